Source: an optimization exercise on an open RTL-to-GDS flow (aim: small area). Production flows keep margins and buffers that such runs may drop. Only simulation tests tie the RTL to the original design; equivalence was not proved. The runs stand in the order in which they began. Some may have run side by side, so a run need not build on the results above it, and the first need not be the original design. The series may have gaps, and a smaller design here may also do less where the tests do not look. Power is estimated from default activity; no workload was simulated.

==> design/flow/design.v <==
`default_nettype none
module sd_crc16(
  input  wire       CLK,    
  input  wire       RST,   
  input  wire       IN,  
  input  wire       SH, 
  input  wire       EN,  
  output reg [15:0] CRC
); 
wire         xor15;
assign xor15 = IN ^ CRC[15];  
always @(posedge CLK or posedge RST) 
    if (RST) CRC = 16'd0;  
    else if (EN || SH) 
        begin                                        
            CRC[15]=        CRC[14];                 
            CRC[14]=        CRC[13];                 
            CRC[13]=        CRC[12];                 
            CRC[12]= SH?    CRC[11] : xor15 ^ CRC[11];           
            CRC[11]=        CRC[10];
            CRC[10]=        CRC[9];
            CRC[9] =        CRC[8];
            CRC[8] =        CRC[7];
            CRC[7] =        CRC[6];
            CRC[6] =        CRC[5];
            CRC[5] = SH?    CRC[4] : xor15 ^ CRC[4];
            CRC[4] =        CRC[3];
            CRC[3] =        CRC[2];
            CRC[2] =        CRC[1];
            CRC[1] =        CRC[0];
            CRC[0] = SH?      1'b1 : xor15         ;  
        end
endmodule
`default_nettype none
`timescale 1ns / 1ns                            
module sd_data_form
#(
parameter  [31:0] AVAIL_DATA_BITS      =  32'd4       
)
(                  
input  wire        SD_CLK,             
input  wire        RST,            
input  wire        SD_I_TRG,  
output wire        SD_I_DONE,
input  wire        SD_I_PKT_RDY, 
input  wire [ 63:0]SD_I_DAT,   
output wire        SD_I_ACK,
input  wire        SD_I_FIRST,  
input  wire        SD_I_LAST, 
output wire [(AVAIL_DATA_BITS-'d1):0]SD_O_DAT,
output wire        SD_OE
);                                                                                                  
localparam IDLE                     =  32'h00000000;
localparam WAIT_PKT                 =  32'h00000001;
localparam SEND_START               =  32'h00000002;
localparam SEND_DATA                =  32'h00000004;
localparam SEND_CRC                 =  32'h00000008;
localparam SEND_END                 =  32'h00000010;
integer     state;
wire        state_idle_f;      
wire        state_wait_pkt_f;    
wire        state_send_start_f;   
wire        state_send_data_f;   
wire        state_send_crc_f;   
wire        state_send_end_f;    
reg         o0_data_load; 
reg  [  6:0]o0_64nib_ptr;
wire        o0_64nib_last; 
wire        o0_64nib_1blast;
wire        o0_512nib_last;
wire        o0_crc_last;
reg         o1_en;      
reg  [ 63:0]o1_data; 
reg         o1_last_dw;
reg  [  1:0]o1_mux_ctrl;
wire        o1_crc_rst;                                                                             
reg         o1_crc_en; 
wire [  3:0]o1_crc_data;                                     
reg         o2_en;
reg  [(AVAIL_DATA_BITS-'d1):0]o2_data;
reg  [  1:0]o2_mux_ctrl;
reg         o2_crc_sh; 
wire [ 15:0]o2_crc_out[0:3];                        
wire [  3:0]o2_crc_out_4msb;                        
wire        o2_crc_out_1msb;      
wire [(AVAIL_DATA_BITS-'d1):0]o2_crc_out_mux;  
reg         o2_endbit_f;
reg         o3_en;
reg  [(AVAIL_DATA_BITS-'d1):0]o3_data_mux; 
reg         o3_endbit_f;
assign state_idle_f         =                                             (state == IDLE         );
assign state_wait_pkt_f     =                                             (state == WAIT_PKT     );
assign state_send_start_f   =                                             (state == SEND_START   );
assign state_send_data_f    =                                             (state == SEND_DATA    );
assign state_send_crc_f     =                                             (state == SEND_CRC     );
assign state_send_end_f     =                                             (state == SEND_END     );
always@(posedge SD_CLK or posedge RST)
 if(RST)                                                state   <=                          IDLE;
 else case(state)                                                  
 IDLE:          if(SD_I_TRG                           ) state   <=                      WAIT_PKT; 
           else                                         state   <=                          IDLE;
 WAIT_PKT:      if(SD_I_PKT_RDY                       ) state   <=                    SEND_START; 
           else                                         state   <=                      WAIT_PKT;                                                                 
 SEND_START:                                            state   <=                     SEND_DATA;                                                                 
 SEND_DATA:     if(o0_512nib_last                     ) state   <=                      SEND_CRC;                                                                 
           else                                         state   <=                     SEND_DATA;                                                                 
 SEND_CRC:      if(o0_crc_last                        ) state   <=                      SEND_END;                                                                
           else                                         state   <=                      SEND_CRC;   
 SEND_END:                                              state   <=                          IDLE;                                                                 
 endcase   
always@(posedge SD_CLK or posedge RST)
if(RST)                                      o0_data_load  <=                                 1'b0;        
else if(state_send_start_f                 ) o0_data_load  <=                                 1'b1;      
else if(state_send_data_f & o0_64nib_1blast) o0_data_load  <=                          !o1_last_dw; 
else                                         o0_data_load  <=                                 1'b0; 
always@(posedge SD_CLK or posedge RST)
if(RST)                                      o0_64nib_ptr  <=                                 7'd0;      
else if(state_send_start_f                 ) o0_64nib_ptr  <= (AVAIL_DATA_BITS=='d4)?7'd15 : 7'd63;      
else if(      o1_last_dw && o0_64nib_last  ) o0_64nib_ptr  <=                        7'd14        ;  
else if(                    o0_64nib_last  ) o0_64nib_ptr  <= (AVAIL_DATA_BITS=='d4)?7'd14 : 7'd62;  
else                                         o0_64nib_ptr  <=                  o0_64nib_ptr - 7'd1; 
assign o0_64nib_last   =                                                           o0_64nib_ptr[6]; 
assign o0_64nib_1blast =                                                 o0_64nib_ptr[5:0] == 6'd0; 
assign o0_512nib_last  =                                               o1_last_dw && o0_64nib_last;
assign o0_crc_last     =                                         state_send_crc_f && o0_64nib_last;
assign SD_I_ACK       =                                                               o0_data_load;
always@(posedge SD_CLK or posedge RST)
if(RST)                                      o1_en         <=                                 1'd0;        
else if(state_send_start_f                 ) o1_en         <=                                 1'b1;        
else if(state_send_data_f                  ) o1_en         <=                                 1'b1;        
else if(state_send_crc_f                   ) o1_en         <=                                 1'b1; 
else                                         o1_en         <=                                 1'b0; 
always@(posedge SD_CLK)
     if(o0_data_load                    ) o1_data <= {SD_I_DAT[7:0], SD_I_DAT[15:8], SD_I_DAT[23:16], SD_I_DAT[31:24], SD_I_DAT[39:32], SD_I_DAT[47:40], SD_I_DAT[55:48], SD_I_DAT[63:56]};      
else if(state_send_data_f               ) o1_data <= (AVAIL_DATA_BITS=='d4)? {o1_data[59:0], 4'hF}: 
                                                                             {o1_data[62:0], 1'h1}; 
else                                      o1_data <=                                       o1_data;
always@(posedge SD_CLK or posedge RST)
if(RST)                                      o1_last_dw    <=                                 1'd0;        
else if(o0_data_load                       ) o1_last_dw    <=                            SD_I_LAST;        
else if(state_send_end_f                   ) o1_last_dw    <=                                 1'b0; 
else                                         o1_last_dw    <=                           o1_last_dw; 
always@(posedge SD_CLK or posedge RST)
if(RST)                                      o1_mux_ctrl   <=                                 2'd3;      
else if(state_send_start_f                 ) o1_mux_ctrl   <=                                 2'd0;      
else if(state_send_data_f                  ) o1_mux_ctrl   <= (o0_512nib_last)?        2'd2 : 2'd1;      
else if(state_send_crc_f                   ) o1_mux_ctrl   <= (o0_64nib_last )?        2'd3 : 2'd2; 
else                                         o1_mux_ctrl   <=                                 2'd3; 
always@(posedge SD_CLK or posedge RST)
if(RST)                                      o1_crc_en     <=                                 1'd0;    
else if(state_send_data_f                  ) o1_crc_en     <= (o0_512nib_last)?        1'b0 : 1'b1; 
else                                         o1_crc_en     <=                                 1'b0; 
assign o1_crc_rst =                                                             state_send_start_f;
assign o1_crc_data= (AVAIL_DATA_BITS=='d4)?                    o1_data[63:60]: {3'd0, o1_data[63]}; 
sd_crc16 dat_crc3(
  .CLK  (SD_CLK),    
  .RST  ((AVAIL_DATA_BITS=='d4)? o1_crc_rst     : 1'b0),   
  .IN   ((AVAIL_DATA_BITS=='d4)? o1_crc_data[3] : 1'b0), 
  .SH   ((AVAIL_DATA_BITS=='d4)? o2_crc_sh      : 1'b0),  
  .EN   ((AVAIL_DATA_BITS=='d4)? o1_crc_en      : 1'b0),
  .CRC  (o2_crc_out[3])
);                                                                                             
sd_crc16 dat_crc2(
  .CLK  (SD_CLK),    
  .RST  ((AVAIL_DATA_BITS=='d4)? o1_crc_rst     : 1'b0),   
  .IN   ((AVAIL_DATA_BITS=='d4)? o1_crc_data[2] : 1'b0), 
  .SH   ((AVAIL_DATA_BITS=='d4)? o2_crc_sh      : 1'b0),  
  .EN   ((AVAIL_DATA_BITS=='d4)? o1_crc_en      : 1'b0),
  .CRC  (o2_crc_out[2])
);                                                                                             
sd_crc16 dat_crc1(
  .CLK  (SD_CLK),    
  .RST  ((AVAIL_DATA_BITS=='d4)? o1_crc_rst     : 1'b0),   
  .IN   ((AVAIL_DATA_BITS=='d4)? o1_crc_data[1] : 1'b0), 
  .SH   ((AVAIL_DATA_BITS=='d4)? o2_crc_sh      : 1'b0),  
  .EN   ((AVAIL_DATA_BITS=='d4)? o1_crc_en      : 1'b0),
  .CRC  (o2_crc_out[1])
);                                                                                             
sd_crc16 dat_crc0(
  .CLK  (SD_CLK),    
  .RST  (o1_crc_rst),   
  .IN   (o1_crc_data[0]), 
  .SH   (o2_crc_sh),  
  .EN   (o1_crc_en),
  .CRC  (o2_crc_out[0])
);                                                                                             
always@(posedge SD_CLK or posedge RST)
if(RST)                                      o2_crc_sh     <=                                 1'd0;    
else if(o1_mux_ctrl == 2'd2                ) o2_crc_sh     <=                                 1'b1; 
else                                         o2_crc_sh     <=                                 1'b0; 
assign o2_crc_out_4msb = {o2_crc_out[3][15], o2_crc_out[2][15], o2_crc_out[1][15], o2_crc_out[0][15]};
assign o2_crc_out_1msb =                                                           o2_crc_out[0][15];
assign o2_crc_out_mux  = (AVAIL_DATA_BITS=='d4)?                 o2_crc_out_4msb : o2_crc_out_1msb;
always@(posedge SD_CLK or posedge RST)
if(RST)                                      o2_mux_ctrl    <=                                1'd0; 
else                                         o2_mux_ctrl    <=                         o1_mux_ctrl; 
always@(posedge SD_CLK or posedge RST)
if(RST)                                      o2_data     <=                                     -1;        
else                                         o2_data     <= (AVAIL_DATA_BITS=='d4)? o1_data[63:60]:
                                                                                    o1_data[63   ];
always@(posedge SD_CLK or posedge RST)
if(RST)                                      o2_en         <=                                 1'b0;
else                                         o2_en         <=                                o1_en;
always@(posedge SD_CLK or posedge RST)
if(RST)                                      o2_endbit_f   <=                                 1'b0;
else                                         o2_endbit_f   <=                     state_send_end_f;  
always@(posedge SD_CLK)
     if(o2_mux_ctrl == 2'd0    ) o3_data_mux <=                                                'd0;  
else if(o2_mux_ctrl == 2'd1    ) o3_data_mux <=                                            o2_data;  
else if(o2_mux_ctrl == 2'd2    ) o3_data_mux <=                                     o2_crc_out_mux;  
else   o3_data_mux <=                                                 -1;  
always@(posedge SD_CLK or posedge RST)
if(RST)                                      o3_en         <=                                 1'b0;
else                                         o3_en         <=                                o2_en; 
always@(posedge SD_CLK or posedge RST)
if(RST)                                      o3_endbit_f   <=                                 1'b0;
else                                         o3_endbit_f   <=                          o2_endbit_f; 
assign SD_O_DAT   =                                                                    o3_data_mux;
assign SD_OE      =                                                                          o3_en;
assign SD_I_DONE  =                                                                    o3_endbit_f;
endmodule
==> design/flow/run.sh <==
#!/bin/bash
# synth_recipe.tcl (not shown) runs the flow's synth.tcl, then flattens the netlist and writes it again
# the make line also repeats each setting of config.mk as NAME=value (left out here)
make -C /OpenROAD-flow-scripts/flow DESIGN_CONFIG=/design/flow/config.mk WORK_HOME=/design/flow/orfs CLKGATE_MAP_FILE= SYNTH_SCRIPT=/design/flow/synth_recipe.tcl finish
==> design/flow/config.mk <==
export PLATFORM = sky130hd
export DESIGN_NAME = sd_data_form
export DESIGN_NICKNAME = sd_data_form
export VERILOG_FILES = /design/flow/design.v
export SDC_FILE = /design/flow/constraint.sdc
export NUM_CORES = 4
export LEC_CHECK = 0
export CAP_MARGIN = 20
export CORE_MARGIN = 2
export CORE_UTILIZATION = 40
export SLEW_MARGIN = 20
==> design/flow/constraint.sdc <==
create_clock -name core_clock -period 5.0 [get_ports {SD_CLK}]
set_input_delay 1.0000 -clock core_clock [delete_from_list [all_inputs] [get_ports {SD_CLK}]]
set_output_delay 1.0000 -clock core_clock [all_outputs]
set_load 0.01 [all_outputs]
==> implementation parameters, run 1 <==
Parameter                              Value

Worst setup path
  Crit path launch type    register
  Crit path max fanout    52
  Reg-to-Reg Start    state[0]
  Kind of capture point of the worst setup path    output port
  Worst setup path category    reg2out
  Arrival time of data at the critical path endpoint    2.28 ns
  Critical path startpoint    o0_data_load
  Required time at the endpoint of the critical path    4.00 ns

Clock tree
  TritonCTS clock tree    done
  CTS Hold Buffers Added    0
  Setup Fix Bufs, Post-CTS    0
  Clock Tree Buf Depth    2
  Number of buffers created by CTS    17
  Clock latency (worst-skew pair)    0.41 ns
  Clock Sinks    161
  Register clock-pin slew on the reported worst setup and hold paths    0.06 ns
  Number of H-tree levels    4
  Root buffer selected by CTS    sky130_fd_sc_hd__clkbuf_16
  Count of cells resized by post-cts repair    0

Placement
  HPWL Detailed    7050 um
  Buffers on Ports    75
  Final weighted congestion in routability-driven placement    0.7896

Logic synthesis
  Post-Syn Instances    420
  Sequential area share after synthesis    0.6676
  Unique masters post-synth    39
  Synthesized Nets    491
  Post-synth EDFFs    64
  Top flip-flop cell by instance count after synthesis    sky130_fd_sc_hd__dfrtp_1
  Flop and latch count out of synthesis    161
  Mean instance size in the synthesized netlist    15.47 um^2
  Warning count from the yosys run    2
  Mapped cell area    6496 um^2
  Asr flop ratio synth    0.5776

Die
  # IOs    77
  Total number of placement rows    46
  Initial standard-cell utilization of the core    0.4089
  Floorplan die width    131.4 um
  Core area    15890 um^2
  Die Height    131.4 um
  Area enclosed by the die boundary    17280 um^2

Global routing
  Initial antenna violation count    1
  Wire length of the first global-routing pass    18270 um
  Global-route usage over all layers    0.1347
  Number of global-route vias before repair    3723
  Overflow left after global routing    0
  Largest net degree at the start of global routing    67

Min path
  Worst min-delay path category    reg2reg
  Min-Delay Startpoint    o2_endbit_f

STA
  Max-slew violation count    0
  Setup repair after global routing missed its margin    false
  Transition at the pin with the smallest max-transition slack    0.8215 ns
  Achievable Freq    305.1 MHz
  Worst Clk Skew    0.007083 ns
  Accumulated negative setup slack    0 ns
  Number of endpoints with negative hold slack in the final report    0
  Final worst path period need    3.278 ns
  Worst slew margin relative to its limit    0.4523
  Final number of setup-violating endpoints    0
  Final worst-path cycle share    0.6556

Routing
  Post-route ant nets    0
  Length of routed wiring on met1    4653 um
  Count of routing violations after the opening detailed-route iteration    226
  DR WL met3    767 um
  Detailed Routing Iterations Pass 1    4
  Total wirelength of the detailed-routed design    10810 um
  Via density per instance    4.889
  Uppermost signal routing layer after detailed routing    met4
  Vias post-DR    3559
  DRC violations left    0
  Detailed route wirelength on metal2    5176 um
  WL/cell    14.85 um

Flow run
  Max-capacitance violation count    0

Cells and area
  Number of nets in the layout    570
  Fill cell count    1342
  Commonest non-fill, non-tap cell in the layout    sky130_fd_sc_hd__mux2_2
  Top library cells by usage in the layout, fill and taps aside    111 x sky130_fd_sc_hd__mux2_2, 86 x sky130_fd_sc_hd__dfrtp_1, 75 x sky130_fd_sc_hd__clkdlybuf4s50_1
  Proportion of layout cells with a drive suffix above 1    0.3105
  Share of the core filled with cells    0.5092
  Total area of multi-input combinational cells    2013 um^2
  Antenna Cells    0
  Combined flip-flop and latch cell area    4338 um^2
  Area Overhead vs Synth    24.52%

Power
  Power consumption    4.994 mW
  Static leakage power    2.948 nW
  Worst IR drop on VDD    0.3450 mV
  Pwr/cell area    617.4 nW/um^2

Status
  Outcome    complete, no violations
-- path summary, 6_finish.rpt --
path,slack [ns],cells past startpoint,end
min in group asynchronous,0.82,3,dat_crc1.CRC[0]
max reg2reg,2.51,5,o1_data[54]
min reg2reg,0.35,0,o3_endbit_f
max in group asynchronous,3.51,3,o2_data[0]
max,1.72,2,SD_I_ACK
min,0.35,0,o3_endbit_f
-- registers in the layout (all words and copies together), names as in the netlist, 2 cells and up --
signal / flops
dat_crc0.CRC: 16
o0_64nib_ptr: 7
o2_mux_ctrl: 2
state: 5
o2_data: 4
dat_crc2.CRC: 16
o1_mux_ctrl: 2
dat_crc1.CRC: 16
o3_data_mux: 4
dat_crc3.CRC: 16
o1_data: 64
-- critical path, cell delays in order, from the launching register on --
cell and delay [ns]:
sky130_fd_sc_hd__dfrtp_2 0.57, sky130_fd_sc_hd__buf_4 0.60, sky130_fd_sc_hd__clkdlybuf4s50_1 0.66
-- cell type report --
class,count,share of cell area
flip-flops and latches,161,0.5363
multi-input cells,231,0.2489
repair buffers,82,0.1043
clock buffers,20,0.05398
well taps,216,0.03341
clock inverters,12,0.02042
inverters,6,0.002784
-- stage by stage --
| stage | instances | cell area (um^2) | worst slack (ns) | hold slack, ns |
|---|---|---|---|---|
| 2_1_floorplan | 420 | 6496 | 2.117 | 0.3312 |
| 3_3_place_gp | 694 | 7432 | 2.159 | 0.3388 |
| 3_5_place_dp | 695 | 7460 | 2.136 | 0.3410 |
| 4_1_cts | 727 | 8061 | 1.665 | 0.3554 |
| 5_1_grt | 728 | 8089 | 1.560 | 0.3673 |
| 6_report | 728 | 8089 | 1.722 | 0.3501 |
-- where the power goes --
group	switching [mW]	leakage [nW]	internal, mW
combinational	0.593	1.05	0.776
clock	0.486	0.295	0.830
sequential	0.303	1.60	2.01
total	1.38	2.95	3.61
-- cells by family (layout without fill, tap and decap cells) --
| kind of cell | count (synthesis) | after routing | synth area share |
|---|---|---|---|
| simple gates | 56 | 56 | 0.04584 |
| xor+xnor | 12 | 12 | 0.01618 |
| flops | 161 | 161 | 0.6676 |
| buf+inv | 28 | 120 | 0.02330 |
| compound gates | 50 | 50 | 0.05104 |
| fa+ha+maj | 1 | 1 | 0.001926 |
| mux | 112 | 112 | 0.1941 |
-- synthesized netlist by cell type (all sizes together), types with 2 or more instances --
master / count / area share
mux2: 112 / 0.19
a211o: 4 / 0.0054
o22a: 8 / 0.011
xor2: 6 / 0.0081
edfxtp: 64 / 0.30
nor2: 21 / 0.013
nor3b: 2 / 0.0023
clkbuf: 2 / 0.0012
nor2b: 6 / 0.0058
a21oi: 16 / 0.012
nor3: 5 / 0.0039
inv: 6 / 0.0035
nand2: 6 / 0.0035
dfstp: 6 / 0.024
nand2b: 7 / 0.0067
nand3: 2 / 0.0015
xnor2: 6 / 0.0081
dfrtp: 87 / 0.34
a31oi: 10 / 0.0096
buf: 20 / 0.019
dfxtp: 4 / 0.012
o21ai: 7 / 0.0054
-- routing by layer --
metal  vias to the layer above  track usage
li1                       1693            -
met1                      1773       0.1612
met2                        75       0.2097
met3                        18      0.06250
met4                         0      0.05676
met5                         -            0
==> run 2: changes to the inputs <==
==> design/flow/design.v (replaced) <==
`default_nettype none
module sd_crc16(
  input  wire       CLK,
  input  wire       IN,
  input  wire       DAT,
  input  wire       CS,
  output reg [15:0] CRC
);
wire fb  = DAT & (IN ^ CRC[15]);
wire clr = ~(DAT | CS);
always @(posedge CLK)
  CRC <= {CRC[14:12], (CRC[11] ^ fb) & ~clr, CRC[10:8], CRC[7] & ~clr,
          CRC[6:5], CRC[4] ^ fb, CRC[3] & ~clr, CRC[2:0], fb | CS};
endmodule
`default_nettype none
`timescale 1ns / 1ns
module sd_data_form
#(
parameter  [31:0] AVAIL_DATA_BITS      =  32'd4       
)
(
input  wire        SD_CLK,
input  wire        RST,
input  wire        SD_I_TRG,
output wire        SD_I_DONE,
input  wire        SD_I_PKT_RDY,
input  wire [ 63:0]SD_I_DAT,
output wire        SD_I_ACK,
input  wire        SD_I_FIRST,
input  wire        SD_I_LAST,
output wire [(AVAIL_DATA_BITS-'d1):0]SD_O_DAT,
output wire        SD_OE
);
reg         s_wait;      
reg         s_pre;       
reg         s_data;      
reg         s_crc;       
reg         s_end;       
reg  [  3:0]cnt;         
wire        c15  = &cnt;
wire        idle = ~(s_wait | s_pre | s_data | s_crc) | (s_crc & c15);
always @(posedge SD_CLK or posedge RST)
if (RST) begin
  s_wait <= 1'b0; s_pre <= 1'b0; s_data <= 1'b0; s_crc <= 1'b0; s_end <= 1'b0;
end else begin
  s_wait <= (idle & SD_I_TRG) | (s_wait & ~SD_I_PKT_RDY);
  s_pre  <= (s_wait & SD_I_PKT_RDY) | (s_pre & ~c15);
  s_data <= (s_pre & c15) | (s_data & ~(c15 & SD_I_LAST));
  s_crc  <= (s_data & c15 & SD_I_LAST) | (s_crc & ~c15);
  s_end  <= s_crc & c15;
end
always @(posedge SD_CLK)
  cnt <= (s_pre | s_data | s_crc) ? cnt + 4'd1 : 4'd12;
wire [  3:0]nib = SD_I_DAT[{cnt[3:1], ~cnt[0], 2'b00} +: 4];
wire [ 15:0]crc[0:3];
genvar i;
generate for (i = 0; i < 4; i = i + 1) begin : lane
  sd_crc16 dat_crc(.CLK(SD_CLK), .IN(nib[i]), .DAT(s_data), .CS(s_crc), .CRC(crc[i]));
end endgenerate
wire [  3:0]crc_msb = {crc[3][15], crc[2][15], crc[1][15], crc[0][15]};
assign SD_O_DAT  = s_data ? nib : crc_msb;
assign SD_OE     = (s_pre & c15) | s_data | s_crc | s_end;
assign SD_I_DONE = s_end;
assign SD_I_ACK  = s_data & c15;
endmodule
==> run 2 against run 1 <==
  * Core utilization increased by 4.2 points
  * Synthesized cell count decreased by 40%
  * Largest power group unchanged
  * Area after synthesis decreased by 54%
  * Global-route usage increased by 3.0 points
  * Worst hold slack got worse by 0.025 ns
  * Still clean
  * Die area decreased by 52%
  * Register-to-register slack got worse by 0.16 ns
==> implementation parameters, run 2 <==
Parameter                              Value

Routing
  Vias post-DR    2169
  DRC violations left    0
  Via density per instance    5.021
  Detailed Routing Iterations Pass 1    4
  WL/cell    14.73 um
  Post-route ant nets    0
  Total wirelength of the detailed-routed design    6363 um
  Count of routing violations after the opening detailed-route iteration    126

STA
  Number of endpoints with negative hold slack in the final report    0
  Final number of setup-violating endpoints    0
  Achievable Freq    243.2 MHz
  Setup repair after global routing missed its margin    false
  Transition at the pin with the smallest max-transition slack    0.8583 ns
  Accumulated negative setup slack    0 ns
  Worst slew margin relative to its limit    0.4270
  Final worst-path cycle share    0.8223
  Max-slew violation count    0
  WHS    0.3247 ns
  Worst Clk Skew    0.01061 ns
  Worst-case setup margin in the final layout    0.8887 ns
  Final worst path period need    4.111 ns

Logic synthesis
  Most frequent cells after synthesis    68 x sky130_fd_sc_hd__dfxtp_1, 17 x sky130_fd_sc_hd__mux2i_1, 15 x sky130_fd_sc_hd__nand2_1
  Flop and latch count out of synthesis    73
  Asr flop ratio synth    0.06849
  Sequential area share after synthesis    0.4952
  Unique masters post-synth    49
  Warning count from the yosys run    2
  Mapped cell area    3002 um^2
  Post-synth EDFFs    0
  Post-Syn Instances    254
  Top flip-flop cell by instance count after synthesis    sky130_fd_sc_hd__dfxtp_1
  Mean instance size in the synthesized netlist    11.82 um^2
  Cell with the most instances after synthesis    sky130_fd_sc_hd__dfxtp_1
  Fraction of post-synthesis cell area in the top cell type by area    0.4535
  Synthesized Nets    325
  Leading cell types by total area after synthesis    sky130_fd_sc_hd__dfxtp_1 45%, sky130_fd_sc_hd__mux4_2 9.8%, sky130_fd_sc_hd__mux2i_1 5.7%, sky130_fd_sc_hd__dfrtp_1 4.2%, sky130_fd_sc_hd__nor2b_1 2.9%
  Yosys top cell by area    sky130_fd_sc_hd__dfxtp_1

Clock tree
  Number of buffers created by CTS    9
  Number of H-tree levels    3
  Clock Tree Buf Depth    2
  Root buffer selected by CTS    sky130_fd_sc_hd__clkbuf_8
  Clock Sinks    73
  Clock latency (worst-skew pair)    0.34 ns
  Setup Fix Bufs, Post-CTS    0
  Count of cells resized by post-cts repair    0
  CTS Hold Buffers Added    0
  Register clock-pin slew on the reported worst setup and hold paths    0.07 ns
  TritonCTS clock tree    done

Worst setup path
  Worst setup path category    in2out
  Arrival time of data at the critical path endpoint    3.11 ns
  Slowest library cell on the worst path    sky130_fd_sc_hd__clkdlybuf4s50_1
  Kind of capture point of the worst setup path    output port
  Delay of the slowest cell on the worst path    0.50 ns
  Cell chain of the critical path    clkdlybuf4s50_1, mux4_2, mux2i_1, and2_1, or2_2, o21ai_0, clkdlybuf4s50_1
  Crit path launch type    primary input
  Library cell appearing most often on the critical path    sky130_fd_sc_hd__clkdlybuf4s50_1
  Required time at the endpoint of the critical path    4.00 ns
  Crit path max fanout    5

Cells and area
  Finished Cell Area    3996 um^2
  Fin cells    432
  Antenna Cells    0
  Register bank with the most flops    lane.dat_crc.CRC
  Area Overhead vs Synth    33.14%
  Share of the core filled with cells    0.5510
  Commonest non-fill, non-tap cell in the layout    sky130_fd_sc_hd__clkdlybuf4s50_1
  Top library cells by usage in the layout, fill and taps aside    75 x sky130_fd_sc_hd__clkdlybuf4s50_1, 68 x sky130_fd_sc_hd__dfxtp_1, 17 x sky130_fd_sc_hd__mux2i_1
  Max FFs per register    64
  Largest regs    lane.dat_crc.CRC x64, cnt x4
  Number of nets in the layout    399
  Fill cell count    645
  Proportion of layout cells with a drive suffix above 1    0.1231

Power
  Power consumption    2.542 mW
  Static leakage power    1.614 nW
  Worst IR drop on VDD    0.2883 mV
  Pwr/cell area    636.2 nW/um^2

Min path
  Worst min-delay path category    reg2reg

Die
  # IOs    77
  Die Height    90.63 um
  Floorplan die width    90.63 um
  Initial standard-cell utilization of the core    0.4138
  Area enclosed by the die boundary    8213 um^2
  Core area    7253 um^2
  Total number of placement rows    31

Global routing
  GR met1 Demand/Resource    0.2101
  Global Route met3 Usage    0.04424
  Wire length of the first global-routing pass    10610 um
  Overflow left after global routing    0
  Initial antenna violation count    0
  Number of global-route vias before repair    2203
  GRT met2 Usage    0.2575
  Most utilized layer in the global route result    met2
  Largest net degree at the start of global routing    24
  Global-route usage over all layers    0.1648

Status
  Outcome    complete, no violations

Placement
  HPWL Detailed    4752 um
  Final weighted congestion in routability-driven placement    0.7539
  Post-place instance area    3806 um^2
  Placed cell count    416
  Buffers on Ports    75
  Worst slack, placed    0.8639 ns

Flow run
  Max-capacitance violation count    0
-- run 2: worst paths after layout --
| kind | start | endpoint | slack [ns] | cells past startpoint |
|---|---|---|---|---|
| worst max-delay path | SD_I_DAT[25] | SD_O_DAT[1] | 0.89 | 7 |
| worst min-delay path | lane[1].dat_crc.CRC[10] | lane[1].dat_crc.CRC[11] | 0.32 | 0 |
| worst max register to register | cnt[1] | lane[1].dat_crc.CRC[0] | 2.35 | 5 |
| worst min register to register | lane[1].dat_crc.CRC[10] | lane[1].dat_crc.CRC[11] | 0.32 | 0 |
| max in group asynchronous | RST | s_data | 3.96 | 2 |
| min in group asynchronous | RST | s_end | 0.85 | 2 |
-- run 2: area by class of cell --
class	count	area, um^2	share of cell area
Inverter	6	22.52	0.005636
Sequential cell	73	1486	0.3719
Timing Repair Buffer	77	765.7	0.1916
Clock inverter	6	41.29	0.01033
Clock buffer	10	148.9	0.03726
Tap cell	99	123.9	0.03100
Multi-Input combinational cell	161	1408	0.3522
-- run 2: kinds of logic after synthesis --
| group | after synthesis | share of synthesized area |
|---|---|---|
| AND/OR/NAND/NOR | 84 | 0.1517 |
| flip-flops | 73 | 0.4952 |
| multiplexers | 39 | 0.2151 |
| AO/OA/AOI/OAI | 28 | 0.07170 |
| buffers and inverters | 20 | 0.03584 |
| XOR/XNOR | 9 | 0.02626 |
| adder cells (fa/ha/maj) | 1 | 0.004168 |
-- run 2: per-layer routing --
layer | vias to the layer above | wire, um
li1 | 1072 | -
met1 | 1027 | 2799
met2 | 54 | 3076
met3 | 16 | 326
met4 | 0 | 161
met5 | - | 0
-- run 2: worst max-delay path, delay by kind of cell --
kind | cells | cell delay (ns)
buffers and inverters | 2 | 0.91
multiplexers | 2 | 0.83
AND/OR/NAND/NOR | 2 | 0.31
AO/OA/AOI/OAI | 1 | 0.07
-- run 2: power breakdown --
group          leakage (nW)  internal [mW]  switching [mW]
clock                 0.101          0.210           0.210
sequential            0.633          0.861           0.219
combinational         0.879          0.588           0.455
==> run 3: changes to the inputs <==
==> design/flow/flow/run.sh (new file) <==
#!/bin/bash
# Standard layout, but with the smallest buffer on the ports.
set -euo pipefail
bash standard.sh finish BUFFER_PORTS_ARGS="-buffer_cell sky130_fd_sc_hd__buf_1" > standard.log 2>&1
==> design/flow/standard.sh (new file) <==
#!/bin/bash
# synth_recipe.tcl (not shown) runs the flow's synth.tcl, then flattens the netlist and writes it again
# the make line also repeats each setting of config.mk as NAME=value (left out here)
make -C /OpenROAD-flow-scripts/flow DESIGN_CONFIG=/design/flow/config.mk WORK_HOME=/design/flow/orfs CLKGATE_MAP_FILE= SYNTH_SCRIPT=/design/flow/synth_recipe.tcl "${@:-finish}"
removed: design/flow/run.sh
==> run 3 against run 2 <==
  * Power shrank 1.7%
  * Combinational power shrank 7%
  * Worst setup slack gained 0.32 ns
  * Non-clock buffer count is the same
  * Critical endpoint unchanged
  * Cell count is the same
  * Synthesized cell count is the same
  * Worst hold slack lost 0.0053 ns
==> implementation parameters, run 3 <==
Parameter                              Value

Cells and area
  Max FFs per register    64
  Number of nets in the layout    399
  Proportion of layout cells with a drive suffix above 1    0.1231
  Commonest non-fill, non-tap cell in the layout    sky130_fd_sc_hd__buf_1
  Largest regs    lane.dat_crc.CRC x64, cnt x4
  Total area of multi-input combinational cells    1408 um^2
  Combined flip-flop and latch cell area    1486 um^2
  Antenna Cells    0
  Area Overhead vs Synth    17.92%
  Register bank with the most flops    lane.dat_crc.CRC
  Fill cell count    707
  Top library cells by usage in the layout, fill and taps aside    75 x sky130_fd_sc_hd__buf_1, 68 x sky130_fd_sc_hd__dfxtp_1, 17 x sky130_fd_sc_hd__mux2i_1

Power
  Pwr/cell area    706.1 nW/um^2
  Net Sw Power    0.8888 mW
  Seq pwr share    0.431
  Switching portion of total power    0.3556
  Share of power burned in combinational logic    0.387
  Part of the total power dissipated in the clock network    0.182
  Worst IR drop on VDD    0.4523 mV
  Internal Power    1.611 mW
  Static leakage power    1.412 nW

Routing
  Post-route ant nets    0
  Count of routing violations after the opening detailed-route iteration    105
  Total wirelength of the detailed-routed design    5900 um
  DRC violations left    0
  Vias post-DR    2180
  Detailed Routing Iterations Pass 1    4
  Via density per instance    5.046
  WL/cell    13.66 um

Global routing
  Overflow left after global routing    0
  Number of global-route vias before repair    2239
  Global-route usage over all layers    0.1587
  Largest net degree at the start of global routing    25
  Wire length of the first global-routing pass    10250 um
  Initial antenna violation count    0

STA
  Worst Clk Skew    0.01250 ns
  Worst slew margin relative to its limit    0.3871
  WHS    0.3194 ns
  Transition at the pin with the smallest max-transition slack    0.9181 ns
  Final worst path period need    3.791 ns
  Setup repair after global routing missed its margin    false
  Accumulated negative setup slack    0 ns
  Final worst-path cycle share    0.7582
  Max-slew violation count    0
  Achievable Freq    263.8 MHz
  Number of endpoints with negative hold slack in the final report    0
  Final number of setup-violating endpoints    0

Clock tree
  Clock latency (worst-skew pair)    0.35 ns
  Clock Sinks    73
  TritonCTS clock tree    done
  CTS Hold Buffers Added    0
  Register clock-pin slew on the reported worst setup and hold paths    0.08 ns
  Count of cells resized by post-cts repair    0
  Root buffer selected by CTS    sky130_fd_sc_hd__clkbuf_8
  Number of buffers created by CTS    9
  Setup Fix Bufs, Post-CTS    0
  Clock Tree Buf Depth    2
  Number of H-tree levels    3

Worst setup path
  Required time at the endpoint of the critical path    4.00 ns
  Kind of capture point of the worst setup path    output port
  Crit path launch type    register
  Crit path max fanout    17
  Arrival time of data at the critical path endpoint    2.79 ns
  Worst setup path category    reg2out

Status
  Outcome    complete, no violations

Logic synthesis
  Top flip-flop cell by instance count after synthesis    sky130_fd_sc_hd__dfxtp_1
  Leading cell types by total area after synthesis    sky130_fd_sc_hd__dfxtp_1 45%, sky130_fd_sc_hd__mux4_2 9.8%, sky130_fd_sc_hd__mux2i_1 5.7%, sky130_fd_sc_hd__dfrtp_1 4.2%, sky130_fd_sc_hd__nor2b_1 2.9%
  Post-synth EDFFs    0
  Most frequent cells after synthesis    68 x sky130_fd_sc_hd__dfxtp_1, 17 x sky130_fd_sc_hd__mux2i_1, 15 x sky130_fd_sc_hd__nand2_1
  Sequential area share after synthesis    0.4952
  Asr flop ratio synth    0.06849
  Yosys top cell by area    sky130_fd_sc_hd__dfxtp_1
  Mapped cell area    3002 um^2
  Synthesized Nets    325
  Mean instance size in the synthesized netlist    11.82 um^2
  Unique masters post-synth    49
  Warning count from the yosys run    2
  Cell with the most instances after synthesis    sky130_fd_sc_hd__dfxtp_1
  Flop and latch count out of synthesis    73
  Fraction of post-synthesis cell area in the top cell type by area    0.4535
  Post-Syn Instances    254

Die
  Floorplan die width    90.63 um
  # IOs    77
  Core area    7253 um^2
  Initial standard-cell utilization of the core    0.4138
  Area enclosed by the die boundary    8213 um^2
  Die Height    90.63 um
  Total number of placement rows    31

Placement
  Final weighted congestion in routability-driven placement    0.7567
  HPWL Detailed    4351 um
  Buffers on Ports    75

Min path
  Worst min-delay path category    reg2reg

Flow run
  Max-capacitance violation count    0
-- run 3: changes by cell type in the layout (fill, tap and decap cells not counted), sizes merged --
cell	before	now
clkinvlp	0	1
buf	2	77
bufinv	0	1
clkdlybuf4s50	75	0
clkinv	6	3
inv	6	7
-- run 3: worst max-delay path: stages (launching register included) --
cell	delay, ns
sky130_fd_sc_hd__dfxtp_1	0.93
sky130_fd_sc_hd__mux4_2	0.59
sky130_fd_sc_hd__mux2i_1	0.38
sky130_fd_sc_hd__and2_1	0.20
sky130_fd_sc_hd__or2_2	0.11
sky130_fd_sc_hd__o21ai_0	0.08
sky130_fd_sc_hd__buf_1	0.15
-- run 3: layout make-up --
class / instances / share of cell area
multi-input cells: 161 / 0.3977
clock buffers: 10 / 0.03888
flip-flops and latches: 73 / 0.4199
repair buffers: 77 / 0.08378
well taps: 99 / 0.03499
inverters: 6 / 0.006363
clock inverters: 6 / 0.01838
-- run 3: power by group through the flow --
| stage | Combinational, mW | Clock, mW | Sequential [mW] |
|---|---|---|---|
| floorplan | 0.899 | 0 | 0.948 |
| global placement | 0.966 | 0 | 1.08 |
| detailed placement | 0.973 | 0 | 1.09 |
| CTS | 0.982 | 0.468 | 1.09 |
| global route | 1.08 | 0.497 | 1.12 |
| finish | 0.967 | 0.455 | 1.08 |
-- run 3: final timing paths --
check	slack (ns)	to	depth (start not counted)	startpoint
setup / recovery	1.21	SD_O_DAT[1]	6	cnt[1]
hold / removal	0.32	lane[0].dat_crc.CRC[14]	0	lane[0].dat_crc.CRC[13]
setup reg to reg	2.34	lane[3].dat_crc.CRC[0]	5	cnt[1]
hold reg to reg	0.32	lane[0].dat_crc.CRC[14]	0	lane[0].dat_crc.CRC[13]
max in group asynchronous	4.32	s_crc	2	RST
min in group asynchronous	0.51	s_wait	2	RST
-- run 3: kinds of logic after synthesis --
kind of cell               after synthesis  synth area share
and+or+nand+nor                         84            0.1517
DFF                                     73            0.4952
muxes                                   39            0.2151
AOI/OAI and AO/OA                       28           0.07170
buffers and inverters                   20           0.03584
xor gates and xnor gates                 9           0.02626
adders and majority gates                1          0.004168
-- run 3: routing by layer --
| metal | up-vias | part of all wire | track usage |
|---|---|---|---|
| met5 | - | 0 | 0 |
| met4 | 0 | 0.021 | 0.07564 |
| met3 | 16 | 0.042 | 0.04341 |
| met2 | 40 | 0.47 | 0.2537 |
| met1 | 1050 | 0.46 | 0.1988 |
| li1 | 1074 | - | - |
-- run 3: metrics by stage --
step | setup slack [ns] | instance area, um^2 | utilization | std cells | power [mW]
floorplan | 1.903 | 3002 | - | 254 | 1.847
global placement | 1.551 | 3337 | 0.4601 | 416 | 2.050
detailed placement | 1.517 | 3337 | 0.4601 | 416 | 2.066
CTS | 1.128 | 3540 | 0.4880 | 432 | 2.535
global route | 0.9452 | 3540 | 0.4880 | 432 | 2.695
finish | 1.209 | 3540 | 0.4880 | 432 | 2.499
==> run 4: changes to the inputs <==
--- a/design/flow/config.mk
+++ b/design/flow/config.mk
@@ -10,2 +10,5 @@
 export CORE_UTILIZATION = 40
+export CTS_BUF_LIST = sky130_fd_sc_hd__clkbuf_16 sky130_fd_sc_hd__clkbuf_8
+export CTS_CLUSTER_DIAMETER = 500
+export CTS_CLUSTER_SIZE = 100
 export SLEW_MARGIN = 20
==> run 4 against run 3 <==
  * Area after synthesis stayed put
  * Still clean on timing, DRC and antenna
  * Critical path depth stayed put
  * Clock-buffer cell count stayed put
  * Via count stayed put
  * Worst setup slack stayed put
  * Wire length stayed put
  * Critical endpoint unchanged
  * Core utilization stayed put
  * Design area stayed put
  * First-iteration DRC count stayed put
  * Sequential power hardly changed
  * Synthesized cell count stayed put
  * Cell count stayed put
==> implementation parameters, run 4 <==
Parameter                              Value

Routing
  Count of routing violations after the opening detailed-route iteration    105
  WL/cell    13.66 um
  Post-route ant nets    0
  DRC violations left    0
  Vias post-DR    2180
  Detailed Routing Iterations Pass 1    4
  Total wirelength of the detailed-routed design    5900 um
  Via density per instance    5.046

Die
  Floorplan die width    90.63 um
  Area enclosed by the die boundary    8213 um^2
  Initial standard-cell utilization of the core    0.4138
  # IOs    77
  Total number of placement rows    31
  Die Height    90.63 um
  Core area    7253 um^2

Placement
  HPWL Detailed    4351 um
  Worst slack, placed    1.517 ns
  Final weighted congestion in routability-driven placement    0.7567
  Buffers on Ports    75

Worst setup path
  Crit path max fanout    17
  Worst setup path category    reg2out
  Kind of capture point of the worst setup path    output port
  Worst reg2reg endpoint    lane[3].dat_crc.CRC[0]
  Crit path launch type    register
  Required time at the endpoint of the critical path    4.00 ns
  Setup slack of the worst register-to-register path    2.34 ns
  Worst-case reg-to-reg path depth    5
  Reg-to-Reg Start    cnt[1]
  Arrival time of data at the critical path endpoint    2.79 ns
  Critical path startpoint    cnt[1]

Cells and area
  Antenna Cells    0
  Largest regs    lane.dat_crc.CRC x64, cnt x4
  Number of nets in the layout    399
  Proportion of layout cells with a drive suffix above 1    0.1231
  Max FFs per register    64
  Area Overhead vs Synth    17.92%
  Commonest non-fill, non-tap cell in the layout    sky130_fd_sc_hd__buf_1
  Top library cells by usage in the layout, fill and taps aside    75 x sky130_fd_sc_hd__buf_1, 68 x sky130_fd_sc_hd__dfxtp_1, 17 x sky130_fd_sc_hd__mux2i_1
  Register bank with the most flops    lane.dat_crc.CRC

Logic synthesis
  Top flip-flop cell by instance count after synthesis    sky130_fd_sc_hd__dfxtp_1
  Asr flop ratio synth    0.06849
  Synthesized-area fraction occupied by ao, oa, aoi and oai cells    0.07170
  Mean instance size in the synthesized netlist    11.82 um^2
  Warning count from the yosys run    2
  Post-synthesis adder-cell area fraction    0.004168
  Simple-Gate Fraction of Synth Area    0.1517
  Post-Syn Instances    254
  Yosys top cell by area    sky130_fd_sc_hd__dfxtp_1
  Most frequent cells after synthesis    68 x sky130_fd_sc_hd__dfxtp_1, 17 x sky130_fd_sc_hd__mux2i_1, 15 x sky130_fd_sc_hd__nand2_1
  Sequential area share after synthesis    0.4952
  Flop and latch count out of synthesis    73
  Unique masters post-synth    49
  Post-synthesis share of cell area spent on xor and xnor gates    0.02626
  Largest family of logic cells by synthesized area    multiplexers
  Fraction of post-synthesis cell area in the top cell type by area    0.4535
  Leading cell types by total area after synthesis    sky130_fd_sc_hd__dfxtp_1 45%, sky130_fd_sc_hd__mux4_2 9.8%, sky130_fd_sc_hd__mux2i_1 5.7%, sky130_fd_sc_hd__dfrtp_1 4.2%, sky130_fd_sc_hd__nor2b_1 2.9%
  Post-synth EDFFs    0
  Multiplexer area fraction after synthesis    0.2151
  Cell with the most instances after synthesis    sky130_fd_sc_hd__dfxtp_1
  Mapped cell area    3002 um^2
  Synthesized Nets    325

Global routing
  GR met1 Demand/Resource    0.1988
  Overflow left after global routing    0
  Wire length of the first global-routing pass    10250 um
  Most utilized layer in the global route result    met2
  Initial antenna violation count    0
  GRT met2 Usage    0.2537
  Number of global-route vias before repair    2239
  Global-route usage over all layers    0.1587
  Global Route met3 Usage    0.04341
  Largest net degree at the start of global routing    25

STA
  Final number of setup-violating endpoints    0
  Transition at the pin with the smallest max-transition slack    0.9181 ns
  Worst-case setup margin in the final layout    1.209 ns
  Setup repair after global routing missed its margin    false
  Final worst-path cycle share    0.7582
  Accumulated negative setup slack    0 ns
  Number of endpoints with negative hold slack in the final report    0
  Final worst path period need    3.791 ns
  Max-slew violation count    0
  Achievable Freq    263.8 MHz
  Worst slew margin relative to its limit    0.3871
  WHS    0.3194 ns
  Worst Clk Skew    0.01250 ns

Status
  Outcome    complete, no violations

Clock tree
  Register clock-pin slew on the reported worst setup and hold paths    0.08 ns
  Clock latency (worst-skew pair)    0.35 ns
  Clock Tree Buf Depth    2
  Root buffer selected by CTS    sky130_fd_sc_hd__clkbuf_8
  CTS Hold Buffers Added    0
  Setup Fix Bufs, Post-CTS    0
  Number of buffers created by CTS    9
  TritonCTS clock tree    done
  Count of cells resized by post-cts repair    0
  Number of H-tree levels    3
  Clock Sinks    73

Min path
  Min-Delay Startpoint    lane[0].dat_crc.CRC[13]
  End of the worst hold path    lane[0].dat_crc.CRC[14]
  Worst min-delay path category    reg2reg
  Worst hold path stage count    0

Flow run
  Max-capacitance violation count    0

Power
  Pwr/cell area    706.1 nW/um^2
  Power consumption    2.499 mW
  Worst IR drop on VDD    0.4523 mV
  Static leakage power    1.412 nW
-- run 4: cell counts after synthesis --
No cell type changed its count.
-- run 4: report_power, final --
group          switching, mW  leakage, nW  internal (mW)
Combinational          0.462        0.676          0.505
Clock                  0.211        0.103          0.245
Sequential             0.216        0.633          0.861
-- run 4: how the worst max path moves through the flow --
stage,endpoint,slack (ns),cells after the start
final,SD_O_DAT[1],1.21,6
after global routing,SD_O_DAT[1],0.95,6
after CTS,SD_O_DAT[1],1.13,6
after detailed placement,SD_O_DAT[1],1.52,6
after global placement,SD_O_DAT[1],1.55,6
after floorplan,SD_O_DAT[1],1.90,5
-- run 4: stage by stage --
step,instance area (um^2),cells,util
CTS,3540,432,0.4880
detailed placement,3337,416,0.4601
global route,3540,432,0.4880
global placement,3337,416,0.4601
finish,3540,432,0.4880
floorplan,3002,254,-
-- run 4: logic make-up (layout without fill, tap and decap cells) --
logic type / Yosys count / count (layout)
AND/OR/NAND/NOR: 84 / 84
flip-flops: 73 / 73
multiplexers: 39 / 39
AO/OA/AOI/OAI: 28 / 28
buffers and inverters: 20 / 99
XOR/XNOR: 9 / 9
adder cells (fa/ha/maj): 1 / 1
-- run 4: critical path: stages (launching register included) --
cell	delay, ns
sky130_fd_sc_hd__dfxtp_1	0.93
sky130_fd_sc_hd__mux4_2	0.59
sky130_fd_sc_hd__mux2i_1	0.38
sky130_fd_sc_hd__and2_1	0.20
sky130_fd_sc_hd__or2_2	0.11
sky130_fd_sc_hd__o21ai_0	0.08
sky130_fd_sc_hd__buf_1	0.15
-- run 4: final cells by class --
| type | count | area (um^2) |
|---|---|---|
| clock buffer | 10 | 137.6 |
| clock inverter | 6 | 65.06 |
| fill | 707 | 3714 |
| inverter | 6 | 22.52 |
| multi-input combinational | 161 | 1408 |
| sequential | 73 | 1486 |
| tap | 99 | 123.9 |
| timing repair buffer | 77 | 296.5 |
-- run 4: routing by layer --
layer,vias up,wire length (um),share of wire
met5,-,0,0
met4,0,121,0.021
met2,40,2790,0.47
li1,1074,-,-
met1,1050,2741,0.46
met3,16,247,0.042
==> run 5: changes to the inputs <==
==> design/flow/config.mk (replaced) <==
export PLATFORM = sky130hd
export DESIGN_NAME = sd_data_form
export DESIGN_NICKNAME = sd_data_form
export VERILOG_FILES = /design/flow/design.v
export SDC_FILE = /design/flow/constraint.sdc
export NUM_CORES = 4
export LEC_CHECK = 0
export ABC_AREA = 1
export CAP_MARGIN = 20
export CORE_MARGIN = 2
export CORE_UTILIZATION = 40
export SLEW_MARGIN = 20
==> run 5 against run 4 <==
  * Clock power shrank 5.7%
  * Power shrank 3.4%
  * Wire length grew 0.95%
  * Critical path depth grew 5
  * Maximum frequency grew 16%
  * Die area shrank 1.6%
  * Via count grew 14%
  * Non-clock buffer count shrank 2
  * Combinational power shrank 4.8%
  * Design area shrank 3.2%
  * Largest cell class unchanged
  * Highest routed layer unchanged
==> implementation parameters, run 5 <==
Parameter                              Value

Logic synthesis
  Fraction of post-synthesis cell area in the top cell type by area    0.4612
  Asr flop ratio synth    0.06849
  Mapped cell area    2952 um^2
  Leading cell types by total area after synthesis    sky130_fd_sc_hd__dfxtp_1 46%, sky130_fd_sc_hd__nand2_1 18%, sky130_fd_sc_hd__inv_1 9.0%, sky130_fd_sc_hd__nand3_1 5.3%, sky130_fd_sc_hd__dfrtp_1 4.2%
  Cell with the most instances after synthesis    sky130_fd_sc_hd__nand2_1
  Flop and latch count out of synthesis    73
  Yosys top cell by area    sky130_fd_sc_hd__dfxtp_1
  Mean instance size in the synthesized netlist    7.530 um^2
  Sequential area share after synthesis    0.5036
  Top flip-flop cell by instance count after synthesis    sky130_fd_sc_hd__dfxtp_1
  Warning count from the yosys run    2
  Synthesized Nets    463
  Post-synth EDFFs    0
  Most frequent cells after synthesis    142 x sky130_fd_sc_hd__nand2_1, 71 x sky130_fd_sc_hd__inv_1, 68 x sky130_fd_sc_hd__dfxtp_1
  Unique masters post-synth    23
  Post-Syn Instances    392

Die
  Die Height    89.90 um
  Total number of placement rows    31
  Floorplan die width    89.90 um
  Core area    7214 um^2
  Area enclosed by the die boundary    8082 um^2
  Initial standard-cell utilization of the core    0.4091
  # IOs    77

Clock tree
  Root buffer selected by CTS    sky130_fd_sc_hd__clkbuf_8
  Count of cells resized by post-cts repair    0
  Clock latency (worst-skew pair)    0.34 ns
  Number of H-tree levels    3
  Clock Tree Buf Depth    2
  Setup Fix Bufs, Post-CTS    0
  Register clock-pin slew on the reported worst setup and hold paths    0.07 ns
  Clock Sinks    73
  Number of buffers created by CTS    9
  TritonCTS clock tree    done
  CTS Hold Buffers Added    0

STA
  Final worst path period need    3.273 ns
  Setup repair after global routing missed its margin    false
  Final number of setup-violating endpoints    0
  Max-slew violation count    0
  Final worst-path cycle share    0.6546
  Achievable Freq    305.6 MHz
  Accumulated negative setup slack    0 ns
  Number of endpoints with negative hold slack in the final report    0
  Worst slew margin relative to its limit    0.4775
  Transition at the pin with the smallest max-transition slack    0.7837 ns
  Worst-case setup margin in the final layout    1.727 ns
  Worst Clk Skew    0.008231 ns

Worst setup path
  Worst setup path category    reg2out
  Required time at the endpoint of the critical path    4.00 ns
  Cell chain of the critical path    inv_6, nand2_1, nand3_1, nand2_1, nand2_1, nand2_1, inv_2, nand2_2, nand2_1, o21ai_0, buf_1
  Arrival time of data at the critical path endpoint    2.27 ns
  Crit path launch type    register
  Library cell appearing most often on the critical path    sky130_fd_sc_hd__nand2_1
  Delay of the slowest cell on the worst path    0.77 ns
  Crit path max fanout    36
  Slowest library cell on the worst path    sky130_fd_sc_hd__dfxtp_2
  Kind of capture point of the worst setup path    output port

Routing
  Vias post-DR    2486
  DRC violations left    0
  Via density per instance    4.377
  Total wirelength of the detailed-routed design    5956 um
  Length of routed wiring on met1    2802 um
  DR WL met3    294 um
  WL/cell    10.49 um
  Post-route ant nets    0
  Detailed route wirelength on metal2    2804 um
  Count of routing violations after the opening detailed-route iteration    72
  Detailed Routing Iterations Pass 1    4
  Uppermost signal routing layer after detailed routing    met4

Placement
  Placed cell count    553
  HPWL Detailed    4380 um
  Worst slack, placed    2.003 ns
  Final weighted congestion in routability-driven placement    0.7652
  Buffers on Ports    75

Global routing
  Initial antenna violation count    0
  Wire length of the first global-routing pass    10090 um
  Global-route usage over all layers    0.1552
  Largest net degree at the start of global routing    37
  Overflow left after global routing    0
  Number of global-route vias before repair    2395

Min path
  Worst min-delay path category    reg2reg

Power
  Static leakage power    1.785 nW
  Worst IR drop on VDD    0.2739 mV
  Pwr/cell area    704.8 nW/um^2

Cells and area
  Proportion of layout cells with a drive suffix above 1    0.08955
  Number of nets in the layout    536
  Register bank with the most flops    lane.dat_crc.CRC
  Fin cells    568
  Share of the core filled with cells    0.4750
  Top library cells by usage in the layout, fill and taps aside    142 x sky130_fd_sc_hd__nand2_1, 75 x sky130_fd_sc_hd__buf_1, 71 x sky130_fd_sc_hd__inv_1
  Commonest non-fill, non-tap cell in the layout    sky130_fd_sc_hd__nand2_1
  Antenna Cells    0
  Max FFs per register    64
  Largest regs    lane.dat_crc.CRC x64, cnt x4
  Area Overhead vs Synth    16.11%

Flow run
  Max-capacitance violation count    0

Status
  Outcome    complete, no violations
run 5: cell types whose count changed in the layout (fill, tap and decap cells not counted), sizes merged, moves of 5 or more:
cell    before  now
nand2       15  150
inv          7   77
nand3       14   43
mux2i       21    0
mux4        16    0
nor2b       14    0
nand4        0    9
nor2         9   16
or3          6    0
and2         5    0
nand2b       5    0
run 5: critical path, delay by kind of cell, from the launching register on:
family                 cells  cell delay (ns)
and+or+nand+nor            7             0.59
DFF                        1             0.77
AOI/OAI and AO/OA          1             0.12
buffers and inverters      3             0.45
run 5: final timing paths:
| path | slack, ns | cells past startpoint | to | from |
|---|---|---|---|---|
| max in group asynchronous | 4.30 | 2 | s_crc | RST |
| min reg2reg | 0.32 | 0 | lane[0].dat_crc.CRC[1] | lane[0].dat_crc.CRC[0] |
| max reg2reg | 2.94 | 5 | s_wait | s_data |
| min | 0.32 | 0 | lane[0].dat_crc.CRC[1] | lane[0].dat_crc.CRC[0] |
| min in group asynchronous | 0.52 | 2 | s_data | RST |
| max | 1.73 | 11 | SD_O_DAT[2] | cnt[0] |
run 5: per-layer routing:
| layer | GRT usage | up-vias |
|---|---|---|
| met3 | 0.05700 | 10 |
| met4 | 0.04487 | 0 |
| li1 | - | 1317 |
| met2 | 0.2582 | 48 |
| met1 | 0.1895 | 1111 |
| met5 | 0 | - |
run 5: power by group:
part | switching (mW) | total (mW) | internal (mW)
clock | 0.203 | 0.429 | 0.227
sequential | 0.186 | 1.07 | 0.880
combinational | 0.592 | 0.921 | 0.328
run 5: logic make-up after synthesis:
logic type | Yosys count | share of synthesized area
AND/OR/NAND/NOR | 218 | 0.3311
buffers and inverters | 90 | 0.1390
flip-flops | 73 | 0.5036
AO/OA/AOI/OAI | 9 | 0.01908
XOR/XNOR | 1 | 0.002968
adder cells (fa/ha/maj) | 1 | 0.004238
run 5: layout make-up:
cell class	instances	area, um^2
fillers	751	3787
clock buffers	10	127.6
flip-flops and latches	73	1488
repair buffers	75	281.5
well taps	99	123.9
multi-input cells	229	1055
clock inverters	5	57.56
inverters	77	294.0
run 5: through the flow:
step / total power [mW] / instance area (um^2) / hold WS, ns
4_1_cts: 2.443 / 3427 / 0.3291
3_5_place_dp: 2.006 / 3242 / 0.3121
5_1_grt: 2.640 / 3427 / 0.3340
6_report: 2.415 / 3427 / 0.3243
3_3_place_gp: 1.980 / 3241 / 0.3104
2_1_floorplan: 1.826 / 2952 / 0.3096
==> run 6: changes to the inputs <==
==> design/flow/flow/run.sh (replaced) <==
#!/bin/bash
# The standard layout (standard.sh), with two changes:
#  - synthesis maps the logic with an area-oriented ABC script (flow/area.abc)
#    instead of ORFS's; everything else in the standard flow's synthesis script is kept,
#    so the registers are the standard synthesis's;
#  - the port buffers are the smallest buffer, sky130_fd_sc_hd__buf_1.
set -euo pipefail
W=$(pwd)
{
  printf 'proc abc {args} {\n'
  printf '  set i [lsearch -exact $args -script]\n'
  printf '  if {$i >= 0} { lset args [expr {$i + 1}] %s }\n' "$W/flow/area.abc"
  printf '  yosys abc {*}$args\n'
  printf '}\n'
  cat synth_recipe.tcl
} > flow_synth.tcl
bash standard.sh finish SYNTH_SCRIPT="$W/flow_synth.tcl" \
  BUFFER_PORTS_ARGS="-buffer_cell sky130_fd_sc_hd__buf_1" > standard.log 2>&1
==> design/flow/flow/area.abc (new file) <==
&get -n
&deepsyn -T 30
&put
dch -f
amap
--- a/design/flow/config.mk
+++ b/design/flow/config.mk
@@ -7,3 +7,2 @@
 export LEC_CHECK = 0
-export ABC_AREA = 1
 export CAP_MARGIN = 20
==> run 6 against run 5 <==
  * Combinational power fell by 21%
  * Synthesized cell count is 41% lower
  * Critical path depth shrank 3
  * Clock-buffer cell count grew 2
  * Power decreased by 8.2%
  * Flip-flop and latch count unchanged
  * Register-to-register slack lost 0.80 ns
  * Design area shrank 15%
  * Global-route usage decreased by 0.099 points
  * Core utilization rose by 5.4 points
  * Clock skew is essentially flat
  * Wire length shrank 20%
  * Critical endpoint is now SD_O_DAT[0]
==> implementation parameters, run 6 <==
Parameter                              Value

Clock tree
  Clock latency (worst-skew pair)    0.33 ns
  Number of buffers created by CTS    9
  TritonCTS clock tree    done
  CTS Hold Buffers Added    0
  Register clock-pin slew on the reported worst setup and hold paths    0.07 ns
  Clock Tree Buf Depth    2
  Number of H-tree levels    3
  Count of cells resized by post-cts repair    0
  Setup Fix Bufs, Post-CTS    0
  Root buffer selected by CTS    sky130_fd_sc_hd__clkbuf_8
  Clock Sinks    73

Global routing
  Wire length of the first global-routing pass    7348 um
  Global-route usage over all layers    0.1542
  Largest net degree at the start of global routing    16
  Initial antenna violation count    0
  Overflow left after global routing    0
  Number of global-route vias before repair    1693

Placement
  Worst slack, placed    1.648 ns
  HPWL Detailed    3600 um
  Buffers on Ports    75
  Placed cell count    378
  Final weighted congestion in routability-driven placement    0.7138

Power
  Worst IR drop on VDD    0.3187 mV
  Pwr/cell area    757.0 nW/um^2
  Net Sw Power    0.7451 mW
  Part of the total power dissipated in the clock network    0.226
  Share of power burned in combinational logic    0.329
  Switching portion of total power    0.3361
  Seq pwr share    0.445
  Internal Power    1.472 mW
  Static leakage power    1.119 nW

Worst setup path
  Arrival time of data at the critical path endpoint    2.69 ns
  Worst setup path category    reg2out
  Crit path max fanout    15
  Kind of capture point of the worst setup path    output port
  Crit path launch type    register
  Library cell appearing most often on the critical path    sky130_fd_sc_hd__clkinv_1
  Required time at the endpoint of the critical path    4.00 ns
  Slowest library cell on the worst path    sky130_fd_sc_hd__dfxtp_1
  Buffers plus inverters on the worst setup path    3
  Delay of the slowest cell on the worst path    0.41 ns
  Cell chain of the critical path    clkinv_1, nor2_1, clkinv_1, o221ai_1, o41ai_1, a222oi_1, o22ai_1, buf_1
  Critical path's top delay family    compound AO/OA/AOI/OAI gates

Logic synthesis
  Fraction of post-synthesis cell area in the top cell type by area    0.5868
  Yosys top cell by area    sky130_fd_sc_hd__dfxtp_1
  Post-Syn Instances    230
  Mean instance size in the synthesized netlist    10.09 um^2
  Leading cell types by total area after synthesis    sky130_fd_sc_hd__dfxtp_1 59%, sky130_fd_sc_hd__nor2_1 6.0%, sky130_fd_sc_hd__dfrtp_1 5.4%, sky130_fd_sc_hd__clkinv_1 3.7%, sky130_fd_sc_hd__o21ai_0 3.0%
  Cell with the most instances after synthesis    sky130_fd_sc_hd__dfxtp_1
  Most frequent cells after synthesis    68 x sky130_fd_sc_hd__dfxtp_1, 37 x sky130_fd_sc_hd__nor2_1, 23 x sky130_fd_sc_hd__clkinv_1
  Synthesized Nets    301
  Warning count from the yosys run    2
  Top flip-flop cell by instance count after synthesis    sky130_fd_sc_hd__dfxtp_1
  Unique masters post-synth    29
  Asr flop ratio synth    0.06849
  Sequential area share after synthesis    0.6408
  Post-synth EDFFs    0
  Flop and latch count out of synthesis    73
  Mapped cell area    2320 um^2

Cells and area
  Antenna Cells    0
  Top library cells by usage in the layout, fill and taps aside    75 x sky130_fd_sc_hd__buf_1, 68 x sky130_fd_sc_hd__dfxtp_1, 37 x sky130_fd_sc_hd__nor2_1
  Fin cells    394
  Largest regs    lane.dat_crc.CRC x64, cnt x4
  Number of nets in the layout    388
  Max FFs per register    64
  Fill cell count    540
  Register bank with the most flops    lane.dat_crc.CRC
  Commonest non-fill, non-tap cell in the layout    sky130_fd_sc_hd__buf_1
  Proportion of layout cells with a drive suffix above 1    0.04969
  Area Overhead vs Synth    26.27%

STA
  Worst Clk Skew    0.008017 ns
  Accumulated negative setup slack    0 ns
  Final number of setup-violating endpoints    0
  Final worst path period need    3.692 ns
  Number of endpoints with negative hold slack in the final report    0
  Worst slew margin relative to its limit    0.6556
  Transition at the pin with the smallest max-transition slack    0.5112 ns
  Final worst-path cycle share    0.7385
  Worst-case setup margin in the final layout    1.308 ns
  Setup repair after global routing missed its margin    false
  Achievable Freq    270.8 MHz
  Max-slew violation count    0

Die
  # IOs    77
  Initial standard-cell utilization of the core    0.4187
  Core area    5540 um^2
  Die Height    80.16 um
  Area enclosed by the die boundary    6425 um^2
  Total number of placement rows    27
  Floorplan die width    80.16 um

Routing
  Total wirelength of the detailed-routed design    4761 um
  Detailed Routing Iterations Pass 1    4
  Post-route ant nets    0
  WL/cell    12.08 um
  DRC violations left    0
  Vias post-DR    1841
  Count of routing violations after the opening detailed-route iteration    42
  Via density per instance    4.673

Min path
  Worst min-delay path category    reg2reg

Status
  Outcome    complete, no violations

Flow run
  Max-capacitance violation count    0
==> run 6: cell types whose count changed in the layout (fill, tap and decap cells not counted), sizes merged, moves of 8 or more <==
cell | before | now
o22ai | 1 | 9
inv | 77 | 0
nand2 | 150 | 9
clkinv | 1 | 23
nor2b | 0 | 9
nor2 | 16 | 37
nand4 | 9 | 0
o21ai | 4 | 14
nand3 | 43 | 3
a21oi | 1 | 12
==> run 6: layer usage <==
layer | track usage | vias up | share of wire
met3 | 0.05618 | 10 | 0.094
met1 | 0.1651 | 783 | 0.45
met4 | 0.08136 | 0 | 0.020
met5 | 0 | - | 0
met2 | 0.2642 | 71 | 0.44
li1 | - | 977 | -
==> run 6: cell families after synthesis <==
logic type      count (synthesis)  share of synthesized area
simple gates                   70                     0.1354
flops                          73                     0.6408
compound gates                 63                     0.1812
buf+inv                        23                    0.03722
fa+ha+maj                       1                   0.005393
==> run 6: per-stage QoR <==
stage	power, mW	hold slack, ns	cell area (um^2)	util
after global routing	2.404	0.3308	2929	0.5287
after global placement	1.722	0.3104	2699	0.4871
after detailed placement	1.737	0.3121	2699	0.4871
after floorplan	1.504	0.3096	2320	-
final	2.217	0.3224	2929	0.5287
after CTS	2.252	0.3260	2929	0.5287
==> run 6: final timing paths <==
check	startpoint	endpoint	slack, ns	cells after the start
worst max-delay path	cnt[0]	SD_O_DAT[0]	1.31	8
worst min-delay path	lane[2].dat_crc.CRC[2]	lane[2].dat_crc.CRC[3]	0.32	0
worst max register to register	cnt[0]	lane[0].dat_crc.CRC[5]	2.14	10
worst min register to register	lane[2].dat_crc.CRC[2]	lane[2].dat_crc.CRC[3]	0.32	0
max in group asynchronous	RST	s_pre	4.34	2
min in group asynchronous	RST	s_crc	0.52	2
==> run 6: final cells by class <==
type	instances	area (um^2)	share of cell area
sequential	73	1486	0.5075
multi-input combinational	134	747.0	0.2550
timing repair buffer	76	289.0	0.09868
clock buffer	12	155.1	0.05297
tap	72	90.09	0.03076
inverter	23	86.33	0.02947
clock inverter	4	75.07	0.02563
==> run 6: power groups by stage <==
stage / logic [mW] / clock network, mW / registers [mW]
detailed placement: 0.735 / 0 / 1.00
global route: 0.844 / 0.541 / 1.02
CTS: 0.742 / 0.519 / 0.991
floorplan: 0.533 / 0 / 0.970
global placement: 0.729 / 0 / 0.993
finish: 0.729 / 0.502 / 0.987
==> run 6: worst reg2reg max path: stages, from the launching register on <==
cell and delay [ns]:
sky130_fd_sc_hd__dfxtp_1 0.41, sky130_fd_sc_hd__clkinv_1 0.19, sky130_fd_sc_hd__nor2_1 0.22, sky130_fd_sc_hd__clkinv_1 0.38
sky130_fd_sc_hd__o221ai_1 0.33, sky130_fd_sc_hd__o41ai_1 0.12, sky130_fd_sc_hd__a222oi_1 0.41, sky130_fd_sc_hd__o21ai_0 0.14
sky130_fd_sc_hd__a21oi_1 0.34, sky130_fd_sc_hd__nor2_1 0.08, sky130_fd_sc_hd__a21oi_1 0.15
==> run 7: changes to the inputs <==
--- a/design/flow/flow/run.sh
+++ b/design/flow/flow/run.sh
@@ -17,2 +17,2 @@
 bash standard.sh finish SYNTH_SCRIPT="$W/flow_synth.tcl" \
-  BUFFER_PORTS_ARGS="-buffer_cell sky130_fd_sc_hd__buf_1" > standard.log 2>&1
+  BUFFER_PORTS_ARGS="-buffer_cell sky130_fd_sc_hd__buf_1" CTS_ARGS="-sink_clustering_enable -repair_clock_nets -dont_use_dummy_load -buf_list sky130_fd_sc_hd__clkbuf_4" > standard.log 2>&1
==> run 7 against run 6 <==
  * Largest cell class unchanged
  * Highest routed layer unchanged
  * Clock-buffer cell count shrank 3
  * First-iteration DRC count up 38%
  * Worst hold slack worse by 0.023 ns
  * Critical path type unchanged
  * Critical endpoint unchanged
  * Register-to-register slack improved by 0.03 ns
  * Die area is the same
  * Cell count down 1.8%
  * Wire length is 0.97% lower
  * Power fell by 12%
  * Sequential power about the same
  * Via count decreased by 1.1%
  * Still clean
  * Combinational power hardly changed
  * Sequential share of layout area is 3.0 points higher
==> implementation parameters, run 7 <==
Parameter                              Value

Global routing
  Number of global-route vias before repair    1682
  Wire length of the first global-routing pass    7272 um
  Global-route usage over all layers    0.1526
  Largest net degree at the start of global routing    16
  Initial antenna violation count    0
  Overflow left after global routing    0

Logic synthesis
  Unique masters post-synth    29
  Cell with the most instances after synthesis    sky130_fd_sc_hd__dfxtp_1
  Post-Syn Instances    230
  Asr flop ratio synth    0.06849
  Fraction of post-synthesis cell area in the top cell type by area    0.5868
  Sequential area share after synthesis    0.6408
  Mean instance size in the synthesized netlist    10.09 um^2
  Flop and latch count out of synthesis    73
  Leading cell types by total area after synthesis    sky130_fd_sc_hd__dfxtp_1 59%, sky130_fd_sc_hd__nor2_1 6.0%, sky130_fd_sc_hd__dfrtp_1 5.4%, sky130_fd_sc_hd__clkinv_1 3.7%, sky130_fd_sc_hd__o21ai_0 3.0%
  Synthesized Nets    301
  Most frequent cells after synthesis    68 x sky130_fd_sc_hd__dfxtp_1, 37 x sky130_fd_sc_hd__nor2_1, 23 x sky130_fd_sc_hd__clkinv_1
  Post-synth EDFFs    0
  Warning count from the yosys run    2
  Top flip-flop cell by instance count after synthesis    sky130_fd_sc_hd__dfxtp_1
  Yosys top cell by area    sky130_fd_sc_hd__dfxtp_1
  Mapped cell area    2320 um^2

Cells and area
  Largest regs    lane.dat_crc.CRC x64, cnt x4
  Commonest non-fill, non-tap cell in the layout    sky130_fd_sc_hd__buf_1
  Register bank with the most flops    lane.dat_crc.CRC
  Proportion of layout cells with a drive suffix above 1    0.03175
  Number of nets in the layout    388
  Antenna Cells    0
  Area Overhead vs Synth    19.26%
  Max FFs per register    64
  Top library cells by usage in the layout, fill and taps aside    75 x sky130_fd_sc_hd__buf_1, 68 x sky130_fd_sc_hd__dfxtp_1, 37 x sky130_fd_sc_hd__nor2_1

STA
  Transition at the pin with the smallest max-transition slack    0.5342 ns
  WHS    0.2998 ns
  Number of endpoints with negative hold slack in the final report    0
  Achievable Freq    268.2 MHz
  Final worst path period need    3.729 ns
  Accumulated negative setup slack    0 ns
  Worst Clk Skew    0.02722 ns
  Final worst-path cycle share    0.7458
  Setup repair after global routing missed its margin    false
  Worst slew margin relative to its limit    0.6401
  Final number of setup-violating endpoints    0
  Max-slew violation count    0

Worst setup path
  Worst setup path category    reg2out
  Required time at the endpoint of the critical path    4.00 ns
  Kind of capture point of the worst setup path    output port
  Arrival time of data at the critical path endpoint    2.73 ns
  Crit path max fanout    15
  Cell chain of the critical path    clkinv_1, nor2_1, clkinv_1, o221ai_1, o41ai_1, a222oi_1, o22ai_1, buf_1
  Library cell appearing most often on the critical path    sky130_fd_sc_hd__clkinv_1
  Slowest library cell on the worst path    sky130_fd_sc_hd__dfxtp_1
  Delay of the slowest cell on the worst path    0.41 ns
  Crit path launch type    register
  Critical path's top delay family    compound AO/OA/AOI/OAI gates
  Buffers plus inverters on the worst setup path    3

Flow run
  Max-capacitance violation count    0

Placement
  Buffers on Ports    75
  Final weighted congestion in routability-driven placement    0.7138
  HPWL Detailed    3600 um

Die
  # IOs    77
  Core area    5540 um^2
  Initial standard-cell utilization of the core    0.4187
  Total number of placement rows    27
  Floorplan die width    80.16 um
  Die Height    80.16 um
  Area enclosed by the die boundary    6425 um^2

Clock tree
  CTS Hold Buffers Added    0
  Setup Fix Bufs, Post-CTS    0
  Root buffer selected by CTS    sky130_fd_sc_hd__clkbuf_4
  Clock Sinks    73
  Number of H-tree levels    3
  Clock Tree Buf Depth    2
  Number of buffers created by CTS    9
  Count of cells resized by post-cts repair    0
  TritonCTS clock tree    done
  Register clock-pin slew on the reported worst setup and hold paths    0.11 ns
  Clock latency (worst-skew pair)    0.39 ns

Routing
  DRC violations left    0
  WL/cell    12.18 um
  Via density per instance    4.703
  Count of routing violations after the opening detailed-route iteration    58
  Total wirelength of the detailed-routed design    4715 um
  Vias post-DR    1820
  Post-route ant nets    0
  Detailed Routing Iterations Pass 1    4

Power
  Static leakage power    1.051 nW
  Worst IR drop on VDD    0.2714 mV
  Pwr/cell area    704.7 nW/um^2

Status
  Outcome    complete, no violations

Min path
  Worst min-delay path category    reg2reg
==> run 7: cell types whose count changed in the layout (fill, tap and decap cells not counted) <==
| cell | before | now |
|---|---|---|
| sky130_fd_sc_hd__clkinvlp_4 | 2 | 0 |
| sky130_fd_sc_hd__clkbuf_1 | 1 | 0 |
| sky130_fd_sc_hd__clkbuf_4 | 0 | 9 |
| sky130_fd_sc_hd__bufinv_16 | 2 | 0 |
| sky130_fd_sc_hd__clkbuf_8 | 11 | 0 |
==> run 7: power by group <==
| part | internal, mW | switching [mW] |
|---|---|---|
| clock network | 0.0838 | 0.153 |
| logic | 0.278 | 0.450 |
| registers | 0.885 | 0.100 |
| total | 1.25 | 0.703 |
==> run 7: layout make-up <==
cell class / count / area (um^2)
inverter: 23 / 86.33
tap: 72 / 90.09
fill: 563 / 2774
multi-input combinational: 134 / 747.0
timing repair buffer: 76 / 289.0
sequential: 73 / 1486
clock buffer: 9 / 67.56
==> run 7: kinds of logic after synthesis <==
kind of cell / count (synthesis) / share of synthesized area
flip-flops: 73 / 0.6408
AND/OR/NAND/NOR: 70 / 0.1354
AO/OA/AOI/OAI: 63 / 0.1812
buffers and inverters: 23 / 0.03722
adder cells (fa/ha/maj): 1 / 0.005393
==> run 7: worst paths after layout <==
check                                       start                endpoint  slack [ns]  cells after the start
max reg2reg                                cnt[0]  lane[0].dat_crc.CRC[5]        2.17                     10
min in group asynchronous                     RST                   s_crc        0.47                      2
max                                        cnt[0]             SD_O_DAT[0]        1.27                      8
max in group asynchronous                     RST                  s_data        4.40                      2
min                        lane[2].dat_crc.CRC[2]  lane[2].dat_crc.CRC[3]        0.30                      0
min reg2reg                lane[2].dat_crc.CRC[2]  lane[2].dat_crc.CRC[3]        0.30                      0
==> run 7: through the flow <==
step / area (um^2) / power, mW / setup slack (ns) / utilization / std cells
final: 2766 / 1.950 / 1.271 / 0.4993 / 387
after global routing: 2766 / 2.134 / 0.9351 / 0.4993 / 387
after CTS: 2766 / 1.982 / 1.210 / 0.4993 / 387
after detailed placement: 2699 / 1.737 / 1.648 / 0.4871 / 378
after global placement: 2699 / 1.722 / 1.673 / 0.4871 / 378
after floorplan: 2320 / 1.504 / 2.086 / - / 230
==> run 7: metal layers <==
layer / vias up / part of all wire / GRT usage / routed length, um
met4: 0 / 0.0091 / 0.07627 / 43
li1: 975 / - / - / -
met3: 4 / 0.085 / 0.05955 / 400
met1: 775 / 0.46 / 0.1644 / 2165
met2: 66 / 0.45 / 0.2592 / 2107
met5: - / 0 / 0 / 0
==> run 8: changes to the inputs <==
--- a/design/flow/flow/run.sh
+++ b/design/flow/flow/run.sh
@@ -17,2 +17,2 @@
 bash standard.sh finish SYNTH_SCRIPT="$W/flow_synth.tcl" \
-  BUFFER_PORTS_ARGS="-buffer_cell sky130_fd_sc_hd__buf_1" CTS_ARGS="-sink_clustering_enable -repair_clock_nets -dont_use_dummy_load -buf_list sky130_fd_sc_hd__clkbuf_4" > standard.log 2>&1
+  BUFFER_PORTS_ARGS="-buffer_cell sky130_fd_sc_hd__buf_1" CTS_ARGS="-repair_clock_nets -dont_use_dummy_load -buf_list {sky130_fd_sc_hd__clkbuf_16}" > standard.log 2>&1
==> run 8 against run 7 <==
  * Still clean on timing, DRC and antenna
  * Critical path depth unchanged
  * Die area unchanged
  * Clock-buffer cell count is the same
  * Synthesized cell count unchanged
  * Clock skew down 0.013 ns
  * Area after synthesis did not move
  * Via count increased by 0.88%
  * Register-to-register slack about the same
  * Worst hold slack better by 0.0094 ns
  * Critical endpoint unchanged
  * Largest power group unchanged
==> implementation parameters, run 8 <==
Parameter                              Value

Clock tree
  Register clock-pin slew on the reported worst setup and hold paths    0.05 ns
  Root buffer selected by CTS    sky130_fd_sc_hd__clkbuf_16
  Clock Tree Buf Depth    2
  Count of cells resized by post-cts repair    0
  Clock latency (worst-skew pair)    0.32 ns
  CTS Hold Buffers Added    0
  Number of H-tree levels    3
  TritonCTS clock tree    done
  Setup Fix Bufs, Post-CTS    0
  Number of buffers created by CTS    9
  Clock Sinks    73

Routing
  Detailed Routing Iterations Pass 1    4
  Count of routing violations after the opening detailed-route iteration    53
  Vias post-DR    1836
  WL/cell    12.38 um
  Via density per instance    4.744
  Total wirelength of the detailed-routed design    4791 um
  Post-route ant nets    0
  DRC violations left    0

Logic synthesis
  Post-synth EDFFs    0
  Multiplexer area fraction after synthesis    0
  Post-Syn Instances    230
  Unique masters post-synth    29
  Mapped cell area    2320 um^2
  Post-synthesis adder-cell area fraction    0.005394
  Mean instance size in the synthesized netlist    10.09 um^2
  Top flip-flop cell by instance count after synthesis    sky130_fd_sc_hd__dfxtp_1
  Sequential area share after synthesis    0.6408
  Simple-Gate Fraction of Synth Area    0.1354
  Leading cell types by total area after synthesis    sky130_fd_sc_hd__dfxtp_1 59%, sky130_fd_sc_hd__nor2_1 6.0%, sky130_fd_sc_hd__dfrtp_1 5.4%, sky130_fd_sc_hd__clkinv_1 3.7%, sky130_fd_sc_hd__o21ai_0 3.0%
  Yosys top cell by area    sky130_fd_sc_hd__dfxtp_1
  Warning count from the yosys run    2
  Asr flop ratio synth    0.06849
  Cell with the most instances after synthesis    sky130_fd_sc_hd__dfxtp_1
  Fraction of post-synthesis cell area in the top cell type by area    0.5868
  Flop and latch count out of synthesis    73
  Synthesized-area fraction occupied by ao, oa, aoi and oai cells    0.1812
  Largest family of logic cells by synthesized area    compound AO/OA/AOI/OAI gates
  Synthesized Nets    301
  Most frequent cells after synthesis    68 x sky130_fd_sc_hd__dfxtp_1, 37 x sky130_fd_sc_hd__nor2_1, 23 x sky130_fd_sc_hd__clkinv_1
  Post-synthesis share of cell area spent on xor and xnor gates    0

Cells and area
  Area Overhead vs Synth    26.05%
  Antenna Cells    0
  Fill cell count    537
  Commonest non-fill, non-tap cell in the layout    sky130_fd_sc_hd__buf_1
  Largest regs    lane.dat_crc.CRC x64, cnt x4
  Number of nets in the layout    388
  Share of the core filled with cells    0.5278
  Top library cells by usage in the layout, fill and taps aside    75 x sky130_fd_sc_hd__buf_1, 68 x sky130_fd_sc_hd__dfxtp_1, 37 x sky130_fd_sc_hd__nor2_1
  Proportion of layout cells with a drive suffix above 1    0.03175
  Max FFs per register    64
  Combined flip-flop and latch cell area    1486 um^2
  Register bank with the most flops    lane.dat_crc.CRC
  Total area of multi-input combinational cells    747.0 um^2

Worst setup path
  Crit path launch type    register
  Arrival time of data at the critical path endpoint    2.66 ns
  Worst setup path category    reg2out
  Crit path max fanout    15
  Kind of capture point of the worst setup path    output port
  Required time at the endpoint of the critical path    4.00 ns
  Setup slack of the worst register-to-register path    2.17 ns
  Cell chain of the critical path    clkinv_1, nor2_1, clkinv_1, o221ai_1, o41ai_1, a222oi_1, o22ai_1, buf_1
  Slowest library cell on the worst path    sky130_fd_sc_hd__a222oi_1
  Library cell appearing most often on the critical path    sky130_fd_sc_hd__clkinv_1
  Delay of the slowest cell on the worst path    0.41 ns

STA
  Accumulated negative setup slack    0 ns
  Final worst path period need    3.664 ns
  Transition at the pin with the smallest max-transition slack    0.5160 ns
  Final number of setup-violating endpoints    0
  Final worst-path cycle share    0.7327
  Setup repair after global routing missed its margin    false
  Number of endpoints with negative hold slack in the final report    0
  Worst Clk Skew    0.01468 ns
  Max-slew violation count    0
  Worst slew margin relative to its limit    0.6524
  Achievable Freq    273.0 MHz

Die
  Floorplan die width    80.16 um
  Core area    5540 um^2
  Area enclosed by the die boundary    6425 um^2
  # IOs    77
  Total number of placement rows    27
  Die Height    80.16 um
  Initial standard-cell utilization of the core    0.4187

Global routing
  GRT met2 Usage    0.2683
  Global-route usage over all layers    0.1569
  Overflow left after global routing    0
  Largest net degree at the start of global routing    16
  Wire length of the first global-routing pass    7458 um
  Initial antenna violation count    0
  Number of global-route vias before repair    1703
  Most utilized layer in the global route result    met2
  Global Route met3 Usage    0.06966
  GR met1 Demand/Resource    0.1673

Power
  Seq pwr share    0.447
  Switching portion of total power    0.3325
  Worst IR drop on VDD    0.3795 mV
  Net Sw Power    0.7368 mW
  Static leakage power    1.121 nW
  Pwr/cell area    757.9 nW/um^2
  Part of the total power dissipated in the clock network    0.225
  Internal Power    1.479 mW
  Share of power burned in combinational logic    0.329

Flow run
  Max-capacitance violation count    0

Min path
  Worst min-delay path category    reg2reg

Placement
  Buffers on Ports    75
  Final weighted congestion in routability-driven placement    0.7138
  HPWL Detailed    3600 um

Status
  Outcome    complete, no violations
==> run 8: area by class of cell <==
cell class,count,area share
clock buffers,9,0.07702
inverters,23,0.02953
multi-input cells,134,0.2555
flip-flops and latches,73,0.5083
well taps,72,0.03081
repair buffers,76,0.09884
==> run 8: final timing paths <==
check,startpoint,end,depth (start not counted)
min in group asynchronous,RST,s_crc,2
worst max register to register,cnt[0],lane[0].dat_crc.CRC[5],10
worst min register to register,lane[2].dat_crc.CRC[2],lane[2].dat_crc.CRC[3],0
worst min-delay path,lane[2].dat_crc.CRC[2],lane[2].dat_crc.CRC[3],0
worst max-delay path,cnt[0],SD_O_DAT[0],8
max in group asynchronous,RST,s_data,2
==> run 8: power by group through the flow <==
stage | Sequential (mW) | Clock (mW) | Combinational, mW
floorplan | 0.970 | 0 | 0.533
global placement | 0.993 | 0 | 0.729
detailed placement | 1.00 | 0 | 0.735
CTS | 0.995 | 0.512 | 0.742
global route | 1.02 | 0.542 | 0.844
finish | 0.990 | 0.498 | 0.728
==> run 8: cell families after synthesis <==
kind of cell / count (synthesis)
and+or+nand+nor: 70
DFF: 73
buffers and inverters: 23
AOI/OAI and AO/OA: 63
adders and majority gates: 1
==> run 8: critical path, delay by kind of cell (launching register included) <==
| kind | cells | cell delay (ns) |
|---|---|---|
| buffers and inverters | 3 | 0.72 |
| and+or+nand+nor | 1 | 0.22 |
| DFF | 1 | 0.40 |
| AOI/OAI and AO/OA | 4 | 1.01 |
==> run 8: routing by layer <==
layer	vias to the layer above	wire, um
met5	-	0
li1	971	-
met4	0	48
met3	5	459
met2	68	2134
met1	792	2148
==> run 8: metrics by stage <==
stage	cells	setup WS (ns)	hold slack [ns]	power [mW]	cell area, um^2
CTS	387	1.309	0.3180	2.249	2924
detailed placement	378	1.648	0.3121	1.737	2699
global route	387	1.038	0.3250	2.408	2924
floorplan	230	2.086	0.3096	1.504	2320
finish	387	1.336	0.3092	2.216	2924
global placement	378	1.673	0.3104	1.722	2699
==> run 9: changes to the inputs <==
--- a/design/flow/flow/run.sh
+++ b/design/flow/flow/run.sh
@@ -17,2 +17,2 @@
 bash standard.sh finish SYNTH_SCRIPT="$W/flow_synth.tcl" \
-  BUFFER_PORTS_ARGS="-buffer_cell sky130_fd_sc_hd__buf_1" CTS_ARGS="-repair_clock_nets -dont_use_dummy_load -buf_list {sky130_fd_sc_hd__clkbuf_16}" > standard.log 2>&1
+  BUFFER_PORTS_ARGS="-buffer_cell sky130_fd_sc_hd__buf_1" CTS_ARGS="-sink_clustering_enable -repair_clock_nets -dont_use_dummy_load -sink_clustering_size 40 -sink_clustering_max_diameter 200 -buf_list {sky130_fd_sc_hd__clkbuf_8 sky130_fd_sc_hd__clkbuf_16}" > standard.log 2>&1
==> run 9 against run 8 <==
  * Still clean on timing, DRC and antenna
  * Cell count stayed put
  * Sequential share of layout area is 1.8 points higher
  * Core utilization shrank 1.8 points
  * Maximum frequency shrank 0.36%
  * Sequential power shrank 0.4%
  * First-iteration DRC count decreased by 3.8%
  * Via count shrank 0.49%
  * Clock-buffer cell count stayed put
  * Flip-flop and latch count unchanged
  * Critical path type unchanged
  * Largest power group unchanged
  * Highest routed layer unchanged
==> implementation parameters, run 9 <==
Parameter                              Value

Power
  Share of power burned in combinational logic    0.357
  Power consumption    2.036 mW
  Internal Power    1.325 mW
  Pwr/cell area    721.2 nW/um^2
  Part of the total power dissipated in the clock network    0.159
  Net Sw Power    0.7113 mW
  Static leakage power    1.075 nW
  Seq pwr share    0.484
  Worst IR drop on VDD    0.3073 mV
  Switching portion of total power    0.3494

Clock tree
  Root buffer selected by CTS    sky130_fd_sc_hd__clkbuf_8
  Count of cells resized by post-cts repair    0
  Number of H-tree levels    3
  Number of buffers created by CTS    9
  TritonCTS clock tree    done
  CTS Hold Buffers Added    0
  Register clock-pin slew on the reported worst setup and hold paths    0.07 ns
  Clock Sinks    73
  Clock latency (worst-skew pair)    0.33 ns
  Clock Tree Buf Depth    2
  Setup Fix Bufs, Post-CTS    0

Routing
  DRC violations left    0
  Via density per instance    4.721
  Post-route ant nets    0
  Count of routing violations after the opening detailed-route iteration    51
  Vias post-DR    1827
  Detailed Routing Iterations Pass 1    4
  Total wirelength of the detailed-routed design    4698 um
  WL/cell    12.14 um

Logic synthesis
  Flop and latch count out of synthesis    73
  Sequential area share after synthesis    0.6408
  Asr flop ratio synth    0.06849
  Cell with the most instances after synthesis    sky130_fd_sc_hd__dfxtp_1
  Warning count from the yosys run    2
  Synthesized Nets    301
  Post-Syn Instances    230
  Mapped cell area    2320 um^2
  Leading cell types by total area after synthesis    sky130_fd_sc_hd__dfxtp_1 59%, sky130_fd_sc_hd__nor2_1 6.0%, sky130_fd_sc_hd__dfrtp_1 5.4%, sky130_fd_sc_hd__clkinv_1 3.7%, sky130_fd_sc_hd__o21ai_0 3.0%
  Fraction of post-synthesis cell area in the top cell type by area    0.5868
  Top flip-flop cell by instance count after synthesis    sky130_fd_sc_hd__dfxtp_1
  Yosys top cell by area    sky130_fd_sc_hd__dfxtp_1
  Mean instance size in the synthesized netlist    10.09 um^2
  Post-synth EDFFs    0
  Most frequent cells after synthesis    68 x sky130_fd_sc_hd__dfxtp_1, 37 x sky130_fd_sc_hd__nor2_1, 23 x sky130_fd_sc_hd__clkinv_1
  Unique masters post-synth    29

Flow run
  Max-capacitance violation count    0

Min path
  Worst min-delay path category    reg2reg
  End of the worst hold path    lane[2].dat_crc.CRC[3]
  Min-Delay Startpoint    lane[2].dat_crc.CRC[2]
  Worst hold path stage count    0

Worst setup path
  Reg-to-Reg Start    cnt[0]
  Arrival time of data at the critical path endpoint    2.68 ns
  Worst-case reg-to-reg path depth    10
  Critical path's top delay family    compound AO/OA/AOI/OAI gates
  Cell chain of the critical path    clkinv_1, nor2_1, clkinv_1, o221ai_1, o41ai_1, a222oi_1, o22ai_1, buf_1
  Worst setup path category    reg2out
  Required time at the endpoint of the critical path    4.00 ns
  Setup slack of the worst register-to-register path    2.16 ns
  Library cell appearing most often on the critical path    sky130_fd_sc_hd__clkinv_1
  Delay of the slowest cell on the worst path    0.41 ns
  Worst reg2reg endpoint    lane[0].dat_crc.CRC[5]
  Crit path max fanout    15
  Slowest library cell on the worst path    sky130_fd_sc_hd__dfxtp_1
  Kind of capture point of the worst setup path    output port
  Buffers plus inverters on the worst setup path    3
  Crit path launch type    register

Status
  Outcome    complete, no violations

Global routing
  Number of global-route vias before repair    1688
  Largest net degree at the start of global routing    16
  Global-route usage over all layers    0.1523
  Initial antenna violation count    0
  Overflow left after global routing    0
  Wire length of the first global-routing pass    7245 um

Die
  Floorplan die width    80.16 um
  Total number of placement rows    27
  Die Height    80.16 um
  Core area    5540 um^2
  Initial standard-cell utilization of the core    0.4187
  Area enclosed by the die boundary    6425 um^2
  # IOs    77

Cells and area
  Largest regs    lane.dat_crc.CRC x64, cnt x4
  Antenna Cells    0
  Commonest non-fill, non-tap cell in the layout    sky130_fd_sc_hd__buf_1
  Fill cell count    549
  Fin cells    387
  Max FFs per register    64
  Area Overhead vs Synth    21.68%
  Top library cells by usage in the layout, fill and taps aside    75 x sky130_fd_sc_hd__buf_1, 68 x sky130_fd_sc_hd__dfxtp_1, 37 x sky130_fd_sc_hd__nor2_1
  Register bank with the most flops    lane.dat_crc.CRC
  Proportion of layout cells with a drive suffix above 1    0.03175
  Number of nets in the layout    388

STA
  Setup repair after global routing missed its margin    false
  Worst-case setup margin in the final layout    1.323 ns
  Achievable Freq    272.0 MHz
  Accumulated negative setup slack    0 ns
  Worst Clk Skew    0.01431 ns
  WHS    0.3104 ns
  Final number of setup-violating endpoints    0
  Final worst-path cycle share    0.7354
  Number of endpoints with negative hold slack in the final report    0
  Final worst path period need    3.677 ns
  Max-slew violation count    0
  Transition at the pin with the smallest max-transition slack    0.5105 ns
  Worst slew margin relative to its limit    0.6560

Placement
  HPWL Detailed    3600 um
  Worst slack, placed    1.648 ns
  Placed cell count    378
  Buffers on Ports    75
  Final weighted congestion in routability-driven placement    0.7138
## run 9: cell counts after synthesis
Identical to the previous run, type by type.
## run 9: metrics by stage
stage / area [um^2] / utilization
floorplan: 2320 / -
detailed placement: 2699 / 0.4871
finish: 2823 / 0.5095
global placement: 2699 / 0.4871
CTS: 2823 / 0.5095
global route: 2823 / 0.5095
## run 9: worst register-to-register path: stages (launching register included)
cell                       delay (ns)
sky130_fd_sc_hd__dfxtp_1         0.41
sky130_fd_sc_hd__clkinv_1        0.19
sky130_fd_sc_hd__nor2_1          0.22
sky130_fd_sc_hd__clkinv_1        0.38
sky130_fd_sc_hd__o221ai_1        0.33
sky130_fd_sc_hd__o41ai_1         0.12
sky130_fd_sc_hd__a222oi_1        0.41
sky130_fd_sc_hd__o21ai_0         0.14
sky130_fd_sc_hd__a21oi_1         0.34
sky130_fd_sc_hd__nor2_1          0.08
sky130_fd_sc_hd__a21oi_1         0.14
## run 9: kinds of logic (layout without fill, tap and decap cells)
kind of cell / after synthesis / count (layout) / synth area share
flip-flops: 73 / 73 / 0.6408
AND/OR/NAND/NOR: 70 / 70 / 0.1354
AO/OA/AOI/OAI: 63 / 63 / 0.1812
buffers and inverters: 23 / 108 / 0.03722
adder cells (fa/ha/maj): 1 / 1 / 0.005393
## run 9: area by class of cell
| cell class | count | area (um^2) | area share |
|---|---|---|---|
| clock buffer | 9 | 123.9 | 0.04388 |
| multi-input combinational | 134 | 747.0 | 0.2646 |
| tap | 72 | 90.09 | 0.03191 |
| inverter | 23 | 86.33 | 0.03059 |
| timing repair buffer | 76 | 289.0 | 0.1024 |
| sequential | 73 | 1486 | 0.5266 |
## run 9: worst max-delay path by stage
| stage | from | end | depth (start not counted) |
|---|---|---|---|
| floorplan | SD_I_DAT[29] | SD_O_DAT[1] | 6 |
| global placement | cnt[0] | SD_O_DAT[0] | 8 |
| detailed placement | cnt[0] | SD_O_DAT[0] | 8 |
| CTS | cnt[0] | SD_O_DAT[0] | 8 |
| global route | cnt[0] | SD_O_DAT[0] | 8 |
| finish | cnt[0] | SD_O_DAT[0] | 8 |
## run 9: metal layers
layer | up-vias | part of all wire | global-route usage
met5 | - | 0 | 0
met4 | 0 | 0.019 | 0.08136
met3 | 10 | 0.091 | 0.05618
met2 | 74 | 0.44 | 0.2600
met1 | 773 | 0.45 | 0.1630
li1 | 970 | - | -
## run 9: power groups by stage
stage	logic, mW	registers (mW)	clock network, mW
2_1_floorplan	0.533	0.970	0
3_3_place_gp	0.729	0.993	0
3_5_place_dp	0.735	1.00	0
4_1_cts	0.740	0.992	0.337
5_1_grt	0.842	1.02	0.360
6_report	0.726	0.986	0.324
==> run 10: changes to the inputs <==
==> design/flow/design.v (replaced) <==
`default_nettype none
module sd_crc16(
  input  wire       CLK,
  input  wire       IN,
  input  wire       DAT,
  input  wire       RUN,
  input  wire       END,
  output wire       OUT
);
reg  [15:0] crc;
assign OUT = DAT ? IN : crc[15];
wire fb = OUT ^ crc[15];
always @(posedge CLK)
  crc <= {crc[14] | END, crc[13], crc[12], (crc[11] ^ fb) & RUN, crc[10:6],
          crc[5] & RUN, crc[4] ^ fb, crc[3:0], fb};
endmodule
`default_nettype none
`timescale 1ns / 1ns
module sd_data_form
#(
parameter  [31:0] AVAIL_DATA_BITS      =  32'd4       
)
(
input  wire        SD_CLK,
input  wire        RST,
input  wire        SD_I_TRG,
output wire        SD_I_DONE,
input  wire        SD_I_PKT_RDY,
input  wire [ 63:0]SD_I_DAT,
output wire        SD_I_ACK,
input  wire        SD_I_FIRST,
input  wire        SD_I_LAST,
output wire [(AVAIL_DATA_BITS-'d1):0]SD_O_DAT,
output wire        SD_OE
);
reg         x, y, z;
reg  [  3:0]cnt;
wire        c15  = &cnt;
wire        s_data = x & y & ~z;
wire        s_crc  = x & z;
always @(posedge SD_CLK or posedge RST)
if (RST) begin
  x <= 1'b0; y <= 1'b0; z <= 1'b0;
end else begin
  x <= x ? ~(z & c15) : (z & SD_I_PKT_RDY);
  y <= x & (y | c15);
  z <= x ? (y & (z ? (~c15 | SD_I_TRG) : (c15 & SD_I_LAST)))
         : (z ? ~SD_I_PKT_RDY : SD_I_TRG);
end
always @(posedge SD_CLK)
  cnt <= x ? cnt + 4'd1 : 4'd12;
wire [  3:0]nib = SD_I_DAT[{cnt[3:1], ~cnt[0], 2'b00} +: 4];
genvar i;
generate for (i = 0; i < 4; i = i + 1) begin : lane
  sd_crc16 dat_crc(.CLK(SD_CLK), .IN(nib[i]), .DAT(s_data), .RUN(x & y),
                   .END(s_crc & c15), .OUT(SD_O_DAT[i]));
end endgenerate
assign SD_OE     = y | (x & c15);
assign SD_I_DONE = ~x & y;
assign SD_I_ACK  = s_data & c15;
endmodule
--- a/design/flow/flow/run.sh
+++ b/design/flow/flow/run.sh
@@ -17,2 +17,2 @@
 bash standard.sh finish SYNTH_SCRIPT="$W/flow_synth.tcl" \
-  BUFFER_PORTS_ARGS="-buffer_cell sky130_fd_sc_hd__buf_1" CTS_ARGS="-sink_clustering_enable -repair_clock_nets -dont_use_dummy_load -sink_clustering_size 40 -sink_clustering_max_diameter 200 -buf_list {sky130_fd_sc_hd__clkbuf_8 sky130_fd_sc_hd__clkbuf_16}" > standard.log 2>&1
+  BUFFER_PORTS_ARGS="-buffer_cell sky130_fd_sc_hd__buf_1" CTS_ARGS="-sink_clustering_enable -repair_clock_nets -dont_use_dummy_load -buf_list sky130_fd_sc_hd__clkbuf_4" > standard.log 2>&1
==> run 10 against run 9 <==
  * Still clean
  * Maximum frequency down 5.3%
  * Wire length is 8.6% lower
  * Flip-flop and latch count decreased by 2
  * Critical path depth increased by 1
  * Die area is 4.2% lower
  * Core utilization down 2.6 points
  * Synthesized cell count fell by 9.6%
  * Register-to-register slack worse by 0.10 ns
  * Clock power shrank 29%
  * Sequential power shrank 21%
  * Highest routed layer unchanged
==> implementation parameters, run 10 <==
Parameter                              Value

Status
  Outcome    complete, no violations

Die
  Area enclosed by the die boundary    6158 um^2
  Total number of placement rows    27
  Initial standard-cell utilization of the core    0.4079
  Die Height    78.47 um
  Floorplan die width    78.47 um
  Core area    5439 um^2
  # IOs    77

Worst setup path
  Worst-case reg-to-reg path depth    11
  Required time at the endpoint of the critical path    4.00 ns
  Worst setup path category    reg2out
  Crit path max fanout    7
  Kind of capture point of the worst setup path    output port
  Arrival time of data at the critical path endpoint    2.88 ns
  Crit path launch type    register

Global routing
  Number of global-route vias before repair    1548
  Wire length of the first global-routing pass    6768 um
  Initial antenna violation count    0
  Global-route usage over all layers    0.1424
  Largest net degree at the start of global routing    13
  Overflow left after global routing    0

Cells and area
  Area Overhead vs Synth    18.44%
  Top library cells by usage in the layout, fill and taps aside    75 x sky130_fd_sc_hd__buf_1, 68 x sky130_fd_sc_hd__dfxtp_1, 23 x sky130_fd_sc_hd__nor2_1
  Share of the core filled with cells    0.4831
  Max FFs per register    64
  Number of nets in the layout    361
  Proportion of layout cells with a drive suffix above 1    0.03125
  Commonest non-fill, non-tap cell in the layout    sky130_fd_sc_hd__buf_1
  Largest regs    lane.dat_crc.crc x64, cnt x4
  Register bank with the most flops    lane.dat_crc.crc
  Antenna Cells    0

Power
  Net Sw Power    0.5245 mW
  Pwr/cell area    577.6 nW/um^2
  Share of power burned in combinational logic    0.337
  Switching portion of total power    0.3456
  Static leakage power    1.011 nW
  Seq pwr share    0.511
  Part of the total power dissipated in the clock network    0.151
  Worst IR drop on VDD    0.2347 mV
  Internal Power    0.9931 mW

Logic synthesis
  Synthesized Nets    279
  Unique masters post-synth    24
  Sequential area share after synthesis    0.6475
  Mapped cell area    2218 um^2
  Most frequent cells after synthesis    68 x sky130_fd_sc_hd__dfxtp_1, 23 x sky130_fd_sc_hd__nor2_1, 19 x sky130_fd_sc_hd__nand2_1
  Asr flop ratio synth    0.04225
  Fraction of post-synthesis cell area in the top cell type by area    0.6136
  Cell with the most instances after synthesis    sky130_fd_sc_hd__dfxtp_1
  Post-Syn Instances    208
  Mean instance size in the synthesized netlist    10.67 um^2
  Top flip-flop cell by instance count after synthesis    sky130_fd_sc_hd__dfxtp_1
  Warning count from the yosys run    2
  Leading cell types by total area after synthesis    sky130_fd_sc_hd__dfxtp_1 61%, sky130_fd_sc_hd__a222oi_1 4.5%, sky130_fd_sc_hd__nor2_1 3.9%, sky130_fd_sc_hd__dfrtp_1 3.4%, sky130_fd_sc_hd__nand2_1 3.2%
  Yosys top cell by area    sky130_fd_sc_hd__dfxtp_1
  Post-synth EDFFs    0
  Flop and latch count out of synthesis    71

Clock tree
  Root buffer selected by CTS    sky130_fd_sc_hd__clkbuf_4
  Clock Sinks    71
  Count of cells resized by post-cts repair    0
  Number of H-tree levels    3
  CTS Hold Buffers Added    0
  Clock Tree Buf Depth    2
  Number of buffers created by CTS    9
  TritonCTS clock tree    done
  Register clock-pin slew on the reported worst setup and hold paths    0.11 ns
  Clock latency (worst-skew pair)    0.38 ns
  Setup Fix Bufs, Post-CTS    0

STA
  Achievable Freq    257.4 MHz
  Max-slew violation count    0
  Accumulated negative setup slack    0 ns
  Worst slew margin relative to its limit    0.5044
  Final worst-path cycle share    0.7769
  Transition at the pin with the smallest max-transition slack    0.7406 ns
  Number of endpoints with negative hold slack in the final report    0
  Worst Clk Skew    0.02869 ns
  Setup repair after global routing missed its margin    false
  Final worst path period need    3.885 ns
  Final number of setup-violating endpoints    0

Routing
  Count of routing violations after the opening detailed-route iteration    96
  DRC violations left    0
  Detailed Routing Iterations Pass 1    4
  Vias post-DR    1748
  Total wirelength of the detailed-routed design    4296 um
  Post-route ant nets    0
  WL/cell    11.93 um
  Via density per instance    4.856

Flow run
  Max-capacitance violation count    0

Min path
  Worst min-delay path category    reg2reg
  Worst hold path stage count    0

Placement
  Final weighted congestion in routability-driven placement    0.7397
  Buffers on Ports    75
  HPWL Detailed    3236 um
==> run 10: cell count changes in the layout (fill, tap and decap cells not counted), moves of 6 or more <==
cell	delta
sky130_fd_sc_hd__o22ai_1	-6
sky130_fd_sc_hd__o21ai_0	-7
sky130_fd_sc_hd__a222oi_1	+9
sky130_fd_sc_hd__nand2_1	+10
sky130_fd_sc_hd__clkbuf_4	+9
sky130_fd_sc_hd__clkbuf_8	-9
sky130_fd_sc_hd__clkinv_1	-9
sky130_fd_sc_hd__nor2_1	-14
==> run 10: power groups by stage <==
stage          Combinational (mW)  Sequential (mW)  Clock (mW)
6_report                    0.512            0.776       0.230
5_1_grt                     0.588            0.794       0.266
4_1_cts                     0.517            0.777       0.246
3_5_place_dp                0.513            0.790           0
3_3_place_gp                0.514            0.784           0
2_1_floorplan               0.404            0.772           0
==> run 10: kinds of logic (layout without fill, tap and decap cells) <==
family	Yosys count	in the layout	synth area share
buf+inv	18	98	0.03723
compound gates	57	57	0.1856
fa+ha+maj	1	1	0.005639
simple gates	61	61	0.1241
flops	71	71	0.6475
==> run 10: final timing paths <==
check                                     endpoint  slack, ns                    from
max reg2reg                lane[2].dat_crc.crc[12]       2.06                       x
max in group asynchronous                        y       4.44                     RST
min                        lane[1].dat_crc.crc[10]       0.31  lane[1].dat_crc.crc[9]
min in group asynchronous                        z       0.46                     RST
max                                    SD_O_DAT[2]       1.12                       x
min reg2reg                lane[1].dat_crc.crc[10]       0.31  lane[1].dat_crc.crc[9]
==> run 10: metal layers <==
| layer | vias to the layer above | track usage | part of all wire |
|---|---|---|---|
| li1 | 901 | - | - |
| met1 | 768 | 0.1729 | 0.46 |
| met2 | 77 | 0.2284 | 0.45 |
| met3 | 2 | 0.04943 | 0.088 |
| met4 | 0 | 0.06316 | 0.0054 |
| met5 | - | 0 | 0 |
==> run 10: critical path: stages (launching register included) <==
cell and delay [ns]:
sky130_fd_sc_hd__dfrtp_1 0.43, sky130_fd_sc_hd__clkinv_1 0.18, sky130_fd_sc_hd__nor2_1 0.29, sky130_fd_sc_hd__clkinv_1 0.27
sky130_fd_sc_hd__nor2_1 0.35, sky130_fd_sc_hd__clkinv_1 0.26, sky130_fd_sc_hd__a311oi_1 0.29, sky130_fd_sc_hd__o21ai_0 0.15
sky130_fd_sc_hd__o21ai_0 0.14, sky130_fd_sc_hd__buf_1 0.18
==> run 10: metrics by stage <==
step / cell area [um^2] / instances / setup WS [ns] / power [mW] / hold WS (ns)
after floorplan: 2218 / 208 / 2.099 / 1.176 / 0.3096
after global placement: 2560 / 351 / 1.452 / 1.299 / 0.3101
after detailed placement: 2560 / 351 / 1.437 / 1.303 / 0.3121
after CTS: 2628 / 360 / 1.010 / 1.539 / 0.3170
after global routing: 2628 / 360 / 0.7324 / 1.647 / 0.3243
final: 2628 / 360 / 1.115 / 1.518 / 0.3134
==> run 10: area by class of cell <==
cell class              count  area, um^2
inverters                  14       52.55
well taps                  72       90.09
repair buffers             75       281.5
flip-flops and latches     71        1436
clock buffers               9       67.56
multi-input cells         119       699.4
fillers                   552        2811
==> run 11: changes to the inputs <==
--- a/design/flow/flow/run.sh
+++ b/design/flow/flow/run.sh
@@ -17,2 +17,2 @@
 bash standard.sh finish SYNTH_SCRIPT="$W/flow_synth.tcl" \
-  BUFFER_PORTS_ARGS="-buffer_cell sky130_fd_sc_hd__buf_1" CTS_ARGS="-sink_clustering_enable -repair_clock_nets -dont_use_dummy_load -buf_list sky130_fd_sc_hd__clkbuf_4" > standard.log 2>&1
+  BUFFER_PORTS_ARGS="-buffer_cell sky130_fd_sc_hd__buf_1" CTS_ARGS="-sink_clustering_enable -repair_clock_nets -dont_use_dummy_load -sink_buffer_max_cap_derate 1.0 -buf_list sky130_fd_sc_hd__clkbuf_4" > standard.log 2>&1
==> run 11 against run 10 <==
  * Still clean
  * Area after synthesis unchanged
  * Worst hold slack did not move
  * Synthesized cell count stayed put
  * Sequential power about the same
  * Critical endpoint unchanged
==> implementation parameters, run 11 <==
Parameter                              Value

Cells and area
  Max FFs per register    64
  Commonest non-fill, non-tap cell in the layout    sky130_fd_sc_hd__buf_1
  Largest regs    lane.dat_crc.crc x64, cnt x4
  Antenna Cells    0
  Top library cells by usage in the layout, fill and taps aside    75 x sky130_fd_sc_hd__buf_1, 68 x sky130_fd_sc_hd__dfxtp_1, 23 x sky130_fd_sc_hd__nor2_1
  Register bank with the most flops    lane.dat_crc.crc
  Finished Cell Area    2628 um^2
  Area Overhead vs Synth    18.44%
  Fin cells    360
  Proportion of layout cells with a drive suffix above 1    0.03125
  Number of nets in the layout    361

Logic synthesis
  Mean instance size in the synthesized netlist    10.67 um^2
  Top flip-flop cell by instance count after synthesis    sky130_fd_sc_hd__dfxtp_1
  Cell with the most instances after synthesis    sky130_fd_sc_hd__dfxtp_1
  Fraction of post-synthesis cell area in the top cell type by area    0.6136
  Sequential area share after synthesis    0.6475
  Flop and latch count out of synthesis    71
  Warning count from the yosys run    2
  Post-Syn Instances    208
  Unique masters post-synth    24
  Yosys top cell by area    sky130_fd_sc_hd__dfxtp_1
  Leading cell types by total area after synthesis    sky130_fd_sc_hd__dfxtp_1 61%, sky130_fd_sc_hd__a222oi_1 4.5%, sky130_fd_sc_hd__nor2_1 3.9%, sky130_fd_sc_hd__dfrtp_1 3.4%, sky130_fd_sc_hd__nand2_1 3.2%
  Asr flop ratio synth    0.04225
  Mapped cell area    2218 um^2
  Post-synth EDFFs    0
  Synthesized Nets    279
  Most frequent cells after synthesis    68 x sky130_fd_sc_hd__dfxtp_1, 23 x sky130_fd_sc_hd__nor2_1, 19 x sky130_fd_sc_hd__nand2_1

Worst setup path
  Buffers plus inverters on the worst setup path    4
  Kind of capture point of the worst setup path    output port
  Slowest library cell on the worst path    sky130_fd_sc_hd__dfrtp_1
  Cell chain of the critical path    clkinv_1, nor2_1, clkinv_1, nor2_1, clkinv_1, a311oi_1, o21ai_0, o21ai_0, buf_1
  Crit path max fanout    7
  Reg-to-Reg Start    x
  Library cell appearing most often on the critical path    sky130_fd_sc_hd__clkinv_1
  Critical path's top delay family    buffers and inverters
  Critical path startpoint    x
  Crit path launch type    register
  Arrival time of data at the critical path endpoint    2.88 ns
  Required time at the endpoint of the critical path    4.00 ns
  Worst setup path category    reg2out
  Delay of the slowest cell on the worst path    0.43 ns

Clock tree
  Number of buffers created by CTS    9
  Root buffer selected by CTS    sky130_fd_sc_hd__clkbuf_4
  Clock Tree Buf Depth    2
  Clock Sinks    71
  CTS Hold Buffers Added    0
  Register clock-pin slew on the reported worst setup and hold paths    0.11 ns
  Clock latency (worst-skew pair)    0.38 ns
  Count of cells resized by post-cts repair    0
  Setup Fix Bufs, Post-CTS    0
  Number of H-tree levels    3
  TritonCTS clock tree    done

Placement
  HPWL Detailed    3236 um
  Post-place instance area    2560 um^2
  Final weighted congestion in routability-driven placement    0.7397
  Buffers on Ports    75
  Placed cell count    351
  Worst slack, placed    1.437 ns

Power
  Static leakage power    1.011 nW
  Internal Power    0.9931 mW
  Part of the total power dissipated in the clock network    0.151
  Power consumption    1.518 mW
  Worst IR drop on VDD    0.2347 mV
  Share of power burned in combinational logic    0.337
  Switching portion of total power    0.3456
  Pwr/cell area    577.6 nW/um^2
  Net Sw Power    0.5245 mW
  Seq pwr share    0.511

STA
  Setup repair after global routing missed its margin    false
  Final number of setup-violating endpoints    0
  Transition at the pin with the smallest max-transition slack    0.7406 ns
  Accumulated negative setup slack    0 ns
  Final worst path period need    3.885 ns
  Worst slew margin relative to its limit    0.5044
  Number of endpoints with negative hold slack in the final report    0
  Worst-case setup margin in the final layout    1.115 ns
  Worst Clk Skew    0.02869 ns
  Achievable Freq    257.4 MHz
  Final worst-path cycle share    0.7769
  Max-slew violation count    0

Routing
  Vias post-DR    1748
  Total wirelength of the detailed-routed design    4296 um
  Via density per instance    4.856
  WL/cell    11.93 um
  Detailed Routing Iterations Pass 1    4
  Post-route ant nets    0
  Count of routing violations after the opening detailed-route iteration    96
  DRC violations left    0

Global routing
  Initial antenna violation count    0
  Global-route usage over all layers    0.1424
  Wire length of the first global-routing pass    6768 um
  Largest net degree at the start of global routing    13
  Overflow left after global routing    0
  Number of global-route vias before repair    1548

Die
  Floorplan die width    78.47 um
  # IOs    77
  Area enclosed by the die boundary    6158 um^2
  Core area    5439 um^2
  Die Height    78.47 um
  Total number of placement rows    27
  Initial standard-cell utilization of the core    0.4079

Flow run
  Max-capacitance violation count    0

Min path
  Min-Delay Startpoint    lane[1].dat_crc.crc[9]
  Worst min-delay path category    reg2reg

Status
  Outcome    complete, no violations
-- run 11: cell counts after synthesis --
No cell type changed its count.
-- run 11: cells by family (layout without fill, tap and decap cells) --
| group | after synthesis | after routing | share of synthesized area |
|---|---|---|---|
| and+or+nand+nor | 61 | 61 | 0.1241 |
| AOI/OAI and AO/OA | 57 | 57 | 0.1856 |
| buffers and inverters | 18 | 98 | 0.03723 |
| adders and majority gates | 1 | 1 | 0.005639 |
| DFF | 71 | 71 | 0.6475 |
-- run 11: worst reg2reg max path, stage by stage, from the launching register on --
cell and delay, ns:
sky130_fd_sc_hd__dfrtp_1 0.43, sky130_fd_sc_hd__clkinv_1 0.18, sky130_fd_sc_hd__nor2_1 0.29, sky130_fd_sc_hd__clkinv_1 0.28, sky130_fd_sc_hd__nor2_1 0.35, sky130_fd_sc_hd__clkinv_1 0.26, sky130_fd_sc_hd__a311oi_1 0.29, sky130_fd_sc_hd__o21ai_0 0.15
sky130_fd_sc_hd__o21ai_0 0.14, sky130_fd_sc_hd__o22ai_1 0.21, sky130_fd_sc_hd__o21ai_0 0.20, sky130_fd_sc_hd__a21oi_1 0.06
-- run 11: final timing paths --
path / to / slack (ns) / depth (start not counted)
worst max register to register: lane[2].dat_crc.crc[12] / 2.06 / 11
worst min-delay path: lane[1].dat_crc.crc[10] / 0.31 / 0
max in group asynchronous: y / 4.44 / 2
worst max-delay path: SD_O_DAT[2] / 1.12 / 9
worst min register to register: lane[1].dat_crc.crc[10] / 0.31 / 0
min in group asynchronous: z / 0.46 / 2
-- run 11: power groups by stage --
stage                     logic (mW)  clock network [mW]  registers [mW]
after floorplan                0.404                   0           0.772
after global placement         0.514                   0           0.784
after detailed placement       0.513                   0           0.790
after CTS                      0.517               0.246           0.777
after global routing           0.588               0.266           0.794
final                          0.512               0.230           0.776
-- run 11: metrics by stage --
stage | hold WS [ns] | utilization
after detailed placement | 0.3121 | 0.4707
after floorplan | 0.3096 | -
after global placement | 0.3101 | 0.4707
final | 0.3134 | 0.4831
after global routing | 0.3243 | 0.4831
after CTS | 0.3170 | 0.4831
-- run 11: layer usage --
metal / global-route usage / vias up / wire, um
met1: 0.1729 / 768 / 1980
met5: 0 / - / 0
met4: 0.06316 / 0 / 23
met2: 0.2284 / 77 / 1914
li1: - / 901 / -
met3: 0.04943 / 2 / 377
-- run 11: cell type report --
type | instances | area, um^2
Multi-Input combinational cell | 119 | 699.4
Inverter | 14 | 52.55
Tap cell | 72 | 90.09
Timing Repair Buffer | 75 | 281.5
Clock buffer | 9 | 67.56
Sequential cell | 71 | 1436
Fill cell | 552 | 2811
==> run 12: changes to the inputs <==
--- a/design/flow/flow/run.sh
+++ b/design/flow/flow/run.sh
@@ -17,2 +17,2 @@
 bash standard.sh finish SYNTH_SCRIPT="$W/flow_synth.tcl" \
-  BUFFER_PORTS_ARGS="-buffer_cell sky130_fd_sc_hd__buf_1" CTS_ARGS="-sink_clustering_enable -repair_clock_nets -dont_use_dummy_load -sink_buffer_max_cap_derate 1.0 -buf_list sky130_fd_sc_hd__clkbuf_4" > standard.log 2>&1
+  BUFFER_PORTS_ARGS="-buffer_cell sky130_fd_sc_hd__buf_1" CTS_ARGS="-sink_clustering_enable -repair_clock_nets -dont_use_dummy_load -sink_clustering_size 30 -sink_clustering_max_diameter 150 -buf_list sky130_fd_sc_hd__clkbuf_4" > standard.log 2>&1
==> run 12 against run 11 <==
  * Critical path depth did not move
  * Highest routed layer unchanged
  * Power did not move
  * Global-route usage did not move
  * Sequential power barely moved
  * Largest power group unchanged
  * First-iteration DRC count did not move
  * Via count did not move
  * Combinational power barely moved
  * Critical path type unchanged
  * Worst setup slack did not move
==> implementation parameters, run 12 <==
Parameter                              Value

Die
  Initial standard-cell utilization of the core    0.4079
  Total number of placement rows    27
  Die Height    78.47 um
  Core area    5439 um^2
  Floorplan die width    78.47 um
  Area enclosed by the die boundary    6158 um^2
  # IOs    77

Power
  Net Sw Power    0.5245 mW
  Switching portion of total power    0.3456
  Power consumption    1.518 mW
  Seq pwr share    0.511
  Pwr/cell area    577.6 nW/um^2
  Worst IR drop on VDD    0.2347 mV
  Internal Power    0.9931 mW
  Static leakage power    1.011 nW
  Part of the total power dissipated in the clock network    0.151
  Share of power burned in combinational logic    0.337

STA
  Final worst-path cycle share    0.7769
  Final worst path period need    3.885 ns
  Worst slew margin relative to its limit    0.5044
  Transition at the pin with the smallest max-transition slack    0.7406 ns
  Number of endpoints with negative hold slack in the final report    0
  Worst-case setup margin in the final layout    1.115 ns
  Final number of setup-violating endpoints    0
  Setup repair after global routing missed its margin    false
  Accumulated negative setup slack    0 ns
  Max-slew violation count    0
  Achievable Freq    257.4 MHz
  Worst Clk Skew    0.02869 ns

Global routing
  Global-route usage over all layers    0.1424
  Number of global-route vias before repair    1548
  Initial antenna violation count    0
  Wire length of the first global-routing pass    6768 um
  Largest net degree at the start of global routing    13
  Overflow left after global routing    0

Logic synthesis
  Most frequent cells after synthesis    68 x sky130_fd_sc_hd__dfxtp_1, 23 x sky130_fd_sc_hd__nor2_1, 19 x sky130_fd_sc_hd__nand2_1
  Post-Syn Instances    208
  Mapped cell area    2218 um^2
  Unique masters post-synth    24
  Yosys top cell by area    sky130_fd_sc_hd__dfxtp_1
  Cell with the most instances after synthesis    sky130_fd_sc_hd__dfxtp_1
  Fraction of post-synthesis cell area in the top cell type by area    0.6136
  Asr flop ratio synth    0.04225
  Post-synth EDFFs    0
  Leading cell types by total area after synthesis    sky130_fd_sc_hd__dfxtp_1 61%, sky130_fd_sc_hd__a222oi_1 4.5%, sky130_fd_sc_hd__nor2_1 3.9%, sky130_fd_sc_hd__dfrtp_1 3.4%, sky130_fd_sc_hd__nand2_1 3.2%
  Synthesized Nets    279
  Flop and latch count out of synthesis    71
  Sequential area share after synthesis    0.6475
  Mean instance size in the synthesized netlist    10.67 um^2
  Top flip-flop cell by instance count after synthesis    sky130_fd_sc_hd__dfxtp_1
  Warning count from the yosys run    2

Routing
  Via density per instance    4.856
  Detailed Routing Iterations Pass 1    4
  Total wirelength of the detailed-routed design    4296 um
  Vias post-DR    1748
  DRC violations left    0
  WL/cell    11.93 um
  Count of routing violations after the opening detailed-route iteration    96
  Post-route ant nets    0

Clock tree
  CTS Hold Buffers Added    0
  Clock Tree Buf Depth    2
  Setup Fix Bufs, Post-CTS    0
  Count of cells resized by post-cts repair    0
  Number of buffers created by CTS    9
  Clock latency (worst-skew pair)    0.38 ns
  TritonCTS clock tree    done
  Number of H-tree levels    3
  Clock Sinks    71
  Root buffer selected by CTS    sky130_fd_sc_hd__clkbuf_4
  Register clock-pin slew on the reported worst setup and hold paths    0.11 ns

Worst setup path
  Kind of capture point of the worst setup path    output port
  Critical path startpoint    x
  Reg-to-Reg Start    x
  Slowest library cell on the worst path    sky130_fd_sc_hd__dfrtp_1
  Buffers plus inverters on the worst setup path    4
  Cell chain of the critical path    clkinv_1, nor2_1, clkinv_1, nor2_1, clkinv_1, a311oi_1, o21ai_0, o21ai_0, buf_1
  Number of logic stages on the critical path including buffering    9
  Critical path's top delay family    buffers and inverters
  Worst reg2reg endpoint    lane[2].dat_crc.crc[12]
  Delay of the slowest cell on the worst path    0.43 ns
  Worst-case reg-to-reg path depth    11
  Worst setup path category    reg2out
  Library cell appearing most often on the critical path    sky130_fd_sc_hd__clkinv_1
  Crit path launch type    register
  Setup slack of the worst register-to-register path    2.06 ns
  Critical path capture point    SD_O_DAT[2]
  Required time at the endpoint of the critical path    4.00 ns
  Crit path max fanout    7
  Arrival time of data at the critical path endpoint    2.88 ns

Placement
  Worst slack, placed    1.437 ns
  HPWL Detailed    3236 um
  Buffers on Ports    75
  Placed cell count    351
  Post-place instance area    2560 um^2
  Final weighted congestion in routability-driven placement    0.7397

Cells and area
  Proportion of layout cells with a drive suffix above 1    0.03125
  Register bank with the most flops    lane.dat_crc.crc
  Commonest non-fill, non-tap cell in the layout    sky130_fd_sc_hd__buf_1
  Number of nets in the layout    361
  Finished Cell Area    2628 um^2
  Antenna Cells    0
  Max FFs per register    64
  Largest regs    lane.dat_crc.crc x64, cnt x4
  Area Overhead vs Synth    18.44%
  Fin cells    360
  Top library cells by usage in the layout, fill and taps aside    75 x sky130_fd_sc_hd__buf_1, 68 x sky130_fd_sc_hd__dfxtp_1, 23 x sky130_fd_sc_hd__nor2_1

Min path
  Worst min-delay path category    reg2reg

Flow run
  Max-capacitance violation count    0

Status
  Outcome    complete, no violations
-- run 12: per-layer routing --
metal,track usage,wire [um],vias up,share of wire
met5,0,0,-,0
met3,0.04943,377,2,0.088
met2,0.2284,1914,77,0.45
met1,0.1729,1980,768,0.46
li1,-,-,901,-
met4,0.06316,23,0,0.0054
-- run 12: worst min-delay path by stage --
stage                            startpoint                       to  slack, ns  cells after the start
CTS                  lane[1].dat_crc.crc[9]  lane[1].dat_crc.crc[10]       0.32                      0
finish               lane[1].dat_crc.crc[9]  lane[1].dat_crc.crc[10]       0.31                      0
global placement    lane[0].dat_crc.crc[10]  lane[0].dat_crc.crc[11]       0.31                      0
global route         lane[1].dat_crc.crc[9]  lane[1].dat_crc.crc[10]       0.32                      0
floorplan            lane[0].dat_crc.crc[9]  lane[0].dat_crc.crc[10]       0.31                      0
detailed placement   lane[3].dat_crc.crc[0]   lane[3].dat_crc.crc[1]       0.31                      0
-- run 12: power groups by stage --
stage               registers (mW)  clock network (mW)  logic, mW
floorplan                    0.772                   0      0.404
CTS                          0.777               0.246      0.517
global placement             0.784                   0      0.514
global route                 0.794               0.266      0.588
detailed placement           0.790                   0      0.513
finish                       0.776               0.230      0.512
-- run 12: worst reg2reg max path, cell delays in order (launching register included) --
cell and delay (ns):
sky130_fd_sc_hd__dfrtp_1 0.43, sky130_fd_sc_hd__clkinv_1 0.18, sky130_fd_sc_hd__nor2_1 0.29, sky130_fd_sc_hd__clkinv_1 0.28, sky130_fd_sc_hd__nor2_1 0.35, sky130_fd_sc_hd__clkinv_1 0.26
sky130_fd_sc_hd__a311oi_1 0.29, sky130_fd_sc_hd__o21ai_0 0.15, sky130_fd_sc_hd__o21ai_0 0.14, sky130_fd_sc_hd__o22ai_1 0.21, sky130_fd_sc_hd__o21ai_0 0.20, sky130_fd_sc_hd__a21oi_1 0.06
-- run 12: per-stage QoR --
stage,utilization,hold slack (ns)
2_1_floorplan,-,0.3096
3_3_place_gp,0.4707,0.3101
3_5_place_dp,0.4707,0.3121
4_1_cts,0.4831,0.3170
5_1_grt,0.4831,0.3243
6_report,0.4831,0.3134
-- run 12: area by class of cell --
type                       count  area, um^2
tap                           72       90.09
clock buffer                   9       67.56
multi-input combinational    119       699.4
sequential                    71        1436
timing repair buffer          75       281.5
inverter                      14       52.55
fill                         552        2811
-- run 12: cells by family after synthesis --
logic type               synth area share
buffers and inverters             0.03723
AND/OR/NAND/NOR                    0.1241
adder cells (fa/ha/maj)          0.005639
AO/OA/AOI/OAI                      0.1856
flip-flops                         0.6475
==> run 13: changes to the inputs <==
--- a/design/flow/flow/run.sh
+++ b/design/flow/flow/run.sh
@@ -17,2 +17,2 @@
 bash standard.sh finish SYNTH_SCRIPT="$W/flow_synth.tcl" \
-  BUFFER_PORTS_ARGS="-buffer_cell sky130_fd_sc_hd__buf_1" CTS_ARGS="-sink_clustering_enable -repair_clock_nets -dont_use_dummy_load -sink_clustering_size 30 -sink_clustering_max_diameter 150 -buf_list sky130_fd_sc_hd__clkbuf_4" > standard.log 2>&1
+  BUFFER_PORTS_ARGS="-buffer_cell sky130_fd_sc_hd__buf_1" CTS_ARGS="-sink_clustering_enable -repair_clock_nets -dont_use_dummy_load -buf_list sky130_fd_sc_hd__clkbuf_4" > standard.log 2>&1
==> design/flow/flow/area.abc (replaced) <==
&get -n
&deepsyn -T 10
&put
dch -f
amap -F 4 -A 10
==> run 13 against run 12 <==
  * Sequential power grew 0.6%
  * Maximum frequency grew 2.7%
  * Critical path depth is the same
  * Still clean on timing, DRC and antenna
  * Largest power group unchanged
  * Highest routed layer unchanged
==> implementation parameters, run 13 <==
Parameter                              Value

Status
  Outcome    complete, no violations

Cells and area
  Number of nets in the layout    357
  Share of the core filled with cells    0.4861
  Register bank with the most flops    lane.dat_crc.crc
  Antenna Cells    0
  Total area of multi-input combinational cells    684.4 um^2
  Max FFs per register    64
  Combined flip-flop and latch cell area    1436 um^2
  Largest regs    lane.dat_crc.crc x64, cnt x4
  Proportion of layout cells with a drive suffix above 1    0.03521
  Area Overhead vs Synth    18.85%
  Top library cells by usage in the layout, fill and taps aside    75 x sky130_fd_sc_hd__buf_1, 68 x sky130_fd_sc_hd__dfxtp_1, 26 x sky130_fd_sc_hd__nor2_1
  Commonest non-fill, non-tap cell in the layout    sky130_fd_sc_hd__buf_1
  Fill cell count    536

STA
  Achievable Freq    264.5 MHz
  Setup repair after global routing missed its margin    false
  Transition at the pin with the smallest max-transition slack    0.8768 ns
  Final number of setup-violating endpoints    0
  Worst slew margin relative to its limit    0.4133
  Max-slew violation count    0
  Final worst-path cycle share    0.7561
  Worst-case setup margin in the final layout    1.219 ns
  Worst Clk Skew    0.01066 ns
  Final worst path period need    3.781 ns
  Number of endpoints with negative hold slack in the final report    0
  Accumulated negative setup slack    0 ns

Global routing
  Global-route usage over all layers    0.1543
  Largest net degree at the start of global routing    13
  Wire length of the first global-routing pass    7196 um
  Number of global-route vias before repair    1600
  Initial antenna violation count    0
  Overflow left after global routing    0

Power
  Switching portion of total power    0.3483
  Part of the total power dissipated in the clock network    0.153
  Seq pwr share    0.509
  Pwr/cell area    583.8 nW/um^2
  Worst IR drop on VDD    0.2729 mV
  Static leakage power    0.9962 nW
  Share of power burned in combinational logic    0.338
  Net Sw Power    0.5343 mW
  Internal Power    0.9997 mW

Worst setup path
  Crit path max fanout    8
  Crit path launch type    register
  Worst setup path category    reg2out
  Arrival time of data at the critical path endpoint    2.78 ns
  Required time at the endpoint of the critical path    4.00 ns
  Kind of capture point of the worst setup path    output port

Logic synthesis
  Fraction of post-synthesis cell area in the top cell type by area    0.6157
  Asr flop ratio synth    0.04225
  Top flip-flop cell by instance count after synthesis    sky130_fd_sc_hd__dfxtp_1
  Flop and latch count out of synthesis    71
  Warning count from the yosys run    2
  Yosys top cell by area    sky130_fd_sc_hd__dfxtp_1
  Mean instance size in the synthesized netlist    10.89 um^2
  Unique masters post-synth    25
  Sequential area share after synthesis    0.6497
  Leading cell types by total area after synthesis    sky130_fd_sc_hd__dfxtp_1 62%, sky130_fd_sc_hd__a222oi_1 4.5%, sky130_fd_sc_hd__nor2_1 4.4%, sky130_fd_sc_hd__dfrtp_1 3.4%, sky130_fd_sc_hd__a21oi_1 2.9%
  Post-Syn Instances    203
  Cell with the most instances after synthesis    sky130_fd_sc_hd__dfxtp_1
  Synthesized Nets    274
  Post-synth EDFFs    0
  Most frequent cells after synthesis    68 x sky130_fd_sc_hd__dfxtp_1, 26 x sky130_fd_sc_hd__nor2_1, 16 x sky130_fd_sc_hd__clkinv_1
  Mapped cell area    2211 um^2

Routing
  Detailed Routing Iterations Pass 1    5
  Vias post-DR    1758
  DRC violations left    0
  Via density per instance    4.938
  Total wirelength of the detailed-routed design    4608 um
  Post-route ant nets    0
  WL/cell    12.94 um
  Count of routing violations after the opening detailed-route iteration    81

Clock tree
  Setup Fix Bufs, Post-CTS    0
  Root buffer selected by CTS    sky130_fd_sc_hd__clkbuf_4
  Register clock-pin slew on the reported worst setup and hold paths    0.09 ns
  Number of buffers created by CTS    9
  Clock latency (worst-skew pair)    0.37 ns
  Number of H-tree levels    3
  CTS Hold Buffers Added    0
  Count of cells resized by post-cts repair    0
  Clock Sinks    71
  TritonCTS clock tree    done
  Clock Tree Buf Depth    2

Die
  Area enclosed by the die boundary    6138 um^2
  # IOs    77
  Total number of placement rows    27
  Die Height    78.35 um
  Floorplan die width    78.35 um
  Initial standard-cell utilization of the core    0.4090
  Core area    5405 um^2

Placement
  Buffers on Ports    75
  Final weighted congestion in routability-driven placement    0.7505
  HPWL Detailed    3515 um
  Worst slack, placed    1.562 ns

Flow run
  Max-capacitance violation count    0

Min path
  Worst min-delay path category    reg2reg
[run 13: cell types whose count changed after synthesis, moves of 2 or more]
cell	change
sky130_fd_sc_hd__nand2_1	-7
sky130_fd_sc_hd__a31oi_1	-6
sky130_fd_sc_hd__and3_1	-4
sky130_fd_sc_hd__nor2b_1	-4
sky130_fd_sc_hd__a211oi_1	+3
sky130_fd_sc_hd__a32o_1	+3
sky130_fd_sc_hd__nor2_1	+3
sky130_fd_sc_hd__nor3_1	+3
sky130_fd_sc_hd__o221ai_1	+3
sky130_fd_sc_hd__clkinv_1	+2
sky130_fd_sc_hd__o211ai_1	-2
[run 13: power groups by stage]
stage          clock network [mW]  logic (mW)  registers (mW)
2_1_floorplan                   0       0.405           0.774
3_3_place_gp                    0       0.518           0.790
3_5_place_dp                    0       0.520           0.796
4_1_cts                     0.246       0.525           0.783
5_1_grt                     0.266       0.589           0.800
6_report                    0.235       0.518           0.781
[run 13: worst paths after layout]
path                                            to  slack [ns]               startpoint  cells after the start
max                                    SD_O_DAT[2]        1.22                        x                      9
min                        lane[3].dat_crc.crc[14]        0.32  lane[3].dat_crc.crc[13]                      0
max reg2reg                lane[3].dat_crc.crc[12]        2.02                   cnt[0]                     10
min reg2reg                lane[3].dat_crc.crc[14]        0.32  lane[3].dat_crc.crc[13]                      0
max in group asynchronous                        x        4.45                      RST                      2
min in group asynchronous                        z        0.44                      RST                      2
[run 13: kinds of logic after synthesis]
group / after synthesis / synth area share
DFF: 71 / 0.6497
AOI/OAI and AO/OA: 59 / 0.2020
buffers and inverters: 20 / 0.04075
and+or+nand+nor: 52 / 0.1019
adders and majority gates: 1 / 0.005658
[run 13: area by class of cell]
| class | instances | area share |
|---|---|---|
| Timing Repair Buffer | 76 | 0.1100 |
| Inverter | 16 | 0.02286 |
| Clock buffer | 9 | 0.02571 |
| Multi-Input combinational cell | 112 | 0.2605 |
| Tap cell | 72 | 0.03429 |
| Sequential cell | 71 | 0.5467 |
[run 13: critical path: stages, from the launching register on]
cell and delay (ns):
sky130_fd_sc_hd__dfrtp_1 0.45, sky130_fd_sc_hd__clkinv_1 0.18, sky130_fd_sc_hd__nor2_1 0.30, sky130_fd_sc_hd__clkinv_1 0.29, sky130_fd_sc_hd__nor2_1 0.20, sky130_fd_sc_hd__clkinv_1 0.25, sky130_fd_sc_hd__a41oi_1 0.23, sky130_fd_sc_hd__o221ai_1 0.17
sky130_fd_sc_hd__o21ai_0 0.16, sky130_fd_sc_hd__buf_1 0.18
[run 13: routing by layer]
metal  share of wire  vias to the layer above  track usage
li1                -                      902            -
met1            0.42                      756       0.1712
met2            0.45                       93       0.2612
met3            0.11                        7      0.05402
met4           0.018                        0      0.07895
met5               0                        -            0
[run 13: through the flow]
stage / hold WS (ns) / cells / area (um^2) / total power, mW
after floorplan: 0.3096 / 203 / 2211 / 1.180
after global placement: 0.3096 / 347 / 2560 / 1.307
after detailed placement: 0.3121 / 347 / 2560 / 1.317
after CTS: 0.3222 / 356 / 2628 / 1.555
after global routing: 0.3350 / 356 / 2628 / 1.655
final: 0.3237 / 356 / 2628 / 1.534
==> run 14: changes to the inputs <==
==> design/flow/flow/run.sh (replaced) <==
#!/bin/bash
# The standard layout (standard.sh), with these changes:
#  - synthesis maps the logic with several area-oriented ABC scripts and keeps
#    the smallest result (flow/abc_multi.tcl) instead of ORFS's one script;
#    everything else in the standard flow's synthesis script is kept, so the registers are
#    the standard synthesis's;
#  - the port buffers are the smallest buffer, sky130_fd_sc_hd__buf_1;
#  - CTS uses sky130_fd_sc_hd__clkbuf_4 and no dummy loads.
# Each tool's output is in the ORFS logs (orfs/logs/); make's in standard.log.
set -euo pipefail
W=$(pwd)
mkdir -p abc_scripts
i=0
for s in 0 1 2 3 4 5 6 7; do
  for d in "dch" "dch -f"; do
    printf '&get -n\n&deepsyn -J 50 -S %s -T 20\n&put\n%s\namap -F 4 -A 10\n' "$s" "$d" \
      > abc_scripts/s$i.abc
    i=$((i + 1))
  done
done
printf 'strash\ndch\namap -F 4 -A 10\n' > abc_scripts/s$i.abc; i=$((i + 1))
printf 'strash\ndch -f\namap -F 4 -A 10\n' > abc_scripts/s$i.abc
{
  printf 'set ::abc_scripts [lsort -dictionary [glob %s/abc_scripts/*.abc]]\n' "$W"
  cat flow/abc_multi.tcl
  cat synth_recipe.tcl
} > flow_synth.tcl
bash standard.sh finish SYNTH_SCRIPT="$W/flow_synth.tcl" \
  BUFFER_PORTS_ARGS="-buffer_cell sky130_fd_sc_hd__buf_1" \
  CTS_ARGS="-sink_clustering_enable -repair_clock_nets -dont_use_dummy_load -buf_list sky130_fd_sc_hd__clkbuf_4" \
  > standard.log 2>&1
==> design/flow/flow/abc_multi.tcl (new file) <==
# Area-oriented replacement of the abc command ORFS's synthesis calls: maps the
# logic with each script in abc_scripts and keeps the smallest result.
proc abc {args} {
  set libs {}
  for {set i 0} {$i < [llength $args]} {incr i} {
    if {[lindex $args $i] eq "-liberty"} { lappend libs -liberty [lindex $args [expr {$i + 1}]] }
  }
  set si [lsearch -exact $args -script]
  yosys design -save abc_multi_in
  set best_area ""
  set best_script ""
  foreach script $::abc_scripts {
    yosys design -load abc_multi_in
    set a $args
    lset a [expr {$si + 1}] $script
    yosys abc {*}$a
    set rpt [yosys tee -q -s result.string stat {*}$libs]
    set area ""
    regexp {Chip area for (?:top )?module[^:]*:\s*([0-9.eE+]+)} $rpt -> area
    puts "abc_multi: $script area $area"
    if {$area ne "" && ($best_area eq "" || $area < $best_area)} {
      set best_area $area
      set best_script $script
      yosys design -save abc_multi_best
    }
  }
  puts "abc_multi: kept $best_script area $best_area"
  yosys design -load abc_multi_best
}
removed: design/flow/flow/area.abc
==> run 14 against run 13 <==
  * Non-clock buffer count is 3 higher
  * Sequential power fell by 2%
  * Sequential share of layout area increased by 0.21 points
  * Flip-flop and latch count did not move
  * Combinational power is essentially flat
  * Highest routed layer unchanged
==> implementation parameters, run 14 <==
Parameter                              Value

Status
  Outcome    complete, no violations

Cells and area
  Proportion of layout cells with a drive suffix above 1    0.04545
  Fill cell count    505
  Top library cells by usage in the layout, fill and taps aside    75 x sky130_fd_sc_hd__buf_1, 68 x sky130_fd_sc_hd__dfxtp_1, 21 x sky130_fd_sc_hd__nor2_1
  Largest regs    lane.dat_crc.crc x64, cnt x4
  Register bank with the most flops    lane.dat_crc.crc
  Area Overhead vs Synth    20.02%
  Max FFs per register    64
  Antenna Cells    0
  Finished Cell Area    2618 um^2
  Number of nets in the layout    359
  Commonest non-fill, non-tap cell in the layout    sky130_fd_sc_hd__buf_1

Worst setup path
  Kind of capture point of the worst setup path    output port
  Slowest library cell on the worst path    sky130_fd_sc_hd__nor2_1
  Crit path max fanout    8
  Worst setup path category    reg2out
  Required time at the endpoint of the critical path    4.00 ns
  Delay of the slowest cell on the worst path    0.48 ns
  Arrival time of data at the critical path endpoint    2.75 ns
  Cell chain of the critical path    clkinv_1, nor2_1, clkinv_1, nor2_1, o311ai_0, o21ai_0, buf_1
  Crit path launch type    register
  Setup slack of the worst register-to-register path    2.20 ns

Clock tree
  Count of cells resized by post-cts repair    0
  Number of H-tree levels    3
  Setup Fix Bufs, Post-CTS    0
  Root buffer selected by CTS    sky130_fd_sc_hd__clkbuf_4
  CTS Hold Buffers Added    0
  Number of buffers created by CTS    9
  Clock latency (worst-skew pair)    0.37 ns
  Clock Tree Buf Depth    2
  Register clock-pin slew on the reported worst setup and hold paths    0.09 ns
  TritonCTS clock tree    done
  Clock Sinks    71

Placement
  Buffers on Ports    75
  Final weighted congestion in routability-driven placement    0.7375
  Post-place instance area    2550 um^2
  HPWL Detailed    3537 um

Routing
  Post-route ant nets    0
  Detailed Routing Iterations Pass 1    6
  Total wirelength of the detailed-routed design    4678 um
  Count of routing violations after the opening detailed-route iteration    83
  Via density per instance    4.944
  DRC violations left    0
  Vias post-DR    1760
  WL/cell    13.14 um

STA
  Final number of setup-violating endpoints    0
  Achievable Freq    266.5 MHz
  Final worst path period need    3.753 ns
  Worst slew margin relative to its limit    0.6570
  Transition at the pin with the smallest max-transition slack    0.5135 ns
  Number of endpoints with negative hold slack in the final report    0
  Setup repair after global routing missed its margin    false
  Max-slew violation count    0
  Worst Clk Skew    0.01726 ns
  Final worst-path cycle share    0.7506
  Accumulated negative setup slack    0 ns
  WHS    0.3137 ns

Global routing
  Wire length of the first global-routing pass    7721 um
  Largest net degree at the start of global routing    13
  Initial antenna violation count    0
  Overflow left after global routing    0
  Global-route usage over all layers    0.1652
  Number of global-route vias before repair    1694

Die
  Initial standard-cell utilization of the core    0.4216
  Floorplan die width    77.84 um
  # IOs    77
  Die Height    77.84 um
  Total number of placement rows    26
  Core area    5172 um^2
  Area enclosed by the die boundary    6059 um^2

Logic synthesis
  Mapped cell area    2181 um^2
  Synthesized Nets    273
  Top flip-flop cell by instance count after synthesis    sky130_fd_sc_hd__dfxtp_1
  Most frequent cells after synthesis    68 x sky130_fd_sc_hd__dfxtp_1, 21 x sky130_fd_sc_hd__nor2_1, 16 x sky130_fd_sc_hd__clkinv_1
  Cell with the most instances after synthesis    sky130_fd_sc_hd__dfxtp_1
  Mean instance size in the synthesized netlist    10.80 um^2
  Unique masters post-synth    22
  Sequential area share after synthesis    0.6586
  Post-Syn Instances    202
  Flop and latch count out of synthesis    71
  Warning count from the yosys run    2
  Fraction of post-synthesis cell area in the top cell type by area    0.6242
  Asr flop ratio synth    0.04225
  Post-synth EDFFs    0
  Leading cell types by total area after synthesis    sky130_fd_sc_hd__dfxtp_1 62%, sky130_fd_sc_hd__a222oi_1 4.6%, sky130_fd_sc_hd__nor2_1 3.6%, sky130_fd_sc_hd__a21oi_1 3.4%, sky130_fd_sc_hd__dfrtp_1 3.4%
  Yosys top cell by area    sky130_fd_sc_hd__dfxtp_1

Power
  Static leakage power    0.9723 nW
  Worst IR drop on VDD    0.3002 mV
  Pwr/cell area    581.8 nW/um^2

Min path
  Worst min-delay path category    reg2reg

Flow run
  Max-capacitance violation count    0
-- run 14: cell types whose count changed after synthesis, sizes merged, moves of 2 or more --
cell	before	now
o221a	3	0
nor2	26	21
a32o	3	0
o21ai	7	12
o311ai	1	4
a32oi	1	5
a211oi	3	0
a21o	4	1
a22oi	0	2
a21oi	13	15
o22ai	4	9
o221ai	7	3
-- run 14: cell type report --
type	count	area, um^2	share of cell area
Timing Repair Buffer	79	311.5	0.1190
Multi-Input combinational cell	111	654.4	0.2500
Clock buffer	9	67.56	0.02581
Inverter	16	60.06	0.02294
Tap cell	70	87.58	0.03346
Sequential cell	71	1436	0.5488
-- run 14: power breakdown --
part           total [mW]  switching (mW)  internal [mW]
combinational       0.520           0.323          0.197
clock               0.234           0.151         0.0837
sequential          0.768          0.0579          0.710
-- run 14: per-stage QoR --
stage               cells  power [mW]  setup slack (ns)    util
floorplan             202       1.145             1.876       -
global placement      347       1.295             1.597  0.4930
detailed placement    347       1.306             1.550  0.4930
CTS                   356       1.545             1.121  0.5060
global route          356       1.654            0.8544  0.5060
finish                356       1.523             1.247  0.5060
-- run 14: kinds of logic (layout without fill, tap and decap cells) --
| kind of cell | count (synthesis) | in the layout | share of synthesized area |
|---|---|---|---|
| AO/OA/AOI/OAI | 62 | 62 | 0.1956 |
| adder cells (fa/ha/maj) | 1 | 1 | 0.005736 |
| buffers and inverters | 20 | 104 | 0.04131 |
| flip-flops | 71 | 71 | 0.6586 |
| AND/OR/NAND/NOR | 48 | 48 | 0.09868 |
-- run 14: critical path: cells and delay by family, from the launching register on --
family | cells | cell delay [ns]
compound gates | 2 | 0.48
buf+inv | 3 | 0.70
flops | 1 | 0.45
simple gates | 2 | 0.75
-- run 14: final timing paths --
kind                                              from                       to  cells past startpoint
worst max register to register                       x  lane[1].dat_crc.crc[12]                      9
worst min register to register  lane[2].dat_crc.crc[7]   lane[2].dat_crc.crc[8]                      0
worst max-delay path                                 x              SD_O_DAT[1]                      7
worst min-delay path            lane[2].dat_crc.crc[7]   lane[2].dat_crc.crc[8]                      0
min in group asynchronous                          RST                        x                      2
max in group asynchronous                          RST                        z                      2
-- run 14: layer usage --
metal / wire, um / up-vias / global-route usage / part of all wire
li1: - / 903 / - / -
met1: 2026 / 768 / 0.1810 / 0.43
met2: 2128 / 85 / 0.2810 / 0.45
met3: 471 / 4 / 0.06744 / 0.10
met4: 51 / 0 / 0.06964 / 0.011
met5: 0 / - / 0 / 0
==> run 15: changes to the inputs <==
--- a/design/flow/config.mk
+++ b/design/flow/config.mk
@@ -7,5 +7,5 @@
 export LEC_CHECK = 0
-export CAP_MARGIN = 20
+export CAP_MARGIN = 0
 export CORE_MARGIN = 2
 export CORE_UTILIZATION = 40
-export SLEW_MARGIN = 20
+export SLEW_MARGIN = 0
==> run 15 against run 14 <==
  * Largest cell class unchanged
  * Clock-buffer cell count unchanged
  * Largest power group unchanged
  * Flip-flop and latch count stayed put
  * Cell count unchanged
  * First-iteration DRC count did not move
  * Wire length is the same
  * Highest routed layer unchanged
  * Synthesized cell count unchanged
  * Sequential share of layout area did not move
  * Worst hold slack did not move
  * Register-to-register slack about the same
  * Sequential power is essentially flat
==> implementation parameters, run 15 <==
Parameter                              Value

Logic synthesis
  Post-synthesis adder-cell area fraction    0.005737
  Post-synth EDFFs    0
  Mean instance size in the synthesized netlist    10.80 um^2
  Asr flop ratio synth    0.04225
  Leading cell types by total area after synthesis    sky130_fd_sc_hd__dfxtp_1 62%, sky130_fd_sc_hd__a222oi_1 4.6%, sky130_fd_sc_hd__nor2_1 3.6%, sky130_fd_sc_hd__a21oi_1 3.4%, sky130_fd_sc_hd__dfrtp_1 3.4%
  Yosys top cell by area    sky130_fd_sc_hd__dfxtp_1
  Multiplexer area fraction after synthesis    0
  Warning count from the yosys run    2
  Simple-Gate Fraction of Synth Area    0.09868
  Unique masters post-synth    22
  Post-synthesis share of cell area spent on xor and xnor gates    0
  Cell with the most instances after synthesis    sky130_fd_sc_hd__dfxtp_1
  Flop and latch count out of synthesis    71
  Post-Syn Instances    202
  Largest family of logic cells by synthesized area    compound AO/OA/AOI/OAI gates
  Most frequent cells after synthesis    68 x sky130_fd_sc_hd__dfxtp_1, 21 x sky130_fd_sc_hd__nor2_1, 16 x sky130_fd_sc_hd__clkinv_1
  Mapped cell area    2181 um^2
  Fraction of post-synthesis cell area in the top cell type by area    0.6242
  Synthesized Nets    273
  Sequential area share after synthesis    0.6586
  Synthesized-area fraction occupied by ao, oa, aoi and oai cells    0.1956
  Top flip-flop cell by instance count after synthesis    sky130_fd_sc_hd__dfxtp_1

Power
  Pwr/cell area    581.8 nW/um^2
  Worst IR drop on VDD    0.3002 mV
  Static leakage power    0.9723 nW
  Part of the total power dissipated in the clock network    0.154
  Switching portion of total power    0.3490
  Share of power burned in combinational logic    0.342
  Seq pwr share    0.505
  Internal Power    0.9913 mW
  Net Sw Power    0.5315 mW

Worst setup path
  Kind of capture point of the worst setup path    output port
  Crit path max fanout    8
  Worst setup path category    reg2out
  Crit path launch type    register
  Required time at the endpoint of the critical path    4.00 ns
  Arrival time of data at the critical path endpoint    2.75 ns
  Reg-to-Reg Start    x
  Critical path startpoint    x

Global routing
  Global-route usage over all layers    0.1652
  Number of global-route vias before repair    1694
  Largest net degree at the start of global routing    13
  Overflow left after global routing    0
  Wire length of the first global-routing pass    7721 um
  Initial antenna violation count    0

Routing
  Post-route ant nets    0
  WL/cell    13.14 um
  Via density per instance    4.944
  DRC violations left    0
  Vias post-DR    1760
  Detailed Routing Iterations Pass 1    6
  Total wirelength of the detailed-routed design    4678 um
  Count of routing violations after the opening detailed-route iteration    83

Cells and area
  Area Overhead vs Synth    20.02%
  Max FFs per register    64
  Largest regs    lane.dat_crc.crc x64, cnt x4
  Proportion of layout cells with a drive suffix above 1    0.04545
  Share of the core filled with cells    0.5060
  Top library cells by usage in the layout, fill and taps aside    75 x sky130_fd_sc_hd__buf_1, 68 x sky130_fd_sc_hd__dfxtp_1, 21 x sky130_fd_sc_hd__nor2_1
  Commonest non-fill, non-tap cell in the layout    sky130_fd_sc_hd__buf_1
  Number of nets in the layout    359
  Antenna Cells    0
  Register bank with the most flops    lane.dat_crc.crc

STA
  Final worst-path cycle share    0.7506
  Final worst path period need    3.753 ns
  Accumulated negative setup slack    0 ns
  Achievable Freq    266.5 MHz
  Transition at the pin with the smallest max-transition slack    0.5135 ns
  Worst slew margin relative to its limit    0.6570
  Worst Clk Skew    0.01726 ns
  Max-slew violation count    0
  Setup repair after global routing missed its margin    false
  Final number of setup-violating endpoints    0
  Number of endpoints with negative hold slack in the final report    0

Clock tree
  CTS Hold Buffers Added    0
  TritonCTS clock tree    done
  Number of buffers created by CTS    9
  Register clock-pin slew on the reported worst setup and hold paths    0.09 ns
  Clock Tree Buf Depth    2
  Count of cells resized by post-cts repair    0
  Root buffer selected by CTS    sky130_fd_sc_hd__clkbuf_4
  Setup Fix Bufs, Post-CTS    0
  Clock Sinks    71
  Clock latency (worst-skew pair)    0.37 ns
  Number of H-tree levels    3

Placement
  HPWL Detailed    3537 um
  Final weighted congestion in routability-driven placement    0.7375
  Buffers on Ports    75

Die
  Die Height    77.84 um
  Core area    5172 um^2
  # IOs    77
  Area enclosed by the die boundary    6059 um^2
  Initial standard-cell utilization of the core    0.4216
  Total number of placement rows    26
  Floorplan die width    77.84 um

Flow run
  Max-capacitance violation count    0

Status
  Outcome    complete, no violations

Min path
  Min-Delay Startpoint    lane[2].dat_crc.crc[7]
  Worst min-delay path category    reg2reg
-- run 15: cell counts after synthesis --
No cell type changed its count.
-- run 15: per-stage QoR --
| stage | std cells | area (um^2) | hold WS (ns) | power, mW | setup WS (ns) |
|---|---|---|---|---|---|
| 2_1_floorplan | 202 | 2181 | 0.3096 | 1.145 | 1.876 |
| 6_report | 356 | 2618 | 0.3137 | 1.523 | 1.247 |
| 3_5_place_dp | 347 | 2550 | 0.3121 | 1.306 | 1.550 |
| 4_1_cts | 356 | 2618 | 0.3151 | 1.545 | 1.121 |
| 3_3_place_gp | 347 | 2550 | 0.3105 | 1.295 | 1.597 |
| 5_1_grt | 356 | 2618 | 0.3188 | 1.654 | 0.8544 |
-- run 15: critical path, cell delays in order (launching register included) --
cell                       delay (ns)
sky130_fd_sc_hd__dfrtp_1         0.45
sky130_fd_sc_hd__clkinv_1        0.17
sky130_fd_sc_hd__nor2_1          0.27
sky130_fd_sc_hd__clkinv_1        0.34
sky130_fd_sc_hd__nor2_1          0.48
sky130_fd_sc_hd__o311ai_0        0.29
sky130_fd_sc_hd__o21ai_0         0.19
sky130_fd_sc_hd__buf_1           0.19
-- run 15: kinds of logic after synthesis --
| kind of cell | Yosys count |
|---|---|
| simple gates | 48 |
| compound gates | 62 |
| flops | 71 |
| fa+ha+maj | 1 |
| buf+inv | 20 |
-- run 15: worst paths after layout --
| path | to | slack [ns] | cells past startpoint |
|---|---|---|---|
| hold reg to reg | lane[2].dat_crc.crc[8] | 0.31 | 0 |
| hold / removal | lane[2].dat_crc.crc[8] | 0.31 | 0 |
| max in group asynchronous | z | 4.45 | 2 |
| setup / recovery | SD_O_DAT[1] | 1.25 | 7 |
| setup reg to reg | lane[1].dat_crc.crc[12] | 2.20 | 9 |
| min in group asynchronous | x | 0.44 | 2 |
-- run 15: layer usage --
metal	up-vias	part of all wire	global-route usage
li1	903	-	-
met1	768	0.43	0.1810
met2	85	0.45	0.2810
met3	4	0.10	0.06744
met4	0	0.011	0.06964
met5	-	0	0
-- run 15: cell type report --
| type | instances | area, um^2 |
|---|---|---|
| clock buffers | 9 | 67.56 |
| fillers | 505 | 2555 |
| inverters | 16 | 60.06 |
| multi-input cells | 111 | 654.4 |
| flip-flops and latches | 71 | 1436 |
| well taps | 70 | 87.58 |
| repair buffers | 79 | 311.5 |
-- run 15: power by group through the flow --
stage	combinational (mW)	sequential [mW]	clock, mW
floorplan	0.381	0.764	0
global placement	0.518	0.777	0
detailed placement	0.523	0.783	0
CTS	0.525	0.770	0.250
global route	0.594	0.788	0.273
finish	0.520	0.768	0.234
==> run 16: changes to the inputs <==
--- a/design/flow/config.mk
+++ b/design/flow/config.mk
@@ -7,5 +7,5 @@
 export LEC_CHECK = 0
-export CAP_MARGIN = 0
+export CAP_MARGIN = 5
 export CORE_MARGIN = 2
 export CORE_UTILIZATION = 40
-export SLEW_MARGIN = 0
+export SLEW_MARGIN = 5
==> run 16 against run 15 <==
  * Still clean
  * Register-to-register slack about the same
  * Cell count did not move
  * Design area unchanged
  * Die area unchanged
  * Clock-buffer cell count unchanged
  * Worst setup slack is the same
  * Flip-flop and latch count did not move
  * Synthesized cell count did not move
  * First-iteration DRC count unchanged
  * Combinational power is essentially flat
  * Core utilization did not move
  * Non-clock buffer count stayed put
  * Critical path type unchanged
  * Largest cell class unchanged
  * Largest power group unchanged
==> implementation parameters, run 16 <==
Parameter                              Value

Status
  Outcome    complete, no violations

Worst setup path
  Arrival time of data at the critical path endpoint    2.75 ns
  Kind of capture point of the worst setup path    output port
  Crit path max fanout    8
  Crit path launch type    register
  Worst setup path category    reg2out
  Required time at the endpoint of the critical path    4.00 ns

Cells and area
  Total area of multi-input combinational cells    654.4 um^2
  Combined flip-flop and latch cell area    1436 um^2
  Fill cell count    505
  Number of nets in the layout    359
  Antenna Cells    0
  Max FFs per register    64
  Finished Cell Area    2618 um^2
  Largest regs    lane.dat_crc.crc x64, cnt x4
  Area Overhead vs Synth    20.02%
  Proportion of layout cells with a drive suffix above 1    0.04545
  Top library cells by usage in the layout, fill and taps aside    75 x sky130_fd_sc_hd__buf_1, 68 x sky130_fd_sc_hd__dfxtp_1, 21 x sky130_fd_sc_hd__nor2_1
  Commonest non-fill, non-tap cell in the layout    sky130_fd_sc_hd__buf_1
  Register bank with the most flops    lane.dat_crc.crc

Placement
  HPWL Detailed    3537 um
  Post-place instance area    2550 um^2
  Buffers on Ports    75
  Final weighted congestion in routability-driven placement    0.7375

Logic synthesis
  Most frequent cells after synthesis    68 x sky130_fd_sc_hd__dfxtp_1, 21 x sky130_fd_sc_hd__nor2_1, 16 x sky130_fd_sc_hd__clkinv_1
  Leading cell types by total area after synthesis    sky130_fd_sc_hd__dfxtp_1 62%, sky130_fd_sc_hd__a222oi_1 4.6%, sky130_fd_sc_hd__nor2_1 3.6%, sky130_fd_sc_hd__a21oi_1 3.4%, sky130_fd_sc_hd__dfrtp_1 3.4%
  Flop and latch count out of synthesis    71
  Mapped cell area    2181 um^2
  Sequential area share after synthesis    0.6586
  Top flip-flop cell by instance count after synthesis    sky130_fd_sc_hd__dfxtp_1
  Unique masters post-synth    22
  Cell with the most instances after synthesis    sky130_fd_sc_hd__dfxtp_1
  Post-Syn Instances    202
  Asr flop ratio synth    0.04225
  Fraction of post-synthesis cell area in the top cell type by area    0.6242
  Synthesized Nets    273
  Mean instance size in the synthesized netlist    10.80 um^2
  Warning count from the yosys run    2
  Yosys top cell by area    sky130_fd_sc_hd__dfxtp_1
  Post-synth EDFFs    0

STA
  Worst Clk Skew    0.01726 ns
  Max-slew violation count    0
  Transition at the pin with the smallest max-transition slack    0.5135 ns
  Achievable Freq    266.5 MHz
  Worst slew margin relative to its limit    0.6570
  Number of endpoints with negative hold slack in the final report    0
  Final worst path period need    3.753 ns
  Accumulated negative setup slack    0 ns
  Setup repair after global routing missed its margin    false
  Final number of setup-violating endpoints    0
  Final worst-path cycle share    0.7506

Global routing
  Largest net degree at the start of global routing    13
  Overflow left after global routing    0
  Wire length of the first global-routing pass    7721 um
  Global-route usage over all layers    0.1652
  Number of global-route vias before repair    1694
  Initial antenna violation count    0

Routing
  Vias post-DR    1760
  Count of routing violations after the opening detailed-route iteration    83
  DRC violations left    0
  Via density per instance    4.944
  Total wirelength of the detailed-routed design    4678 um
  Detailed Routing Iterations Pass 1    6
  Post-route ant nets    0
  WL/cell    13.14 um

Clock tree
  Root buffer selected by CTS    sky130_fd_sc_hd__clkbuf_4
  Clock Sinks    71
  Clock Tree Buf Depth    2
  Register clock-pin slew on the reported worst setup and hold paths    0.09 ns
  Number of H-tree levels    3
  Count of cells resized by post-cts repair    0
  TritonCTS clock tree    done
  Number of buffers created by CTS    9
  CTS Hold Buffers Added    0
  Setup Fix Bufs, Post-CTS    0
  Clock latency (worst-skew pair)    0.37 ns

Power
  Static leakage power    0.9723 nW
  Worst IR drop on VDD    0.3002 mV
  Internal Power    0.9913 mW
  Part of the total power dissipated in the clock network    0.154
  Switching portion of total power    0.3490
  Seq pwr share    0.505
  Pwr/cell area    581.8 nW/um^2
  Net Sw Power    0.5315 mW
  Share of power burned in combinational logic    0.342

Flow run
  Max-capacitance violation count    0

Die
  Total number of placement rows    26
  Floorplan die width    77.84 um
  Initial standard-cell utilization of the core    0.4216
  Die Height    77.84 um
  # IOs    77
  Area enclosed by the die boundary    6059 um^2
  Core area    5172 um^2

Min path
  Worst min-delay path category    reg2reg
-- run 16: per-stage QoR --
stage	power, mW	util	hold WS, ns	cells	setup slack [ns]
final	1.523	0.5060	0.3137	356	1.247
after global routing	1.654	0.5060	0.3188	356	0.8544
after CTS	1.545	0.5060	0.3151	356	1.121
after detailed placement	1.306	0.4930	0.3121	347	1.550
after global placement	1.295	0.4930	0.3105	347	1.597
after floorplan	1.145	-	0.3096	202	1.876
-- run 16: power by group through the flow --
stage	Combinational (mW)	Sequential (mW)	Clock (mW)
final	0.520	0.768	0.234
after global routing	0.594	0.788	0.273
after CTS	0.525	0.770	0.250
after detailed placement	0.523	0.783	0
after global placement	0.518	0.777	0
after floorplan	0.381	0.764	0
-- run 16: area by class of cell --
cell class,instances,area share
multi-input combinational,111,0.2500
inverter,16,0.02294
tap,70,0.03346
clock buffer,9,0.02581
sequential,71,0.5488
timing repair buffer,79,0.1190
-- run 16: cells by family after synthesis --
logic type / synth area share
DFF: 0.6586
adders and majority gates: 0.005736
buffers and inverters: 0.04131
AOI/OAI and AO/OA: 0.1956
and+or+nand+nor: 0.09868
-- run 16: critical path: stages, from the launching register on --
cell	delay (ns)
sky130_fd_sc_hd__dfrtp_1	0.45
sky130_fd_sc_hd__clkinv_1	0.17
sky130_fd_sc_hd__nor2_1	0.27
sky130_fd_sc_hd__clkinv_1	0.34
sky130_fd_sc_hd__nor2_1	0.48
sky130_fd_sc_hd__o311ai_0	0.29
sky130_fd_sc_hd__o21ai_0	0.19
sky130_fd_sc_hd__buf_1	0.19
-- run 16: metal layers --
metal | vias to the layer above | share of wire | GRT usage | wire length, um
met2 | 85 | 0.45 | 0.2810 | 2128
met3 | 4 | 0.10 | 0.06744 | 471
met4 | 0 | 0.011 | 0.06964 | 51
met1 | 768 | 0.43 | 0.1810 | 2026
li1 | 903 | - | - | -
met5 | - | 0 | 0 | 0
-- run 16: path summary, 6_finish.rpt --
check                                       startpoint  depth (start not counted)                 endpoint  slack (ns)
worst max-delay path                                 x                          7              SD_O_DAT[1]        1.25
worst min-delay path            lane[2].dat_crc.crc[7]                          0   lane[2].dat_crc.crc[8]        0.31
worst max register to register                       x                          9  lane[1].dat_crc.crc[12]        2.20
worst min register to register  lane[2].dat_crc.crc[7]                          0   lane[2].dat_crc.crc[8]        0.31
max in group asynchronous                          RST                          2                        z        4.45
min in group asynchronous                          RST                          2                        x        0.44
==> run 17: changes to the inputs <==
--- a/design/flow/flow/run.sh
+++ b/design/flow/flow/run.sh
@@ -29,3 +29,3 @@
   BUFFER_PORTS_ARGS="-buffer_cell sky130_fd_sc_hd__buf_1" \
-  CTS_ARGS="-sink_clustering_enable -repair_clock_nets -dont_use_dummy_load -buf_list sky130_fd_sc_hd__clkbuf_4" \
+  CTS_ARGS="-sink_clustering_enable -sink_clustering_size 80 -sink_clustering_max_diameter 500 -sink_clustering_levels 1 -dont_use_dummy_load -buf_list sky130_fd_sc_hd__clkbuf_16" \
   > standard.log 2>&1
--- a/design/flow/config.mk
+++ b/design/flow/config.mk
@@ -7,5 +7,5 @@
 export LEC_CHECK = 0
-export CAP_MARGIN = 5
+export CAP_MARGIN = 20
 export CORE_MARGIN = 2
 export CORE_UTILIZATION = 40
-export SLEW_MARGIN = 5
+export SLEW_MARGIN = 20
==> run 17 against run 16 <==
  * Still clean
  * Maximum frequency is 2.0% higher
  * Worst hold slack better by 0.0027 ns
  * Via count is 1.4% lower
  * Design area is 6.0% higher
  * Sequential share of layout area is 3.1 points lower
  * Largest cell class unchanged
==> implementation parameters, run 17 <==
Parameter                              Value

Status
  Outcome    complete, no violations

Global routing
  Largest net degree at the start of global routing    13
  Wire length of the first global-routing pass    7803 um
  Number of global-route vias before repair    1701
  Overflow left after global routing    0
  Global-route usage over all layers    0.1672
  Initial antenna violation count    0

STA
  Achievable Freq    271.8 MHz
  Final worst-path cycle share    0.7358
  Final worst path period need    3.679 ns
  Number of endpoints with negative hold slack in the final report    0
  Max-slew violation count    0
  Setup repair after global routing missed its margin    false
  Final number of setup-violating endpoints    0
  Worst-case setup margin in the final layout    1.321 ns
  Worst slew margin relative to its limit    0.6507
  Worst Clk Skew    0.008389 ns
  Accumulated negative setup slack    0 ns
  Transition at the pin with the smallest max-transition slack    0.5228 ns

Routing
  Via density per instance    4.874
  WL/cell    13.26 um
  DRC violations left    0
  Detailed Routing Iterations Pass 1    4
  Total wirelength of the detailed-routed design    4720 um
  Count of routing violations after the opening detailed-route iteration    87
  Vias post-DR    1735
  Post-route ant nets    0

Placement
  Final weighted congestion in routability-driven placement    0.7375
  HPWL Detailed    3537 um
  Worst slack, placed    1.550 ns
  Post-place instance area    2550 um^2
  Buffers on Ports    75

Power
  Power consumption    1.785 mW
  Pwr/cell area    643.3 nW/um^2
  Static leakage power    1.042 nW
  Worst IR drop on VDD    0.3071 mV

Clock tree
  Count of cells resized by post-cts repair    0
  Clock latency (worst-skew pair)    0.31 ns
  Root buffer selected by CTS    sky130_fd_sc_hd__clkbuf_16
  Clock Tree Buf Depth    2
  TritonCTS clock tree    done
  Register clock-pin slew on the reported worst setup and hold paths    0.05 ns
  Clock Sinks    71
  Number of buffers created by CTS    9
  Number of H-tree levels    3
  CTS Hold Buffers Added    0
  Setup Fix Bufs, Post-CTS    0

Cells and area
  Number of nets in the layout    359
  Top library cells by usage in the layout, fill and taps aside    75 x sky130_fd_sc_hd__buf_1, 68 x sky130_fd_sc_hd__dfxtp_1, 21 x sky130_fd_sc_hd__nor2_1
  Commonest non-fill, non-tap cell in the layout    sky130_fd_sc_hd__buf_1
  Proportion of layout cells with a drive suffix above 1    0.04545
  Antenna Cells    0
  Max FFs per register    64
  Share of the core filled with cells    0.5365
  Finished Cell Area    2775 um^2
  Largest regs    lane.dat_crc.crc x64, cnt x4
  Register bank with the most flops    lane.dat_crc.crc
  Area Overhead vs Synth    27.25%

Worst setup path
  Worst setup path category    reg2out
  Required time at the endpoint of the critical path    4.00 ns
  Crit path max fanout    8
  Crit path launch type    register
  Kind of capture point of the worst setup path    output port
  Setup slack of the worst register-to-register path    2.20 ns
  Arrival time of data at the critical path endpoint    2.68 ns

Die
  Die Height    77.84 um
  Initial standard-cell utilization of the core    0.4216
  Total number of placement rows    26
  Area enclosed by the die boundary    6059 um^2
  Core area    5172 um^2
  Floorplan die width    77.84 um
  # IOs    77

Logic synthesis
  Mean instance size in the synthesized netlist    10.80 um^2
  Unique masters post-synth    22
  Asr flop ratio synth    0.04225
  Yosys top cell by area    sky130_fd_sc_hd__dfxtp_1
  Sequential area share after synthesis    0.6586
  Post-synth EDFFs    0
  Cell with the most instances after synthesis    sky130_fd_sc_hd__dfxtp_1
  Synthesized Nets    273
  Flop and latch count out of synthesis    71
  Post-Syn Instances    202
  Mapped cell area    2181 um^2
  Top flip-flop cell by instance count after synthesis    sky130_fd_sc_hd__dfxtp_1
  Most frequent cells after synthesis    68 x sky130_fd_sc_hd__dfxtp_1, 21 x sky130_fd_sc_hd__nor2_1, 16 x sky130_fd_sc_hd__clkinv_1
  Leading cell types by total area after synthesis    sky130_fd_sc_hd__dfxtp_1 62%, sky130_fd_sc_hd__a222oi_1 4.6%, sky130_fd_sc_hd__nor2_1 3.6%, sky130_fd_sc_hd__a21oi_1 3.4%, sky130_fd_sc_hd__dfrtp_1 3.4%
  Warning count from the yosys run    2
  Fraction of post-synthesis cell area in the top cell type by area    0.6242

Flow run
  Max-capacitance violation count    0

Min path
  Worst min-delay path category    reg2reg
==> run 17: cell counts after synthesis <==
Identical to the previous run, type by type.
==> run 17: area by class of cell <==
class	count	area (um^2)
Clock buffer	9	225.2
Multi-Input combinational cell	111	654.4
Sequential cell	71	1436
Tap cell	70	87.58
Timing Repair Buffer	79	311.5
Inverter	16	60.06
Fill cell	495	2397
==> run 17: per-layer routing <==
metal / routed length, um / share of wire / GRT usage / up-vias
met3: 413 / 0.088 / 0.07093 / 2
met5: 0 / 0 / 0 / -
li1: - / - / - / 899
met1: 2062 / 0.44 / 0.1824 / 768
met2: 2222 / 0.47 / 0.2836 / 66
met4: 23 / 0.0049 / 0.06964 / 0
==> run 17: metrics by stage <==
stage / hold WS (ns) / std cells
2_1_floorplan: 0.3096 / 202
5_1_grt: 0.3249 / 356
4_1_cts: 0.3209 / 356
6_report: 0.3165 / 356
3_5_place_dp: 0.3121 / 347
3_3_place_gp: 0.3105 / 347
==> run 17: cells by family (layout without fill, tap and decap cells) <==
kind of cell | count (synthesis) | after routing | share of synthesized area
buffers and inverters | 20 | 104 | 0.04131
AOI/OAI and AO/OA | 62 | 62 | 0.1956
and+or+nand+nor | 48 | 48 | 0.09868
adders and majority gates | 1 | 1 | 0.005736
DFF | 71 | 71 | 0.6586
==> run 17: worst max-delay path, stage by stage (launching register included) <==
cell	delay [ns]
sky130_fd_sc_hd__dfrtp_1	0.44
sky130_fd_sc_hd__clkinv_1	0.17
sky130_fd_sc_hd__nor2_1	0.28
sky130_fd_sc_hd__clkinv_1	0.34
sky130_fd_sc_hd__nor2_1	0.48
sky130_fd_sc_hd__o311ai_0	0.29
sky130_fd_sc_hd__o21ai_0	0.19
sky130_fd_sc_hd__buf_1	0.19
==> run 17: report_power, final <==
| group | internal [mW] | total, mW | switching, mW |
|---|---|---|---|
| registers | 0.713 | 0.771 | 0.0581 |
| clock network | 0.314 | 0.495 | 0.182 |
| logic | 0.197 | 0.519 | 0.322 |
==> run 17: final timing paths <==
check	start	endpoint	cells past startpoint
worst max-delay path	x	SD_O_DAT[1]	7
worst min-delay path	lane[2].dat_crc.crc[7]	lane[2].dat_crc.crc[8]	0
worst max register to register	x	lane[1].dat_crc.crc[12]	9
worst min register to register	lane[2].dat_crc.crc[7]	lane[2].dat_crc.crc[8]	0
max in group asynchronous	RST	x	2
min in group asynchronous	RST	y	2
==> run 18: changes to the inputs <==
--- a/design/flow/flow/run.sh
+++ b/design/flow/flow/run.sh
@@ -29,3 +29,3 @@
   BUFFER_PORTS_ARGS="-buffer_cell sky130_fd_sc_hd__buf_1" \
-  CTS_ARGS="-sink_clustering_enable -sink_clustering_size 80 -sink_clustering_max_diameter 500 -sink_clustering_levels 1 -dont_use_dummy_load -buf_list sky130_fd_sc_hd__clkbuf_16" \
+  CTS_ARGS="-sink_clustering_enable -repair_clock_nets -dont_use_dummy_load -buf_list sky130_fd_sc_hd__clkbuf_4" \
   > standard.log 2>&1
--- a/design/flow/config.mk
+++ b/design/flow/config.mk
@@ -10,2 +10,3 @@
 export CORE_UTILIZATION = 40
+export GPL_TIMING_DRIVEN = 0
 export SLEW_MARGIN = 20
==> run 18 against run 17 <==
  * Worst hold slack got worse by 0.00085 ns
  * Power fell by 15%
  * Clock-buffer cell count unchanged
==> implementation parameters, run 18 <==
Parameter                              Value

Status
  Outcome    complete, no violations

STA
  Accumulated negative setup slack    0 ns
  Transition at the pin with the smallest max-transition slack    0.8284 ns
  Final worst path period need    4.249 ns
  WHS    0.3156 ns
  Final worst-path cycle share    0.8497
  Worst slew margin relative to its limit    0.4457
  Worst Clk Skew    0.02711 ns
  Number of endpoints with negative hold slack in the final report    0
  Final number of setup-violating endpoints    0
  Max-slew violation count    0
  Setup repair after global routing missed its margin    false
  Achievable Freq    235.4 MHz

Routing
  Total wirelength of the detailed-routed design    4536 um
  Via density per instance    4.890
  Post-route ant nets    0
  Detailed Routing Iterations Pass 1    4
  DRC violations left    0
  Vias post-DR    1741
  Count of routing violations after the opening detailed-route iteration    69
  WL/cell    12.74 um

Placement
  Buffers on Ports    75
  Placed cell count    347
  HPWL Detailed    3474 um
  Final weighted congestion in routability-driven placement    0.7446
  Post-place instance area    2550 um^2

Cells and area
  Share of the core filled with cells    0.5060
  Combined flip-flop and latch cell area    1436 um^2
  Area Overhead vs Synth    20.02%
  Finished Cell Area    2618 um^2
  Largest regs    lane.dat_crc.crc x64, cnt x4
  Proportion of layout cells with a drive suffix above 1    0.04545
  Fill cell count    523
  Top library cells by usage in the layout, fill and taps aside    75 x sky130_fd_sc_hd__buf_1, 68 x sky130_fd_sc_hd__dfxtp_1, 21 x sky130_fd_sc_hd__nor2_1
  Register bank with the most flops    lane.dat_crc.crc
  Fin cells    356
  Total area of multi-input combinational cells    654.4 um^2
  Commonest non-fill, non-tap cell in the layout    sky130_fd_sc_hd__buf_1
  Number of nets in the layout    359
  Antenna Cells    0
  Max FFs per register    64

Logic synthesis
  Asr flop ratio synth    0.04225
  Post-synth EDFFs    0
  Fraction of post-synthesis cell area in the top cell type by area    0.6242
  Leading cell types by total area after synthesis    sky130_fd_sc_hd__dfxtp_1 62%, sky130_fd_sc_hd__a222oi_1 4.6%, sky130_fd_sc_hd__nor2_1 3.6%, sky130_fd_sc_hd__a21oi_1 3.4%, sky130_fd_sc_hd__dfrtp_1 3.4%
  Top flip-flop cell by instance count after synthesis    sky130_fd_sc_hd__dfxtp_1
  Post-Syn Instances    202
  Warning count from the yosys run    2
  Mean instance size in the synthesized netlist    10.80 um^2
  Most frequent cells after synthesis    68 x sky130_fd_sc_hd__dfxtp_1, 21 x sky130_fd_sc_hd__nor2_1, 16 x sky130_fd_sc_hd__clkinv_1
  Unique masters post-synth    22
  Cell with the most instances after synthesis    sky130_fd_sc_hd__dfxtp_1
  Flop and latch count out of synthesis    71
  Mapped cell area    2181 um^2
  Sequential area share after synthesis    0.6586
  Yosys top cell by area    sky130_fd_sc_hd__dfxtp_1
  Synthesized Nets    273

Die
  Total number of placement rows    26
  Core area    5172 um^2
  Floorplan die width    77.84 um
  # IOs    77
  Die Height    77.84 um
  Initial standard-cell utilization of the core    0.4216
  Area enclosed by the die boundary    6059 um^2

Global routing
  Overflow left after global routing    0
  Most utilized layer in the global route result    met2
  Wire length of the first global-routing pass    7555 um
  Number of global-route vias before repair    1677
  Global Route met3 Usage    0.05930
  GR met1 Demand/Resource    0.1817
  Largest net degree at the start of global routing    13
  Initial antenna violation count    0
  Global-route usage over all layers    0.1635
  GRT met2 Usage    0.2750

Clock tree
  Clock Tree Buf Depth    2
  TritonCTS clock tree    done
  Number of H-tree levels    3
  Register clock-pin slew on the reported worst setup and hold paths    0.09 ns
  Clock Sinks    71
  Number of buffers created by CTS    9
  Clock latency (worst-skew pair)    0.38 ns
  Root buffer selected by CTS    sky130_fd_sc_hd__clkbuf_4
  Setup Fix Bufs, Post-CTS    0
  Count of cells resized by post-cts repair    0
  CTS Hold Buffers Added    0

Worst setup path
  Cell chain of the critical path    clkinv_1, nor2_1, clkinv_1, o221ai_1, nor2_1, o311ai_0, o21ai_0, buf_4, buf_1
  Slowest library cell on the worst path    sky130_fd_sc_hd__nor2_1
  Required time at the endpoint of the critical path    4.00 ns
  Kind of capture point of the worst setup path    output port
  Worst-case reg-to-reg path depth    10
  Worst setup path category    reg2out
  Buffers plus inverters on the worst setup path    4
  Number of logic stages on the critical path including buffering    9
  Critical path's top delay family    compound AO/OA/AOI/OAI gates
  Arrival time of data at the critical path endpoint    3.25 ns
  Crit path launch type    register
  Delay of the slowest cell on the worst path    0.66 ns
  Crit path max fanout    12

Min path
  Worst min-delay path category    reg2reg
  Worst hold path stage count    0

Flow run
  Max-capacitance violation count    0

Power
  Worst IR drop on VDD    0.3106 mV
  Static leakage power    0.9730 nW
  Pwr/cell area    580.6 nW/um^2
[run 18: cell counts after synthesis]
No cell type changed its count.
[run 18: worst paths after layout]
path                                    startpoint                       to  slack (ns)
hold reg to reg            lane[1].dat_crc.crc[12]  lane[1].dat_crc.crc[13]        0.32
hold / removal             lane[1].dat_crc.crc[12]  lane[1].dat_crc.crc[13]        0.32
setup reg to reg                            cnt[0]  lane[0].dat_crc.crc[12]        1.65
max in group asynchronous                      RST                        x        4.47
min in group asynchronous                      RST                        y        0.42
setup / recovery                            cnt[0]              SD_O_DAT[0]        0.75
[run 18: per-stage QoR]
stage,setup WS (ns),total power [mW]
after floorplan,1.876,1.145
after global placement,1.191,1.296
after detailed placement,1.152,1.303
after CTS,0.7055,1.540
after global routing,0.2130,1.655
final,0.7514,1.520
[run 18: final cells by class]
cell class | count | share of cell area
timing repair buffer | 75 | 0.1076
tap | 70 | 0.03346
inverter | 16 | 0.02294
multi-input combinational | 111 | 0.2500
buffer | 4 | 0.01147
clock buffer | 9 | 0.02581
sequential | 71 | 0.5488
[run 18: layer usage]
layer | vias up | wire length [um]
met5 | - | 0
met4 | 0 | 99
met3 | 8 | 421
met2 | 67 | 2037
met1 | 768 | 1977
li1 | 898 | -
[run 18: where the power goes]
| part | switching (mW) | leakage, nW | total, mW | internal [mW] |
|---|---|---|---|---|
| combinational | 0.318 | 0.340 | 0.518 | 0.200 |
| sequential | 0.0574 | 0.592 | 0.768 | 0.710 |
| clock | 0.150 | 0.0414 | 0.234 | 0.0837 |
[run 18: logic make-up after synthesis]
logic type                 synth area share
and+or+nand+nor                     0.09868
adders and majority gates          0.005736
DFF                                  0.6586
AOI/OAI and AO/OA                    0.1956
buffers and inverters               0.04131
[run 18: worst reg2reg max path, delay by kind of cell (launching register included)]
family          cells  cell delay, ns
compound gates      6            1.66
flops               1            0.41
buf+inv             2            0.51
simple gates        2            0.72
==> run 19: changes to the inputs <==
--- a/design/flow/flow/run.sh
+++ b/design/flow/flow/run.sh
@@ -27,3 +27,3 @@
 } > flow_synth.tcl
-bash standard.sh finish SYNTH_SCRIPT="$W/flow_synth.tcl" \
+bash standard.sh finish SYNTH_SCRIPT="$W/flow_synth.tcl" SYNTH_INSBUF=0 \
   BUFFER_PORTS_ARGS="-buffer_cell sky130_fd_sc_hd__buf_1" \
--- a/design/flow/config.mk
+++ b/design/flow/config.mk
@@ -10,3 +10,2 @@
 export CORE_UTILIZATION = 40
-export GPL_TIMING_DRIVEN = 0
 export SLEW_MARGIN = 20
==> run 19 against run 18 <==
  * Area after synthesis fell by 1.4%
  * Still clean on timing, DRC and antenna
  * Global-route usage fell by 0.43 points
  * Register-to-register slack improved by 0.57 ns
  * Clock-buffer cell count did not move
  * Core utilization rose by 0.32 points
  * Worst hold slack got worse by 0.013 ns
  * Power fell by 0.60%
  * Cell count did not move
==> implementation parameters, run 19 <==
Parameter                              Value

Worst setup path
  Delay of the slowest cell on the worst path    0.48 ns
  Worst-case reg-to-reg path depth    9
  Slowest library cell on the worst path    sky130_fd_sc_hd__nor2_1
  Arrival time of data at the critical path endpoint    2.73 ns
  Crit path launch type    register
  Crit path max fanout    8
  Cell chain of the critical path    clkinv_1, nor2_1, clkinv_1, nor2_1, o311ai_0, o21ai_0, buf_1
  Kind of capture point of the worst setup path    output port
  Worst setup path category    reg2out
  Required time at the endpoint of the critical path    4.00 ns

Die
  Die Height    77.33 um
  # IOs    77
  Floorplan die width    77.33 um
  Total number of placement rows    26
  Initial standard-cell utilization of the core    0.4185
  Area enclosed by the die boundary    5980 um^2
  Core area    5140 um^2

Power
  Static leakage power    0.9723 nW
  Worst IR drop on VDD    0.2750 mV
  Pwr/cell area    577.1 nW/um^2
  Switching portion of total power    0.3439
  Part of the total power dissipated in the clock network    0.154
  Net Sw Power    0.5196 mW
  Internal Power    0.9911 mW
  Share of power burned in combinational logic    0.339
  Seq pwr share    0.507
  Power consumption    1.511 mW

STA
  Accumulated negative setup slack    0 ns
  Final worst-path cycle share    0.7457
  Worst slew margin relative to its limit    0.6455
  Worst Clk Skew    0.02823 ns
  Max-slew violation count    0
  Transition at the pin with the smallest max-transition slack    0.5306 ns
  Final worst path period need    3.728 ns
  Setup repair after global routing missed its margin    false
  Number of endpoints with negative hold slack in the final report    0
  Final number of setup-violating endpoints    0
  WHS    0.3029 ns
  Achievable Freq    268.2 MHz

Logic synthesis
  Unique masters post-synth    21
  Yosys top cell by area    sky130_fd_sc_hd__dfxtp_1
  Synthesized Nets    269
  Sequential area share after synthesis    0.6678
  Fraction of post-synthesis cell area in the top cell type by area    0.6329
  Warning count from the yosys run    2
  Asr flop ratio synth    0.04225
  Top flip-flop cell by instance count after synthesis    sky130_fd_sc_hd__dfxtp_1
  Mapped cell area    2151 um^2
  Post-Syn Instances    198
  Mean instance size in the synthesized netlist    10.86 um^2
  Flop and latch count out of synthesis    71
  Cell with the most instances after synthesis    sky130_fd_sc_hd__dfxtp_1
  Most frequent cells after synthesis    68 x sky130_fd_sc_hd__dfxtp_1, 21 x sky130_fd_sc_hd__nor2_1, 16 x sky130_fd_sc_hd__clkinv_1
  Leading cell types by total area after synthesis    sky130_fd_sc_hd__dfxtp_1 63%, sky130_fd_sc_hd__a222oi_1 4.7%, sky130_fd_sc_hd__nor2_1 3.7%, sky130_fd_sc_hd__a21oi_1 3.5%, sky130_fd_sc_hd__dfrtp_1 3.5%
  Post-synth EDFFs    0

Routing
  Vias post-DR    1789
  Detailed Routing Iterations Pass 1    5
  Length of routed wiring on met1    1916 um
  Post-route ant nets    0
  Via density per instance    5.025
  WL/cell    12.61 um
  DRC violations left    0
  Total wirelength of the detailed-routed design    4489 um
  Count of routing violations after the opening detailed-route iteration    70
  Uppermost signal routing layer after detailed routing    met4
  DR WL met3    382 um
  Detailed route wirelength on metal2    2117 um

Min path
  Worst hold path stage count    0
  Worst min-delay path category    reg2reg

Status
  Outcome    complete, no violations

Cells and area
  Max FFs per register    64
  Antenna Cells    0
  Largest regs    lane.dat_crc.crc x64, cnt x4
  Number of nets in the layout    359
  Proportion of layout cells with a drive suffix above 1    0.04545
  Fin cells    356
  Area Overhead vs Synth    21.70%
  Top library cells by usage in the layout, fill and taps aside    75 x sky130_fd_sc_hd__buf_1, 68 x sky130_fd_sc_hd__dfxtp_1, 21 x sky130_fd_sc_hd__nor2_1
  Commonest non-fill, non-tap cell in the layout    sky130_fd_sc_hd__buf_1
  Register bank with the most flops    lane.dat_crc.crc

Clock tree
  Clock Sinks    71
  CTS Hold Buffers Added    0
  Clock latency (worst-skew pair)    0.38 ns
  Clock Tree Buf Depth    2
  Count of cells resized by post-cts repair    0
  Number of buffers created by CTS    9
  TritonCTS clock tree    done
  Root buffer selected by CTS    sky130_fd_sc_hd__clkbuf_4
  Register clock-pin slew on the reported worst setup and hold paths    0.11 ns
  Setup Fix Bufs, Post-CTS    0
  Number of H-tree levels    3

Flow run
  Max-capacitance violation count    0

Global routing
  Wire length of the first global-routing pass    7472 um
  Overflow left after global routing    0
  Largest net degree at the start of global routing    13
  Initial antenna violation count    0
  Number of global-route vias before repair    1647
  Global-route usage over all layers    0.1592

Placement
  HPWL Detailed    3469 um
  Buffers on Ports    75
  Final weighted congestion in routability-driven placement    0.7496
  Placed cell count    347
## run 19: metal layers
layer,up-vias,GRT usage
met4,0,0.09107
met3,10,0.04419
li1,904,-
met1,793,0.1849
met5,-,0
met2,82,0.2635
## run 19: area by class of cell
type | count | area [um^2]
fillers | 534 | 2522
flip-flops and latches | 71 | 1436
multi-input cells | 111 | 654.4
repair buffers | 79 | 311.5
well taps | 70 | 87.58
clock buffers | 9 | 67.56
inverters | 16 | 60.06
## run 19: power by group through the flow
| stage | clock network [mW] | registers [mW] | logic (mW) |
|---|---|---|---|
| 2_1_floorplan | 0 | 0.764 | 0.353 |
| 3_3_place_gp | 0 | 0.776 | 0.513 |
| 3_5_place_dp | 0 | 0.781 | 0.515 |
| 4_1_cts | 0.247 | 0.769 | 0.517 |
| 5_1_grt | 0.269 | 0.788 | 0.587 |
| 6_report | 0.233 | 0.766 | 0.512 |
## run 19: critical path: cells and delay by family, from the launching register on
kind / cells / cell delay (ns)
AND/OR/NAND/NOR: 2 / 0.76
buffers and inverters: 3 / 0.67
AO/OA/AOI/OAI: 2 / 0.51
flip-flops: 1 / 0.43
## run 19: final timing paths
path | slack, ns | to | from
worst min register to register | 0.30 | lane[1].dat_crc.crc[10] | lane[1].dat_crc.crc[9]
min in group asynchronous | 0.46 | z | RST
worst min-delay path | 0.30 | lane[1].dat_crc.crc[10] | lane[1].dat_crc.crc[9]
worst max register to register | 2.22 | lane[1].dat_crc.crc[12] | x
worst max-delay path | 1.27 | SD_O_DAT[1] | x
max in group asynchronous | 4.44 | x | RST
## run 19: stage by stage
step	instance area [um^2]	util	setup WS [ns]
after floorplan	2151	-	1.960
after global placement	2550	0.4961	1.604
after detailed placement	2550	0.4961	1.572
after CTS	2618	0.5093	1.149
after global routing	2618	0.5093	0.9402
final	2618	0.5093	1.272
## run 19: logic make-up (layout without fill, tap and decap cells)
| family | after synthesis | count (layout) | share of synthesized area |
|---|---|---|---|
| compound gates | 62 | 62 | 0.1984 |
| buf+inv | 16 | 104 | 0.02792 |
| simple gates | 48 | 48 | 0.1001 |
| flops | 71 | 71 | 0.6678 |
| fa+ha+maj | 1 | 1 | 0.005816 |
==> run 20: changes to the inputs <==
--- a/design/flow/config.mk
+++ b/design/flow/config.mk
@@ -10,2 +10,3 @@
 export CORE_UTILIZATION = 40
+export GPL_TIMING_DRIVEN = 0
 export SLEW_MARGIN = 20
==> run 20 against run 19 <==
  * Still clean on timing, DRC and antenna
  * Clock power increased by 2%
  * Via count shrank 2.6%
  * Cell count is 1.1% lower
  * Synthesized cell count unchanged
  * Critical path depth grew 1
==> implementation parameters, run 20 <==
Parameter                              Value

Clock tree
  Clock Sinks    71
  Register clock-pin slew on the reported worst setup and hold paths    0.12 ns
  Number of buffers created by CTS    9
  Setup Fix Bufs, Post-CTS    0
  Clock latency (worst-skew pair)    0.39 ns
  Clock Tree Buf Depth    2
  Count of cells resized by post-cts repair    0
  Root buffer selected by CTS    sky130_fd_sc_hd__clkbuf_4
  TritonCTS clock tree    done
  CTS Hold Buffers Added    0
  Number of H-tree levels    3

Logic synthesis
  Post-synth EDFFs    0
  Flop and latch count out of synthesis    71
  Most frequent cells after synthesis    68 x sky130_fd_sc_hd__dfxtp_1, 21 x sky130_fd_sc_hd__nor2_1, 16 x sky130_fd_sc_hd__clkinv_1
  Fraction of post-synthesis cell area in the top cell type by area    0.6329
  Mean instance size in the synthesized netlist    10.86 um^2
  Synthesized Nets    269
  Cell with the most instances after synthesis    sky130_fd_sc_hd__dfxtp_1
  Sequential area share after synthesis    0.6678
  Top flip-flop cell by instance count after synthesis    sky130_fd_sc_hd__dfxtp_1
  Asr flop ratio synth    0.04225
  Mapped cell area    2151 um^2
  Unique masters post-synth    21
  Warning count from the yosys run    2
  Leading cell types by total area after synthesis    sky130_fd_sc_hd__dfxtp_1 63%, sky130_fd_sc_hd__a222oi_1 4.7%, sky130_fd_sc_hd__nor2_1 3.7%, sky130_fd_sc_hd__a21oi_1 3.5%, sky130_fd_sc_hd__dfrtp_1 3.5%
  Post-Syn Instances    198
  Yosys top cell by area    sky130_fd_sc_hd__dfxtp_1

Die
  Initial standard-cell utilization of the core    0.4185
  Area enclosed by the die boundary    5980 um^2
  # IOs    77
  Core area    5140 um^2
  Die Height    77.33 um
  Total number of placement rows    26
  Floorplan die width    77.33 um

Power
  Switching portion of total power    0.3479
  Internal Power    0.9714 mW
  Part of the total power dissipated in the clock network    0.160
  Share of power burned in combinational logic    0.325
  Net Sw Power    0.5181 mW
  Pwr/cell area    575.7 nW/um^2
  Seq pwr share    0.515
  Static leakage power    0.9518 nW
  Worst IR drop on VDD    0.2501 mV

Cells and area
  Proportion of layout cells with a drive suffix above 1    0.03191
  Total area of multi-input combinational cells    654.4 um^2
  Commonest non-fill, non-tap cell in the layout    sky130_fd_sc_hd__buf_1
  Largest regs    lane.dat_crc.crc x64, cnt x4
  Fill cell count    515
  Max FFs per register    64
  Share of the core filled with cells    0.5034
  Area Overhead vs Synth    20.30%
  Number of nets in the layout    355
  Fin cells    352
  Combined flip-flop and latch cell area    1436 um^2
  Antenna Cells    0
  Finished Cell Area    2587 um^2
  Top library cells by usage in the layout, fill and taps aside    75 x sky130_fd_sc_hd__buf_1, 68 x sky130_fd_sc_hd__dfxtp_1, 21 x sky130_fd_sc_hd__nor2_1
  Register bank with the most flops    lane.dat_crc.crc

Global routing
  Initial antenna violation count    0
  Overflow left after global routing    0
  Global-route usage over all layers    0.1576
  Largest net degree at the start of global routing    13
  Number of global-route vias before repair    1602
  Wire length of the first global-routing pass    7251 um

Placement
  Placed cell count    343
  HPWL Detailed    3434 um
  Final weighted congestion in routability-driven placement    0.7666
  Buffers on Ports    75
  Post-place instance area    2520 um^2

Worst setup path
  Kind of capture point of the worst setup path    output port
  Buffers plus inverters on the worst setup path    3
  Worst setup path category    reg2out
  Arrival time of data at the critical path endpoint    3.03 ns
  Required time at the endpoint of the critical path    4.00 ns
  Cell chain of the critical path    clkinv_1, nor2_1, clkinv_1, o221ai_1, nor2_1, o311ai_0, o21ai_0, buf_1
  Slowest library cell on the worst path    sky130_fd_sc_hd__nor2_1
  Crit path launch type    register
  Delay of the slowest cell on the worst path    0.63 ns
  Crit path max fanout    12
  Critical path's top delay family    compound AO/OA/AOI/OAI gates

Routing
  DRC violations left    0
  Detailed Routing Iterations Pass 1    4
  Via density per instance    4.952
  WL/cell    12.77 um
  Total wirelength of the detailed-routed design    4495 um
  Post-route ant nets    0
  Count of routing violations after the opening detailed-route iteration    77
  Vias post-DR    1743

STA
  Worst slew margin relative to its limit    0.4689
  Worst Clk Skew    0.03222 ns
  Final number of setup-violating endpoints    0
  Max-slew violation count    0
  Accumulated negative setup slack    0 ns
  Final worst-path cycle share    0.8053
  Setup repair after global routing missed its margin    false
  Transition at the pin with the smallest max-transition slack    0.7937 ns
  Achievable Freq    248.3 MHz
  Number of endpoints with negative hold slack in the final report    0
  Final worst path period need    4.027 ns

Min path
  Worst min-delay path category    reg2reg

Status
  Outcome    complete, no violations

Flow run
  Max-capacitance violation count    0
-- run 20: cell counts after synthesis --
No cell type changed its count.
-- run 20: path summary, 6_finish.rpt --
path                                            to  cells after the start  slack [ns]                    start
setup reg to reg           lane[0].dat_crc.crc[12]                     10        1.83                   cnt[0]
min in group asynchronous                        y                      2        0.42                      RST
hold reg to reg            lane[3].dat_crc.crc[11]                      0        0.31  lane[3].dat_crc.crc[10]
hold / removal             lane[3].dat_crc.crc[11]                      0        0.31  lane[3].dat_crc.crc[10]
setup / recovery                       SD_O_DAT[0]                      8        0.97                   cnt[0]
max in group asynchronous                        x                      2        4.45                      RST
-- run 20: logic make-up (layout without fill, tap and decap cells) --
| kind of cell | after synthesis | after routing | synth area share |
|---|---|---|---|
| AND/OR/NAND/NOR | 48 | 48 | 0.1001 |
| flip-flops | 71 | 71 | 0.6678 |
| adder cells (fa/ha/maj) | 1 | 1 | 0.005816 |
| buffers and inverters | 16 | 100 | 0.02792 |
| AO/OA/AOI/OAI | 62 | 62 | 0.1984 |
-- run 20: layer usage --
metal / up-vias / part of all wire / GRT usage / wire length [um]
li1: 888 / - / - / -
met1: 774 / 0.43 / 0.1759 / 1945
met2: 75 / 0.46 / 0.2574 / 2052
met3: 6 / 0.097 / 0.07209 / 434
met4: 0 / 0.014 / 0.07143 / 63
met5: - / 0 / 0 / 0
-- run 20: area by class of cell --
| cell class | count | area share |
|---|---|---|
| Inverter | 16 | 0.02321 |
| Clock buffer | 9 | 0.02611 |
| Sequential cell | 71 | 0.5551 |
| Timing Repair Buffer | 75 | 0.1088 |
| Tap cell | 70 | 0.03385 |
| Multi-Input combinational cell | 111 | 0.2529 |
-- run 20: power by group through the flow --
| stage | registers (mW) | logic (mW) | clock network [mW] |
|---|---|---|---|
| floorplan | 0.764 | 0.353 | 0 |
| global placement | 0.777 | 0.490 | 0 |
| detailed placement | 0.782 | 0.487 | 0 |
| CTS | 0.770 | 0.492 | 0.250 |
| global route | 0.784 | 0.561 | 0.274 |
| finish | 0.767 | 0.485 | 0.238 |
-- run 20: metrics by stage --
stage	hold slack, ns	setup WS (ns)	power, mW
global placement	0.3097	1.303	1.267
floorplan	0.3096	1.960	1.117
CTS	0.3185	0.9159	1.512
finish	0.3114	0.9733	1.489
global route	0.3164	0.4740	1.619
detailed placement	0.3121	1.344	1.269
==> run 21: changes to the inputs <==
--- a/design/flow/config.mk
+++ b/design/flow/config.mk
@@ -9,3 +9,3 @@
 export CORE_MARGIN = 2
-export CORE_UTILIZATION = 40
+export CORE_UTILIZATION = 70
 export GPL_TIMING_DRIVEN = 0
==> run 21 against run 20 <==
  * Synthesized cell count stayed put
  * Clock-buffer cell count is the same
  * Worst setup slack got worse by 0.26 ns
  * Register-to-register slack worse by 0.51 ns
  * Area after synthesis unchanged
  * Combinational power increased by 7.4%
  * Global-route usage rose by 16 points
  * Maximum frequency is 6.1% lower
  * Cell count is 11% lower
  * Critical endpoint is now SD_O_DAT[1]
==> implementation parameters, run 21 <==
Parameter                              Value

Die
  # IOs    77
  Core area    2978 um^2
  Die Height    59.43 um
  Area enclosed by the die boundary    3532 um^2
  Floorplan die width    59.43 um
  Total number of placement rows    20
  Initial standard-cell utilization of the core    0.7223

Worst setup path
  Crit path max fanout    12
  Buffers plus inverters on the worst setup path    3
  Slowest library cell on the worst path    sky130_fd_sc_hd__nor2_1
  Required time at the endpoint of the critical path    4.00 ns
  Delay of the slowest cell on the worst path    0.59 ns
  Worst setup path category    reg2out
  Crit path launch type    register
  Cell chain of the critical path    clkinv_1, nor2_1, clkinv_1, o22ai_1, nor4_1, o311ai_0, o21ai_0, buf_1
  Arrival time of data at the critical path endpoint    3.29 ns
  Kind of capture point of the worst setup path    output port
  Library cell appearing most often on the critical path    sky130_fd_sc_hd__clkinv_1
  Critical path's top delay family    compound AO/OA/AOI/OAI gates

Global routing
  Largest net degree at the start of global routing    13
  Initial antenna violation count    0
  Number of global-route vias before repair    1708
  Overflow left after global routing    0
  Global-route usage over all layers    0.3159
  Wire length of the first global-routing pass    7921 um

STA
  WHS    0.3329 ns
  Final worst-path cycle share    0.8575
  Final number of setup-violating endpoints    0
  Worst slew margin relative to its limit    0.5056
  Number of endpoints with negative hold slack in the final report    0
  Worst Clk Skew    0.02640 ns
  Max-slew violation count    0
  Final worst path period need    4.288 ns
  Achievable Freq    233.2 MHz
  Setup repair after global routing missed its margin    false
  Transition at the pin with the smallest max-transition slack    0.7389 ns
  Accumulated negative setup slack    0 ns

Power
  Static leakage power    0.9518 nW
  Internal Power    0.9728 mW
  Pwr/cell area    606.0 nW/um^2
  Worst IR drop on VDD    0.4756 mV
  Switching portion of total power    0.3683
  Power consumption    1.540 mW
  Share of power burned in combinational logic    0.339
  Net Sw Power    0.5671 mW
  Seq pwr share    0.508
  Part of the total power dissipated in the clock network    0.154

Logic synthesis
  Cell with the most instances after synthesis    sky130_fd_sc_hd__dfxtp_1
  Sequential area share after synthesis    0.6678
  Post-Syn Instances    198
  Mean instance size in the synthesized netlist    10.86 um^2
  Unique masters post-synth    21
  Most frequent cells after synthesis    68 x sky130_fd_sc_hd__dfxtp_1, 21 x sky130_fd_sc_hd__nor2_1, 16 x sky130_fd_sc_hd__clkinv_1
  Post-synth EDFFs    0
  Flop and latch count out of synthesis    71
  Mapped cell area    2151 um^2
  Top flip-flop cell by instance count after synthesis    sky130_fd_sc_hd__dfxtp_1
  Synthesized Nets    269
  Asr flop ratio synth    0.04225
  Leading cell types by total area after synthesis    sky130_fd_sc_hd__dfxtp_1 63%, sky130_fd_sc_hd__a222oi_1 4.7%, sky130_fd_sc_hd__nor2_1 3.7%, sky130_fd_sc_hd__a21oi_1 3.5%, sky130_fd_sc_hd__dfrtp_1 3.5%
  Fraction of post-synthesis cell area in the top cell type by area    0.6329
  Yosys top cell by area    sky130_fd_sc_hd__dfxtp_1
  Warning count from the yosys run    2

Routing
  Total wirelength of the detailed-routed design    5371 um
  Uppermost signal routing layer after detailed routing    met4
  DRC violations left    0
  Detailed route wirelength on metal2    2668 um
  DR WL met3    393 um
  Detailed Routing Iterations Pass 1    6
  Count of routing violations after the opening detailed-route iteration    167
  Length of routed wiring on met1    2180 um
  WL/cell    17.05 um
  Post-route ant nets    0
  Vias post-DR    1905
  Via density per instance    6.048

Cells and area
  Area Overhead vs Synth    18.15%
  Largest regs    lane.dat_crc.crc x64, cnt x4
  Register bank with the most flops    lane.dat_crc.crc
  Top library cells by usage in the layout, fill and taps aside    75 x sky130_fd_sc_hd__buf_1, 68 x sky130_fd_sc_hd__dfxtp_1, 21 x sky130_fd_sc_hd__nor2_1
  Commonest non-fill, non-tap cell in the layout    sky130_fd_sc_hd__buf_1
  Fill cell count    161
  Antenna Cells    0
  Proportion of layout cells with a drive suffix above 1    0.03191
  Number of nets in the layout    355
  Max FFs per register    64

Clock tree
  Number of buffers created by CTS    9
  Register clock-pin slew on the reported worst setup and hold paths    0.10 ns
  Root buffer selected by CTS    sky130_fd_sc_hd__clkbuf_4
  Clock latency (worst-skew pair)    0.37 ns
  Setup Fix Bufs, Post-CTS    0
  Clock Sinks    71
  Number of H-tree levels    3
  TritonCTS clock tree    done
  CTS Hold Buffers Added    0
  Clock Tree Buf Depth    2
  Count of cells resized by post-cts repair    0

Placement
  Buffers on Ports    75
  Final weighted congestion in routability-driven placement    0.7646
  HPWL Detailed    3616 um

Status
  Outcome    complete, no violations

Min path
  Worst min-delay path category    reg2reg

Flow run
  Max-capacitance violation count    0
## run 21: cell counts after synthesis
No cell type changed its count.
## run 21: power groups by stage
stage | combinational, mW | clock (mW) | sequential, mW
6_report | 0.521 | 0.237 | 0.782
5_1_grt | 0.571 | 0.263 | 0.790
4_1_cts | 0.511 | 0.240 | 0.779
3_5_place_dp | 0.496 | 0 | 0.786
3_3_place_gp | 0.474 | 0 | 0.777
2_1_floorplan | 0.353 | 0 | 0.764
## run 21: routing by layer
| layer | vias up | global-route usage |
|---|---|---|
| met5 | - | 0 |
| met3 | 22 | 0.09389 |
| li1 | 892 | - |
| met2 | 118 | 0.5228 |
| met4 | 0 | 0.1558 |
| met1 | 873 | 0.3721 |
## run 21: layout make-up
| class | count | area, um^2 | area share |
|---|---|---|---|
| inverter | 16 | 60.06 | 0.02363 |
| timing repair buffer | 75 | 281.5 | 0.1108 |
| sequential | 71 | 1436 | 0.5652 |
| clock buffer | 9 | 67.56 | 0.02659 |
| multi-input combinational | 111 | 654.4 | 0.2575 |
| tap | 33 | 41.29 | 0.01625 |
## run 21: worst paths after layout
check / from / to / slack (ns) / depth (start not counted)
setup / recovery: cnt[0] / SD_O_DAT[1] / 0.71 / 8
hold / removal: lane[1].dat_crc.crc[6] / lane[1].dat_crc.crc[7] / 0.33 / 0
setup reg to reg: cnt[0] / lane[1].dat_crc.crc[12] / 1.32 / 10
hold reg to reg: lane[1].dat_crc.crc[6] / lane[1].dat_crc.crc[7] / 0.33 / 0
max in group asynchronous: RST / x / 4.43 / 2
min in group asynchronous: RST / z / 0.45 / 2
## run 21: through the flow
step | std cells | utilization | setup slack (ns) | instance area (um^2)
6_report | 315 | 0.8534 | 0.7123 | 2541
5_1_grt | 315 | 0.8534 | 0.5326 | 2541
4_1_cts | 315 | 0.8534 | 0.7596 | 2541
3_5_place_dp | 306 | 0.8307 | 1.282 | 2474
3_3_place_gp | 306 | 0.8307 | 1.380 | 2474
2_1_floorplan | 198 | - | 1.960 | 2151
## run 21: cell families (layout without fill, tap and decap cells)
group / count (synthesis) / in the layout / synth area share
buffers and inverters: 16 / 100 / 0.02792
flip-flops: 71 / 71 / 0.6678
AND/OR/NAND/NOR: 48 / 48 / 0.1001
adder cells (fa/ha/maj): 1 / 1 / 0.005816
AO/OA/AOI/OAI: 62 / 62 / 0.1984
==> run 22: changes to the inputs <==
--- a/design/flow/flow/run.sh
+++ b/design/flow/flow/run.sh
@@ -7,2 +7,3 @@
 #  - the port buffers are the smallest buffer, sky130_fd_sc_hd__buf_1;
+#  - yosys inserts no buffers on ports (SYNTH_INSBUF=0);
 #  - CTS uses sky130_fd_sc_hd__clkbuf_4 and no dummy loads.
--- a/design/flow/config.mk
+++ b/design/flow/config.mk
@@ -9,3 +9,3 @@
 export CORE_MARGIN = 2
-export CORE_UTILIZATION = 70
+export CORE_UTILIZATION = 40
 export GPL_TIMING_DRIVEN = 0
==> run 22 against run 21 <==
  * Still clean on timing, DRC and antenna
  * Clock power is essentially flat
  * Register-to-register slack better by 0.51 ns
  * Design area increased by 1.8%
  * Maximum frequency increased by 6.5%
  * Die area grew 69%
  * Sequential share of layout area decreased by 1.0 points
  * Combinational power shrank 6.9%
  * Power decreased by 3.3%
  * Sequential power down 2%
==> implementation parameters, run 22 <==
Parameter                              Value

Clock tree
  Count of cells resized by post-cts repair    0
  Register clock-pin slew on the reported worst setup and hold paths    0.12 ns
  Setup Fix Bufs, Post-CTS    0
  TritonCTS clock tree    done
  Number of buffers created by CTS    9
  Root buffer selected by CTS    sky130_fd_sc_hd__clkbuf_4
  CTS Hold Buffers Added    0
  Clock Sinks    71
  Clock Tree Buf Depth    2
  Number of H-tree levels    3
  Clock latency (worst-skew pair)    0.39 ns

Logic synthesis
  Warning count from the yosys run    2
  Unique masters post-synth    21
  Fraction of post-synthesis cell area in the top cell type by area    0.6329
  Most frequent cells after synthesis    68 x sky130_fd_sc_hd__dfxtp_1, 21 x sky130_fd_sc_hd__nor2_1, 16 x sky130_fd_sc_hd__clkinv_1
  Mapped cell area    2151 um^2
  Top flip-flop cell by instance count after synthesis    sky130_fd_sc_hd__dfxtp_1
  Post-synth EDFFs    0
  Flop and latch count out of synthesis    71
  Leading cell types by total area after synthesis    sky130_fd_sc_hd__dfxtp_1 63%, sky130_fd_sc_hd__a222oi_1 4.7%, sky130_fd_sc_hd__nor2_1 3.7%, sky130_fd_sc_hd__a21oi_1 3.5%, sky130_fd_sc_hd__dfrtp_1 3.5%
  Mean instance size in the synthesized netlist    10.86 um^2
  Asr flop ratio synth    0.04225
  Sequential area share after synthesis    0.6678
  Cell with the most instances after synthesis    sky130_fd_sc_hd__dfxtp_1
  Synthesized Nets    269
  Yosys top cell by area    sky130_fd_sc_hd__dfxtp_1
  Post-Syn Instances    198

Routing
  Post-route ant nets    0
  WL/cell    12.77 um
  Detailed Routing Iterations Pass 1    4
  Via density per instance    4.952
  Vias post-DR    1743
  DRC violations left    0
  Count of routing violations after the opening detailed-route iteration    77
  Total wirelength of the detailed-routed design    4495 um

Placement
  Final weighted congestion in routability-driven placement    0.7666
  Buffers on Ports    75
  HPWL Detailed    3434 um

STA
  Transition at the pin with the smallest max-transition slack    0.7937 ns
  Accumulated negative setup slack    0 ns
  Final worst-path cycle share    0.8053
  Achievable Freq    248.3 MHz
  Max-slew violation count    0
  Number of endpoints with negative hold slack in the final report    0
  Setup repair after global routing missed its margin    false
  Final number of setup-violating endpoints    0
  Worst slew margin relative to its limit    0.4689
  Final worst path period need    4.027 ns
  Worst Clk Skew    0.03222 ns

Cells and area
  Largest regs    lane.dat_crc.crc x64, cnt x4
  Area Overhead vs Synth    20.30%
  Register bank with the most flops    lane.dat_crc.crc
  Max FFs per register    64
  Number of nets in the layout    355
  Combined flip-flop and latch cell area    1436 um^2
  Proportion of layout cells with a drive suffix above 1    0.03191
  Fill cell count    515
  Total area of multi-input combinational cells    654.4 um^2
  Commonest non-fill, non-tap cell in the layout    sky130_fd_sc_hd__buf_1
  Top library cells by usage in the layout, fill and taps aside    75 x sky130_fd_sc_hd__buf_1, 68 x sky130_fd_sc_hd__dfxtp_1, 21 x sky130_fd_sc_hd__nor2_1
  Antenna Cells    0

Worst setup path
  Arrival time of data at the critical path endpoint    3.03 ns
  Required time at the endpoint of the critical path    4.00 ns
  Reg-to-Reg Start    cnt[0]
  Crit path launch type    register
  Critical path startpoint    cnt[0]
  Crit path max fanout    12
  Worst setup path category    reg2out
  Kind of capture point of the worst setup path    output port

Flow run
  Max-capacitance violation count    0

Die
  Core area    5140 um^2
  Area enclosed by the die boundary    5980 um^2
  Initial standard-cell utilization of the core    0.4185
  Floorplan die width    77.33 um
  Die Height    77.33 um
  Total number of placement rows    26
  # IOs    77

Power
  Static leakage power    0.9518 nW
  Power consumption    1.489 mW
  Worst IR drop on VDD    0.2501 mV
  Pwr/cell area    575.7 nW/um^2

Global routing
  Number of global-route vias before repair    1602
  Wire length of the first global-routing pass    7251 um
  Overflow left after global routing    0
  Initial antenna violation count    0
  Global-route usage over all layers    0.1576
  Largest net degree at the start of global routing    13

Min path
  Worst min-delay path category    reg2reg
  Min-Delay Startpoint    lane[3].dat_crc.crc[10]

Status
  Outcome    complete, no violations
-- run 22: path summary, 6_finish.rpt --
kind / to / slack [ns] / cells past startpoint
worst min-delay path: lane[3].dat_crc.crc[11] / 0.31 / 0
worst min register to register: lane[3].dat_crc.crc[11] / 0.31 / 0
max in group asynchronous: x / 4.45 / 2
worst max-delay path: SD_O_DAT[0] / 0.97 / 8
worst max register to register: lane[0].dat_crc.crc[12] / 1.83 / 10
min in group asynchronous: y / 0.42 / 2
-- run 22: worst max-delay path, stage by stage, from the launching register on --
cell,delay [ns]
sky130_fd_sc_hd__dfxtp_1,0.40
sky130_fd_sc_hd__clkinv_1,0.11
sky130_fd_sc_hd__nor2_1,0.63
sky130_fd_sc_hd__clkinv_1,0.40
sky130_fd_sc_hd__o221ai_1,0.27
sky130_fd_sc_hd__nor2_1,0.06
sky130_fd_sc_hd__o311ai_0,0.39
sky130_fd_sc_hd__o21ai_0,0.22
sky130_fd_sc_hd__buf_1,0.17
-- run 22: cell families (layout without fill, tap and decap cells) --
kind of cell | after synthesis | count (layout) | share of synthesized area
AOI/OAI and AO/OA | 62 | 62 | 0.1984
adders and majority gates | 1 | 1 | 0.005816
buffers and inverters | 16 | 100 | 0.02792
DFF | 71 | 71 | 0.6678
and+or+nand+nor | 48 | 48 | 0.1001
-- run 22: where the power goes --
group	internal [mW]	switching (mW)	leakage (nW)	total, mW
logic	0.177	0.308	0.318	0.485
clock network	0.0837	0.154	0.0414	0.238
registers	0.710	0.0567	0.592	0.767
-- run 22: per-layer routing --
layer / global-route usage / up-vias / wire length, um
li1: - / 888 / -
met1: 0.1759 / 774 / 1945
met2: 0.2574 / 75 / 2052
met3: 0.07209 / 6 / 434
met4: 0.07143 / 0 / 63
met5: 0 / - / 0
-- run 22: final cells by class --
type,count,area share
repair buffers,75,0.1088
well taps,70,0.03385
multi-input cells,111,0.2529
inverters,16,0.02321
flip-flops and latches,71,0.5551
clock buffers,9,0.02611
-- run 22: per-stage QoR --
| stage | hold slack [ns] | utilization | instance area [um^2] | worst slack [ns] | std cells |
|---|---|---|---|---|---|
| floorplan | 0.3096 | - | 2151 | 1.960 | 198 |
| global placement | 0.3097 | 0.4903 | 2520 | 1.303 | 343 |
| detailed placement | 0.3121 | 0.4903 | 2520 | 1.344 | 343 |
| CTS | 0.3185 | 0.5034 | 2587 | 0.9159 | 352 |
| global route | 0.3164 | 0.5034 | 2587 | 0.4740 | 352 |
| finish | 0.3114 | 0.5034 | 2587 | 0.9733 | 352 |

## re-timing with driven ports
No port has a modelled driver above. Below, the same layouts with a new extraction and two added sets of constraints.
Step 1 (the two cells are an assumption about what drives the block):
set clk [get_ports {SD_CLK}]
set_driving_cell -lib_cell sky130_fd_sc_hd__clkbuf_16 $clk
set_driving_cell -lib_cell sky130_fd_sc_hd__buf_2 [delete_from_list [all_inputs] $clk]
Step 2 adds t to the input delays and takes it off the output delays; t is the mean of the earliest and latest rising clock arrival at the registers after step 1. Input paths then give back, and output paths get back, about the clock's delay inside the block.
a / b / c = no drivers / after step 1 / after step 2; a / b = the first two.
| run | t (ns) | setup WS [ns] | worst setup path after step 2 | worst register clock-pin slew, ns |
|---|---|---|---|---|
| run 1 | 0.446 | 1.722 / 1.684 / 2.130 | register to output | 0.06 / 0.06 |
| run 2 | 0.362 | 0.889 / 0.868 / 0.868 | input to output | 0.08 / 0.08 |
| run 3 | 0.368 | 1.209 / 1.179 / 1.542 | input to output | 0.08 / 0.08 |
| run 4 | 0.368 | 1.209 / 1.179 / 1.542 | input to output | 0.08 / 0.08 |
| run 5 | 0.364 | 1.727 / 1.700 / 1.970 | input to output | 0.08 / 0.08 |
| run 6 | 0.353 | 1.308 / 1.282 / 1.635 | register to output | 0.07 / 0.07 |
| run 7 | 0.391 | 1.271 / 1.251 / 1.641 | register to output | 0.11 / 0.11 |
| run 8 | 0.342 | 1.336 / 1.305 / 1.647 | register to output | 0.05 / 0.05 |
| run 9 | 0.345 | 1.323 / 1.297 / 1.642 | register to output | 0.07 / 0.07 |
| run 10 | 0.384 | 1.115 / 1.093 / 1.477 | register to output | 0.11 / 0.11 |
| run 11 | 0.384 | 1.115 / 1.093 / 1.477 | register to output | 0.11 / 0.11 |
| run 12 | 0.384 | 1.115 / 1.093 / 1.477 | register to output | 0.11 / 0.11 |
| run 13 | 0.393 | 1.219 / 1.196 / 1.589 | register to output | 0.09 / 0.09 |
| run 14 | 0.389 | 1.247 / 1.225 / 1.613 | register to output | 0.10 / 0.10 |
| run 15 | 0.389 | 1.247 / 1.225 / 1.613 | register to output | 0.10 / 0.10 |
| run 16 | 0.389 | 1.247 / 1.225 / 1.613 | register to output | 0.10 / 0.10 |
| run 17 | 0.337 | 1.321 / 1.292 / 1.629 | register to output | 0.05 / 0.05 |
| run 18 | 0.391 | 0.751 / 0.729 / 1.120 | register to output | 0.10 / 0.10 |
| run 19 | 0.388 | 1.272 / 1.250 / 1.638 | register to output | 0.11 / 0.11 |
| run 20 | 0.398 | 0.973 / 0.951 / 1.350 | register to output | 0.12 / 0.12 |
| run 21 | 0.382 | 0.712 / 0.690 / 1.071 | register to output | 0.10 / 0.10 |
| run 22 | 0.398 | 0.973 / 0.951 / 1.350 | register to output | 0.12 / 0.12 |
After both steps every run listed still meets setup and hold. The setup slack of run 2, which loses most, moves by -0.021 ns with the drivers and by -0.021 ns with both steps.
